This is an optimization exercise on Yosys and OpenROAD, whose aim is small area, not a production implementation.
RTL that was checked went through simulation tests only; none was proved equivalent to the original.
Runs are listed by start time; runs that overlapped did not see each other's results, and the first one shown may already differ from the original design.
Not every run is shown, and edits may drop behaviour that the tests do not exercise.
Function not checked in runs 1, 12 and 14: the RTL went through the layout flow alone.

[flow/run.sh]
#!/bin/bash
# synth_recipe.tcl (not shown) runs the flow's synth.tcl, then flattens the netlist and writes it again
# the make line also repeats each setting of config.mk as NAME=value (left out here)
make -C /OpenROAD-flow-scripts/flow DESIGN_CONFIG=/design/flow/config.mk WORK_HOME=/design/flow/orfs CLKGATE_MAP_FILE= SYNTH_SCRIPT=/design/flow/synth_recipe.tcl finish
[flow/config.mk]
export PLATFORM = sky130hd
export DESIGN_NAME = daq_top
export DESIGN_NICKNAME = daq_top
export VERILOG_FILES = /design/flow/design.v
export SDC_FILE = /design/flow/constraint.sdc
export NUM_CORES = 4
export LEC_CHECK = 0
export CAP_MARGIN = 20
export CORE_MARGIN = 2
export CORE_UTILIZATION = 40
export SLEW_MARGIN = 20
[flow/constraint.sdc]
create_clock -name core_clock -period 5.0 [get_ports {clk}]
set_input_delay 1.0000 -clock core_clock [delete_from_list [all_inputs] [get_ports {clk}]]
set_output_delay 1.0000 -clock core_clock [all_outputs]
set_load 0.01 [all_outputs]
[flow/design.v]
module data_ingress #(
    parameter int DATA_W = 32,
    parameter int ADC_W = 16
) (
    input logic clk,
    input logic rst,
    output logic [DATA_W-1:0] m_tdata,
    output logic m_tvalid,
    input  logic m_tready,
    output logic m_tlast,
    output logic [7:0] m_tuser,
    input logic [15:0]adc_ch0,
    input logic [15:0]adc_ch1,
    input logic adc_valid
);
    logic tvalid_reg;
    logic [DATA_W-1:0] tdata_reg;
    assign m_tvalid = tvalid_reg;
    assign m_tdata = tdata_reg;
    assign m_tlast = 1'b0;
    assign m_tuser = '0;
    always_ff @( posedge clk ) begin
        if (rst) begin
            tvalid_reg<=1'b0;
            tdata_reg<='0;
        end
        else begin
            if(!tvalid_reg && adc_valid) begin
                tdata_reg<={adc_ch1,adc_ch0};
                tvalid_reg<=1'b1;
            end
            else if(tvalid_reg && m_tready) begin
                tvalid_reg<=1'b0;
            end
        end
    end
endmodule
module axi_capture_controller #(
    parameter int DATA_W = 32,
    parameter int USER_W = 8,
    parameter int TS_W   = 32
)(
    input  logic clk,
    input  logic rst,
    input  logic [DATA_W-1:0] s_tdata,
    input  logic s_tvalid,
    output logic s_tready,
    input  logic s_tlast,
    input  logic [USER_W-1:0] s_tuser,
    output logic [DATA_W-1:0] m_tdata,
    output logic m_tvalid,
    input  logic m_tready,
    output logic m_tlast,
    output logic [USER_W-1:0] m_tuser,
    input  logic trigger_in,
    input  logic [15:0] debounce_cycles,
    input  logic [15:0] capture_length,
    input  logic [TS_W-1:0] timestamp_counter,
    output logic [TS_W-1:0] latched_timestamp,
    output logic capture_active
);
typedef enum logic [1:0] {IDLE, CAPTURE} state_t;
state_t state_curr, state_next;
logic trigger_sync, trigger_prev;
logic trigger_rise;
logic [15:0] debounce_cnt;
logic trigger_valid;
logic trigger_latched;
logic [15:0] sample_count;
wire sample_fire;
wire last_sample;
always_ff @(posedge clk) begin
    if (rst) begin
        trigger_sync <= 0;
        trigger_prev <= 0;
    end else begin
        trigger_sync <= trigger_in;
        trigger_prev <= trigger_sync;
    end
end
assign trigger_rise = trigger_sync & ~trigger_prev;
always_ff @(posedge clk) begin
    if (rst)
        debounce_cnt <= 0;
    else if (trigger_rise)
        debounce_cnt <= (debounce_cycles == 0) ? 16'd1 : debounce_cycles;
    else if (debounce_cnt != 0)
        debounce_cnt <= debounce_cnt - 1;
end
assign trigger_valid = (debounce_cnt == 16'd1);
assign sample_fire = s_tvalid && s_tready;
assign capture_active = (state_curr == CAPTURE);
assign s_tready = (state_curr == CAPTURE) && m_tready;
assign m_tvalid = (state_curr == CAPTURE) && s_tvalid;
assign m_tdata  = s_tdata;
assign m_tuser  = s_tuser;
assign last_sample =
    (state_curr == CAPTURE) &&
    sample_fire &&
    (sample_count == capture_length - 1);
assign m_tlast = last_sample;
always_ff @(posedge clk) begin
    if (rst)
        state_curr <= IDLE;
    else
        state_curr <= state_next;
end
always_comb begin
    state_next = state_curr;
    case (state_curr)
        IDLE:
            if (trigger_valid && !trigger_latched)
                state_next = CAPTURE;
        CAPTURE:
            if (last_sample)
                state_next = IDLE;
    endcase
end
always_ff @(posedge clk) begin
    if (rst)
        sample_count <= 0;
    else if (state_curr == IDLE)
        sample_count <= 0;
    else if (sample_fire && state_curr==CAPTURE)
        sample_count <= sample_count + 1;
end
always_ff @(posedge clk) begin
    if (rst)
        latched_timestamp <= 0;
    else if (state_curr == IDLE && trigger_valid)
        latched_timestamp <= timestamp_counter;
end
always_ff @(posedge clk) begin
    if (rst)
        trigger_latched <= 0;
    else if (state_curr == CAPTURE)
        trigger_latched <= 1;
    else if (!trigger_sync)
        trigger_latched <= 0;
end
endmodule
module axi_fifo #(
    parameter int DATA_W = 32,
    parameter int USER_W = 8,
    parameter int DEPTH  = 16
)(
    input logic clk,
    input logic rst,
    input  logic [DATA_W-1:0] s_tdata,
    input  logic s_tvalid,
    output logic s_tready,
    input  logic s_tlast,
    input  logic [USER_W-1:0] s_tuser,
    output logic [DATA_W-1:0] m_tdata,
    output logic m_tvalid,
    input  logic m_tready,
    output logic m_tlast,
    output logic [USER_W-1:0] m_tuser
);
localparam int ENTRY_W = DATA_W + 1 + USER_W;
logic [ENTRY_W-1:0] mem [0:DEPTH-1];
logic [ENTRY_W-1:0] out_reg;
logic out_valid;
logic [$clog2(DEPTH)-1:0] wr_ptr, rd_ptr;
logic [$clog2(DEPTH)-1:0] rd_ptr_next;
logic [$clog2(DEPTH+1)-1:0] count;
wire push = s_tvalid && s_tready;
wire pop  = m_tvalid && m_tready;
assign s_tready = (count < DEPTH);
assign m_tvalid = out_valid;
assign rd_ptr_next = (rd_ptr == DEPTH-1) ? '0 : rd_ptr + 1'b1;
assign m_tdata = out_reg[ENTRY_W-1 -: DATA_W];
assign m_tlast = out_reg[USER_W];
assign m_tuser = out_reg[USER_W-1:0];
always_ff @(posedge clk) begin
    if (rst) begin
        wr_ptr    <= '0;
        rd_ptr    <= '0;
        count     <= '0;
        out_valid <= 1'b0;
    end else begin
        if(push) begin
            mem[wr_ptr] <= {s_tdata, s_tlast, s_tuser};
            wr_ptr<= (wr_ptr == DEPTH-1) ? '0 : wr_ptr + 1'b1;
        end
        if (!out_valid&& count != 0) begin
            out_reg<= mem[rd_ptr];
            out_valid <= 1'b1;
        end
        else if(pop) begin
            rd_ptr<= rd_ptr_next;
            if(count>1) begin
               out_reg <= mem[rd_ptr_next];
            end
            else if(push) begin
                out_reg <= {s_tdata, s_tlast, s_tuser};
            end
            else begin
                out_valid <= 0;
            end
        end
        case({push, pop})
            2'b10: count <= count + 1'b1;
            2'b01: count <= count - 1'b1;
            default: ;
        endcase
    end
end
endmodule
module axi_packetizer #(
    parameter int DATA_W = 32,
    parameter int USER_W = 8
) (
    input logic clk,
    input logic rst,
    input  logic [DATA_W-1:0] s_tdata,
    input  logic s_tvalid,
    output logic s_tready,
    input  logic s_tlast,
    input  logic [USER_W-1:0] s_tuser,
    output logic [31:0] m_tdata,
    output logic m_tvalid,
    input  logic m_tready,
    output logic m_tlast,
    input logic [31:0] timestamp_latched,
    input logic [7:0] capture_len_cfg,
    input logic [15:0] error_flags
);
typedef enum logic [3:0]{
    ST_IDLE,
    ST_HEADER,
    ST_TIMESTAMP,
    ST_CHNID,
    ST_SAMPLECOUNT,
    ST_PAYLOAD,
    ST_INFO,
    ST_DONE
} trans_state ;
trans_state state_curr, state_next;
localparam logic [31:0] header=32'h30415144;
logic [31:0] payload_reg;
logic word_active;
logic [7:0] channel_id;
logic [7:0] sample_cnt;
logic [1:0] byte_idx;
logic [7:0] payload_byte_cnt;
logic[1:0] sample_byte_idx;
logic [7:0] capture_len_latched;
logic [31:0] timestamp_reg;
logic [15:0] error_flags_reg;
wire notify_out = m_tvalid && m_tready;
wire notify_in = s_tvalid && s_tready;
always_ff @(posedge clk) begin
    if(rst) state_curr <= ST_IDLE;
    else state_curr <= state_next;
end
always_ff @( posedge clk ) begin 
    if (rst) begin
        byte_idx <= 0;
        sample_cnt <= '0;
        payload_byte_cnt <= 0;
        word_active <= 0;
        sample_byte_idx<='0;
    end
    else begin
        if (state_curr != state_next) byte_idx<=0;
        else if (notify_out) byte_idx<=byte_idx + 1;
        if (state_curr == ST_IDLE && notify_in && state_next == ST_HEADER) begin
            payload_byte_cnt<= 0;
            sample_cnt<=0;
            channel_id <= s_tuser[3:0];
            capture_len_latched <= capture_len_cfg;
            timestamp_reg <= timestamp_latched;
            error_flags_reg <= error_flags;
        end
        if (state_curr == ST_PAYLOAD && notify_in && !word_active) begin
            payload_reg<= s_tdata;
            payload_byte_cnt<= payload_byte_cnt+1;
            sample_byte_idx <= 0;
            word_active <= 1;
            sample_cnt <= sample_cnt+1;
        end
        if (state_curr == ST_PAYLOAD && notify_out && word_active) begin
            sample_byte_idx<=sample_byte_idx+1;
            if (sample_byte_idx == 2'd3) word_active <=0;
        end
        end
end
always_ff @(posedge clk) begin
    if (rst) begin
        m_tvalid <= 1'b0;
        m_tdata  <= 8'h0;
        m_tlast  <= 1'b0;
    end else begin
        m_tvalid <= 1'b0;
        m_tlast  <= 1'b0;
        case (state_next) 
            ST_IDLE: begin
                m_tdata <= 8'h0;
            end
            ST_HEADER: begin
                m_tvalid <= 1'b1;
                m_tdata  <= header >> (8 * (state_curr == ST_HEADER ? (notify_out ? byte_idx + 1 : byte_idx) : 0));
            end
            ST_TIMESTAMP: begin
                m_tvalid <= 1'b1;
                m_tdata  <= timestamp_reg >> (8 * (state_curr == ST_TIMESTAMP ? (notify_out ? byte_idx + 1 : byte_idx) : 0));
            end
            ST_CHNID: begin
                m_tvalid <= 1'b1;
                m_tdata  <= channel_id;
            end
            ST_SAMPLECOUNT: begin
                m_tvalid <= 1'b1;
                m_tdata  <= capture_len_latched;
            end
            ST_PAYLOAD: begin
                if (word_active || (state_curr == ST_IDLE && notify_in)) begin
                    m_tvalid <= 1'b1;
                    m_tdata  <= (word_active) ? (payload_reg >> (8 * sample_byte_idx)) : s_tdata[7:0];
                end
            end
            ST_INFO: begin
                m_tvalid <= 1'b1;
                m_tdata  <= error_flags_reg >> (8 * (state_curr == ST_INFO ? (notify_out ? byte_idx + 1 : byte_idx) : 0));
            end
            ST_DONE: begin
                m_tvalid <= 1'b1;
                m_tdata  <= 8'h00;
                m_tlast  <= 1'b1;
            end
        endcase
    end
end
always_comb begin
    state_next = state_curr;
    s_tready = 1'b0;
    case (state_curr)
        ST_IDLE: begin
            s_tready = 1'b1;
            if (notify_in) state_next = ST_HEADER;
        end
        ST_HEADER: begin
            if (notify_out && byte_idx == 2'd3) state_next = ST_TIMESTAMP;
        end
        ST_TIMESTAMP: begin
            if (notify_out && byte_idx == 2'd3) state_next = ST_CHNID;
        end
        ST_CHNID: begin
            if (notify_out) state_next = ST_SAMPLECOUNT;
        end
        ST_SAMPLECOUNT: begin
            if (notify_out) state_next = ST_PAYLOAD;
        end
        ST_PAYLOAD: begin
            s_tready = !word_active;
            if (notify_out && sample_byte_idx == 2'd3 && sample_cnt == capture_len_latched) 
                state_next = ST_INFO;
        end
        ST_INFO: begin
            if (notify_out && byte_idx == 1'd1) state_next = ST_DONE; 
        end
        ST_DONE: begin
            if (notify_out) state_next = ST_IDLE;
        end
    endcase
end
endmodule
module usb_tx_if #(
    parameter DATA_W = 32
)(
    input  logic clk,
    input  logic rst,
    input  logic [DATA_W-1:0] s_tdata,
    input  logic s_tvalid,
    output logic s_tready,
    input  logic s_tlast,
    output logic [DATA_W-1:0] usb_data,
    output logic usb_wr_en,
    input  logic usb_full
);
    logic write_enable;
    assign s_tready = ~usb_full;
    assign write_enable = s_tvalid & ~usb_full;
    always_ff @(posedge clk) begin
        if (rst) begin
            usb_data <= '0;
            usb_wr_en <= 1'b0;
        end
        else begin
            usb_wr_en <= write_enable;
            if (write_enable) begin
                usb_data <= s_tdata;
            end
        end
    end
endmodule
module daq_top (
    input logic clk,
    input logic rst,
    input logic [15:0] adc_ch0,
    input logic [15:0] adc_ch1,
    input logic adc_valid,
    input logic trigger_in,
    input logic [31:0] timestamp_counter,
    input logic [7:0] capture_len_cfg,
    input logic [15:0] error_flags,
    input logic usb_full,
    output logic [7:0] tx_data,
    output logic tx_valid,
    input  logic tx_ready,
    output logic tx_last,
    output logic capture_active,
    output logic [31:0]usb_data,
    output logic usb_wr_en
);
    logic [31:0] ingress_tdata;
    logic ingress_tvalid, ingress_tready, ingress_tlast;
    logic [7:0] ingress_tuser;
    logic [31:0] capture_tdata;
    logic capture_tvalid, capture_tready, capture_tlast;
    logic [7:0] capture_tuser;
    logic [31:0] fifo_tdata;
    logic fifo_tvalid, fifo_tready, fifo_tlast;
    logic [7:0] fifo_tuser;
    logic [31:0] packet_tdata;
    logic packet_tvalid, packet_tready, packet_tlast;
    logic [31:0] latched_timestamp;
    logic usb_ready;
    data_ingress u_ingress (
        .clk(clk),
        .rst(rst),
        .m_tdata(ingress_tdata),
        .m_tvalid(ingress_tvalid),
        .m_tready(ingress_tready),
        .m_tlast(ingress_tlast),
        .m_tuser(ingress_tuser),
        .adc_ch0(adc_ch0),
        .adc_ch1(adc_ch1),
        .adc_valid(adc_valid)
    );
    axi_capture_controller u_capture (
        .clk(clk),
        .rst(rst),
        .s_tdata(ingress_tdata),
        .s_tvalid(ingress_tvalid),
        .s_tready(ingress_tready),
        .s_tlast(ingress_tlast),
        .s_tuser(ingress_tuser),
        .m_tdata(capture_tdata),
        .m_tvalid(capture_tvalid),
        .m_tready(capture_tready),
        .m_tlast(capture_tlast),
        .m_tuser(capture_tuser),
        .trigger_in(trigger_in),
        .debounce_cycles(16'd2),
        .capture_length({{8{1'b0}},capture_len_cfg}),
        .timestamp_counter(timestamp_counter),
        .latched_timestamp(latched_timestamp),
        .capture_active(capture_active)
    );
    axi_fifo u_fifo (
        .clk(clk),
        .rst(rst),
        .s_tdata(capture_tdata),
        .s_tvalid(capture_tvalid),
        .s_tready(capture_tready),
        .s_tlast(capture_tlast),
        .s_tuser(capture_tuser),
        .m_tdata(fifo_tdata),
        .m_tvalid(fifo_tvalid),
        .m_tready(fifo_tready),
        .m_tlast(fifo_tlast),
        .m_tuser(fifo_tuser)
    );
    axi_packetizer u_packetizer (
        .clk(clk),
        .rst(rst),
        .s_tdata(fifo_tdata),
        .s_tvalid(fifo_tvalid),
        .s_tready(fifo_tready),
        .s_tlast(fifo_tlast),
        .s_tuser(fifo_tuser),
        .m_tdata(packet_tdata),
        .m_tvalid(packet_tvalid),
        .m_tready(packet_tready),
        .m_tlast(packet_tlast),
        .timestamp_latched(latched_timestamp),
        .capture_len_cfg(capture_len_cfg),
        .error_flags(error_flags)
    );
    usb_tx_if usb_tx_inst (
        .clk(clk),
        .rst(rst),
        .s_tdata(packet_tdata),
        .s_tvalid(packet_tvalid),
        .s_tready(usb_ready),
        .s_tlast(packet_tlast),
        .usb_data(usb_data),
        .usb_wr_en(usb_wr_en),
        .usb_full(usb_full)
    );
    assign tx_data  = packet_tdata[7:0];
    assign tx_valid = packet_tvalid;
    assign packet_tready = usb_ready & tx_ready;
    assign tx_last  = packet_tlast;
endmodule
==> flow_metrics.tcl, run 1 <==
set metrics [dict create \
    cts_resized 0 \
    antenna_found_initial 3 \
    ios 138 \
    largest_reg_flops 512 \
    yosys.area_share.simple 0.08076 \
    fin_tns_setup_ns 0 \
    synth_area_sq_mm 0.03774 \
    use_met1 0.2884 \
    fin_crit_ns 3.739 \
    crit_required_ns 5.26 \
    grt_pass1_wl_um 154700 \
    worst-setup-path-type "register to register" \
    report.final.slew_viol_count 0 \
    drive_gt1_frac 0.2098 \
    synth_ff_type "edfxtp_1" \
    fmaxAchievable_ghz 0.2674 \
    gp_congestion 0.8689 \
    arrival_ns 4.00 \
    first_pass_iters 8 \
    syn-num-nets 2717 \
    synth_top_cell_by_area "edfxtp_1" \
    drcViolationCount 0 \
    die_x_um 311.2 \
    use_met2 0.3523 \
    critPathMaxFanout 32 \
    final_common_cell "edfxtp_1" \
    synth_adder_area_share 0.007957 \
    syn_to_final_growth_pct 15.96 \
    regMostFlops "u_fifo.mem" \
    synth-compound-area-share 0.05851 \
    cts_buffers 88 \
    root_buffer "clkbuf_16" \
    yosys_warnings 5 \
    setup_viol 0 \
    portBuffers 137 \
    start_kind "register" \
    grt_pass1_vias 23440 \
    mostFrequentLayoutCells "632 x edfxtp_1, 386 x nand2_1, 266 x mux4_2" \
    die_area_sq_mm 0.09683 \
    synth_top_area_share 0.5029 \
    clock-sinks 835 \
    ys_seq_area_frac 0.6105 \
    grt.met3_usage 0.03492 \
    wl_per_cell_um 25.64 \
    core-area_sq_mm 0.09347 \
    top_usage_layer "met2" \
    hold_buffers 0 \
    vias 23450 \
    async_flop_share 0 \
    fp.dieH_um 311.2 \
    row_count 112 \
    h-tree-depth 3 \
    min_path_type "register to register" \
    rsz0062_at_grt "false" \
    tightest_slew_ns 1.102 \
    post-dp-hpwl_um 64280 \
    status "timing/DRC/antenna clean" \
    start_util 0.4038 \
    synth_top_family_by_area "multiplexers" \
    postRouteAntennaNets 0 \
    synth-edff-count 632 \
    synth_area_leaders "edfxtp_1 50%, mux4_2 16%, dfxtp_1 11%" \
    grt_usage 0.2126 \
    grt_max_degree 93 \
    synthMuxAreaShare 0.2060 \
    clkTransAtPathRegs_ns 0.06 \
    ys_ff_latch 835 \
    synthCells 2599 \
    post_cts_buffers 0 \
    diodes 0 \
    maxCapViolations 0 \
    finClkSkew_ns 0.02136 \
    cp-end-kind "register" \
    drt-initial-drc-count 2304 \
    routed_wl_um 103500 \
    clock_latency_ns 0.66 \
    layout.nets 2826 \
    grt_overflow 0 \
    final.period_utilization 0.7479 \
    hold_viol 0 \
    clock_path_buffers 3 \
    syn_avg_cell_area_sq_um 14.52 \
    synthXorXnorAreaFrac 0.01296 \
    cts_tree "built" \
    synth_cell_types 80 \
    drt-vias-per-instance 5.806 \
    nFillCells 8033 \
    slew_headroom 0.2656 \
]
==> per-stage QoR <==
stage	setup slack (ns)	util	hold slack [ns]	area [sq um]	cells
6_report	1.261	0.4682	0.4152	43760	4038
5_1_grt	0.9128	0.4682	0.4268	43760	4038
4_1_cts	1.266	0.4679	0.4162	43740	4037
3_5_place_dp	1.006	0.4358	0.4054	40730	3871
3_3_place_gp	1.020	0.4357	0.4024	40720	3871
2_1_floorplan	0.5577	-	0.4003	37740	2599
==> cell usage after synthesis, types with 10 or more instances <==
library cell and number:
nand2_1 386, nor2_1 139, ha_1 24, o21ai_0 49
buf_2 43, nand3_1 49, buf_1 26, a31oi_1 44
clkbuf_1 105, a21oi_1 146, buf_4 11, xor2_1 22
mux4_2 266, a22oi_1 13, inv_1 19, mux2i_1 121
edfxtp_1 632, nor3_1 20, xnor2_1 32, mux2_2 50
or3_1 10, o211ai_1 13, a211oi_1 12, dfxtp_1 203
and3_1 12, nor2b_1 10
==> per-layer routing <==
metal,routed length [um],up-vias
met3,6800,182
li1,-,10290
met2,50390,963
met5,13,-
met4,2785,2
met1,43530,12010
==> cell type report <==
| class | count | area [sq um] | share of cell area |
|---|---|---|---|
| sequential | 835 | 23050 | 0.5267 |
| multi-input combinational | 1558 | 14040 | 0.3208 |
| clock buffer | 112 | 2447 | 0.05592 |
| timing repair buffer | 206 | 2028 | 0.04634 |
| tap | 1254 | 1569 | 0.03585 |
| clock inverter | 54 | 558.0 | 0.01275 |
| inverter | 19 | 71.32 | 0.001630 |
==> path summary, 6_finish.rpt <==
kind | slack, ns | start | depth (start not counted) | end
setup reg to reg | 1.26 | u_packetizer.state_curr[0] | 7 | u_fifo.out_reg[34]
hold reg to reg | 0.42 | u_fifo.out_reg[38] | 0 | u_packetizer.payload_reg[29]
setup / recovery | 1.26 | u_packetizer.state_curr[0] | 7 | u_fifo.out_reg[34]
hold / removal | 0.42 | u_fifo.out_reg[38] | 0 | u_packetizer.payload_reg[29]
==> cell families (layout without fill, tap and decap cells) <==
| logic type | count (synthesis) | count (layout) |
|---|---|---|
| AO/OA/AOI/OAI | 350 | 350 |
| flip-flops | 835 | 835 |
| AND/OR/NAND/NOR | 691 | 691 |
| adder cells (fa/ha/maj) | 24 | 24 |
| XOR/XNOR | 55 | 55 |
| buffers and inverters | 206 | 391 |
| multiplexers | 438 | 438 |
==> critical path, stage by stage, from the launching register on <==
cell and delay [ns]:
dfxtp_1 0.62, inv_1 0.17, or3_1 0.56, nor3b_2 0.42
nor2_1 0.19, inv_1 0.31, o21ai_0 0.23, a21oi_4 0.84
Power of run 1 is not shown: the default activity estimate is doubtful for this run.
==> inputs of run 2 (changes only) <==
==> flow/design.v (replaced) <==
module data_ingress (
    input  logic        clk,
    input  logic        rst,
    input  logic [15:0] adc_ch0,
    input  logic [15:0] adc_ch1,
    input  logic        adc_valid,
    output logic [31:0] m_tdata,
    output logic        m_tvalid,
    input  logic        m_tready
);
    always_ff @(posedge clk) begin
        if (!m_tvalid) m_tdata <= {adc_ch1, adc_ch0};
        if (rst)
            m_tvalid <= 1'b0;
        else if (!m_tvalid)
            m_tvalid <= adc_valid;
        else if (m_tready)
            m_tvalid <= 1'b0;
    end
endmodule
module axi_capture_controller (
    input  logic        clk,
    input  logic        rst,
    input  logic        s_tvalid,
    output logic        s_tready,
    input  logic        m_tready,
    output logic        m_tvalid,
    input  logic        trigger_in,
    input  logic [7:0]  capture_len_cfg,
    input  logic [31:0] timestamp_counter,
    output logic [31:0] latched_timestamp,
    output logic        capture_active
);
    logic trigger_sync, trigger_prev;
    logic rise_d1, trigger_valid;
    logic trigger_latched;
    logic [15:0] sample_count;
    logic [16:0] sample_count_inc;
    logic sample_fire, last_sample;
    always_ff @(posedge clk) begin
        if (rst) begin
            trigger_sync  <= 1'b0;
            trigger_prev  <= 1'b0;
            rise_d1       <= 1'b0;
            trigger_valid <= 1'b0;
        end else begin
            trigger_sync  <= trigger_in;
            trigger_prev  <= trigger_sync;
            rise_d1       <= trigger_sync & ~trigger_prev;
            trigger_valid <= rise_d1;
        end
    end
    assign s_tready    = capture_active & m_tready;
    assign m_tvalid    = capture_active & s_tvalid;
    assign sample_fire = s_tvalid & s_tready;
    assign sample_count_inc = {1'b0, sample_count} + 17'd1;
    assign last_sample = sample_fire && (sample_count_inc == {9'd0, capture_len_cfg});
    always_ff @(posedge clk) begin
        if (rst)
            capture_active <= 1'b0;
        else if (capture_active)
            capture_active <= !last_sample;
        else
            capture_active <= trigger_valid && !trigger_latched;
        if (rst || !capture_active)
            sample_count <= '0;
        else if (sample_fire)
            sample_count <= sample_count_inc[15:0];
        if (!capture_active && trigger_valid)
            latched_timestamp <= timestamp_counter;
        if (rst)
            trigger_latched <= 1'b0;
        else if (capture_active)
            trigger_latched <= 1'b1;
        else if (!trigger_sync)
            trigger_latched <= 1'b0;
    end
endmodule
module axi_fifo (
    input  logic        clk,
    input  logic        rst,
    input  logic [31:0] s_tdata,
    input  logic        s_tvalid,
    output logic        s_tready,
    output logic [31:0] m_tdata,
    output logic        m_tvalid,
    input  logic        m_tready
);
    logic [31:0] mem [0:15];
    logic [3:0] wr_ptr, rd_ptr;
    logic [4:0] count;
    logic [15:0] rd_sel;
    wire full  = count[4];
    wire empty = (count == 5'd0);
    wire push  = s_tvalid & ~full;
    wire pop   = m_tvalid & m_tready;
    assign s_tready = ~full;
    always_ff @(posedge clk) begin
        for (int i = 0; i < 16; i++)
            if (!full && wr_ptr == i[3:0]) mem[i] <= s_tdata;
    end
    always_comb begin
        m_tdata = '0;
        for (int i = 0; i < 16; i++) begin
            rd_sel[i] = (rd_ptr == i[3:0]);
            m_tdata = m_tdata | ({32{rd_sel[i]}} & mem[i]);
        end
    end
    always_ff @(posedge clk) begin
        if (rst) begin
            wr_ptr   <= '0;
            rd_ptr   <= '0;
            count    <= '0;
            m_tvalid <= 1'b0;
        end else begin
            if (push) wr_ptr <= wr_ptr + 4'd1;
            if (pop)  rd_ptr <= rd_ptr + 4'd1;
            if (push && !pop) count <= count + 5'd1;
            else if (pop && !push) count <= count - 5'd1;
            m_tvalid <= !empty && !(count == 5'd1 && pop && !push);
        end
    end
endmodule
module axi_packetizer (
    input  logic        clk,
    input  logic        rst,
    input  logic [31:0] s_tdata,
    input  logic        s_tvalid,
    output logic        s_tready,
    output logic [31:0] m_tdata,
    output logic        m_tvalid,
    input  logic        m_tready,
    output logic        m_tlast,
    input  logic [31:0] timestamp_latched,
    input  logic [7:0]  capture_len_cfg,
    input  logic [15:0] error_flags
);
    localparam logic [2:0] ST_IDLE        = 3'd0,
                           ST_HEADER      = 3'd1,
                           ST_TIMESTAMP   = 3'd2,
                           ST_CHNID       = 3'd3,
                           ST_SAMPLECOUNT = 3'd4,
                           ST_PAYLOAD     = 3'd5,
                           ST_INFO        = 3'd6,
                           ST_DONE        = 3'd7;
    localparam logic [31:0] HEADER = 32'h30415144;
    logic [2:0]  state;
    logic [1:0]  byte_idx;
    logic [1:0]  out_idx;
    logic        word_active, word_active_d;
    logic [7:0]  remaining;
    logic [31:0] timestamp_reg;
    logic [15:0] error_flags_reg;
    logic [31:0] payload_reg;
    wire st_idle    = (state == ST_IDLE);
    wire st_header  = (state == ST_HEADER);
    wire st_ts      = (state == ST_TIMESTAMP);
    wire st_count   = (state == ST_SAMPLECOUNT);
    wire st_payload = (state == ST_PAYLOAD);
    wire st_info    = (state == ST_INFO);
    assign s_tready = st_idle | (st_payload & ~word_active);
    assign m_tvalid = ~st_idle & (~st_payload | word_active_d);
    assign m_tlast  = (state == ST_DONE);
    wire notify_out = m_tvalid & m_tready;
    wire load_word  = st_payload & ~word_active & s_tvalid;
    logic advance;
    always_comb begin
        case (state)
            ST_IDLE:      advance = s_tvalid;
            ST_HEADER,
            ST_TIMESTAMP: advance = notify_out & (byte_idx == 2'd3);
            ST_PAYLOAD:   advance = notify_out & (byte_idx == 2'd3) & (remaining == 8'd0);
            ST_INFO:      advance = notify_out & byte_idx[0];
            default:      advance = notify_out;
        endcase
    end
    wire idx_inc = notify_out & (st_header | st_ts | st_info | (st_payload & word_active));
    always_ff @(posedge clk) begin
        if (rst) state <= ST_IDLE;
        else if (advance) state <= state + 3'd1;
        if (st_idle) byte_idx <= 2'd0;
        else if (idx_inc) byte_idx <= byte_idx + 2'd1;
        word_active   <= st_payload & (word_active ? ~(notify_out & byte_idx == 2'd3) : s_tvalid);
        word_active_d <= word_active;
        out_idx       <= byte_idx;
        if (st_idle) begin
            remaining       <= capture_len_cfg;
            timestamp_reg   <= timestamp_latched;
            error_flags_reg <= error_flags;
        end else if (load_word) begin
            remaining <= remaining - 8'd1;
        end
        if (!word_active) payload_reg <= s_tdata;
    end
    logic [31:0] field;
    logic [1:0]  shift;
    always_comb begin
        field = '0;
        if (st_header)  field = HEADER;
        if (st_ts)      field = timestamp_reg;
        if (st_count)   field = {24'd0, remaining};
        if (st_payload) field = payload_reg;
        if (st_info)    field = {16'd0, error_flags_reg};
        shift = st_payload ? out_idx : byte_idx;
        m_tdata = field >> (8 * shift);
    end
endmodule
module usb_tx_if (
    input  logic        clk,
    input  logic        rst,
    input  logic [31:0] s_tdata,
    input  logic        s_tvalid,
    output logic        s_tready,
    output logic [31:0] usb_data,
    output logic        usb_wr_en,
    input  logic        usb_full
);
    assign s_tready = ~usb_full;
    always_ff @(posedge clk) begin
        usb_data <= s_tdata;
        if (rst) usb_wr_en <= 1'b0;
        else     usb_wr_en <= s_tvalid & ~usb_full;
    end
endmodule
module daq_top (
    input logic clk,
    input logic rst,
    input logic [15:0] adc_ch0,
    input logic [15:0] adc_ch1,
    input logic adc_valid,
    input logic trigger_in,
    input logic [31:0] timestamp_counter,
    input logic [7:0] capture_len_cfg,
    input logic [15:0] error_flags,
    input logic usb_full,
    output logic [7:0] tx_data,
    output logic tx_valid,
    input  logic tx_ready,
    output logic tx_last,
    output logic capture_active,
    output logic [31:0]usb_data,
    output logic usb_wr_en
);
    logic [31:0] ingress_tdata;
    logic ingress_tvalid, ingress_tready;
    logic capture_tvalid, capture_tready;
    logic [31:0] fifo_tdata;
    logic fifo_tvalid, fifo_tready;
    logic [31:0] packet_tdata;
    logic packet_tvalid, packet_tready, packet_tlast;
    logic [31:0] latched_timestamp;
    logic usb_ready;
    data_ingress u_ingress (
        .clk(clk),
        .rst(rst),
        .adc_ch0(adc_ch0),
        .adc_ch1(adc_ch1),
        .adc_valid(adc_valid),
        .m_tdata(ingress_tdata),
        .m_tvalid(ingress_tvalid),
        .m_tready(ingress_tready)
    );
    axi_capture_controller u_capture (
        .clk(clk),
        .rst(rst),
        .s_tvalid(ingress_tvalid),
        .s_tready(ingress_tready),
        .m_tready(capture_tready),
        .m_tvalid(capture_tvalid),
        .trigger_in(trigger_in),
        .capture_len_cfg(capture_len_cfg),
        .timestamp_counter(timestamp_counter),
        .latched_timestamp(latched_timestamp),
        .capture_active(capture_active)
    );
    axi_fifo u_fifo (
        .clk(clk),
        .rst(rst),
        .s_tdata(ingress_tdata),
        .s_tvalid(capture_tvalid),
        .s_tready(capture_tready),
        .m_tdata(fifo_tdata),
        .m_tvalid(fifo_tvalid),
        .m_tready(fifo_tready)
    );
    axi_packetizer u_packetizer (
        .clk(clk),
        .rst(rst),
        .s_tdata(fifo_tdata),
        .s_tvalid(fifo_tvalid),
        .s_tready(fifo_tready),
        .m_tdata(packet_tdata),
        .m_tvalid(packet_tvalid),
        .m_tready(packet_tready),
        .m_tlast(packet_tlast),
        .timestamp_latched(latched_timestamp),
        .capture_len_cfg(capture_len_cfg),
        .error_flags(error_flags)
    );
    usb_tx_if usb_tx_inst (
        .clk(clk),
        .rst(rst),
        .s_tdata(packet_tdata),
        .s_tvalid(packet_tvalid),
        .s_tready(usb_ready),
        .usb_data(usb_data),
        .usb_wr_en(usb_wr_en),
        .usb_full(usb_full)
    );
    assign tx_data  = packet_tdata[7:0];
    assign tx_valid = packet_tvalid;
    assign packet_tready = usb_ready & tx_ready;
    assign tx_last  = packet_tlast;
endmodule
==> run 2 against run 1 <==
  * Register-to-register slack improved by 0.33 ns
  * Synthesized cell count fell by 32%
  * Synthesized area fell by 25%
  * Final area fell by 24%
  * Non-clock buffer count fell by 19
  * Global-route usage fell by 0.46 points
  * Worst setup slack got worse by 0.77 ns
  * Die area fell by 25%
  * Cell count fell by 28%
  * Critical path depth fell by 1
==> flow_metrics.tcl, run 2 <==
set metrics [dict create \
    synth-edff-count 664 \
    row_count 97 \
    cp-end-kind "primary output" \
    regMostFlops "u_fifo.mem" \
    crit_buf_inv 1 \
    path_cells "nand2_2 > nor2_2 > a22o_1 > o21ai_0 > o21ai_0 > clkdlybuf4s50_1" \
    ys_seq_area_frac 0.7642 \
    fin_crit_ns 4.510 \
    arrival_ns 3.51 \
    fp.dieH_um 269.3 \
    ios 138 \
    crit_start "u_packetizer.state[2]" \
    vias 16730 \
    drt-initial-drc-count 2047 \
    start_util 0.4028 \
    synth_area_leaders "edfxtp_1 71%, dfxtp_1 5.6%, a22oi_1 2.8%" \
    grt_pass1_vias 16270 \
    portBuffers 137 \
    tightest_slew_ns 1.135 \
    rsz0062_at_grt "false" \
    syn-num-nets 1886 \
    status "timing/DRC/antenna clean" \
    postRouteAntennaNets 0 \
    clock_path_buffers 3 \
    grt_usage 0.2079 \
    final_common_cell "edfxtp_1" \
    h-tree-depth 3 \
    slew_headroom 0.2436 \
    critPathMaxFanout 19 \
    die_x_um 269.3 \
    ff2ff_setup_slack_ns 1.59 \
    clock-sinks 743 \
    whs_endpoint "u_capture.rise_d1" \
    max_stage_delay_ns 0.69 \
    drt-vias-per-instance 5.733 \
    synth_ff_type "edfxtp_1" \
    start_kind "register" \
    ys_ff_latch 743 \
    fin_tns_setup_ns 0 \
    synth_area_sq_mm 0.02816 \
    antenna_found_initial 2 \
    grt_overflow 0 \
    gp_congestion 0.8801 \
    yosysMostFrequentCell "edfxtp_1" \
    cts_resized 0 \
    synth_top_area_share 0.7080 \
    root_buffer "clkbuf_16" \
    crit_required_ns 4.00 \
    crit_slowest_cell "dfxtp_1" \
    clkTransAtPathRegs_ns 0.06 \
    maxCapViolations 0 \
    drcViolationCount 0 \
    final.period_utilization 0.9019 \
    r2r-start "u_fifo.rd_ptr[3]" \
    synthTopCellsByCount "664 x edfxtp_1, 118 x nand2_1, 104 x a22oi_1, 87 x nor2_1, 79 x dfxtp_1" \
    finClkSkew_ns 0.02111 \
    mostFrequentLayoutCells "664 x edfxtp_1, 137 x clkdlybuf4s50_1, 118 x nand2_1" \
    worst-setup-path-type "register to primary output" \
    setup_viol 0 \
    largest_reg_flops 512 \
    synth_top_cell_by_area "edfxtp_1" \
    crit_family "simple AND/OR/NAND/NOR gates" \
    yosys_warnings 6 \
    r2r_end "u_packetizer.payload_reg[29]" \
    grt_max_degree 72 \
    layout.nets 2035 \
    async_flop_share 0 \
    fin_util 0.4737 \
    die_area_sq_mm 0.07254 \
    hold_depth 1 \
    ff2ff_path_depth 6 \
    cts_tree "built" \
    hold_buffers 0 \
    place_ws_ns 1.158 \
    nFillCells 5971 \
    fmaxAchievable_ghz 0.2217 \
    core-area_sq_mm 0.06991 \
    routed_wl_um 76700 \
    clock_latency_ns 0.62 \
    syn_to_final_growth_pct 17.59 \
    drive_gt1_frac 0.1088 \
    post_cts_buffers 0 \
    setup_slack_ns 0.4904 \
    critPathMostFrequentCell "o21ai_0" \
    wl_per_cell_um 26.29 \
    synth_cell_types 68 \
    cts_buffers 78 \
    grt_pass1_wl_um 111100 \
    min_path_type "register to register" \
    post-dp-hpwl_um 44470 \
    hold_viol 0 \
    hp-start "u_capture.trigger_prev" \
    synthCells 1771 \
    report.final.slew_viol_count 0 \
    syn_avg_cell_area_sq_um 15.90 \
    first_pass_iters 6 \
]
run 2: worst max path at each step:
stage	endpoint	slack (ns)	depth (start not counted)
final	tx_data[3]	0.49	6
after global routing	tx_data[6]	0.24	6
after CTS	tx_data[6]	0.48	6
after detailed placement	tx_data[6]	1.16	8
after global placement	tx_data[6]	1.20	8
after floorplan	tx_valid	1.30	7
run 2: worst reg2reg max path: cells and delay by family (launching register included):
| family | cells | cell delay [ns] |
|---|---|---|
| flops | 1 | 0.51 |
| simple gates | 3 | 1.89 |
| buf+inv | 1 | 0.31 |
| compound gates | 2 | 0.43 |
run 2: kinds of logic (layout without fill, tap and decap cells):
group                      Yosys count  after routing  share of synthesized area
AOI/OAI and AO/OA                  412            412                     0.1097
xor gates and xnor gates            40             40                    0.01244
adders and majority gates           21             21                   0.009330
buffers and inverters              137            343                    0.02244
DFF                                743            743                     0.7642
muxes                               35             35                    0.01471
other                                0              1                          0
and+or+nand+nor                    383            383                    0.06718
run 2: area by class of cell:
type / count / area (sq um) / area share
sequential: 743 / 21520 / 0.6500
multi-input combinational: 891 / 6143 / 0.1855
clock buffer: 104 / 2153 / 0.06503
timing repair buffer: 187 / 1774 / 0.05358
tap: 940 / 1176 / 0.03552
clock inverter: 33 / 270.3 / 0.008161
inverter: 19 / 71.32 / 0.002154
antenna: 1 / 2.502 / 0.00007557
run 2: routing by layer:
metal	track usage	vias to the layer above	part of all wire
met5	0	-	0
met4	0.06535	0	0.024
met3	0.03633	118	0.092
met2	0.3331	886	0.47
met1	0.2899	8412	0.41
li1	-	7312	-
run 2: metrics by stage:
step	instance area (sq um)	std cells	hold WS, ns
finish	33110	2918	0.3879
global placement	30640	2778	0.3770
global route	33110	2917	0.4099
CTS	33080	2916	0.3927
detailed placement	30660	2779	0.3858
floorplan	28160	1771	0.3674
Power of run 2 is not shown: the default activity estimate is doubtful for this run.
==> inputs of run 3 (changes only) <==
--- a/flow/config.mk
+++ b/flow/config.mk
@@ -8,4 +8,7 @@
 export CAP_MARGIN = 20
 export CORE_MARGIN = 2
 export CORE_UTILIZATION = 40
+export CTS_BUF_LIST = sky130_fd_sc_hd__clkbuf_16
+export CTS_CLUSTER_DIAMETER = 100
+export CTS_CLUSTER_SIZE = 24
 export SLEW_MARGIN = 20
==> run 3 against run 2 <==
  * Still clean on timing, DRC and antenna
  * Worst setup slack better by 0.015 ns
  * Final area fell by 4.0%
  * Cell count down 2.9%
  * Sequential share of layout area rose by 2.7 points
  * Count of clock-buffer cells in the layout decreased by 65
  * Register-to-register slack about the same
  * Hold slack improved by 0.0062 ns
  * Synthesized area stayed put
  * Maximum frequency up 0.33%
  * Routed wire length down 1.1%
  * Critical endpoint unchanged
  * Largest cell class unchanged
  * Highest routed layer unchanged
==> flow_metrics.tcl, run 3 <==
set metrics [dict create \
    crit_required_ns 4.00 \
    routed_wl_um 75830 \
    first_pass_iters 5 \
    max_stage_delay_ns 0.71 \
    hold_buffers 0 \
    grt_pass1_vias 15850 \
    final_common_cell "edfxtp_1" \
    cts_resized 0 \
    arrival_ns 3.49 \
    async_flop_share 0 \
    synth_ff_type "edfxtp_1" \
    crit_slowest_cell "dfxtp_1" \
    drive_gt1_frac 0.08289 \
    gp_congestion 0.8801 \
    syn_to_final_growth_pct 12.89 \
    grt_pass1_wl_um 109500 \
    clock_path_buffers 3 \
    die_area_sq_mm 0.07254 \
    ios 138 \
    rsz0062_at_grt "false" \
    final.period_utilization 0.8990 \
    cp-end-kind "primary output" \
    synth_top_area_share 0.7080 \
    row_count 97 \
    syn-num-nets 1886 \
    drt-initial-drc-count 2025 \
    vias 16410 \
    fin_crit_ns 4.495 \
    fp.dieH_um 269.3 \
    finClkSkew_ns 0.02091 \
    nFillCells 6095 \
    maxCapViolations 0 \
    hold_viol 0 \
    h-tree-depth 2 \
    grt_max_degree 72 \
    hold_slack_ns 0.3941 \
    postRouteAntennaNets 0 \
    grt_overflow 0 \
    start_util 0.4028 \
    post_cts_buffers 0 \
    ff_latch_area_sq_mm 0.02152 \
    regMostFlops "u_fifo.mem" \
    clock-sinks 743 \
    yosysMostFrequentCell "edfxtp_1" \
    synth_area_leaders "edfxtp_1 71%, dfxtp_1 5.6%, a22oi_1 2.8%" \
    multi_input_area_sq_mm 0.006143 \
    critPathMostFrequentCell "o21ai_0" \
    layout.nets 1995 \
    worst-setup-path-type "register to primary output" \
    synth_top_cell_by_area "edfxtp_1" \
    finish.instance_area_sq_mm 0.03179 \
    setup_viol 0 \
    syn_avg_cell_area_sq_um 15.90 \
    synth_cell_types 68 \
    drt-vias-per-instance 5.792 \
    drcViolationCount 0 \
    critPathMaxFanout 19 \
    wl_per_cell_um 26.76 \
    min_path_type "register to register" \
    synthCells 1771 \
    fin_tns_setup_ns 0 \
    synthTopCellsByCount "664 x edfxtp_1, 118 x nand2_1, 104 x a22oi_1, 87 x nor2_1, 79 x dfxtp_1" \
    clock_latency_ns 0.61 \
    path_cells "nand2_2 > nor2_2 > a22o_1 > o21ai_0 > o21ai_0 > clkdlybuf4s50_1" \
    root_buffer "clkbuf_16" \
    tightest_slew_ns 1.099 \
    clkTransAtPathRegs_ns 0.10 \
    ys_seq_area_frac 0.7642 \
    grt_usage 0.2042 \
    start_kind "register" \
    dpl_cell_area_sq_mm 0.03066 \
    portBuffers 137 \
    diodes 0 \
    yosys_warnings 6 \
    report.final.slew_viol_count 0 \
    synth-edff-count 664 \
    fmaxAchievable_ghz 0.2225 \
    post-dp-hpwl_um 44470 \
    synth_area_sq_mm 0.02816 \
    status "timing/DRC/antenna clean" \
    antenna_found_initial 2 \
    cts_tree "built" \
    die_x_um 269.3 \
    largest_reg_flops 512 \
    slew_headroom 0.2676 \
    core-area_sq_mm 0.06991 \
    mostFrequentLayoutCells "664 x edfxtp_1, 137 x clkdlybuf4s50_1, 118 x nand2_1" \
    ys_ff_latch 743 \
    cts_buffers 38 \
]
[run 3: path summary, 6_finish.rpt]
kind / start / to / slack (ns) / cells after the start
setup / recovery: u_packetizer.state[2] / tx_data[3] / 0.51 / 6
hold / removal: u_capture.trigger_prev / u_capture.rise_d1 / 0.39 / 1
hold reg to reg: u_capture.trigger_prev / u_capture.rise_d1 / 0.39 / 1
setup reg to reg: u_fifo.rd_ptr[3] / u_packetizer.payload_reg[28] / 1.58 / 7
[run 3: layer usage]
layer / track usage / vias to the layer above / share of wire
li1: - / 7160 / -
met1: 0.2874 / 8379 / 0.42
met2: 0.3317 / 777 / 0.48
met3: 0.03322 / 98 / 0.083
met4: 0.05161 / 0 / 0.021
met5: 0 / - / 0
[run 3: layout make-up]
cell class | instances | area share
flip-flops and latches | 743 | 0.6770
multi-input cells | 891 | 0.1932
repair buffers | 187 | 0.05581
well taps | 940 | 0.03700
clock buffers | 39 | 0.03070
clock inverters | 15 | 0.003975
inverters | 19 | 0.002243
[run 3: through the flow]
| step | util | setup WS (ns) | instances |
|---|---|---|---|
| after floorplan | - | 1.298 | 1771 |
| after global placement | 0.4383 | 1.196 | 2778 |
| after detailed placement | 0.4386 | 1.158 | 2779 |
| after CTS | 0.4544 | 0.4992 | 2833 |
| after global routing | 0.4548 | 0.2355 | 2834 |
| final | 0.4548 | 0.5051 | 2834 |
[run 3: kinds of logic (layout without fill, tap and decap cells)]
logic type,after synthesis,count (layout),synth area share
flip-flops,743,743,0.7642
buffers and inverters,137,260,0.02244
multiplexers,35,35,0.01471
AND/OR/NAND/NOR,383,383,0.06718
adder cells (fa/ha/maj),21,21,0.009330
XOR/XNOR,40,40,0.01244
AO/OA/AOI/OAI,412,412,0.1097
[run 3: worst max-delay path: cells and delay by family, from the launching register on]
kind / cells / cell delay (ns)
AND/OR/NAND/NOR: 2 / 0.85
AO/OA/AOI/OAI: 3 / 0.73
flip-flops: 1 / 0.71
buffers and inverters: 1 / 0.61
Power of run 3 is not shown: the default activity estimate is doubtful for this run.
==> inputs of run 4 (changes only) <==
--- a/flow/config.mk
+++ b/flow/config.mk
@@ -8,7 +8,7 @@
 export CAP_MARGIN = 20
 export CORE_MARGIN = 2
 export CORE_UTILIZATION = 40
-export CTS_BUF_LIST = sky130_fd_sc_hd__clkbuf_16
-export CTS_CLUSTER_DIAMETER = 100
-export CTS_CLUSTER_SIZE = 24
+export CTS_BUF_LIST = sky130_fd_sc_hd__clkbuf_8
+export CTS_CLUSTER_DIAMETER = 60
+export CTS_CLUSTER_SIZE = 16
 export SLEW_MARGIN = 20
==> run 4 against run 3 <==
  * Worst setup slack got worse by 0.097 ns
  * Non-clock buffer count unchanged
  * Routed wire length grew 0.28%
  * Count of clock-buffer cells in the layout is 20 higher
==> flow_metrics.tcl, run 4 <==
set metrics [dict create \
    crit_start "u_packetizer.state[2]" \
    fp.dieH_um 269.3 \
    fin_crit_ns 4.592 \
    fin_tns_setup_ns 0 \
    clock-sinks 743 \
    postRouteAntennaNets 0 \
    critPathMaxFanout 19 \
    r2r_end "u_packetizer.payload_reg[29]" \
    crit_family "simple AND/OR/NAND/NOR gates" \
    arrival_ns 3.59 \
    fmaxAchievable_ghz 0.2178 \
    place_inst 2779 \
    cts_resized 0 \
    path_cells "nand2_2 > nor2_2 > a22o_1 > o21ai_0 > o21ai_0 > clkdlybuf4s50_1" \
    maxCapViolations 0 \
    syn-num-nets 1886 \
    yosys_warnings 6 \
    crit_end "tx_data[4]" \
    report.final.slew_viol_count 0 \
    cts_buffers 57 \
    r2r-start "u_fifo.rd_ptr[3]" \
    synth_area_leaders "edfxtp_1 71%, dfxtp_1 5.6%, a22oi_1 2.8%" \
    post_cts_buffers 0 \
    routed_wl_um 76050 \
    grt_pass1_wl_um 109900 \
    diodes 0 \
    synth_area_sq_mm 0.02816 \
    nFillCells 6120 \
    first_pass_iters 5 \
    grt_pass1_vias 16040 \
    grt_max_degree 72 \
    synth_top_area_share 0.7080 \
    critPathMostFrequentCell "o21ai_0" \
    layoutNonFillerInstCount 2869 \
    drcViolationCount 0 \
    setup_viol 0 \
    gp_congestion 0.8801 \
    antenna_found_initial 1 \
    status "timing/DRC/antenna clean" \
    synth-edff-count 664 \
    tightest_slew_ns 1.090 \
    ys_ff_latch 743 \
    h-tree-depth 2 \
    start_kind "register" \
    crit_cells 6 \
    hold_buffers 0 \
    post-dp-hpwl_um 44470 \
    async_flop_share 0 \
    synthTopCellsByCount "664 x edfxtp_1, 118 x nand2_1, 104 x a22oi_1, 87 x nor2_1, 79 x dfxtp_1" \
    synth_cell_types 68 \
    slew_headroom 0.2732 \
    syn_avg_cell_area_sq_um 15.90 \
    cp-end-kind "primary output" \
    rsz0062_at_grt "false" \
    regMostFlops "u_fifo.mem" \
    drt-vias-per-instance 5.735 \
    crit_required_ns 4.00 \
    ys_seq_area_frac 0.7642 \
    drt-initial-drc-count 1965 \
    grt_usage 0.2051 \
    finClkSkew_ns 0.03112 \
    die_area_sq_mm 0.07254 \
    mostFrequentLayoutCells "664 x edfxtp_1, 137 x clkdlybuf4s50_1, 118 x nand2_1" \
    row_count 97 \
    core-area_sq_mm 0.06991 \
    drive_gt1_frac 0.09539 \
    syn_to_final_growth_pct 12.61 \
    cts_tree "built" \
    die_x_um 269.3 \
    start_util 0.4028 \
    root_buffer "clkbuf_8" \
    vias 16450 \
    ff2ff_path_depth 6 \
    ff2ff_setup_slack_ns 1.63 \
    max_stage_delay_ns 0.71 \
    clkTransAtPathRegs_ns 0.10 \
    clock_path_buffers 3 \
    crit_buf_inv 1 \
    largest_reg_flops 512 \
    grt_overflow 0 \
    hold_viol 0 \
    worst-setup-path-type "register to primary output" \
    synth_ff_type "edfxtp_1" \
    synthCells 1771 \
    yosysMostFrequentCell "edfxtp_1" \
    min_path_type "register to register" \
    synth_top_cell_by_area "edfxtp_1" \
    ios 138 \
    clock_latency_ns 0.72 \
    layout.nets 2014 \
    portBuffers 137 \
    crit_slowest_cell "dfxtp_1" \
    final.period_utilization 0.9185 \
    wl_per_cell_um 26.51 \
    final_common_cell "edfxtp_1" \
]
[run 4: cell counts after synthesis]
Identical to the previous run, type by type.
[run 4: cells by family after synthesis]
logic type | count (synthesis) | synth area share
multiplexers | 35 | 0.01471
buffers and inverters | 137 | 0.02244
flip-flops | 743 | 0.7642
AO/OA/AOI/OAI | 412 | 0.1097
AND/OR/NAND/NOR | 383 | 0.06718
XOR/XNOR | 40 | 0.01244
adder cells (fa/ha/maj) | 21 | 0.009330
[run 4: worst min path at each step]
stage	slack (ns)	cells past startpoint	to	from
floorplan	0.37	1	u_capture.rise_d1	u_capture.trigger_prev
global placement	0.38	1	u_capture.rise_d1	u_capture.trigger_prev
detailed placement	0.39	1	u_capture.rise_d1	u_capture.trigger_prev
CTS	0.41	0	u_packetizer.out_idx[1]	u_packetizer.byte_idx[1]
global route	0.42	0	u_packetizer.timestamp_reg[31]	u_capture.latched_timestamp[31]
finish	0.40	0	u_packetizer.out_idx[1]	u_packetizer.byte_idx[1]
[run 4: stage by stage]
step,utilization,cell area [sq um],setup WS [ns],hold WS (ns)
global route,0.4536,31710,0.1160,0.4180
finish,0.4536,31710,0.4077,0.3968
global placement,0.4383,30640,1.196,0.3770
CTS,0.4532,31680,0.3545,0.4058
floorplan,-,28160,1.298,0.3674
detailed placement,0.4386,30660,1.158,0.3858
[run 4: metal layers]
layer | share of wire | wire length, um | global-route usage
met3 | 0.082 | 6252 | 0.03411
met1 | 0.42 | 32120 | 0.2852
met2 | 0.47 | 35800 | 0.3328
met5 | 0 | 0 | 0
met4 | 0.025 | 1878 | 0.05994
[run 4: cell type report]
cell class                      count  area, sq um  area share
Sequential cell                   743        21520      0.6787
Inverter                           19        71.32    0.002249
Timing Repair Buffer              187         1774     0.05595
Multi-Input combinational cell    891         6143      0.1937
Clock inverter                     30        211.5    0.006668
Clock buffer                       59        812.0     0.02561
Tap cell                          940         1176     0.03709
[run 4: worst register-to-register path, stage by stage, from the launching register on]
cell and delay (ns):
dfxtp_2 0.52, nor2_1 0.89, buf_4 0.32, and2_2 0.75, a221oi_1 0.24, and4_1 0.24
o21ai_0 0.19
Power of run 4 is not shown: the default activity estimate is doubtful for this run.
==> inputs of run 5 (changes only) <==
--- a/flow/design.v
+++ b/flow/design.v
@@ -87,9 +87,9 @@
     input  logic        m_tready
 );
     logic [31:0] mem [0:15];
-    logic [3:0] wr_ptr, rd_ptr;
+    logic [3:0] wr_ptr;
+    logic [15:0] rd_oh;
     logic [4:0] count;
-    logic [15:0] rd_sel;
     wire full  = count[4];
     wire empty = (count == 5'd0);
     wire push  = s_tvalid & ~full;
@@ -101,20 +101,18 @@
     end
     always_comb begin
         m_tdata = '0;
-        for (int i = 0; i < 16; i++) begin
-            rd_sel[i] = (rd_ptr == i[3:0]);
-            m_tdata = m_tdata | ({32{rd_sel[i]}} & mem[i]);
-        end
+        for (int i = 0; i < 16; i++)
+            m_tdata = m_tdata | ({32{rd_oh[i]}} & mem[i]);
     end
     always_ff @(posedge clk) begin
         if (rst) begin
             wr_ptr   <= '0;
-            rd_ptr   <= '0;
+            rd_oh    <= 16'd1;
             count    <= '0;
             m_tvalid <= 1'b0;
         end else begin
             if (push) wr_ptr <= wr_ptr + 4'd1;
-            if (pop)  rd_ptr <= rd_ptr + 4'd1;
+            if (pop)  rd_oh <= {rd_oh[14:0], rd_oh[15]};
             if (push && !pop) count <= count + 5'd1;
             else if (pop && !push) count <= count - 5'd1;
             m_tvalid <= !empty && !(count == 5'd1 && pop && !push);
@@ -149,7 +147,6 @@
     logic [1:0]  out_idx;
     logic        word_active, word_active_d;
     logic [7:0]  remaining;
-    logic [31:0] timestamp_reg;
     logic [15:0] error_flags_reg;
     logic [31:0] payload_reg;
     wire st_idle    = (state == ST_IDLE);
@@ -185,19 +182,19 @@
         out_idx       <= byte_idx;
         if (st_idle) begin
             remaining       <= capture_len_cfg;
-            timestamp_reg   <= timestamp_latched;
             error_flags_reg <= error_flags;
         end else if (load_word) begin
             remaining <= remaining - 8'd1;
         end
-        if (!word_active) payload_reg <= s_tdata;
+        if (st_idle) payload_reg <= timestamp_latched;
+        else if (st_payload && !word_active) payload_reg <= s_tdata;
     end
     logic [31:0] field;
     logic [1:0]  shift;
     always_comb begin
         field = '0;
         if (st_header)  field = HEADER;
-        if (st_ts)      field = timestamp_reg;
+        if (st_ts)      field = payload_reg;
         if (st_count)   field = {24'd0, remaining};
         if (st_payload) field = payload_reg;
         if (st_info)    field = {16'd0, error_flags_reg};
==> run 5 against run 4 <==
  * Count of clock-buffer cells in the layout down 4
  * Critical endpoint is now tx_data[6]
  * First-iteration DRC count down 8.0%
  * Global-route usage up 0.34 points
  * Sequential share of layout area up 0.73 points
==> flow_metrics.tcl, run 5 <==
set metrics [dict create \
    min_path_type "register to register" \
    clock-sinks 723 \
    die_area_sq_mm 0.06953 \
    ff2ff_setup_slack_ns 1.20 \
    grt_max_degree 47 \
    fin_crit_ns 4.781 \
    portBuffers 137 \
    cts_tree "built" \
    synth_cell_types 59 \
    die_x_um 263.7 \
    cp-end-kind "primary output" \
    first_pass_iters 7 \
    clkTransAtPathRegs_ns 0.10 \
    diodes 0 \
    maxCapViolations 0 \
    postRouteAntennaNets 0 \
    setup_slack_ns 0.2190 \
    drt-vias-per-instance 5.793 \
    status "timing/DRC/antenna clean" \
    slew_headroom 0.2468 \
    drive_gt1_frac 0.07981 \
    routed_wl_um 73580 \
    ff2ff_path_depth 9 \
    grt_pass1_vias 15510 \
    r2r_end "u_fifo.count[4]" \
    finClkSkew_ns 0.03210 \
    async_flop_share 0 \
    post_cts_buffers 0 \
    synth_top_cell_by_area "edfxtp_1" \
    cts_resized 0 \
    synth_area_sq_mm 0.02697 \
    synthTopCellsByCount "632 x edfxtp_1, 142 x a22oi_1, 129 x nor2_1, 91 x dfxtp_1, 91 x nand2_1" \
    fp.dieH_um 263.7 \
    fmaxAchievable_ghz 0.2092 \
    synth_ff_type "edfxtp_1" \
    largest_reg_flops 512 \
    h-tree-depth 2 \
    wl_per_cell_um 26.85 \
    final_common_cell "edfxtp_1" \
    hold_slack_ns 0.3962 \
    grt_pass1_wl_um 106500 \
    hold_depth 1 \
    nFillCells 5797 \
    grt_overflow 0 \
    cts_buffers 54 \
    drcViolationCount 0 \
    tightest_slew_ns 1.128 \
    drt-initial-drc-count 1808 \
    syn-num-nets 1831 \
    clock_latency_ns 0.70 \
    row_count 95 \
    synth_top_area_share 0.7036 \
    fin_tns_setup_ns 0 \
    whs_endpoint "u_capture.rise_d1" \
    hold_viol 0 \
    setup_viol 0 \
    layout.nets 1951 \
    rsz0062_at_grt "false" \
    synth_area_leaders "edfxtp_1 70%, dfxtp_1 6.8%, a22oi_1 4.0%" \
    start_kind "register" \
    synth-edff-count 632 \
    regMostFlops "u_fifo.mem" \
    core-area_sq_mm 0.06692 \
    worst-setup-path-type "register to primary output" \
    critPathMaxFanout 20 \
    yosysMostFrequentCell "edfxtp_1" \
    post-dp-hpwl_um 41550 \
    report.final.slew_viol_count 0 \
    ys_seq_area_frac 0.7711 \
    mostFrequentLayoutCells "632 x edfxtp_1, 142 x a22oi_1, 137 x clkdlybuf4s50_1" \
    r2r-start "u_packetizer.state[2]" \
    syn_to_final_growth_pct 12.40 \
    clock_path_buffers 3 \
    arrival_ns 3.78 \
    ys_ff_latch 723 \
    synthCells 1720 \
    crit_start "u_packetizer.state[0]" \
    yosys_warnings 6 \
    hp-start "u_capture.trigger_prev" \
    antenna_found_initial 1 \
    vias 15870 \
    final.period_utilization 0.9562 \
    grt_usage 0.2085 \
    gp_congestion 0.8673 \
    hold_buffers 0 \
    start_util 0.4031 \
    syn_avg_cell_area_sq_um 15.68 \
    ios 138 \
    place_ws_ns 0.8975 \
    crit_required_ns 4.00 \
    root_buffer "clkbuf_8" \
]
-- run 5: cell types whose count changed after synthesis, moves of 16 or more --
cell / change
edfxtp_1: -32
nor2_1: +42
nand2_1: -27
a222oi_1: -27
a221oi_1: +35
o21ai_0: -32
a22oi_1: +38
nor3_1: +17
clkbuf_1: +16
buf_2: -16
mux2_2: -16
-- run 5: how the worst max path moves through the flow --
stage / to / cells past startpoint
finish: tx_data[6] / 8
global route: tx_data[6] / 8
CTS: tx_data[7] / 8
detailed placement: tx_data[6] / 8
global placement: tx_data[5] / 9
floorplan: u_fifo.count[4] / 14
-- run 5: layout make-up --
cell class,count,area [sq um],share of cell area
Multi-Input combinational cell,861,5693,0.1878
Sequential cell,723,20800,0.6860
Tap cell,873,1092,0.03603
Inverter,16,61.31,0.002022
Clock buffer,55,757.0,0.02497
Timing Repair Buffer,184,1762,0.05810
Clock inverter,28,153.9,0.005076
-- run 5: critical path, cell delays in order, from the launching register on --
cell             delay [ns]
dfxtp_1                0.38
inv_1                  0.10
ha_1                   0.45
nor2b_4                0.45
a21bo_2                0.44
nand3_1                0.12
o21a_1                 0.13
o21ai_0                0.36
clkdlybuf4s50_1        0.63
-- run 5: layer usage --
layer,wire length [um],GRT usage
met1,30520,0.2880
met2,35160,0.3423
met3,6254,0.03486
met4,1649,0.05699
met5,0,0
-- run 5: per-stage QoR --
step | std cells | util | cell area (sq um)
3_3_place_gp | 2657 | 0.4395 | 29410
5_1_grt | 2740 | 0.4531 | 30320
2_1_floorplan | 1720 | - | 26970
4_1_cts | 2740 | 0.4531 | 30320
3_5_place_dp | 2657 | 0.4395 | 29410
6_report | 2740 | 0.4531 | 30320
-- run 5: cell families (layout without fill, tap and decap cells) --
group | Yosys count | after routing | synth area share
flops | 723 | 723 | 0.7711
compound gates | 408 | 408 | 0.1127
simple gates | 381 | 381 | 0.06684
buf+inv | 136 | 283 | 0.02254
xor+xnor | 38 | 38 | 0.01234
fa+ha+maj | 17 | 17 | 0.007885
mux | 17 | 17 | 0.006586
Power of run 5 is not shown: the default activity estimate is doubtful for this run.
==> inputs of run 6 (changes only) <==
--- a/flow/config.mk
+++ b/flow/config.mk
@@ -9,6 +9,6 @@
 export CORE_MARGIN = 2
 export CORE_UTILIZATION = 40
 export CTS_BUF_LIST = sky130_fd_sc_hd__clkbuf_8
-export CTS_CLUSTER_DIAMETER = 60
-export CTS_CLUSTER_SIZE = 16
+export CTS_CLUSTER_DIAMETER = 50
+export CTS_CLUSTER_SIZE = 20
 export SLEW_MARGIN = 20
==> run 6 against run 5 <==
  * Still clean
  * Register-to-register slack lost 0.02 ns
  * Maximum frequency grew 0.91%
  * Sequential share of layout area shrank 1.7 points
  * Sequential cell count is the same
  * Critical path type unchanged
  * Largest cell class unchanged
==> flow_metrics.tcl, run 6 <==
set metrics [dict create \
    yosys_warnings 6 \
    hold_viol 0 \
    drt-vias-per-instance 5.739 \
    max_stage_delay_ns 0.63 \
    maxCapViolations 0 \
    ys_ff_latch 723 \
    grt_max_degree 47 \
    rsz0062_at_grt "false" \
    final.period_utilization 0.9476 \
    post_cts_buffers 0 \
    report.final.slew_viol_count 0 \
    largest_reg_flops 512 \
    syn_avg_cell_area_sq_um 15.68 \
    regMostFlops "u_fifo.mem" \
    cts_tree "built" \
    ys_seq_area_frac 0.7711 \
    synth_top_cell_by_area "edfxtp_1" \
    yosysMostFrequentCell "edfxtp_1" \
    crit_family "compound AO/OA/AOI/OAI gates" \
    grt_usage 0.2108 \
    synth_cell_types 59 \
    drive_gt1_frac 0.1074 \
    slew_headroom 0.2642 \
    synth_top_area_share 0.7036 \
    row_count 95 \
    clock_latency_ns 0.70 \
    crit_slowest_cell "clkdlybuf4s50_1" \
    die_x_um 263.7 \
    synth_area_leaders "edfxtp_1 70%, dfxtp_1 6.8%, a22oi_1 4.0%" \
    fin_util 0.4647 \
    syn-num-nets 1831 \
    start_util 0.4031 \
    drt-initial-drc-count 1933 \
    critPathMaxFanout 20 \
    grt_overflow 0 \
    place_inst 2657 \
    vias 16020 \
    crit_required_ns 4.00 \
    diodes 0 \
    syn_to_final_growth_pct 15.29 \
    async_flop_share 0 \
    status "timing/DRC/antenna clean" \
    root_buffer "clkbuf_8" \
    antenna_found_initial 1 \
    drcViolationCount 0 \
    fin_tns_setup_ns 0 \
    first_pass_iters 5 \
    gp_congestion 0.8673 \
    post-dp-hpwl_um 41550 \
    final_common_cell "edfxtp_1" \
    fp.dieH_um 263.7 \
    portBuffers 137 \
    synth_ff_type "edfxtp_1" \
    path_cells "inv_1 > ha_1 > nor2b_4 > a21bo_2 > nand3_1 > o21a_1 > o21ai_0 > clkdlybuf4s50_1" \
    tightest_slew_ns 1.102 \
    core-area_sq_mm 0.06692 \
    clkTransAtPathRegs_ns 0.08 \
    worst-setup-path-type "register to primary output" \
    synth_area_sq_mm 0.02697 \
    synthCells 1720 \
    crit_buf_inv 2 \
    grt_pass1_wl_um 107400 \
    finClkSkew_ns 0.03517 \
    synth-edff-count 632 \
    min_path_type "register to register" \
    setup_viol 0 \
    layoutNonFillerInstCount 2791 \
    mostFrequentLayoutCells "632 x edfxtp_1, 142 x a22oi_1, 137 x clkdlybuf4s50_1" \
    routed_wl_um 74110 \
    wl_per_cell_um 26.55 \
    die_area_sq_mm 0.06953 \
    fmaxAchievable_ghz 0.2111 \
    clock_path_buffers 3 \
    clock-sinks 723 \
    cp-end-kind "primary output" \
    arrival_ns 3.74 \
    fin_crit_ns 4.738 \
    cts_buffers 73 \
    layout.nets 1970 \
    postRouteAntennaNets 0 \
    h-tree-depth 3 \
    synthTopCellsByCount "632 x edfxtp_1, 142 x a22oi_1, 129 x nor2_1, 91 x dfxtp_1, 91 x nand2_1" \
    start_kind "register" \
    ios 138 \
    grt_pass1_vias 15710 \
]
[run 6: cell counts after synthesis]
No cell type changed its count.
[run 6: worst paths after layout]
check	start	to	slack, ns	cells past startpoint
min	u_capture.trigger_prev	u_capture.rise_d1	0.39	1
min reg2reg	u_capture.trigger_prev	u_capture.rise_d1	0.39	1
max	u_packetizer.state[0]	tx_data[6]	0.26	8
max reg2reg	u_packetizer.state[1]	u_fifo.count[4]	1.18	11
[run 6: routing by layer]
| layer | up-vias | wire length [um] | global-route usage |
|---|---|---|---|
| met5 | - | 0 | 0 |
| met4 | 0 | 1721 | 0.05714 |
| met3 | 112 | 5908 | 0.03896 |
| met2 | 762 | 35270 | 0.3449 |
| met1 | 8110 | 31210 | 0.2899 |
| li1 | 7033 | - | - |
[run 6: cells by family (layout without fill, tap and decap cells)]
| group | Yosys count | after routing | share of synthesized area |
|---|---|---|---|
| flip-flops | 723 | 723 | 0.7711 |
| AO/OA/AOI/OAI | 408 | 408 | 0.1127 |
| AND/OR/NAND/NOR | 381 | 381 | 0.06684 |
| buffers and inverters | 136 | 334 | 0.02254 |
| XOR/XNOR | 38 | 38 | 0.01234 |
| adder cells (fa/ha/maj) | 17 | 17 | 0.007885 |
| multiplexers | 17 | 17 | 0.006586 |
[run 6: worst reg2reg max path, cell delays in order (launching register included)]
cell and delay (ns):
dfxtp_1 0.35, inv_1 0.09, ha_1 0.34, nand2_2 0.24, o21ai_4 0.21, and2_1 0.58, clkinv_2 0.42, ha_1 0.40
or4b_2 0.66, a21oi_1 0.22, xnor2_1 0.15, nor2_1 0.05
[run 6: final cells by class]
type	count	area [sq um]
flip-flops and latches	723	20800
clock inverters	55	604.3
multi-input cells	861	5693
well taps	873	1092
repair buffers	184	1762
inverters	16	61.31
clock buffers	79	1087
fillers	5723	35820
[run 6: per-stage QoR]
step,setup WS [ns],hold WS (ns),instance area [sq um]
after CTS,0.1411,0.3974,31100
after detailed placement,0.8975,0.3815,29410
after global placement,0.9509,0.3748,29410
after floorplan,0.7089,0.3674,26970
after global routing,0.06231,0.4234,31100
final,0.2622,0.3924,31100
[run 6: timing repair]
item | in CTS | in global routing
setup endpoints to repair | 0 | 5
hold buffers | 0 | 0
gates resized for setup | 0 | 1
Power of run 6 is not shown: the default activity estimate is doubtful for this run.
==> inputs of run 7 (changes only) <==
--- a/flow/config.mk
+++ b/flow/config.mk
@@ -7,8 +7,8 @@
 export LEC_CHECK = 0
 export CAP_MARGIN = 20
 export CORE_MARGIN = 2
-export CORE_UTILIZATION = 40
+export CORE_UTILIZATION = 65
 export CTS_BUF_LIST = sky130_fd_sc_hd__clkbuf_8
-export CTS_CLUSTER_DIAMETER = 50
-export CTS_CLUSTER_SIZE = 20
+export CTS_CLUSTER_DIAMETER = 60
+export CTS_CLUSTER_SIZE = 16
 export SLEW_MARGIN = 20
==> run 7 against run 6 <==
  * Register-to-register slack improved by 0.04 ns
  * Routed wire length is 7.6% lower
  * Sequential share of layout area is 2.4 points higher
  * Synthesized area stayed put
  * Clock skew increased by 0.013 ns
  * Hold slack lost 0.0015 ns
  * Sequential cell count is the same
  * Final area decreased by 3.4%
  * Synthesized cell count unchanged
  * Global-route usage grew 11 points
==> flow_metrics.tcl, run 7 <==
set metrics [dict create \
    status "timing/DRC/antenna clean" \
    routed_wl_um 68480 \
    highest_layer "met4" \
    setup_viol 0 \
    cts_tree "built" \
    drt-vias-per-instance 6.688 \
    r2r-start "u_packetizer.state[2]" \
    grt_overflow 0 \
    grt_usage 0.3174 \
    slew_headroom 0.2840 \
    drt-initial-drc-count 1924 \
    vias 16110 \
    ff2ff_path_depth 9 \
    synth_ff_type "edfxtp_1" \
    regMostFlops "u_fifo.mem" \
    place_ws_ns 0.8944 \
    yosys_warnings 6 \
    tightest_slew_ns 1.072 \
    crit_end "tx_data[5]" \
    die_x_um 207.7 \
    yosysMostFrequentCell "edfxtp_1" \
    final.period_utilization 0.9479 \
    synth_top_cell_by_area "edfxtp_1" \
    met3RoutedLength_um 7967 \
    h-tree-depth 2 \
    arrival_ns 3.74 \
    postRouteAntennaNets 0 \
    ff2ff_setup_slack_ns 1.22 \
    wl_per_cell_um 28.43 \
    layout.nets 1956 \
    fmaxAchievable_ghz 0.2110 \
    critPathMaxFanout 42 \
    hold_slack_ns 0.3910 \
    drive_gt1_frac 0.08098 \
    cp-end-kind "primary output" \
    synth-edff-count 632 \
    maxCapViolations 0 \
    row_count 74 \
    clock_path_buffers 3 \
    fin_crit_ns 4.739 \
    antenna_found_initial 1 \
    first_pass_iters 5 \
    synth_top_area_share 0.7036 \
    r2r_end "u_fifo.count[4]" \
    crit_start "u_packetizer.state[0]" \
    crit_required_ns 4.00 \
    cts_buffers 53 \
    root_buffer "clkbuf_8" \
    worst-setup-path-type "register to primary output" \
    grt_max_degree 43 \
    final_common_cell "edfxtp_1" \
    start_util 0.6591 \
    synth_area_sq_mm 0.02697 \
    clock_latency_ns 0.70 \
    ios 138 \
    async_flop_share 0 \
    hold_viol 0 \
    mostFrequentLayoutCells "632 x edfxtp_1, 142 x a22oi_1, 137 x clkdlybuf4s50_1" \
    post_cts_buffers 0 \
    finClkSkew_ns 0.04835 \
    gp_congestion 0.8789 \
    ys_seq_area_frac 0.7711 \
    grt_pass1_wl_um 100100 \
    synth_area_leaders "edfxtp_1 70%, dfxtp_1 6.8%, a22oi_1 4.0%" \
    synthTopCellsByCount "632 x edfxtp_1, 142 x a22oi_1, 129 x nor2_1, 91 x dfxtp_1, 91 x nand2_1" \
    ys_ff_latch 723 \
    min_path_type "register to register" \
    portBuffers 137 \
    drcViolationCount 0 \
    clock-sinks 723 \
    setup_slack_ns 0.2607 \
    core-area_sq_mm 0.04092 \
    syn_to_final_growth_pct 11.36 \
    largest_reg_flops 512 \
    die_area_sq_mm 0.04315 \
    synthCells 1720 \
    start_kind "register" \
    wl_met2_um 31850 \
    clkTransAtPathRegs_ns 0.10 \
    fin_tns_setup_ns 0 \
    rsz0062_at_grt "false" \
    syn_avg_cell_area_sq_um 15.68 \
    syn-num-nets 1831 \
    synth_cell_types 59 \
    diodes 0 \
    report.final.slew_viol_count 0 \
    grt_pass1_vias 15420 \
    fp.dieH_um 207.7 \
    wl_met1_um 26630 \
    post-dp-hpwl_um 38970 \
]
## run 7: cell counts after synthesis
Identical to the previous run, type by type.
## run 7: kinds of logic (layout without fill, tap and decap cells)
family | after synthesis | in the layout | synth area share
xor gates and xnor gates | 38 | 38 | 0.01234
muxes | 17 | 17 | 0.006586
DFF | 723 | 723 | 0.7711
and+or+nand+nor | 381 | 381 | 0.06684
adders and majority gates | 17 | 17 | 0.007885
buffers and inverters | 136 | 293 | 0.02254
AOI/OAI and AO/OA | 408 | 408 | 0.1127
## run 7: stage by stage
step / cells / area (sq um) / util
2_1_floorplan: 1720 / 26970 / -
3_3_place_gp: 2321 / 29000 / 0.7086
3_5_place_dp: 2321 / 29000 / 0.7086
4_1_cts: 2408 / 30020 / 0.7335
5_1_grt: 2409 / 30040 / 0.7340
6_report: 2409 / 30040 / 0.7340
## run 7: what timing repair did
item,CTS,global route
hold buffers,0,0
endpoints found under the hold margin,0,0
endpoints found under the setup margin,0,2
gates resized for setup,0,1
## run 7: layout make-up
| type | instances | area [sq um] |
|---|---|---|
| tap | 532 | 665.6 |
| sequential | 723 | 20800 |
| inverter | 16 | 61.31 |
| multi-input combinational | 861 | 5699 |
| timing repair buffer | 190 | 1794 |
| clock buffer | 55 | 757.0 |
| clock inverter | 32 | 260.3 |
| fill | 2582 | 10890 |
## run 7: worst min path at each step
| stage | start | to | slack (ns) | cells past startpoint |
|---|---|---|---|---|
| 6_report | u_capture.trigger_prev | u_capture.rise_d1 | 0.39 | 1 |
| 3_5_place_dp | u_capture.trigger_prev | u_capture.rise_d1 | 0.39 | 1 |
| 4_1_cts | u_capture.trigger_prev | u_capture.rise_d1 | 0.40 | 1 |
| 2_1_floorplan | u_capture.trigger_prev | u_capture.rise_d1 | 0.37 | 1 |
| 5_1_grt | u_capture.trigger_prev | u_capture.rise_d1 | 0.43 | 1 |
| 3_3_place_gp | u_capture.trigger_prev | u_capture.rise_d1 | 0.37 | 1 |
## run 7: worst max-delay path, cell delays in order (launching register included)
cell	delay [ns]
dfxtp_1	0.38
inv_1	0.10
ha_1	0.21
buf_4	0.26
nor2b_4	0.41
a21bo_2	0.44
a221oi_1	0.20
a21oi_1	0.18
nor2_1	0.06
a21oi_1	0.22
clkdlybuf4s50_1	0.58
## run 7: routing by layer
| layer | global-route usage | up-vias |
|---|---|---|
| met5 | 0 | - |
| met4 | 0.09611 | 0 |
| met3 | 0.08079 | 148 |
| met2 | 0.5002 | 997 |
| li1 | - | 6958 |
| met1 | 0.4443 | 8009 |
Power of run 7 is not shown: the default activity estimate is doubtful for this run.
==> inputs of run 8 (changes only) <==
==> flow/flow/run.sh (new file) <==
#!/bin/bash
# Standard layout (standard.sh: standard synthesis and ORFS flow) with two
# changes passed as make variables:
#  - port buffers are sky130_fd_sc_hd__buf_1 instead of the default choice;
#  - CTS without dummy loads, with clkbuf_8 and the clustering of config.mk.
# Each tool's full output goes to the ORFS logs under orfs/logs; make's own
# output goes to flow_make.log here.
set -euo pipefail
bash standard.sh \
  "BUFFER_PORTS_ARGS=-buffer_cell sky130_fd_sc_hd__buf_1" \
  "CTS_ARGS=-sink_clustering_enable -repair_clock_nets -dont_use_dummy_load -buf_list sky130_fd_sc_hd__clkbuf_8 -sink_clustering_size 16 -sink_clustering_max_diameter 60" \
  finish > flow_make.log 2>&1
==> flow/standard.sh (new file) <==
#!/bin/bash
# synth_recipe.tcl (not shown) runs the flow's synth.tcl, then flattens the netlist and writes it again
# the make line also repeats each setting of config.mk as NAME=value (left out here)
make -C /OpenROAD-flow-scripts/flow DESIGN_CONFIG=/design/flow/config.mk WORK_HOME=/design/flow/orfs CLKGATE_MAP_FILE= SYNTH_SCRIPT=/design/flow/synth_recipe.tcl "${@:-finish}"
--- a/flow/config.mk
+++ b/flow/config.mk
@@ -7,7 +7,7 @@
 export LEC_CHECK = 0
 export CAP_MARGIN = 20
 export CORE_MARGIN = 2
-export CORE_UTILIZATION = 65
+export CORE_UTILIZATION = 40
 export CTS_BUF_LIST = sky130_fd_sc_hd__clkbuf_8
 export CTS_CLUSTER_DIAMETER = 60
 export CTS_CLUSTER_SIZE = 16
removed: flow/run.sh
==> run 8 against run 7 <==
  * Still clean on timing, DRC and antenna
  * Die area is 61% higher
  * Via count shrank 1.7%
  * Synthesized area unchanged
  * Critical path depth down 2
  * Worst setup slack improved by 0.44 ns
  * Cell count grew 13%
==> flow_metrics.tcl, run 8 <==
set metrics [dict create \
    status "timing/DRC/antenna clean" \
    drcViolationCount 0 \
    grt_usage 0.2064 \
    grt_max_degree 59 \
    async_flop_share 0 \
    ff_latch_area_sq_mm 0.02080 \
    multi_input_area_sq_mm 0.005693 \
    row_count 95 \
    setup_slack_ns 0.6970 \
    setup_viol 0 \
    hp-start "u_capture.trigger_prev" \
    synth_top_area_share 0.7036 \
    crit_end "tx_data[0]" \
    routed_wl_um 72500 \
    start_kind "register" \
    crit_required_ns 4.00 \
    cp-end-kind "primary output" \
    synth_area_sq_mm 0.02697 \
    syn-num-nets 1831 \
    wl_per_cell_um 26.67 \
    drt-vias-per-instance 5.826 \
    finClkSkew_ns 0.04736 \
    rsz0062_at_grt "false" \
    syn_to_final_growth_pct 8.832 \
    gp_congestion 0.9308 \
    largest_reg_flops 512 \
    critPathMaxFanout 18 \
    postRouteAntennaNets 0 \
    cts_buffers 56 \
    r2r_end "u_fifo.count[4]" \
    post-dp-hpwl_um 41530 \
    final_common_cell "edfxtp_1" \
    ys_ff_latch 723 \
    yosysMostFrequentCell "edfxtp_1" \
    post_cts_buffers 0 \
    yosys_warnings 6 \
    hold_viol 0 \
    drive_gt1_frac 0.07696 \
    clock_path_buffers 3 \
    fp.dieH_um 263.7 \
    dpl_cell_area_sq_mm 0.02856 \
    arrival_ns 3.30 \
    h-tree-depth 2 \
    crit_start "u_packetizer.state[0]" \
    portBuffers 137 \
    nFillCells 5912 \
    grt_pass1_wl_um 105600 \
    synth_area_leaders "edfxtp_1 70%, dfxtp_1 6.8%, a22oi_1 4.0%" \
    die_x_um 263.7 \
    r2r-start "u_packetizer.state[1]" \
    maxCapViolations 0 \
    mostFrequentLayoutCells "632 x edfxtp_1, 142 x a22oi_1, 137 x buf_1" \
    worst-setup-path-type "register to primary output" \
    antenna_found_initial 2 \
    synth-edff-count 632 \
    hold_buffers 0 \
    drt-initial-drc-count 1594 \
    report.final.slew_viol_count 0 \
    grt_overflow 0 \
    fin_util 0.4387 \
    layout.nets 1958 \
    cts_tree "built" \
    first_pass_iters 5 \
    synth_ff_type "edfxtp_1" \
    cts_resized 0 \
    core-area_sq_mm 0.06692 \
    place_ws_ns 1.398 \
    regMostFlops "u_fifo.mem" \
    finish.instance_area_sq_mm 0.02936 \
    grt_pass1_vias 15530 \
    min_path_type "register to register" \
    clock_latency_ns 0.68 \
    start_util 0.4031 \
    synthCells 1720 \
    tightest_slew_ns 1.054 \
    ff2ff_path_depth 11 \
    ys_seq_area_frac 0.7711 \
    synth_cell_types 59 \
    synth_top_cell_by_area "edfxtp_1" \
    die_area_sq_mm 0.06953 \
    final.period_utilization 0.8606 \
    slew_headroom 0.2774 \
    fin_tns_setup_ns 0 \
    fin_crit_ns 4.303 \
    ios 138 \
    root_buffer "clkbuf_8" \
    fmaxAchievable_ghz 0.2324 \
    syn_avg_cell_area_sq_um 15.68 \
    synthTopCellsByCount "632 x edfxtp_1, 142 x a22oi_1, 129 x nor2_1, 91 x dfxtp_1, 91 x nand2_1" \
    vias 15840 \
    clock-sinks 723 \
    clkTransAtPathRegs_ns 0.08 \
    ff2ff_setup_slack_ns 1.33 \
]
-- run 8: cell counts after synthesis --
Identical to the previous run, type by type.
-- run 8: cell families (layout without fill, tap and decap cells) --
logic type	Yosys count	after routing	share of synthesized area
other cells	0	1	0
fa+ha+maj	17	17	0.007885
xor+xnor	38	38	0.01234
mux	17	17	0.006586
flops	723	723	0.7711
buf+inv	136	261	0.02254
simple gates	381	381	0.06684
compound gates	408	408	0.1127
-- run 8: critical path: stages, from the launching register on --
cell and delay [ns]:
dfxtp_1 0.37, inv_1 0.10, ha_1 0.43, nor2b_4 0.44
a21bo_1 0.50, nand3_1 0.17, o21a_1 0.15, o21ai_0 0.28
buf_1 0.19
-- run 8: area by class of cell --
cell class                 count  area share
clock buffer                  56     0.02625
inverter                      16    0.002088
sequential                   723      0.7085
tap                          873     0.03721
antenna                        1  0.00008524
multi-input combinational    861      0.1939
timing repair buffer         189     0.03192
-- run 8: per-layer routing --
layer | share of wire | GRT usage
met5 | 0 | 0
met2 | 0.48 | 0.3396
met4 | 0.027 | 0.06208
met3 | 0.077 | 0.02852
met1 | 0.42 | 0.2863
-- run 8: metrics by stage --
stage               hold slack [ns]  instances
CTS                          0.3869       2717
global placement             0.3736       2661
finish                       0.3837       2719
floorplan                    0.3674       1720
detailed placement           0.3752       2661
global route                 0.4060       2718
-- run 8: worst min-delay path by stage --
stage	depth (start not counted)	slack, ns	end
after CTS	1	0.39	u_capture.rise_d1
after global placement	1	0.37	u_capture.rise_d1
after global routing	1	0.41	u_capture.rise_d1
after detailed placement	1	0.38	u_capture.rise_d1
after floorplan	1	0.37	u_capture.rise_d1
final	1	0.38	u_capture.rise_d1
Power of run 8 is not shown: the default activity estimate is doubtful for this run.
==> inputs of run 9 (changes only) <==
==> flow/flow/run.sh (replaced) <==
#!/bin/bash
# Standard layout (standard.sh: standard synthesis and ORFS flow) with two
# changes passed as make variables:
#  - port buffers are sky130_fd_sc_hd__buf_1 instead of the default choice;
#  - CTS without dummy loads, with clkbuf_4, at most 10 sinks per cluster.
# Each tool's full output goes to the ORFS logs under orfs/logs; make's own
# output goes to flow_make.log here.
set -euo pipefail
bash standard.sh \
  "BUFFER_PORTS_ARGS=-buffer_cell sky130_fd_sc_hd__buf_1" \
  "CTS_ARGS=-sink_clustering_enable -repair_clock_nets -dont_use_dummy_load -buf_list sky130_fd_sc_hd__clkbuf_4 -sink_clustering_size 10 -sink_clustering_max_diameter 40" \
  finish > flow_make.log 2>&1
==> run 9 against run 8 <==
  * Still clean
  * Via count increased by 1.1%
  * Routed wire length increased by 0.30%
  * First-iteration DRC count shrank 8.1%
  * Critical path depth stayed put
  * Sequential share of layout area about the same
  * Critical path type unchanged
  * Largest cell class unchanged
  * Highest routed layer unchanged
==> flow_metrics.tcl, run 9 <==
set metrics [dict create \
    status "timing/DRC/antenna clean" \
    regMostFlops "u_fifo.mem" \
    synth_ff_type "edfxtp_1" \
    synth_top_family_by_area "compound AO/OA/AOI/OAI gates" \
    maxCapViolations 0 \
    crit_family "compound AO/OA/AOI/OAI gates" \
    mostFrequentLayoutCells "632 x edfxtp_1, 142 x a22oi_1, 137 x buf_1" \
    grt_overflow 0 \
    largest_reg_flops 512 \
    wl_per_cell_um 26.28 \
    hold_viol 0 \
    cp-end-kind "primary output" \
    worst-setup-path-type "register to primary output" \
    final_common_cell "edfxtp_1" \
    arrival_ns 3.48 \
    setup_viol 0 \
    row_count 95 \
    vias 16010 \
    slew_headroom 0.2521 \
    rsz0062_at_grt "false" \
    hold_buffers 0 \
    synth-edff-count 632 \
    cts_buffers 104 \
    fin_tns_setup_ns 0 \
    finClkSkew_ns 0.09094 \
    yosys.area_share.simple 0.06684 \
    fin_crit_ns 4.477 \
    layout.nets 2006 \
    synth_cell_types 59 \
    drt-initial-drc-count 1465 \
    finish.instance_area_sq_mm 0.02937 \
    synth_area_sq_mm 0.02697 \
    synth_top_area_share 0.7036 \
    place_ws_ns 1.398 \
    clock-sinks 723 \
    root_buffer "clkbuf_4" \
    grt_pass1_vias 15940 \
    yosysMostFrequentCell "edfxtp_1" \
    final.period_utilization 0.8954 \
    critPathMaxFanout 18 \
    first_pass_iters 5 \
    crit_slowest_cell "a21bo_1" \
    routed_wl_um 72720 \
    clock_latency_ns 0.91 \
    synth_top_cell_by_area "edfxtp_1" \
    synth-compound-area-share 0.1127 \
    syn_to_final_growth_pct 8.869 \
    dpl_cell_area_sq_mm 0.02856 \
    syn-num-nets 1831 \
    yosys_warnings 6 \
    start_util 0.4031 \
    path_cells "inv_1 > ha_1 > nor2b_4 > a21bo_1 > a221oi_1 > a211o_1 > o21ai_0 > buf_1" \
    die_x_um 263.7 \
    gp_congestion 0.9308 \
    report.final.slew_viol_count 0 \
    synthTopCellsByCount "632 x edfxtp_1, 142 x a22oi_1, 129 x nor2_1, 91 x dfxtp_1, 91 x nand2_1" \
    start_kind "register" \
    synth_area_leaders "edfxtp_1 70%, dfxtp_1 6.8%, a22oi_1 4.0%" \
    ys_ff_latch 723 \
    synth_adder_area_share 0.007885 \
    grt_usage 0.2087 \
    core-area_sq_mm 0.06692 \
    synthXorXnorAreaFrac 0.01234 \
    cts_resized 0 \
    setup_slack_ns 0.5229 \
    fmaxAchievable_ghz 0.2234 \
    ios 138 \
    ys_seq_area_frac 0.7711 \
    cts_tree "built" \
    post-dp-hpwl_um 41530 \
    clkTransAtPathRegs_ns 0.10 \
    crit_buf_inv 2 \
    h-tree-depth 3 \
    synthCells 1720 \
    drt-vias-per-instance 5.786 \
    tightest_slew_ns 1.091 \
    clock_path_buffers 3 \
    drcViolationCount 0 \
    post_cts_buffers 0 \
    min_path_type "input port to register" \
    async_flop_share 0 \
    fp.dieH_um 263.7 \
    antenna_found_initial 3 \
    grt_max_degree 59 \
    postRouteAntennaNets 0 \
    synthMuxAreaShare 0.006587 \
    syn_avg_cell_area_sq_um 15.68 \
    max_stage_delay_ns 0.49 \
    grt_pass1_wl_um 106400 \
    die_area_sq_mm 0.06953 \
    drive_gt1_frac 0.1004 \
    portBuffers 137 \
    crit_required_ns 4.00 \
]
[run 9: through the flow]
| step | hold slack [ns] | util | cells |
|---|---|---|---|
| after floorplan | 0.3674 | - | 1720 |
| after global placement | 0.3736 | 0.4267 | 2661 |
| after detailed placement | 0.3752 | 0.4267 | 2661 |
| after CTS | 0.1743 | 0.4384 | 2765 |
| after global routing | 0.1986 | 0.4388 | 2767 |
| final | 0.2455 | 0.4388 | 2767 |
[run 9: cell type report]
type,count,area [sq um]
Inverter,16,61.31
Sequential cell,723,20800
Tap cell,873,1092
Clock buffer,104,780.7
Timing Repair Buffer,189,937.1
Antenna cell,1,2.502
Fill cell,5944,37550
Multi-Input combinational cell,861,5693
[run 9: worst paths after layout]
kind	start	end	slack (ns)	cells past startpoint
hold reg to reg	u_capture.trigger_prev	u_capture.rise_d1	0.38	1
setup / recovery	u_packetizer.state[0]	tx_data[0]	0.52	8
hold / removal	error_flags[10]	u_packetizer.error_flags_reg[10]	0.25	1
setup reg to reg	u_packetizer.state[1]	u_fifo.count[4]	1.33	11
[run 9: per-layer routing]
layer | track usage | vias to the layer above | part of all wire
met2 | 0.3417 | 708 | 0.48
met1 | 0.2823 | 8106 | 0.42
li1 | - | 7071 | -
met4 | 0.06981 | 0 | 0.026
met5 | 0 | - | 0
met3 | 0.03738 | 124 | 0.075
[run 9: cells by family after synthesis]
logic type	count (synthesis)
adders and majority gates	17
AOI/OAI and AO/OA	408
buffers and inverters	136
xor gates and xnor gates	38
muxes	17
and+or+nand+nor	381
DFF	723
[run 9: worst register-to-register path, cell delays in order, from the launching register on]
cell	delay (ns)
dfxtp_1	0.34
inv_1	0.09
ha_1	0.31
nand2_2	0.24
o21ai_4	0.19
and2_1	0.57
clkinv_2	0.40
ha_1	0.39
or4b_2	0.64
a21oi_1	0.19
xnor2_1	0.13
nor2_1	0.05
Power of run 9 is not shown: the default activity estimate is doubtful for this run.
==> inputs of run 10 (changes only) <==
--- a/flow/design.v
+++ b/flow/design.v
@@ -87,35 +87,30 @@
     input  logic        m_tready
 );
     logic [31:0] mem [0:15];
-    logic [3:0] wr_ptr;
-    logic [15:0] rd_oh;
-    logic [4:0] count;
-    wire full  = count[4];
-    wire empty = (count == 5'd0);
-    wire push  = s_tvalid & ~full;
-    wire pop   = m_tvalid & m_tready;
+    logic [16:0] fill;
+    wire full = fill[16];
+    wire push = s_tvalid & ~full;
+    wire pop  = m_tvalid & m_tready;
     assign s_tready = ~full;
     always_ff @(posedge clk) begin
-        for (int i = 0; i < 16; i++)
-            if (!full && wr_ptr == i[3:0]) mem[i] <= s_tdata;
+        if (push) begin
+            mem[0] <= s_tdata;
+            for (int i = 1; i < 16; i++) mem[i] <= mem[i-1];
+        end
     end
     always_comb begin
         m_tdata = '0;
         for (int i = 0; i < 16; i++)
-            m_tdata = m_tdata | ({32{rd_oh[i]}} & mem[i]);
+            m_tdata = m_tdata | ({32{fill[i+1]}} & mem[i]);
     end
     always_ff @(posedge clk) begin
         if (rst) begin
-            wr_ptr   <= '0;
-            rd_oh    <= 16'd1;
-            count    <= '0;
+            fill     <= 17'd1;
             m_tvalid <= 1'b0;
         end else begin
-            if (push) wr_ptr <= wr_ptr + 4'd1;
-            if (pop)  rd_oh <= {rd_oh[14:0], rd_oh[15]};
-            if (push && !pop) count <= count + 5'd1;
-            else if (pop && !push) count <= count - 5'd1;
-            m_tvalid <= !empty && !(count == 5'd1 && pop && !push);
+            if (push && !pop) fill <= {fill[15:0], 1'b0};
+            else if (pop && !push) fill <= {1'b0, fill[16:1]};
+            m_tvalid <= !fill[0] && !(fill[1] && pop && !push);
         end
     end
 endmodule
==> flow/flow/run.sh (replaced) <==
#!/bin/bash
# Standard layout (standard.sh: standard synthesis and ORFS flow) with two
# changes passed as make variables:
#  - port buffers are sky130_fd_sc_hd__buf_1 instead of the default choice;
#  - CTS without dummy loads, with clkbuf_16, at most 40 sinks per cluster.
# Each tool's full output goes to the ORFS logs under orfs/logs; make's own
# output goes to flow_make.log here.
set -euo pipefail
bash standard.sh \
  "BUFFER_PORTS_ARGS=-buffer_cell sky130_fd_sc_hd__buf_1" \
  "CTS_ARGS=-sink_clustering_enable -repair_clock_nets -dont_use_dummy_load -buf_list sky130_fd_sc_hd__clkbuf_16 -sink_clustering_size 40 -sink_clustering_max_diameter 50" \
  finish > flow_make.log 2>&1
==> run 10 against run 9 <==
  * Still clean
  * First-iteration DRC count increased by 17%
  * Maximum frequency up 4.0%
  * Die area fell by 1.6%
  * Routed wire length shrank 12%
  * Final area up 1.1%
  * Via count shrank 3.8%
  * Utilization up 1.3 points
  * Cell count is 4.1% lower
  * Clock skew fell by 0.018 ns
  * Synthesized cell count is 3.1% lower
==> flow_metrics.tcl, run 10 <==
set metrics [dict create \
    drt-initial-drc-count 1720 \
    clkTransAtPathRegs_ns 0.06 \
    cts_resized 0 \
    syn_avg_cell_area_sq_um 15.92 \
    cp-end-kind "primary output" \
    portBuffers 137 \
    row_count 94 \
    final_common_cell "edfxtp_1" \
    clock-sinks 715 \
    crit_required_ns 4.00 \
    grt_usage 0.1865 \
    grt_pass1_vias 15050 \
    post_cts_buffers 0 \
    syn_to_final_growth_pct 11.90 \
    grt_overflow 0 \
    cts_tree "built" \
    clock_latency_ns 0.62 \
    largest_reg_flops 512 \
    report.final.slew_viol_count 0 \
    layout.nets 1895 \
    final.period_utilization 0.8612 \
    multi_input_area_sq_mm 0.005363 \
    diodes 0 \
    first_pass_iters 6 \
    drcViolationCount 0 \
    grt_pass1_wl_um 95080 \
    synth_area_leaders "edfxtp_1 72%, dfxtp_1 6.3%, a22oi_1 4.4%" \
    fmaxAchievable_ghz 0.2322 \
    status "timing/DRC/antenna clean" \
    synth-edff-count 632 \
    setup_viol 0 \
    synth_top_area_share 0.7155 \
    yosys_warnings 6 \
    start_kind "register" \
    ios 138 \
    core-area_sq_mm 0.06575 \
    start_util 0.4034 \
    hold_viol 0 \
    h-tree-depth 3 \
    yosysMostFrequentCell "edfxtp_1" \
    fin_tns_setup_ns 0 \
    synth_area_sq_mm 0.02652 \
    ys_ff_latch 715 \
    drive_gt1_frac 0.06872 \
    die_x_um 261.5 \
    die_area_sq_mm 0.06839 \
    root_buffer "clkbuf_16" \
    finClkSkew_ns 0.07278 \
    worst-setup-path-type "register to primary output" \
    synthTopCellsByCount "632 x edfxtp_1, 155 x a22oi_1, 134 x nor2_1, 83 x clkbuf_1, 83 x dfxtp_1" \
    antenna_found_initial 2 \
    critPathMaxFanout 13 \
    syn-num-nets 1769 \
    regMostFlops "u_fifo.mem" \
    wl_per_cell_um 24.17 \
    synthCells 1666 \
    fin_crit_ns 4.306 \
    min_path_type "register to register" \
    tightest_slew_ns 1.143 \
    hold_buffers 0 \
    routed_wl_um 64150 \
    drt-vias-per-instance 5.802 \
    post-dp-hpwl_um 38340 \
    ff_latch_area_sq_mm 0.02064 \
    fp.dieH_um 261.5 \
    arrival_ns 3.31 \
    synth_top_cell_by_area "edfxtp_1" \
    nFillCells 5719 \
    cts_buffers 69 \
    synth_ff_type "edfxtp_1" \
    postRouteAntennaNets 0 \
    async_flop_share 0 \
    slew_headroom 0.2370 \
    maxCapViolations 0 \
    clock_path_buffers 3 \
    ys_seq_area_frac 0.7781 \
    grt_max_degree 181 \
    mostFrequentLayoutCells "632 x edfxtp_1, 155 x a22oi_1, 137 x buf_1" \
    vias 15400 \
    synth_cell_types 61 \
    rsz0062_at_grt "false" \
    gp_congestion 0.9076 \
]
==> run 10: layer usage <==
metal,share of wire,global-route usage
met2,0.46,0.2884
met3,0.068,0.03087
met5,0,0
met4,0.026,0.05745
met1,0.44,0.2711
==> run 10: per-stage QoR <==
stage / util / worst slack [ns] / std cells / hold WS, ns / instance area (sq um)
2_1_floorplan: - / 0.1752 / 1666 / 0.3674 / 26530
3_5_place_dp: 0.4249 / 1.365 / 2584 / 0.3911 / 27930
4_1_cts: 0.4511 / 0.7089 / 2653 / 0.3987 / 29660
5_1_grt: 0.4515 / 0.4570 / 2654 / 0.4003 / 29680
6_report: 0.4515 / 0.6941 / 2654 / 0.3937 / 29680
3_3_place_gp: 0.4249 / 1.518 / 2584 / 0.3780 / 27930
==> run 10: area by class of cell <==
type | instances | share of cell area
Sequential cell | 715 | 0.6954
Timing Repair Buffer | 171 | 0.02719
Multi-Input combinational cell | 825 | 0.1807
Clock buffer | 69 | 0.05817
Inverter | 10 | 0.002150
Tap cell | 864 | 0.03642
==> run 10: critical path: stages, from the launching register on <==
cell     delay, ns
dfxtp_1       0.39
inv_1         0.09
ha_1          0.29
nand2_1       0.35
mux2i_1       0.85
o21ai_0       0.26
o22ai_1       0.26
buf_1         0.18
==> run 10: path summary, 6_finish.rpt <==
check	from	to	slack, ns	cells past startpoint
max	u_packetizer.state[1]	tx_data[2]	0.69	7
min	u_ingress.m_tdata[16]	u_fifo.mem[0][16]	0.39	0
max reg2reg	u_capture.capture_active	u_fifo.fill[8]	1.71	7
min reg2reg	u_ingress.m_tdata[16]	u_fifo.mem[0][16]	0.39	0
==> run 10: cell families (layout without fill, tap and decap cells) <==
family / count (synthesis) / in the layout / synth area share
xor gates and xnor gates: 27 / 27 / 0.008916
adders and majority gates: 9 / 9 / 0.004246
buffers and inverters: 126 / 250 / 0.02047
AOI/OAI and AO/OA: 408 / 408 / 0.1142
muxes: 30 / 30 / 0.01160
DFF: 715 / 715 / 0.7781
and+or+nand+nor: 351 / 351 / 0.06246
Power of run 10 is not shown: the default activity estimate is doubtful for this run.
==> inputs of run 11 (changes only) <==
==> flow/flow/run.sh (replaced) <==
#!/bin/bash
# Standard layout (standard.sh: standard synthesis and ORFS flow) with two
# changes passed as make variables:
#  - port buffers are sky130_fd_sc_hd__buf_1 instead of the default choice;
#  - CTS without dummy loads, with clkbuf_8, at most 22 sinks per cluster.
# Each tool's full output goes to the ORFS logs under orfs/logs; make's own
# output goes to flow_make.log here.
set -euo pipefail
bash standard.sh \
  "BUFFER_PORTS_ARGS=-buffer_cell sky130_fd_sc_hd__buf_1" \
  "CTS_ARGS=-sink_clustering_enable -repair_clock_nets -dont_use_dummy_load -buf_list sky130_fd_sc_hd__clkbuf_8 -sink_clustering_size 22 -sink_clustering_max_diameter 35" \
  finish > flow_make.log 2>&1
==> run 11 against run 10 <==
  * Non-clock buffer count is the same
  * Global-route usage grew 0.12 points
  * Hold slack lost 0.011 ns
  * Via count grew 0.99%
  * Clock skew grew 0.00053 ns
  * Critical path type unchanged
  * Utilization shrank 0.32 points
  * Worst setup slack lost 0.064 ns
  * Register-to-register slack is essentially flat
  * Sequential share of layout area grew 0.50 points
  * Synthesized cell count is the same
  * Still clean on timing, DRC and antenna
==> flow_metrics.tcl, run 11 <==
set metrics [dict create \
    core-area_sq_mm 0.06575 \
    synth_top_area_share 0.7155 \
    postRouteAntennaNets 0 \
    synth_area_leaders "edfxtp_1 72%, dfxtp_1 6.3%, a22oi_1 4.4%" \
    grt_overflow 0 \
    largest_reg_flops 512 \
    gp_congestion 0.9076 \
    synth-edff-count 632 \
    root_buffer "clkbuf_8" \
    yosysMostFrequentCell "edfxtp_1" \
    hold_buffers 0 \
    grt_pass1_vias 15370 \
    routed_wl_um 64640 \
    layout.nets 1936 \
    slew_headroom 0.2626 \
    drt-vias-per-instance 5.768 \
    post-dp-hpwl_um 38340 \
    drcViolationCount 0 \
    portBuffers 137 \
    die_area_sq_mm 0.06839 \
    wl_per_cell_um 23.97 \
    clock-sinks 715 \
    nFillCells 5769 \
    start_util 0.4034 \
    synth_top_cell_by_area "edfxtp_1" \
    report.final.slew_viol_count 0 \
    drt-initial-drc-count 1750 \
    syn_to_final_growth_pct 11.11 \
    synthXorXnorAreaFrac 0.008916 \
    fin_crit_ns 4.370 \
    layoutNonFillerInstCount 2696 \
    die_x_um 261.5 \
    ys_seq_area_frac 0.7781 \
    start_kind "register" \
    synth_ff_type "edfxtp_1" \
    ios 138 \
    row_count 94 \
    fin_tns_setup_ns 0 \
    clkTransAtPathRegs_ns 0.08 \
    ys_ff_latch 715 \
    cts_buffers 110 \
    syn_avg_cell_area_sq_um 15.92 \
    regMostFlops "u_fifo.mem" \
    cts_resized 0 \
    crit_start "u_packetizer.state[1]" \
    first_pass_iters 5 \
    vias 15550 \
    r2r-start "u_capture.capture_active" \
    clock_latency_ns 0.71 \
    grt_max_degree 181 \
    finClkSkew_ns 0.07330 \
    synthTopCellsByCount "632 x edfxtp_1, 155 x a22oi_1, 134 x nor2_1, 83 x clkbuf_1, 83 x dfxtp_1" \
    cp-end-kind "primary output" \
    crit_slowest_cell "mux2i_1" \
    synth_top_family_by_area "compound AO/OA/AOI/OAI gates" \
    maxCapViolations 0 \
    cts_tree "built" \
    yosys.area_share.simple 0.06246 \
    synth_area_sq_mm 0.02652 \
    synthMuxAreaShare 0.01160 \
    rsz0062_at_grt "false" \
    yosys_warnings 6 \
    synth_adder_area_share 0.004245 \
    tightest_slew_ns 1.105 \
    h-tree-depth 3 \
    grt_usage 0.1877 \
    final.period_utilization 0.8740 \
    synth_cell_types 61 \
    async_flop_share 0 \
    crit_required_ns 4.00 \
    min_path_type "register to register" \
    place_inst 2584 \
    drive_gt1_frac 0.08957 \
    status "timing/DRC/antenna clean" \
    grt_pass1_wl_um 95900 \
    worst-setup-path-type "register to primary output" \
    fp.dieH_um 261.5 \
    synth-compound-area-share 0.1142 \
    syn-num-nets 1769 \
    max_stage_delay_ns 0.84 \
    arrival_ns 3.37 \
    synthCells 1666 \
    ff2ff_setup_slack_ns 1.72 \
    antenna_found_initial 3 \
    setup_viol 0 \
    clock_path_buffers 3 \
    post_cts_buffers 0 \
    mostFrequentLayoutCells "632 x edfxtp_1, 155 x a22oi_1, 137 x buf_1" \
    final_common_cell "edfxtp_1" \
    hold_viol 0 \
    fmaxAchievable_ghz 0.2288 \
    hp-start "u_fifo.mem[11][13]" \
    fin_util 0.4483 \
    path_cells "inv_1 > ha_1 > nand2_1 > mux2i_1 > o21ai_0 > o22ai_1 > buf_1" \
    critPathMaxFanout 13 \
]
==> run 11: worst max-delay path: cells and delay by family, from the launching register on <==
family | cells | cell delay (ns)
AOI/OAI and AO/OA | 2 | 0.56
and+or+nand+nor | 1 | 0.35
buffers and inverters | 2 | 0.28
DFF | 1 | 0.38
adders and majority gates | 1 | 0.29
muxes | 1 | 0.84
==> run 11: worst paths after layout <==
| path | to | cells after the start |
|---|---|---|
| worst max-delay path | tx_data[2] | 7 |
| worst min-delay path | u_fifo.mem[12][13] | 0 |
| worst max register to register | u_fifo.fill[8] | 7 |
| worst min register to register | u_fifo.mem[12][13] | 0 |
==> run 11: layer usage <==
| layer | track usage | share of wire | vias to the layer above |
|---|---|---|---|
| met4 | 0.06155 | 0.026 | 2 |
| met2 | 0.2865 | 0.46 | 738 |
| met5 | 0 | 0.00020 | - |
| met1 | 0.2693 | 0.44 | 7820 |
| li1 | - | - | 6857 |
| met3 | 0.03910 | 0.079 | 134 |
==> run 11: per-stage QoR <==
stage          instance area [sq um]  hold slack, ns  setup WS, ns
6_report                       29470          0.3829        0.6300
5_1_grt                        29470          0.4072        0.3436
4_1_cts                        29450          0.3909        0.6150
3_5_place_dp                   27930          0.3911         1.365
3_3_place_gp                   27930          0.3780         1.518
2_1_floorplan                  26530          0.3674        0.1752
==> run 11: kinds of logic (layout without fill, tap and decap cells) <==
group | Yosys count | after routing
flops | 715 | 715
compound gates | 408 | 408
simple gates | 351 | 351
buf+inv | 126 | 291
mux | 30 | 30
xor+xnor | 27 | 27
fa+ha+maj | 9 | 9
other cells | 0 | 1
==> run 11: area by class of cell <==
type,instances,area [sq um],area share
tap,864,1081,0.03668
clock buffer,110,1514,0.05137
multi-input combinational,825,5363,0.1820
antenna,1,2.502,0.00008491
timing repair buffer,171,807.0,0.02738
inverter,10,63.81,0.002165
sequential,715,20640,0.7003
Power of run 11 is not shown: the default activity estimate is doubtful for this run.
==> inputs of run 12 (changes only) <==
--- a/flow/design.v
+++ b/flow/design.v
@@ -128,48 +128,36 @@
     input  logic [7:0]  capture_len_cfg,
     input  logic [15:0] error_flags
 );
-    localparam logic [2:0] ST_IDLE        = 3'd0,
-                           ST_HEADER      = 3'd1,
-                           ST_TIMESTAMP   = 3'd2,
-                           ST_CHNID       = 3'd3,
-                           ST_SAMPLECOUNT = 3'd4,
-                           ST_PAYLOAD     = 3'd5,
-                           ST_INFO        = 3'd6,
-                           ST_DONE        = 3'd7;
     localparam logic [31:0] HEADER = 32'h30415144;
-    logic [2:0]  state;
+    logic [7:0]  state;    
     logic [1:0]  byte_idx;
     logic [1:0]  out_idx;
     logic        word_active, word_active_d;
     logic [7:0]  remaining;
     logic [15:0] error_flags_reg;
     logic [31:0] payload_reg;
-    wire st_idle    = (state == ST_IDLE);
-    wire st_header  = (state == ST_HEADER);
-    wire st_ts      = (state == ST_TIMESTAMP);
-    wire st_count   = (state == ST_SAMPLECOUNT);
-    wire st_payload = (state == ST_PAYLOAD);
-    wire st_info    = (state == ST_INFO);
+    wire st_idle    = state[0];
+    wire st_header  = state[1];
+    wire st_ts      = state[2];
+    wire st_chnid   = state[3];
+    wire st_count   = state[4];
+    wire st_payload = state[5];
+    wire st_info    = state[6];
+    wire st_done    = state[7];
     assign s_tready = st_idle | (st_payload & ~word_active);
     assign m_tvalid = ~st_idle & (~st_payload | word_active_d);
-    assign m_tlast  = (state == ST_DONE);
+    assign m_tlast  = st_done;
     wire notify_out = m_tvalid & m_tready;
     wire load_word  = st_payload & ~word_active & s_tvalid;
-    logic advance;
-    always_comb begin
-        case (state)
-            ST_IDLE:      advance = s_tvalid;
-            ST_HEADER,
-            ST_TIMESTAMP: advance = notify_out & (byte_idx == 2'd3);
-            ST_PAYLOAD:   advance = notify_out & (byte_idx == 2'd3) & (remaining == 8'd0);
-            ST_INFO:      advance = notify_out & byte_idx[0];
-            default:      advance = notify_out;
-        endcase
-    end
+    wire advance = (st_idle & s_tvalid)
+                 | (notify_out & (((st_header | st_ts) & byte_idx == 2'd3)
+                                  | (st_payload & byte_idx == 2'd3 & remaining == 8'd0)
+                                  | (st_info & byte_idx[0])
+                                  | st_chnid | st_count | st_done));
     wire idx_inc = notify_out & (st_header | st_ts | st_info | (st_payload & word_active));
     always_ff @(posedge clk) begin
-        if (rst) state <= ST_IDLE;
-        else if (advance) state <= state + 3'd1;
+        if (rst) state <= 8'd1;
+        else if (advance) state <= {state[6:0], state[7]};
         if (st_idle) byte_idx <= 2'd0;
         else if (idx_inc) byte_idx <= byte_idx + 2'd1;
         word_active   <= st_payload & (word_active ? ~(notify_out & byte_idx == 2'd3) : s_tvalid);
==> flow/flow/run.sh (replaced) <==
#!/bin/bash
# Standard layout (standard.sh: standard synthesis and ORFS flow) with two
# changes passed as make variables:
#  - port buffers are sky130_fd_sc_hd__buf_1 instead of the default choice;
#  - CTS without dummy loads, with clkbuf_8 and the clustering of config.mk.
# Each tool's full output goes to the ORFS logs under orfs/logs; make's own
# output goes to flow_make.log here.
set -euo pipefail
bash standard.sh \
  "BUFFER_PORTS_ARGS=-buffer_cell sky130_fd_sc_hd__buf_1" \
  "CTS_ARGS=-sink_clustering_enable -repair_clock_nets -dont_use_dummy_load -buf_list sky130_fd_sc_hd__clkbuf_8 -sink_clustering_size 16 -sink_clustering_max_diameter 60" \
  finish > flow_make.log 2>&1
==> run 12 against run 11 <==
  * Worst setup slack improved by 0.18 ns
  * Synthesized area increased by 0.45%
  * Global-route usage about the same
  * Critical path depth decreased by 3
  * Synthesized cell count decreased by 1.3%
  * Still clean on timing, DRC and antenna
  * Sequential share of layout area increased by 2.0 points
  * Count of clock-buffer cells in the layout decreased by 58
==> flow_metrics.tcl, run 12 <==
set metrics [dict create \
    final.period_utilization 0.8389 \
    crit_buf_inv 1 \
    rsz0062_at_grt "false" \
    hold_buffers 0 \
    drive_gt1_frac 0.06221 \
    drt-initial-drc-count 1770 \
    fin_crit_ns 4.195 \
    routed_wl_um 65210 \
    yosysMostFrequentCell "edfxtp_1" \
    final_common_cell "edfxtp_1" \
    critPathMaxFanout 28 \
    max_stage_delay_ns 0.89 \
    drcViolationCount 0 \
    post_cts_buffers 0 \
    largest_reg_flops 512 \
    regMostFlops "u_fifo.mem" \
    crit_family "flip-flops" \
    grt_pass1_vias 14790 \
    hold_depth 0 \
    portBuffers 137 \
    cts_buffers 52 \
    cts_tree "built" \
    synth-edff-count 632 \
    crit_cells 4 \
    grt_usage 0.1874 \
    root_buffer "clkbuf_8" \
    syn_to_final_growth_pct 8.101 \
    first_pass_iters 5 \
    clock-sinks 720 \
    dpl_cell_area_sq_mm 0.02805 \
    async_flop_share 0 \
    finClkSkew_ns 0.05035 \
    cts_resized 0 \
    crit_required_ns 4.00 \
    vias 15190 \
    setup_viol 0 \
    wl_per_cell_um 24.92 \
    start_util 0.4045 \
    maxCapViolations 0 \
    worst-setup-path-type "register to primary output" \
    synthCells 1645 \
    hold_viol 0 \
    synth_cell_types 73 \
    die_x_um 262.1 \
    clkTransAtPathRegs_ns 0.10 \
    status "timing/DRC/antenna clean" \
    drt-vias-per-instance 5.804 \
    min_path_type "register to register" \
    synth_area_sq_mm 0.02664 \
    ff2ff_path_depth 8 \
    postRouteAntennaNets 0 \
    h-tree-depth 2 \
    clock_path_buffers 3 \
    gp_congestion 0.8932 \
    grt_overflow 0 \
    clock_latency_ns 0.69 \
    layout.nets 1852 \
    tightest_slew_ns 0.9424 \
    synth_top_cell_by_area "edfxtp_1" \
    fp.dieH_um 262.1 \
    syn-num-nets 1743 \
    start_kind "register" \
    report.final.slew_viol_count 0 \
    syn_avg_cell_area_sq_um 16.20 \
    ios 138 \
    synth_top_area_share 0.7123 \
    path_cells "mux2_2 > a21oi_1 > o32ai_1 > buf_1" \
    finish.instance_area_sq_mm 0.02880 \
    mostFrequentLayoutCells "632 x edfxtp_1, 146 x a22oi_1, 137 x buf_1" \
    row_count 94 \
    antenna_found_initial 3 \
    fin_tns_setup_ns 0 \
    grt_pass1_wl_um 95770 \
    slew_headroom 0.3709 \
    ys_ff_latch 720 \
    core-area_sq_mm 0.06586 \
    crit_slowest_cell "dfxtp_1" \
    synth_area_leaders "edfxtp_1 71%, dfxtp_1 6.6%, a22oi_1 4.1%" \
    yosys_warnings 6 \
    synth_ff_type "edfxtp_1" \
    synthTopCellsByCount "632 x edfxtp_1, 146 x a22oi_1, 91 x nor2_1, 88 x dfxtp_1, 66 x clkbuf_1" \
    post-dp-hpwl_um 38670 \
    nFillCells 5832 \
    grt_max_degree 221 \
    arrival_ns 3.19 \
    cp-end-kind "primary output" \
    fmaxAchievable_ghz 0.2384 \
    die_area_sq_mm 0.06869 \
    ys_seq_area_frac 0.7784 \
    fin_util 0.4373 \
]
run 12: cell count changes after synthesis, moves of 11 or more:
cell / delta
inv_1: +26
nand2_1: -24
o21ai_0: -20
a21oi_1: +11
nor2_1: -43
xnor2_1: +11
clkbuf_1: -17
run 12: metrics by stage:
step | hold WS, ns | setup slack (ns) | std cells
2_1_floorplan | 0.3674 | 0.6765 | 1645
3_3_place_gp | 0.3733 | 1.547 | 2562
3_5_place_dp | 0.3843 | 1.505 | 2563
4_1_cts | 0.3934 | 0.7539 | 2615
5_1_grt | 0.3863 | 0.6793 | 2617
6_report | 0.3774 | 0.8054 | 2617
run 12: cells by family after synthesis:
group           share of synthesized area
compound gates                     0.1142
fa+ha+maj                        0.001879
xor+xnor                         0.009862
simple gates                      0.05598
mux                               0.01625
buf+inv                           0.02343
flops                              0.7784
run 12: layout make-up:
cell class                      count  area (sq um)  area share
Timing Repair Buffer              168         807.0     0.02802
Multi-Input combinational cell    776          5290      0.1837
Antenna cell                        1         2.502  0.00008688
Sequential cell                   720         20740      0.7202
Tap cell                          864          1081     0.03753
Clock buffer                       52         715.7     0.02485
Inverter                           36         161.4    0.005604
run 12: worst paths after layout:
| check | startpoint | end | slack, ns |
|---|---|---|---|
| worst max register to register | u_packetizer.state[5] | u_fifo.fill[5] | 1.66 |
| worst max-delay path | u_packetizer.state[5] | tx_data[7] | 0.81 |
| worst min register to register | u_ingress.m_tdata[16] | u_fifo.mem[0][16] | 0.38 |
| worst min-delay path | u_ingress.m_tdata[16] | u_fifo.mem[0][16] | 0.38 |
run 12: per-layer routing:
layer / global-route usage / wire (um) / up-vias
met1: 0.2667 / 28680 / 7723
met4: 0.05807 / 1639 / 4
met5: 0 / 27 / -
met3: 0.03588 / 4821 / 93
li1: - / - / 6694
met2: 0.2923 / 30050 / 675
Power of run 12 is not shown: the default activity estimate is doubtful for this run.
==> inputs of run 13 (changes only) <==
==> flow/design.v: back to that of run 10 <==
==> run 13 against run 12 <==
  * Still clean
  * Maximum frequency down 4.2%
  * Via count up 0.64%
  * Synthesized cell count up 1.3%
  * Critical path type unchanged
  * Highest routed layer unchanged
==> flow_metrics.tcl, run 13 <==
set metrics [dict create \
    tightest_slew_ns 1.149 \
    synth_cell_types 61 \
    synthCells 1666 \
    synth_top_area_share 0.7155 \
    antenna_found_initial 4 \
    slew_headroom 0.2327 \
    synthTopCellsByCount "632 x edfxtp_1, 155 x a22oi_1, 134 x nor2_1, 83 x clkbuf_1, 83 x dfxtp_1" \
    wl_per_cell_um 24.26 \
    synth_top_cell_by_area "edfxtp_1" \
    synth_ff_type "edfxtp_1" \
    layout.nets 1881 \
    synth_area_leaders "edfxtp_1 72%, dfxtp_1 6.3%, a22oi_1 4.4%" \
    fmaxAchievable_ghz 0.2283 \
    fin_tns_setup_ns 0 \
    mostFrequentLayoutCells "632 x edfxtp_1, 155 x a22oi_1, 137 x buf_1" \
    async_flop_share 0 \
    largest_reg_flops 512 \
    status "timing/DRC/antenna clean" \
    synth-edff-count 632 \
    report.final.slew_viol_count 0 \
    layoutNonFillerInstCount 2642 \
    vias 15290 \
    grt_usage 0.1853 \
    ys_seq_area_frac 0.7781 \
    clock_path_buffers 3 \
    clock_latency_ns 0.70 \
    rsz0062_at_grt "false" \
    min_path_type "register to register" \
    fp.dieH_um 261.5 \
    cts_resized 0 \
    final_common_cell "edfxtp_1" \
    drcViolationCount 0 \
    worst-setup-path-type "register to primary output" \
    hold_slack_ns 0.3764 \
    gp_congestion 0.9076 \
    yosys_warnings 6 \
    portBuffers 137 \
    start_kind "register" \
    maxCapViolations 0 \
    hold_buffers 0 \
    regMostFlops "u_fifo.mem" \
    finClkSkew_ns 0.08620 \
    die_x_um 261.5 \
    drt-vias-per-instance 5.786 \
    clkTransAtPathRegs_ns 0.09 \
    post_cts_buffers 0 \
    ys_ff_latch 715 \
    syn_avg_cell_area_sq_um 15.92 \
    die_area_sq_mm 0.06839 \
    syn-num-nets 1769 \
    arrival_ns 3.38 \
    grt_overflow 0 \
    routed_wl_um 64090 \
    ios 138 \
    place_inst 2584 \
    cts_buffers 55 \
    clock-sinks 715 \
    hold_viol 0 \
    final.period_utilization 0.8759 \
    setup_viol 0 \
    fin_util 0.4368 \
    core-area_sq_mm 0.06575 \
    grt_max_degree 181 \
    root_buffer "clkbuf_8" \
    fin_crit_ns 4.379 \
    grt_pass1_wl_um 94960 \
    crit_required_ns 4.00 \
    postRouteAntennaNets 0 \
    cts_tree "built" \
    post-dp-hpwl_um 38340 \
    yosysMostFrequentCell "edfxtp_1" \
    row_count 94 \
    drive_gt1_frac 0.06137 \
    synth_area_sq_mm 0.02652 \
    syn_to_final_growth_pct 8.265 \
    start_util 0.4034 \
    critPathMaxFanout 13 \
    cp-end-kind "primary output" \
    first_pass_iters 8 \
    grt_pass1_vias 14900 \
    h-tree-depth 2 \
    drt-initial-drc-count 1695 \
]
-- run 13: cell types whose count changed after synthesis, moves of 11 or more --
cell | before | now
xnor2_1 | 23 | 12
inv_1 | 35 | 9
clkbuf_1 | 66 | 83
a21oi_1 | 59 | 48
nor2_1 | 91 | 134
o21ai_0 | 24 | 44
nand2_1 | 42 | 66
-- run 13: layout make-up --
| type | count | area, sq um |
|---|---|---|
| clock buffers | 55 | 757.0 |
| repair buffers | 171 | 807.0 |
| multi-input cells | 825 | 5363 |
| well taps | 864 | 1081 |
| fillers | 5818 | 37030 |
| inverters | 10 | 63.81 |
| diodes | 2 | 5.005 |
| flip-flops and latches | 715 | 20640 |
-- run 13: metrics by stage --
step                area [sq um]  setup WS [ns]
floorplan                  26530         0.1752
global placement           27930          1.518
detailed placement         27930          1.365
CTS                        28690         0.6313
global route               28720         0.3980
finish                     28720         0.6205
-- run 13: metal layers --
metal,vias up,global-route usage,part of all wire
met4,2,0.04956,0.021
met3,102,0.02865,0.073
met2,693,0.2886,0.46
met5,-,0,0.00020
met1,7736,0.2721,0.44
li1,6753,-,-
-- run 13: worst paths after layout --
check / startpoint / end / slack, ns / depth (start not counted)
setup reg to reg: u_fifo.fill[16] / u_fifo.fill[2] / 1.65 / 6
hold / removal: u_ingress.m_tdata[16] / u_fifo.mem[0][16] / 0.38 / 0
hold reg to reg: u_ingress.m_tdata[16] / u_fifo.mem[0][16] / 0.38 / 0
setup / recovery: u_packetizer.state[1] / tx_data[2] / 0.62 / 7
-- run 13: critical path, cell delays in order (launching register included) --
cell	delay, ns
dfxtp_1	0.41
inv_1	0.09
ha_1	0.29
nand2_1	0.35
mux2i_1	0.85
o21ai_0	0.27
o22ai_1	0.27
buf_1	0.19
-- run 13: cells by family (layout without fill, tap and decap cells) --
| logic type | count (synthesis) | count (layout) | synth area share |
|---|---|---|---|
| mux | 30 | 30 | 0.01160 |
| other cells | 0 | 2 | 0 |
| flops | 715 | 715 | 0.7781 |
| fa+ha+maj | 9 | 9 | 0.004246 |
| compound gates | 408 | 408 | 0.1142 |
| simple gates | 351 | 351 | 0.06246 |
| xor+xnor | 27 | 27 | 0.008916 |
| buf+inv | 126 | 236 | 0.02047 |
Power of run 13 is not shown: the default activity estimate is doubtful for this run.
==> inputs of run 14 (changes only) <==
--- a/flow/design.v
+++ b/flow/design.v
@@ -34,8 +34,10 @@
     logic trigger_sync, trigger_prev;
     logic rise_d1, trigger_valid;
     logic trigger_latched;
-    logic [15:0] sample_count;
-    logic [16:0] sample_count_inc;
+    logic [7:0]  count_lo;      
+    logic [7:0]  count_hi;      
+    logic [8:0]  count_lo_inc;
+    logic        hi_feedback;
     logic sample_fire, last_sample;
     always_ff @(posedge clk) begin
         if (rst) begin
@@ -53,8 +55,11 @@
     assign s_tready    = capture_active & m_tready;
     assign m_tvalid    = capture_active & s_tvalid;
     assign sample_fire = s_tvalid & s_tready;
-    assign sample_count_inc = {1'b0, sample_count} + 17'd1;
-    assign last_sample = sample_fire && (sample_count_inc == {9'd0, capture_len_cfg});
+    assign count_lo_inc = {1'b0, count_lo} + 9'd1;
+    assign last_sample  = sample_fire && (count_hi == 8'd0)
+                          && (count_lo_inc == {1'b0, capture_len_cfg});
+    assign hi_feedback  = count_hi[7] ^ count_hi[5] ^ count_hi[4] ^ count_hi[3]
+                          ^ (count_hi[6:0] == 7'd0);
     always_ff @(posedge clk) begin
         if (rst)
             capture_active <= 1'b0;
@@ -62,10 +67,13 @@
             capture_active <= !last_sample;
         else
             capture_active <= trigger_valid && !trigger_latched;
-        if (rst || !capture_active)
-            sample_count <= '0;
-        else if (sample_fire)
-            sample_count <= sample_count_inc[15:0];
+        if (rst || !capture_active) begin
+            count_lo <= '0;
+            count_hi <= '0;
+        end else if (sample_fire) begin
+            count_lo <= count_lo_inc[7:0];
+            if (count_lo_inc[8]) count_hi <= {count_hi[6:0], hi_feedback};
+        end
         if (!capture_active && trigger_valid)
             latched_timestamp <= timestamp_counter;
         if (rst)
@@ -184,17 +192,28 @@
         if (st_idle) payload_reg <= timestamp_latched;
         else if (st_payload && !word_active) payload_reg <= s_tdata;
     end
-    logic [31:0] field;
-    logic [1:0]  shift;
+    logic [1:0] shift;
+    logic [3:0] sel_hdr, sel_pl;
+    logic [1:0] sel_ef;
     always_comb begin
-        field = '0;
-        if (st_header)  field = HEADER;
-        if (st_ts)      field = payload_reg;
-        if (st_count)   field = {24'd0, remaining};
-        if (st_payload) field = payload_reg;
-        if (st_info)    field = {16'd0, error_flags_reg};
         shift = st_payload ? out_idx : byte_idx;
-        m_tdata = field >> (8 * shift);
+        for (int d = 0; d < 4; d++) begin
+            sel_hdr[d] = st_header & (shift == d[1:0]);
+            sel_pl[d]  = (st_ts | st_payload) & (shift == d[1:0]);
+        end
+        for (int d = 0; d < 2; d++)
+            sel_ef[d] = st_info & (shift == d[1:0]);
+        m_tdata = '0;
+        for (int lane = 0; lane < 4; lane++)
+            for (int d = 0; d < 4 - lane; d++) begin
+                m_tdata[8*lane +: 8] = m_tdata[8*lane +: 8]
+                    | ({8{sel_hdr[d]}} & HEADER[8*(lane+d) +: 8])
+                    | ({8{sel_pl[d]}}  & payload_reg[8*(lane+d) +: 8]);
+                if (lane + d < 2 && d < 2)
+                    m_tdata[8*lane +: 8] = m_tdata[8*lane +: 8]
+                        | ({8{sel_ef[d]}} & error_flags_reg[8*(lane+d) +: 8]);
+            end
+        m_tdata[7:0] = m_tdata[7:0] | ({8{st_count}} & remaining);
     end
 endmodule
 module usb_tx_if (
==> run 14 against run 13 <==
  * Via count decreased by 1.1%
  * Synthesized cell count decreased by 6.5%
  * Critical path depth increased by 1
  * Highest routed layer unchanged
==> flow_metrics.tcl, run 14 <==
set metrics [dict create \
    status "timing/DRC/antenna clean" \
    ys_ff_latch 715 \
    maxCapViolations 0 \
    min_path_type "register to register" \
    max_stage_delay_ns 0.73 \
    drcViolationCount 0 \
    cts_resized 0 \
    drive_gt1_frac 0.06687 \
    layout.nets 1780 \
    synth_top_cell_by_area "edfxtp_1" \
    diodes 0 \
    ys_seq_area_frac 0.7843 \
    largest_reg_flops 512 \
    crit_required_ns 4.00 \
    fin_crit_ns 4.340 \
    crit_slowest_cell "o31ai_4" \
    whs_endpoint "u_capture.rise_d1" \
    met3RoutedLength_um 5949 \
    cts_tree "built" \
    row_count 94 \
    wl_met2_um 28920 \
    ff2ff_setup_slack_ns 1.75 \
    portBuffers 137 \
    synth_area_sq_mm 0.02632 \
    hold_depth 1 \
    r2r_end "u_fifo.fill[12]" \
    synthTopCellsByCount "632 x edfxtp_1, 105 x a22o_1, 99 x a221oi_1, 99 x nor2_1, 91 x a22oi_1" \
    setup_viol 0 \
    h-tree-depth 2 \
    cp-end-kind "primary output" \
    syn_avg_cell_area_sq_um 16.89 \
    fin_tns_setup_ns 0 \
    grt_usage 0.1864 \
    regMostFlops "u_fifo.mem" \
    post_cts_buffers 0 \
    fmaxAchievable_ghz 0.2304 \
    clock-sinks 715 \
    post-dp-hpwl_um 37940 \
    tightest_slew_ns 0.9940 \
    grt_pass1_wl_um 94410 \
    syn_to_final_growth_pct 8.335 \
    start_util 0.4024 \
    hold_viol 0 \
    drt-vias-per-instance 5.952 \
    synth-edff-count 632 \
    r2r-start "u_packetizer.state[1]" \
    syn-num-nets 1661 \
    grt_max_degree 180 \
    clkTransAtPathRegs_ns 0.10 \
    core-area_sq_mm 0.06539 \
    grt_pass1_vias 14730 \
    final_common_cell "edfxtp_1" \
    final.period_utilization 0.8679 \
    fp.dieH_um 260.5 \
    synthCells 1558 \
    multi_input_area_sq_mm 0.005151 \
    crit_buf_inv 2 \
    worst-setup-path-type "register to primary output" \
    first_pass_iters 7 \
    routed_wl_um 64600 \
    synth_top_area_share 0.7212 \
    crit_start "u_packetizer.state[1]" \
    hold_buffers 0 \
    wl_met1_um 27880 \
    nFillCells 5846 \
    report.final.slew_viol_count 0 \
    ios 138 \
    hp-start "u_capture.trigger_prev" \
    crit_family "compound AO/OA/AOI/OAI gates" \
    critPathMaxFanout 22 \
    cts_buffers 54 \
    clock_latency_ns 0.69 \
    ff_latch_area_sq_mm 0.02064 \
    start_kind "register" \
    synth_area_leaders "edfxtp_1 72%, dfxtp_1 6.3%, a22o_1 3.5%" \
    slew_headroom 0.3374 \
    die_x_um 260.5 \
    root_buffer "clkbuf_8" \
    clock_path_buffers 3 \
    mostFrequentLayoutCells "632 x edfxtp_1, 137 x buf_1, 105 x a22o_1" \
    finClkSkew_ns 0.06686 \
    synth_ff_type "edfxtp_1" \
    die_area_sq_mm 0.06786 \
    highest_layer "met5" \
    drt-initial-drc-count 1861 \
    postRouteAntennaNets 0 \
    async_flop_share 0 \
    yosysMostFrequentCell "edfxtp_1" \
    antenna_found_initial 4 \
    yosys_warnings 6 \
    path_cells "inv_1 > ha_1 > nand2_2 > o31ai_4 > a22o_1 > a22oi_1 > o221ai_1 > buf_1" \
    rsz0062_at_grt "false" \
    ff2ff_path_depth 10 \
    grt_overflow 0 \
    gp_congestion 0.8736 \
    wl_per_cell_um 25.44 \
    vias 15110 \
    synth_cell_types 60 \
    arrival_ns 3.34 \
]
==> run 14: changes by cell type in the layout (fill, tap and decap cells not counted), sizes merged, moves of 11 or more <==
| cell | previous run | this run |
|---|---|---|
| a22oi | 155 | 92 |
| nand2 | 67 | 38 |
| a22o | 58 | 105 |
| a21oi | 48 | 33 |
| and3 | 13 | 38 |
| a221oi | 57 | 99 |
| nor3 | 31 | 9 |
| nor2 | 135 | 101 |
| a41oi | 11 | 32 |
| nand4 | 28 | 4 |
| o22ai | 11 | 0 |
| nand3 | 36 | 13 |
==> run 14: cell families after synthesis <==
family          Yosys count  share of synthesized area
fa+ha+maj                 9                   0.004279
mux                      26                   0.009985
compound gates          427                     0.1291
buf+inv                 123                    0.02092
flops                   715                     0.7843
simple gates            235                    0.04370
xor+xnor                 23                   0.007655
==> run 14: per-stage QoR <==
stage	instances	utilization	hold slack [ns]	cell area, sq um	setup WS (ns)
after floorplan	1558	-	0.3519	26330	0.4138
after global placement	2485	0.4246	0.3769	27770	1.431
after detailed placement	2485	0.4246	0.4045	27770	1.368
final	2539	0.4360	0.3747	28510	0.6604
after global routing	2539	0.4360	0.4015	28510	0.4248
after CTS	2539	0.4360	0.3784	28510	0.6145
==> run 14: worst max path at each step <==
stage | slack [ns] | to | cells past startpoint
3_5_place_dp | 1.37 | tx_data[0] | 8
2_1_floorplan | 0.41 | u_fifo.fill[4] | 11
3_3_place_gp | 1.43 | tx_data[3] | 8
6_report | 0.66 | tx_data[0] | 8
4_1_cts | 0.61 | tx_data[0] | 8
5_1_grt | 0.42 | tx_data[0] | 8
==> run 14: final cells by class <==
class | instances | share of cell area
clock buffers | 54 | 0.02607
inverters | 14 | 0.002765
multi-input cells | 720 | 0.1807
flip-flops and latches | 715 | 0.7240
well taps | 864 | 0.03792
repair buffers | 172 | 0.02857
==> run 14: per-layer routing <==
metal / vias up / GRT usage
met5: - / 0
met4: 2 / 0.06095
met3: 131 / 0.03992
met2: 762 / 0.2838
met1: 7739 / 0.2674
li1: 6478 / -
Power of run 14 is not shown: the default activity estimate is doubtful for this run.
==> inputs of run 15 (changes only) <==
--- a/flow/design.v
+++ b/flow/design.v
@@ -34,10 +34,8 @@
     logic trigger_sync, trigger_prev;
     logic rise_d1, trigger_valid;
     logic trigger_latched;
-    logic [7:0]  count_lo;      
-    logic [7:0]  count_hi;      
-    logic [8:0]  count_lo_inc;
-    logic        hi_feedback;
+    logic [15:0] sample_count;
+    logic [16:0] sample_count_inc;
     logic sample_fire, last_sample;
     always_ff @(posedge clk) begin
         if (rst) begin
@@ -55,11 +53,8 @@
     assign s_tready    = capture_active & m_tready;
     assign m_tvalid    = capture_active & s_tvalid;
     assign sample_fire = s_tvalid & s_tready;
-    assign count_lo_inc = {1'b0, count_lo} + 9'd1;
-    assign last_sample  = sample_fire && (count_hi == 8'd0)
-                          && (count_lo_inc == {1'b0, capture_len_cfg});
-    assign hi_feedback  = count_hi[7] ^ count_hi[5] ^ count_hi[4] ^ count_hi[3]
-                          ^ (count_hi[6:0] == 7'd0);
+    assign sample_count_inc = {1'b0, sample_count} + 17'd1;
+    assign last_sample = sample_fire && (sample_count_inc == {9'd0, capture_len_cfg});
     always_ff @(posedge clk) begin
         if (rst)
             capture_active <= 1'b0;
@@ -67,13 +62,10 @@
             capture_active <= !last_sample;
         else
             capture_active <= trigger_valid && !trigger_latched;
-        if (rst || !capture_active) begin
-            count_lo <= '0;
-            count_hi <= '0;
-        end else if (sample_fire) begin
-            count_lo <= count_lo_inc[7:0];
-            if (count_lo_inc[8]) count_hi <= {count_hi[6:0], hi_feedback};
-        end
+        if (rst || !capture_active)
+            sample_count <= '0;
+        else if (sample_fire)
+            sample_count <= sample_count_inc[15:0];
         if (!capture_active && trigger_valid)
             latched_timestamp <= timestamp_counter;
         if (rst)
==> run 15 against run 14 <==
  * Still clean
  * Sequential share of layout area about the same
  * Maximum frequency fell by 6.6%
  * First-iteration DRC count is 0.21% higher
  * Critical endpoint is now tx_data[7]
  * Highest routed layer unchanged
==> flow_metrics.tcl, run 15 <==
set metrics [dict create \
    synth_top_cell_by_area "edfxtp_1" \
    cp-end-kind "primary output" \
    grt_overflow 0 \
    crit_family "simple AND/OR/NAND/NOR gates" \
    clkTransAtPathRegs_ns 0.11 \
    first_pass_iters 6 \
    status "timing/DRC/antenna clean" \
    syn_to_final_growth_pct 8.386 \
    synth_ff_type "edfxtp_1" \
    layout.nets 1812 \
    drt-vias-per-instance 5.866 \
    ys_seq_area_frac 0.7851 \
    wl_per_cell_um 25.20 \
    critPathMaxFanout 20 \
    final_common_cell "edfxtp_1" \
    regMostFlops "u_fifo.mem" \
    syn_avg_cell_area_sq_um 16.49 \
    path_cells "inv_1 > ha_1 > nand2_1 > o31a_1 > nor2_2 > buf_4 > a22oi_1 > nand3_1 > buf_1" \
    fp.dieH_um 260.4 \
    arrival_ns 3.65 \
    largest_reg_flops 512 \
    synth-compound-area-share 0.1150 \
    finClkSkew_ns 0.07289 \
    core-area_sq_mm 0.06470 \
    ys_ff_latch 715 \
    start_kind "register" \
    synthCells 1594 \
    final.period_utilization 0.9294 \
    grt_pass1_vias 14680 \
    place_ws_ns 1.119 \
    maxCapViolations 0 \
    syn-num-nets 1697 \
    drcViolationCount 0 \
    async_flop_share 0 \
    row_count 93 \
    layoutNonFillerInstCount 2564 \
    tightest_slew_ns 1.128 \
    postRouteAntennaNets 0 \
    hold_buffers 0 \
    crit_required_ns 4.00 \
    die_x_um 260.4 \
    crit_buf_inv 3 \
    clock_latency_ns 0.69 \
    synth_area_leaders "edfxtp_1 72%, dfxtp_1 6.3%, a22oi_1 4.2%" \
    worst-setup-path-type "register to primary output" \
    setup_viol 0 \
    synthMuxAreaShare 0.007805 \
    r2r-start "u_packetizer.state[1]" \
    yosys_warnings 6 \
    synth_top_area_share 0.7219 \
    hold_viol 0 \
    place_inst 2508 \
    fin_tns_setup_ns 0 \
    grt_pass1_wl_um 95610 \
    clock-sinks 715 \
    grt_usage 0.1882 \
    vias 15040 \
    min_path_type "register to register" \
    post_cts_buffers 0 \
    cts_tree "built" \
    setup_slack_ns 0.3529 \
    synthTopCellsByCount "632 x edfxtp_1, 147 x a22oi_1, 113 x nor2_1, 83 x dfxtp_1, 81 x clkbuf_1" \
    slew_headroom 0.2471 \
    synthXorXnorAreaFrac 0.009995 \
    rsz0062_at_grt "false" \
    drive_gt1_frac 0.06151 \
    synth_adder_area_share 0.004283 \
    routed_wl_um 64610 \
    report.final.slew_viol_count 0 \
    ios 138 \
    grt_max_degree 210 \
    h-tree-depth 2 \
    synth_top_family_by_area "compound AO/OA/AOI/OAI gates" \
    cts_buffers 53 \
    fin_crit_ns 4.647 \
    crit_start "u_packetizer.state[1]" \
    drt-initial-drc-count 1865 \
    crit_slowest_cell "ha_1" \
    gp_congestion 0.9006 \
    die_area_sq_mm 0.06779 \
    hold_slack_ns 0.3862 \
    hp-start "u_ingress.m_tdata[2]" \
    start_util 0.4063 \
    synth_cell_types 61 \
    max_stage_delay_ns 0.54 \
    antenna_found_initial 2 \
    cts_resized 0 \
    yosysMostFrequentCell "edfxtp_1" \
    mostFrequentLayoutCells "632 x edfxtp_1, 147 x a22oi_1, 137 x buf_1" \
    post-dp-hpwl_um 38020 \
    portBuffers 137 \
    synth-edff-count 632 \
    synth_area_sq_mm 0.02629 \
    yosys.area_share.simple 0.05826 \
    fmaxAchievable_ghz 0.2152 \
    root_buffer "clkbuf_8" \
    clock_path_buffers 3 \
]
## run 15: changes by cell type in the layout (fill, tap and decap cells not counted), sizes merged, moves of 6 or more
cell / previous run / this run
nor2: 101 / 114
o21ai: 38 / 19
nand4: 4 / 23
a22o: 105 / 68
nor4: 1 / 9
nand3: 13 / 37
nor3b: 0 / 6
nor3: 9 / 24
and3: 38 / 17
a41oi: 32 / 16
a221oi: 99 / 65
a222oi: 2 / 9
a22oi: 92 / 147
## run 15: cells by family (layout without fill, tap and decap cells)
| logic type | count (synthesis) | in the layout |
|---|---|---|
| multiplexers | 20 | 20 |
| adder cells (fa/ha/maj) | 9 | 9 |
| flip-flops | 715 | 715 |
| XOR/XNOR | 30 | 30 |
| buffers and inverters | 123 | 236 |
| AND/OR/NAND/NOR | 309 | 309 |
| AO/OA/AOI/OAI | 388 | 388 |
| other | 0 | 2 |
## run 15: metal layers
metal / share of wire / GRT usage / routed length (um)
met3: 0.083 / 0.03419 / 5346
met4: 0.020 / 0.04698 / 1262
met5: 0.00028 / 0 / 18
met1: 0.44 / 0.2756 / 28340
met2: 0.46 / 0.2911 / 29640
## run 15: through the flow
step                  util  area (sq um)
floorplan                -         26300
global placement    0.4286         27730
detailed placement  0.4286         27730
CTS                 0.4399         28460
global route        0.4404         28490
finish              0.4404         28490
## run 15: worst paths after layout
kind | slack (ns) | cells past startpoint | end
setup / recovery | 0.35 | 9 | tx_data[7]
hold / removal | 0.39 | 0 | u_fifo.mem[0][2]
setup reg to reg | 1.43 | 10 | u_fifo.fill[11]
hold reg to reg | 0.39 | 0 | u_fifo.mem[0][2]
## run 15: area by class of cell
type	instances	area [sq um]
Sequential cell	715	20640
Antenna cell	2	5.005
Multi-Input combinational cell	756	5160
Timing Repair Buffer	172	822.0
Tap cell	855	1070
Inverter	11	67.56
Clock buffer	53	729.5
Fill cell	5709	36200
Power of run 15 is not shown: the default activity estimate is doubtful for this run.
==> inputs of run 16 (changes only) <==
==> flow/config.mk (replaced) <==
export PLATFORM = sky130hd
export DESIGN_NAME = daq_top
export DESIGN_NICKNAME = daq_top
export VERILOG_FILES = /design/flow/design.v
export SDC_FILE = /design/flow/constraint.sdc
export NUM_CORES = 4
export LEC_CHECK = 0
export CAP_MARGIN = 0
export CORE_MARGIN = 2
export CORE_UTILIZATION = 40
export SLEW_MARGIN = 0
==> run 16 against run 15 <==
  * Maximum frequency is essentially flat
  * Sequential cell count unchanged
  * Via count down 0.27%
  * Routed wire length is essentially flat
  * Critical path type unchanged
==> flow_metrics.tcl, run 16 <==
set metrics [dict create \
    status "timing/DRC/antenna clean" \
    yosys_warnings 6 \
    grt_pass1_vias 14680 \
    cts_tree "built" \
    fin_tns_setup_ns 0 \
    drt-vias-per-instance 5.853 \
    place_inst 2508 \
    ys_ff_latch 715 \
    final.period_utilization 0.9289 \
    syn-num-nets 1697 \
    report.final.slew_viol_count 0 \
    fin_crit_ns 4.644 \
    ys_seq_area_frac 0.7851 \
    ff2ff_path_depth 10 \
    finish.instance_area_sq_mm 0.02847 \
    slew_headroom 0.2057 \
    synth_area_leaders "edfxtp_1 72%, dfxtp_1 6.3%, a22oi_1 4.2%" \
    synthTopCellsByCount "632 x edfxtp_1, 147 x a22oi_1, 113 x nor2_1, 83 x dfxtp_1, 81 x clkbuf_1" \
    layoutNonFillerInstCount 2563 \
    synth_ff_type "edfxtp_1" \
    hold_viol 0 \
    drive_gt1_frac 0.06096 \
    maxCapViolations 0 \
    synth_area_sq_mm 0.02629 \
    start_util 0.4063 \
    ios 138 \
    arrival_ns 3.64 \
    regMostFlops "u_fifo.mem" \
    first_pass_iters 5 \
    setup_viol 0 \
    die_x_um 260.4 \
    post_cts_buffers 0 \
    mostFrequentLayoutCells "632 x edfxtp_1, 147 x a22oi_1, 137 x buf_1" \
    root_buffer "clkbuf_8" \
    syn_to_final_growth_pct 8.282 \
    grt_usage 0.1882 \
    h-tree-depth 2 \
    yosysMostFrequentCell "edfxtp_1" \
    vias 15000 \
    clock-sinks 715 \
    grt_pass1_wl_um 95610 \
    synth_top_area_share 0.7219 \
    cp-end-kind "primary output" \
    syn_avg_cell_area_sq_um 16.49 \
    worst-setup-path-type "register to primary output" \
    clkTransAtPathRegs_ns 0.11 \
    fmaxAchievable_ghz 0.2153 \
    synth-edff-count 632 \
    clock_latency_ns 0.69 \
    post-dp-hpwl_um 38020 \
    die_area_sq_mm 0.06779 \
    synthCells 1594 \
    dpl_cell_area_sq_mm 0.02773 \
    portBuffers 137 \
    rsz0062_at_grt "false" \
    row_count 93 \
    start_kind "register" \
    grt_overflow 0 \
    hold_depth 0 \
    largest_reg_flops 512 \
    antenna_found_initial 2 \
    fp.dieH_um 260.4 \
    finClkSkew_ns 0.07575 \
    drcViolationCount 0 \
    clock_path_buffers 3 \
    layout.nets 1811 \
    cts_buffers 53 \
    final_common_cell "edfxtp_1" \
    tightest_slew_ns 1.191 \
    routed_wl_um 64620 \
    hold_slack_ns 0.3861 \
    postRouteAntennaNets 0 \
    drt-initial-drc-count 2054 \
    min_path_type "register to register" \
    grt_max_degree 210 \
    crit_required_ns 4.00 \
    async_flop_share 0 \
    critPathMaxFanout 20 \
    synth_top_cell_by_area "edfxtp_1" \
    cts_resized 0 \
    core-area_sq_mm 0.06470 \
    gp_congestion 0.9006 \
    synth_cell_types 61 \
    hold_buffers 0 \
    wl_per_cell_um 25.21 \
]
[run 16: cell types whose count changed in the layout (fill, tap and decap cells not counted)]
cell    before  now
buf_16       1    0
[run 16: final timing paths]
check	slack [ns]	startpoint	endpoint
setup / recovery	0.36	u_packetizer.state[1]	tx_data[7]
hold / removal	0.39	u_ingress.m_tdata[2]	u_fifo.mem[0][2]
setup reg to reg	1.41	u_packetizer.state[1]	u_fifo.fill[11]
hold reg to reg	0.39	u_ingress.m_tdata[2]	u_fifo.mem[0][2]
[run 16: cells by family after synthesis]
kind of cell	after synthesis	synth area share
xor+xnor	30	0.009995
buf+inv	123	0.01951
simple gates	309	0.05826
compound gates	388	0.1150
flops	715	0.7851
fa+ha+maj	9	0.004284
mux	20	0.007805
[run 16: area by class of cell]
type | count | area [sq um]
Antenna cell | 2 | 5.005
Clock buffer | 53 | 729.5
Fill cell | 5711 | 36230
Inverter | 11 | 67.56
Multi-Input combinational cell | 756 | 5160
Sequential cell | 715 | 20640
Tap cell | 855 | 1070
Timing Repair Buffer | 171 | 794.5
[run 16: metrics by stage]
step                worst slack (ns)  utilization
detailed placement             1.119       0.4286
floorplan                     0.3120            -
finish                        0.3558       0.4400
global placement               1.288       0.4286
CTS                           0.3475       0.4399
global route                  0.1211       0.4400
[run 16: metal layers]
layer  wire length (um)  global-route usage  part of all wire
met5                 18                   0           0.00028
met4               1331             0.04698             0.021
met3               5000             0.03419             0.077
met2              29660              0.2911              0.46
met1              28610              0.2756              0.44
[run 16: critical path, cell delays in order, from the launching register on]
cell     delay, ns
dfxtp_1       0.36
inv_1         0.09
ha_1          0.54
nand2_1       0.41
o31a_1        0.39
nor2_2        0.36
buf_4         0.31
a22oi_1       0.12
nand3_1       0.18
buf_1         0.20
Power of run 16 is not shown: the default activity estimate is doubtful for this run.
==> inputs of run 17 (changes only) <==
--- a/flow/design.v
+++ b/flow/design.v
@@ -87,7 +87,10 @@
     input  logic        m_tready
 );
     logic [31:0] mem [0:15];
-    logic [16:0] fill;
+    logic [16:1] fill;
+    wire empty = ~|fill;
+    logic was_nonempty;
+    assign m_tvalid = was_nonempty & ~empty;
     wire full = fill[16];
     wire push = s_tvalid & ~full;
     wire pop  = m_tvalid & m_tready;
@@ -103,14 +106,13 @@
         for (int i = 0; i < 16; i++)
             m_tdata = m_tdata | ({32{fill[i+1]}} & mem[i]);
     end
+    always_ff @(posedge clk) was_nonempty <= ~empty;
     always_ff @(posedge clk) begin
         if (rst) begin
-            fill     <= 17'd1;
-            m_tvalid <= 1'b0;
+            fill     <= '0;
         end else begin
-            if (push && !pop) fill <= {fill[15:0], 1'b0};
-            else if (pop && !push) fill <= {1'b0, fill[16:1]};
-            m_tvalid <= !fill[0] && !(fill[1] && pop && !push);
+            if (push && !pop) fill <= {fill[15:1], empty};
+            else if (pop && !push) fill <= {1'b0, fill[16:2]};
         end
     end
 endmodule
--- a/flow/config.mk
+++ b/flow/config.mk
@@ -5,7 +5,10 @@
 export SDC_FILE = /design/flow/constraint.sdc
 export NUM_CORES = 4
 export LEC_CHECK = 0
-export CAP_MARGIN = 0
+export CAP_MARGIN = 20
 export CORE_MARGIN = 2
 export CORE_UTILIZATION = 40
-export SLEW_MARGIN = 0
+export CTS_BUF_LIST = sky130_fd_sc_hd__clkbuf_8
+export CTS_CLUSTER_DIAMETER = 60
+export CTS_CLUSTER_SIZE = 16
+export SLEW_MARGIN = 20
==> run 17 against run 16 <==
  * Still clean
  * Final area shrank 0.26%
  * Synthesized area shrank 0.15%
  * Register-to-register slack gained 0.38 ns
  * Worst setup slack gained 0.14 ns
  * Clock skew grew 0.0017 ns
==> flow_metrics.tcl, run 17 <==
set metrics [dict create \
    setup_viol 0 \
    synth_area_leaders "edfxtp_1 72%, dfxtp_1 6.3%, a22oi_1 4.7%" \
    drt-vias-per-instance 5.890 \
    crit_buf_inv 2 \
    largest_reg_flops 512 \
    antenna_found_initial 2 \
    ff2ff_path_depth 9 \
    cts_tree "built" \
    grt_max_degree 184 \
    crit_family "simple AND/OR/NAND/NOR gates" \
    clock_latency_ns 0.70 \
    die_area_sq_mm 0.06769 \
    synthTopCellsByCount "632 x edfxtp_1, 163 x a22oi_1, 124 x nor2_1, 82 x dfxtp_1, 62 x clkbuf_1" \
    mostFrequentLayoutCells "632 x edfxtp_1, 163 x a22oi_1, 137 x buf_1" \
    die_x_um 260.2 \
    synth_top_cell_by_area "edfxtp_1" \
    path_cells "inv_1 > ha_1 > nand2_2 > nor3b_1 > a31oi_1 > nor2_2 > a222oi_1 > nand3_1 > buf_1" \
    yosys_warnings 6 \
    critPathMaxFanout 24 \
    root_buffer "clkbuf_8" \
    synth_ff_type "edfxtp_1" \
    synth_area_sq_mm 0.02625 \
    layout.nets 1795 \
    whs_endpoint "u_fifo.mem[0][27]" \
    grt_overflow 0 \
    hold_depth 0 \
    core-area_sq_mm 0.06470 \
    regMostFlops "u_fifo.mem" \
    nFillCells 5767 \
    fp.dieH_um 260.2 \
    final_common_cell "edfxtp_1" \
    row_count 93 \
    portBuffers 137 \
    syn_avg_cell_area_sq_um 16.62 \
    clkTransAtPathRegs_ns 0.10 \
    fin_crit_ns 4.507 \
    synth_top_area_share 0.7230 \
    start_util 0.4057 \
    routed_wl_um 63690 \
    r2r_end "u_fifo.fill[1]" \
    h-tree-depth 2 \
    vias 15000 \
    synth-edff-count 632 \
    hp-start "u_ingress.m_tdata[27]" \
    yosysMostFrequentCell "edfxtp_1" \
    start_kind "register" \
    drcViolationCount 0 \
    cp-end-kind "primary output" \
    wl_per_cell_um 25.02 \
    maxCapViolations 0 \
    post_cts_buffers 0 \
    syn-num-nets 1682 \
    synthCells 1579 \
    drive_gt1_frac 0.06331 \
    gp_congestion 0.9349 \
    arrival_ns 3.51 \
    worst-setup-path-type "register to primary output" \
    async_flop_share 0 \
    drt-initial-drc-count 2225 \
    cts_buffers 57 \
    tightest_slew_ns 1.047 \
    ff_latch_area_sq_mm 0.02062 \
    place_inst 2488 \
    crit_slowest_cell "nor2_2" \
    fin_tns_setup_ns 0 \
    finClkSkew_ns 0.07748 \
    syn_to_final_growth_pct 8.170 \
    grt_pass1_wl_um 93430 \
    grt_pass1_vias 14470 \
    status "timing/DRC/antenna clean" \
    hold_buffers 0 \
    ios 138 \
    post-dp-hpwl_um 35570 \
    min_path_type "register to register" \
    ys_ff_latch 714 \
    cts_resized 0 \
    fmaxAchievable_ghz 0.2219 \
    ff2ff_setup_slack_ns 1.79 \
    grt_usage 0.1838 \
    multi_input_area_sq_mm 0.005100 \
    hold_viol 0 \
    max_stage_delay_ns 0.78 \
    synth_cell_types 66 \
    first_pass_iters 7 \
    crit_required_ns 4.00 \
    r2r-start "u_packetizer.state[2]" \
    ys_seq_area_frac 0.7855 \
    layoutNonFillerInstCount 2546 \
    clock-sinks 714 \
    slew_headroom 0.3021 \
    clock_path_buffers 3 \
    final.period_utilization 0.9013 \
    postRouteAntennaNets 0 \
    rsz0062_at_grt "false" \
    report.final.slew_viol_count 0 \
]
[run 17: changes by cell type after synthesis, moves of 7 or more]
cell	delta
clkbuf_1	-19
o21ai_0	-7
nor2_1	+11
nand2_1	-10
a22oi_1	+16
a22o_1	-7
buf_1	+10
[run 17: area by class of cell]
class	count	area share
Clock buffer	57	0.02763
Sequential cell	714	0.7262
Timing Repair Buffer	165	0.02640
Inverter	11	0.002380
Multi-Input combinational cell	743	0.1796
Antenna cell	1	0.00008813
Tap cell	855	0.03768
[run 17: cell families after synthesis]
| family | count (synthesis) | share of synthesized area |
|---|---|---|
| flip-flops | 714 | 0.7855 |
| AO/OA/AOI/OAI | 374 | 0.1120 |
| AND/OR/NAND/NOR | 303 | 0.05639 |
| buffers and inverters | 122 | 0.02121 |
| XOR/XNOR | 35 | 0.01168 |
| multiplexers | 22 | 0.008866 |
| adder cells (fa/ha/maj) | 9 | 0.004290 |
[run 17: layer usage]
layer,vias up,part of all wire,GRT usage
met5,-,0.00013,0
met4,2,0.021,0.04206
met3,109,0.090,0.03713
met2,723,0.45,0.2842
met1,7672,0.44,0.2684
li1,6490,-,-
[run 17: how the worst max path moves through the flow]
stage / startpoint / endpoint / slack (ns) / cells past startpoint
final: u_packetizer.state[1] / tx_data[4] / 0.49 / 9
after global routing: u_packetizer.state[1] / tx_data[4] / 0.22 / 9
after detailed placement: u_packetizer.state[1] / tx_data[4] / 1.33 / 9
after floorplan: u_packetizer.state[0] / u_fifo.fill[8] / 0.44 / 12
after global placement: u_packetizer.state[1] / tx_data[4] / 1.49 / 8
after CTS: u_packetizer.state[1] / tx_data[4] / 0.51 / 9
[run 17: per-stage QoR]
| stage | cell area [sq um] | worst slack, ns | utilization | hold slack, ns |
|---|---|---|---|---|
| after floorplan | 26260 | 0.4443 | - | 0.3497 |
| after global placement | 27600 | 1.494 | 0.4266 | 0.3750 |
| after detailed placement | 27600 | 1.329 | 0.4266 | 0.3754 |
| after CTS | 28390 | 0.5146 | 0.4388 | 0.3939 |
| after global routing | 28390 | 0.2208 | 0.4389 | 0.3987 |
| final | 28390 | 0.4933 | 0.4389 | 0.3917 |
Power of run 17 is not shown: the default activity estimate is doubtful for this run.
==> inputs of run 18 (changes only) <==
==> flow/config.mk (replaced) <==
export PLATFORM = sky130hd
export DESIGN_NAME = daq_top
export DESIGN_NICKNAME = daq_top
export VERILOG_FILES = /design/flow/design.v
export SDC_FILE = /design/flow/constraint.sdc
export NUM_CORES = 4
export LEC_CHECK = 0
export CAP_MARGIN = 0
export CORE_MARGIN = 2
export CORE_UTILIZATION = 40
export SLEW_MARGIN = 0
==> run 18 against run 17 <==
  * Clock skew down 0.0054 ns
  * Via count down 0.42%
  * Critical path depth unchanged
  * Sequential share of layout area about the same
  * Die area unchanged
  * Synthesized area unchanged
  * Utilization about the same
  * Final area about the same
  * Count of clock-buffer cells in the layout unchanged
  * Global-route usage unchanged
==> flow_metrics.tcl, run 18 <==
set metrics [dict create \
    synth_cell_types 66 \
    synth_top_area_share 0.7230 \
    hold_viol 0 \
    antenna_found_initial 2 \
    min_path_type "register to register" \
    clock_path_buffers 3 \
    grt_pass1_wl_um 93430 \
    root_buffer "clkbuf_8" \
    gp_congestion 0.9349 \
    clkTransAtPathRegs_ns 0.10 \
    maxCapViolations 0 \
    slew_headroom 0.2137 \
    largest_reg_flops 512 \
    start_util 0.4057 \
    h-tree-depth 2 \
    cts_buffers 57 \
    fp.dieH_um 260.2 \
    met3RoutedLength_um 5720 \
    worst-setup-path-type "register to primary output" \
    tightest_slew_ns 1.179 \
    report.final.slew_viol_count 0 \
    rsz0062_at_grt "false" \
    core-area_sq_mm 0.06470 \
    first_pass_iters 6 \
    path_cells "inv_1 > ha_1 > nand2_2 > nor3b_1 > a31oi_1 > nor2_2 > a222oi_1 > nand3_1 > buf_1" \
    fin_util 0.4388 \
    grt_max_degree 184 \
    max_stage_delay_ns 0.76 \
    syn_avg_cell_area_sq_um 16.62 \
    layout.nets 1795 \
    fin_tns_setup_ns 0 \
    synth_top_cell_by_area "edfxtp_1" \
    grt_usage 0.1838 \
    die_area_sq_mm 0.06769 \
    crit_family "simple AND/OR/NAND/NOR gates" \
    drt-initial-drc-count 2292 \
    drive_gt1_frac 0.06272 \
    synthTopCellsByCount "632 x edfxtp_1, 163 x a22oi_1, 124 x nor2_1, 82 x dfxtp_1, 62 x clkbuf_1" \
    cts_resized 0 \
    drcViolationCount 0 \
    regMostFlops "u_fifo.mem" \
    hold_buffers 0 \
    fin_crit_ns 4.475 \
    critPathMaxFanout 24 \
    async_flop_share 0 \
    cts_tree "built" \
    final_common_cell "edfxtp_1" \
    yosysMostFrequentCell "edfxtp_1" \
    cp-end-kind "primary output" \
    ios 138 \
    synth_area_sq_mm 0.02625 \
    mostFrequentLayoutCells "632 x edfxtp_1, 163 x a22oi_1, 137 x buf_1" \
    postRouteAntennaNets 0 \
    portBuffers 137 \
    wl_met2_um 28860 \
    start_kind "register" \
    final.period_utilization 0.8950 \
    post-dp-hpwl_um 35570 \
    grt_pass1_vias 14470 \
    routed_wl_um 63740 \
    highest_layer "met5" \
    yosys_warnings 6 \
    synth_area_leaders "edfxtp_1 72%, dfxtp_1 6.3%, a22oi_1 4.7%" \
    drt-vias-per-instance 5.865 \
    setup_viol 0 \
    status "timing/DRC/antenna clean" \
    clock_latency_ns 0.69 \
    syn_to_final_growth_pct 8.156 \
    post_cts_buffers 0 \
    synthCells 1579 \
    synth_ff_type "edfxtp_1" \
    fmaxAchievable_ghz 0.2235 \
    syn-num-nets 1682 \
    wl_met1_um 27860 \
    ys_seq_area_frac 0.7855 \
    arrival_ns 3.47 \
    wl_per_cell_um 25.03 \
    ys_ff_latch 714 \
    crit_slowest_cell "nor2_2" \
    row_count 93 \
    grt_overflow 0 \
    finClkSkew_ns 0.07209 \
    synth-edff-count 632 \
    crit_required_ns 4.00 \
    clock-sinks 714 \
    crit_buf_inv 2 \
    die_x_um 260.2 \
    vias 14930 \
]
## run 18: routing by layer
layer | track usage | vias up
met5 | 0 | -
met4 | 0.04206 | 2
met3 | 0.03713 | 97
met2 | 0.2842 | 735
met1 | 0.2684 | 7609
li1 | - | 6490
## run 18: final timing paths
check | endpoint | depth (start not counted) | from | slack [ns]
hold reg to reg | u_fifo.mem[0][27] | 0 | u_ingress.m_tdata[27] | 0.39
setup / recovery | tx_data[4] | 9 | u_packetizer.state[1] | 0.53
setup reg to reg | u_fifo.fill[1] | 9 | u_packetizer.state[2] | 1.80
hold / removal | u_fifo.mem[0][27] | 0 | u_ingress.m_tdata[27] | 0.39
## run 18: cell families (layout without fill, tap and decap cells)
logic type | count (synthesis) | after routing | synth area share
compound gates | 374 | 374 | 0.1120
xor+xnor | 35 | 35 | 0.01168
fa+ha+maj | 9 | 9 | 0.004290
buf+inv | 122 | 233 | 0.02121
flops | 714 | 714 | 0.7855
mux | 22 | 22 | 0.008866
other cells | 0 | 1 | 0
simple gates | 303 | 303 | 0.05639
## run 18: final cells by class
cell class / instances / area, sq um
Fill cell: 5767 / 36310
Sequential cell: 714 / 20620
Multi-Input combinational cell: 743 / 5096
Tap cell: 855 / 1070
Clock buffer: 57 / 784.5
Timing Repair Buffer: 165 / 749.5
Inverter: 11 / 67.56
Antenna cell: 1 / 2.502
## run 18: through the flow
stage	area (sq um)	std cells	hold slack (ns)	setup WS, ns
2_1_floorplan	26260	1579	0.3497	0.4443
3_3_place_gp	27600	2488	0.3750	1.494
3_5_place_dp	27600	2488	0.3754	1.329
4_1_cts	28390	2545	0.3939	0.5146
5_1_grt	28390	2546	0.3987	0.2208
6_report	28390	2546	0.3924	0.5252
Power of run 18 is not shown: the default activity estimate is doubtful for this run.
==> inputs of run 19 (changes only) <==
==> flow/flow/run.sh (replaced) <==
#!/bin/bash
# Standard layout (standard.sh: standard synthesis and ORFS flow) with two
# changes passed as make variables:
#  - port buffers are sky130_fd_sc_hd__buf_1 instead of the default choice;
#  - CTS without dummy loads, with clkbuf_8 in the tree and clkbuf_16 at the leaves, at most 30 sinks per cluster.
# Each tool's full output goes to the ORFS logs under orfs/logs; make's own
# output goes to flow_make.log here.
set -euo pipefail
bash standard.sh \
  "BUFFER_PORTS_ARGS=-buffer_cell sky130_fd_sc_hd__buf_1" \
  "CTS_ARGS=-sink_clustering_enable -repair_clock_nets -dont_use_dummy_load -buf_list sky130_fd_sc_hd__clkbuf_8 -sink_clustering_buffer sky130_fd_sc_hd__clkbuf_16 -sink_clustering_size 30 -sink_clustering_max_diameter 70" \
  finish > flow_make.log 2>&1
==> run 19 against run 18 <==
  * Still clean on timing, DRC and antenna
  * Die area unchanged
  * Largest cell class unchanged
  * Register-to-register slack is essentially flat
  * Critical endpoint unchanged
  * Clock skew is 0.0024 ns higher
  * Via count hardly changed
  * Global-route usage decreased by 0.13 points
  * Maximum frequency is 1.3% lower
  * Routed wire length shrank 0.86%
  * First-iteration DRC count rose by 2.2%
  * Utilization increased by 0.25 points
  * Sequential cell count stayed put
  * Count of clock-buffer cells in the layout shrank 17
  * Non-clock buffer count did not move
==> flow_metrics.tcl, run 19 <==
set metrics [dict create \
    cts_tree "built" \
    row_count 93 \
    crit_required_ns 4.00 \
    cts_resized 0 \
    grt_overflow 0 \
    arrival_ns 3.53 \
    hold_buffers 0 \
    post-dp-hpwl_um 35570 \
    report.final.slew_viol_count 0 \
    path_cells "inv_1 > ha_1 > nand2_2 > nor3b_1 > a31oi_1 > nor2_2 > a222oi_1 > nand3_1 > buf_1" \
    async_flop_share 0 \
    grt_max_degree 184 \
    synth_area_leaders "edfxtp_1 72%, dfxtp_1 6.3%, a22oi_1 4.7%" \
    post_cts_buffers 0 \
    ios 138 \
    rsz0062_at_grt "false" \
    setup_viol 0 \
    postRouteAntennaNets 0 \
    regMostFlops "u_fifo.mem" \
    crit_buf_inv 2 \
    synth_ff_type "edfxtp_1" \
    mostFrequentLayoutCells "632 x edfxtp_1, 163 x a22oi_1, 137 x buf_1" \
    portBuffers 137 \
    worst-setup-path-type "register to primary output" \
    grt_pass1_vias 14330 \
    start_kind "register" \
    vias 14950 \
    first_pass_iters 9 \
    final.period_utilization 0.9066 \
    slew_headroom 0.2201 \
    clock_latency_ns 0.70 \
    clkTransAtPathRegs_ns 0.10 \
    max_stage_delay_ns 0.77 \
    cts_buffers 40 \
    critPathMaxFanout 24 \
    synth_top_area_share 0.7230 \
    routed_wl_um 63190 \
    h-tree-depth 2 \
    die_x_um 260.2 \
    hold_viol 0 \
    layout.nets 1778 \
    syn_to_final_growth_pct 8.776 \
    synthTopCellsByCount "632 x edfxtp_1, 163 x a22oi_1, 124 x nor2_1, 82 x dfxtp_1, 62 x clkbuf_1" \
    fmaxAchievable_ghz 0.2206 \
    die_area_sq_mm 0.06769 \
    drive_gt1_frac 0.05320 \
    yosysMostFrequentCell "edfxtp_1" \
    ys_ff_latch 714 \
    drt-vias-per-instance 5.907 \
    fp.dieH_um 260.2 \
    tightest_slew_ns 1.170 \
    min_path_type "register to register" \
    maxCapViolations 0 \
    root_buffer "clkbuf_8" \
    synth_top_cell_by_area "edfxtp_1" \
    clock-sinks 714 \
    fin_crit_ns 4.533 \
    syn-num-nets 1682 \
    synth_area_sq_mm 0.02625 \
    core-area_sq_mm 0.06470 \
    final_common_cell "edfxtp_1" \
    gp_congestion 0.9349 \
    grt_pass1_wl_um 92670 \
    clock_path_buffers 3 \
    grt_usage 0.1825 \
    fin_tns_setup_ns 0 \
    finClkSkew_ns 0.07452 \
    crit_family "simple AND/OR/NAND/NOR gates" \
    syn_avg_cell_area_sq_um 16.62 \
    status "timing/DRC/antenna clean" \
    start_util 0.4057 \
    drt-initial-drc-count 2343 \
    synth-edff-count 632 \
    drcViolationCount 0 \
    largest_reg_flops 512 \
    ys_seq_area_frac 0.7855 \
    crit_slowest_cell "nor2_2" \
    cp-end-kind "primary output" \
    antenna_found_initial 1 \
    wl_per_cell_um 24.98 \
    synth_cell_types 66 \
    synthCells 1579 \
    yosys_warnings 6 \
]
## run 19: cell count changes in the layout (fill, tap and decap cells not counted)
cell,delta
clkbuf_8,-52
clkbuf_16,+35
diode_2,+1
## run 19: layout make-up
cell class / instances / area, sq um
clock buffers: 40 / 944.7
multi-input cells: 743 / 5096
diodes: 2 / 5.005
inverters: 11 / 67.56
fillers: 5743 / 36140
flip-flops and latches: 714 / 20620
repair buffers: 165 / 749.5
well taps: 855 / 1070
## run 19: kinds of logic (layout without fill, tap and decap cells)
group | Yosys count | count (layout) | share of synthesized area
adders and majority gates | 9 | 9 | 0.004290
muxes | 22 | 22 | 0.008866
AOI/OAI and AO/OA | 374 | 374 | 0.1120
DFF | 714 | 714 | 0.7855
xor gates and xnor gates | 35 | 35 | 0.01168
and+or+nand+nor | 303 | 303 | 0.05639
other | 0 | 2 | 0
buffers and inverters | 122 | 216 | 0.02121
## run 19: through the flow
stage	instances	hold slack, ns	utilization	area, sq um	setup WS [ns]
floorplan	1579	0.3497	-	26260	0.4443
global placement	2488	0.3750	0.4266	27600	1.494
detailed placement	2488	0.3754	0.4266	27600	1.329
CTS	2528	0.3918	0.4412	28550	0.5315
global route	2529	0.4044	0.4413	28550	0.2441
finish	2530	0.3875	0.4413	28550	0.4670
## run 19: final timing paths
check / startpoint / to / slack, ns / depth (start not counted)
worst max-delay path: u_packetizer.state[1] / tx_data[4] / 0.47 / 9
worst min-delay path: u_capture.trigger_prev / u_capture.rise_d1 / 0.39 / 1
worst max register to register: u_packetizer.state[2] / u_fifo.fill[1] / 1.79 / 9
worst min register to register: u_capture.trigger_prev / u_capture.rise_d1 / 0.39 / 1
## run 19: layer usage
metal,global-route usage,up-vias,wire length (um)
met3,0.03333,85,5563
met1,0.2669,7613,27610
met5,0,-,0
met4,0.04063,0,1188
li1,-,6476,-
met2,0.2850,771,28830
Power of run 19 is not shown: the default activity estimate is doubtful for this run.
==> inputs of run 20 (changes only) <==
==> flow/flow/run.sh (replaced) <==
#!/bin/bash
# Standard layout (standard.sh: standard synthesis and ORFS flow) with two
# changes passed as make variables:
#  - port buffers are sky130_fd_sc_hd__buf_1 instead of the default choice;
#  - CTS without dummy loads, with clkbuf_8, at most 18 sinks per cluster.
# Each tool's full output goes to the ORFS logs under orfs/logs; make's own
# output goes to flow_make.log here.
set -euo pipefail
bash standard.sh \
  "BUFFER_PORTS_ARGS=-buffer_cell sky130_fd_sc_hd__buf_1" \
  "CTS_ARGS=-sink_clustering_enable -repair_clock_nets -dont_use_dummy_load -buf_list sky130_fd_sc_hd__clkbuf_8 -sink_clustering_size 18 -sink_clustering_max_diameter 60" \
  finish > flow_make.log 2>&1
--- a/flow/config.mk
+++ b/flow/config.mk
@@ -8,4 +8,5 @@
 export CAP_MARGIN = 0
 export CORE_MARGIN = 2
 export CORE_UTILIZATION = 40
+export GPL_TIMING_DRIVEN = 0
 export SLEW_MARGIN = 0
==> run 20 against run 19 <==
  * Highest routed layer is now met5
  * Now fails the layout checks on max-slew violations
  * Critical endpoint is now tx_data[0]
  * Via count grew 4.0%
  * First-iteration DRC count grew 6.8%
  * Sequential cell count is the same
  * Clock skew is essentially flat
  * Register-to-register slack lost 0.55 ns
  * Count of clock-buffer cells in the layout grew 11
  * Critical path depth grew 3
  * Utilization grew 0.23 points
  * Global-route usage grew 2.4 points
==> flow_metrics.tcl, run 20 <==
set metrics [dict create \
    status "complete, but fails checks" \
    violations "max-slew violations" \
    post-dp-hpwl_um 45230 \
    maxCapViolations 0 \
    drt-vias-per-instance 5.917 \
    worst-setup-path-type "register to primary output" \
    synth_area_leaders "edfxtp_1 72%, dfxtp_1 6.3%, a22oi_1 4.7%" \
    root_buffer "clkbuf_8" \
    r2r-start "u_fifo.fill[3]" \
    arrival_ns 3.33 \
    start_util 0.4057 \
    layout.nets 1876 \
    synth_ff_type "edfxtp_1" \
    finClkSkew_ns 0.07477 \
    fp.dieH_um 260.2 \
    ys_seq_area_frac 0.7855 \
    start_kind "register" \
    critPathMaxFanout 10 \
    grt_pass1_wl_um 101900 \
    synth_top_area_share 0.7230 \
    diodes 0 \
    async_flop_share 0 \
    synthCells 1579 \
    report.final.slew_viol_count 29 \
    cts_resized 0 \
    cts_tree "built" \
    synth_cell_types 66 \
    final_common_cell "edfxtp_1" \
    grt_usage 0.2063 \
    gp_congestion 0.8978 \
    slew_headroom -0.007775 \
    setup_viol 0 \
    fin_crit_ns 4.325 \
    grt_max_degree 255 \
    fmaxAchievable_ghz 0.2312 \
    row_count 93 \
    hold_buffers 0 \
    drt-initial-drc-count 2503 \
    hold_depth 0 \
    hold_viol 0 \
    ff2ff_path_depth 5 \
    postRouteAntennaNets 0 \
    vias 15540 \
    whs_endpoint "u_packetizer.out_idx[1]" \
    ff2ff_setup_slack_ns 1.24 \
    place_inst 2575 \
    tightest_slew_ns 1.512 \
    clock_latency_ns 0.70 \
    hp-start "u_packetizer.byte_idx[1]" \
    clkTransAtPathRegs_ns 0.11 \
    final.period_utilization 0.8650 \
    yosys_warnings 6 \
    drcViolationCount 0 \
    first_pass_iters 7 \
    synth_area_sq_mm 0.02625 \
    synth_top_cell_by_area "edfxtp_1" \
    cts_buffers 51 \
    regMostFlops "u_fifo.mem" \
    clock-sinks 714 \
    syn-num-nets 1682 \
    post_cts_buffers 0 \
    layoutNonFillerInstCount 2626 \
    clock_path_buffers 3 \
    grt_overflow 0 \
    h-tree-depth 2 \
    synthTopCellsByCount "632 x edfxtp_1, 163 x a22oi_1, 124 x nor2_1, 82 x dfxtp_1, 62 x clkbuf_1" \
    syn_to_final_growth_pct 9.333 \
    wl_per_cell_um 26.98 \
    antenna_found_initial 1 \
    grt_pass1_vias 15120 \
    routed_wl_um 70850 \
    synth-edff-count 632 \
    min_path_type "register to register" \
    die_x_um 260.2 \
    syn_avg_cell_area_sq_um 16.62 \
    portBuffers 136 \
    cp-end-kind "primary output" \
    die_area_sq_mm 0.06769 \
    crit_required_ns 4.00 \
    yosysMostFrequentCell "edfxtp_1" \
    mostFrequentLayoutCells "632 x edfxtp_1, 163 x a22oi_1, 151 x buf_1" \
    rsz0062_at_grt "false" \
    ys_ff_latch 714 \
    drive_gt1_frac 0.06155 \
    ios 138 \
    largest_reg_flops 512 \
    core-area_sq_mm 0.06470 \
    r2r_end "u_packetizer.payload_reg[25]" \
]
run 20: layout make-up:
type / instances / area [sq um]
fillers: 5782 / 36000
flip-flops and latches: 714 / 20620
multi-input cells: 743 / 5091
well taps: 855 / 1070
clock buffers: 51 / 701.9
repair buffers: 141 / 633.1
plain buffers: 111 / 515.5
inverters: 11 / 67.56
run 20: routing by layer:
metal	GRT usage	share of wire
met1	0.2955	0.42
met2	0.3189	0.45
met3	0.04055	0.096
met4	0.06317	0.029
met5	0	0.00016
run 20: logic make-up after synthesis:
kind of cell               count (synthesis)  synth area share
muxes                                     22          0.008866
buffers and inverters                    122           0.02121
adders and majority gates                  9          0.004290
and+or+nand+nor                          303           0.05639
AOI/OAI and AO/OA                        374            0.1120
xor gates and xnor gates                  35           0.01168
DFF                                      714            0.7855
run 20: worst max path at each step:
stage	from	end	slack (ns)
2_1_floorplan	u_packetizer.state[0]	u_fifo.fill[8]	0.44
4_1_cts	u_packetizer.state[0]	tx_valid	0.11
5_1_grt	u_packetizer.state[1]	tx_valid	0.44
3_3_place_gp	u_packetizer.state[0]	u_fifo.fill[13]	-1.16
3_5_place_dp	u_packetizer.state[0]	tx_valid	0.84
6_report	u_packetizer.state[1]	tx_data[0]	0.67
run 20: through the flow:
stage	setup WS (ns)	cell area [sq um]	hold slack, ns	util	setup TNS (ns)
after CTS	0.1132	28700	0.3758	0.4436	0
final	0.6748	28700	0.3761	0.4436	0
after global routing	0.4373	28700	0.3879	0.4436	0
after floorplan	0.4443	26260	0.3497	-	0
after detailed placement	0.8447	28000	0.3628	0.4327	0
after global placement	-1.161	27840	0.3591	0.4303	-17.58
run 20: worst max-delay path, stage by stage (launching register included):
cell and delay [ns]:
dfxtp_1 0.40, inv_1 0.08, ha_1 0.17, buf_2 0.17, nand2_2 0.23, nor3_1 0.09, a21oi_2 0.25, nor2_1 0.11
buf_4 0.20, a222oi_1 0.47, nand3_1 0.20, buf_4 0.18, buf_1 0.12
Power of run 20 is not shown: the default activity estimate is doubtful for this run.
==> inputs of run 21 (changes only) <==
--- a/flow/config.mk
+++ b/flow/config.mk
@@ -8,5 +8,5 @@
 export CAP_MARGIN = 0
 export CORE_MARGIN = 2
 export CORE_UTILIZATION = 40
-export GPL_TIMING_DRIVEN = 0
+export PLACE_DENSITY = 0.75
 export SLEW_MARGIN = 0
==> run 21 against run 20 <==
  * The run now finishes clean
  * Via count fell by 2.8%
  * Utilization fell by 0.70 points
  * Critical path depth fell by 4
==> flow_metrics.tcl, run 21 <==
set metrics [dict create \
    portBuffers 137 \
    row_count 93 \
    largest_reg_flops 512 \
    drive_gt1_frac 0.05655 \
    synth_cell_types 66 \
    grt_pass1_vias 14640 \
    setup_viol 0 \
    clock_path_buffers 3 \
    cts_buffers 50 \
    synth_area_sq_mm 0.02625 \
    report.final.slew_viol_count 0 \
    regMostFlops "u_fifo.mem" \
    worst-setup-path-type "register to primary output" \
    clock-sinks 714 \
    post-dp-hpwl_um 35390 \
    cts_tree "built" \
    synthTopCellsByCount "632 x edfxtp_1, 163 x a22oi_1, 124 x nor2_1, 82 x dfxtp_1, 62 x clkbuf_1" \
    die_x_um 260.2 \
    crit_required_ns 4.00 \
    ys_ff_latch 714 \
    status "timing/DRC/antenna clean" \
    core-area_sq_mm 0.06470 \
    multi_input_area_sq_mm 0.005086 \
    first_pass_iters 6 \
    drcViolationCount 0 \
    hold_viol 0 \
    gp_congestion 0.9120 \
    synth_top_cell_by_area "edfxtp_1" \
    cp-end-kind "primary output" \
    drt-initial-drc-count 2137 \
    start_util 0.4057 \
    min_path_type "register to register" \
    start_kind "register" \
    ios 138 \
    die_area_sq_mm 0.06769 \
    final_common_cell "edfxtp_1" \
    postRouteAntennaNets 0 \
    fin_crit_ns 4.451 \
    clkTransAtPathRegs_ns 0.11 \
    finClkSkew_ns 0.06399 \
    async_flop_share 0 \
    synth-edff-count 632 \
    grt_overflow 0 \
    synth_area_leaders "edfxtp_1 72%, dfxtp_1 6.3%, a22oi_1 4.7%" \
    post_cts_buffers 0 \
    fmaxAchievable_ghz 0.2247 \
    root_buffer "clkbuf_8" \
    synth_ff_type "edfxtp_1" \
    critPathMaxFanout 16 \
    grt_usage 0.1762 \
    synthCells 1579 \
    yosysMostFrequentCell "edfxtp_1" \
    synth_top_area_share 0.7230 \
    ys_seq_area_frac 0.7855 \
    cts_resized 0 \
    nFillCells 5664 \
    vias 15100 \
    maxCapViolations 0 \
    syn_avg_cell_area_sq_um 16.62 \
    drt-vias-per-instance 5.957 \
    syn-num-nets 1682 \
    layout.nets 1785 \
    h-tree-depth 2 \
    fin_tns_setup_ns 0 \
    clock_latency_ns 0.68 \
    antenna_found_initial 1 \
    final.period_utilization 0.8901 \
    hold_buffers 0 \
    grt_pass1_wl_um 90400 \
    tightest_slew_ns 1.248 \
    fp.dieH_um 260.2 \
    ff_latch_area_sq_mm 0.02062 \
    wl_per_cell_um 24.21 \
    rsz0062_at_grt "false" \
    grt_max_degree 224 \
    yosys_warnings 6 \
    arrival_ns 3.45 \
    routed_wl_um 61380 \
    diodes 0 \
    slew_headroom 0.1678 \
    mostFrequentLayoutCells "632 x edfxtp_1, 163 x a22oi_1, 137 x buf_1" \
    syn_to_final_growth_pct 7.607 \
]
[run 21: cell counts after synthesis]
Identical to the previous run, type by type.
[run 21: final cells by class]
| class | instances | share of cell area |
|---|---|---|
| tap | 855 | 0.03787 |
| sequential | 714 | 0.7300 |
| clock buffer | 50 | 0.02436 |
| timing repair buffer | 162 | 0.02529 |
| inverter | 11 | 0.002392 |
| multi-input combinational | 743 | 0.1801 |
[run 21: logic make-up after synthesis]
group	Yosys count	share of synthesized area
buf+inv	122	0.02121
flops	714	0.7855
mux	22	0.008866
xor+xnor	35	0.01168
fa+ha+maj	9	0.004290
compound gates	374	0.1120
simple gates	303	0.05639
[run 21: worst paths after layout]
path | depth (start not counted) | slack, ns | to | from
worst max-delay path | 8 | 0.55 | tx_data[1] | u_packetizer.state[0]
worst min register to register | 0 | 0.40 | u_fifo.mem[10][31] | u_fifo.mem[9][31]
worst min-delay path | 0 | 0.40 | u_fifo.mem[10][31] | u_fifo.mem[9][31]
worst max register to register | 7 | 1.89 | u_fifo.fill[9] | u_capture.capture_active
[run 21: critical path, stage by stage (launching register included)]
cell and delay [ns]:
dfxtp_1 0.41, ha_1 0.37, nand2_2 0.21, nor3_1 0.25
a21oi_2 0.11, nor2_1 0.83, a222oi_1 0.28, nand3_1 0.17
buf_1 0.17
[run 21: routing by layer]
metal	GRT usage	part of all wire	vias to the layer above
met5	0	0	-
met4	0.05349	0.025	0
met3	0.03538	0.11	97
met2	0.2714	0.45	990
met1	0.2531	0.41	7528
li1	-	-	6486
[run 21: stage by stage]
step,instances,hold WS [ns],utilization,setup slack (ns),cell area [sq um]
2_1_floorplan,1579,0.3497,-,0.4443,26260
3_3_place_gp,2485,0.3742,0.4260,1.494,27560
3_5_place_dp,2485,0.3869,0.4260,1.340,27560
4_1_cts,2535,0.3954,0.4366,0.5844,28250
5_1_grt,2535,0.3988,0.4366,0.2487,28250
6_report,2535,0.3982,0.4366,0.5495,28250
Power of run 21 is not shown: the default activity estimate is doubtful for this run.
==> inputs of run 22 (changes only) <==
--- a/flow/config.mk
+++ b/flow/config.mk
@@ -8,5 +8,4 @@
 export CAP_MARGIN = 0
 export CORE_MARGIN = 2
 export CORE_UTILIZATION = 40
-export PLACE_DENSITY = 0.75
 export SLEW_MARGIN = 0
==> run 22 against run 21 <==
  * Critical endpoint is now tx_data[4]
  * Cell count rose by 0.39%
  * Highest routed layer is now met5
  * Global-route usage grew 0.70 points
  * Sequential cell count stayed put
  * Maximum frequency shrank 1.5%
  * Via count fell by 0.98%
  * Register-to-register slack got worse by 0.11 ns
  * Count of clock-buffer cells in the layout grew 5
  * Final area grew 0.42%
  * Critical path depth grew 1
  * Still clean
  * Worst setup slack got worse by 0.066 ns
==> flow_metrics.tcl, run 22 <==
set metrics [dict create \
    yosys_warnings 6 \
    fin_util 0.4384 \
    first_pass_iters 6 \
    clkTransAtPathRegs_ns 0.10 \
    clock_path_buffers 3 \
    ff2ff_setup_slack_ns 1.78 \
    hold_slack_ns 0.3747 \
    vias 14950 \
    crit_family "simple AND/OR/NAND/NOR gates" \
    worst-setup-path-type "register to primary output" \
    hold_viol 0 \
    core-area_sq_mm 0.06470 \
    synth-edff-count 632 \
    cp-end-kind "primary output" \
    largest_reg_flops 512 \
    crit_slowest_cell "nor2_2" \
    ios 138 \
    final_common_cell "edfxtp_1" \
    grt_pass1_wl_um 93200 \
    mostFrequentLayoutCells "632 x edfxtp_1, 163 x a22oi_1, 137 x buf_1" \
    max_stage_delay_ns 0.77 \
    cts_resized 0 \
    crit_required_ns 4.00 \
    die_area_sq_mm 0.06769 \
    final.period_utilization 0.9032 \
    die_x_um 260.2 \
    root_buffer "clkbuf_8" \
    finish.instance_area_sq_mm 0.02836 \
    fin_tns_setup_ns 0 \
    synthTopCellsByCount "632 x edfxtp_1, 163 x a22oi_1, 124 x nor2_1, 82 x dfxtp_1, 62 x clkbuf_1" \
    crit_buf_inv 2 \
    drt-vias-per-instance 5.875 \
    grt_usage 0.1833 \
    cts_tree "built" \
    drcViolationCount 0 \
    async_flop_share 0 \
    path_cells "inv_1 > ha_1 > nand2_2 > nor3b_1 > a31oi_1 > nor2_2 > a222oi_1 > nand3_1 > buf_1" \
    cts_buffers 55 \
    status "timing/DRC/antenna clean" \
    syn-num-nets 1682 \
    row_count 93 \
    dpl_cell_area_sq_mm 0.02760 \
    regMostFlops "u_fifo.mem" \
    postRouteAntennaNets 0 \
    synthCells 1579 \
    report.final.slew_viol_count 0 \
    drive_gt1_frac 0.06161 \
    gp_congestion 0.9349 \
    clock_latency_ns 0.69 \
    synth_area_sq_mm 0.02625 \
    h-tree-depth 2 \
    clock-sinks 714 \
    grt_pass1_vias 14540 \
    ys_ff_latch 714 \
    drt-initial-drc-count 2160 \
    fin_crit_ns 4.516 \
    grt_overflow 0 \
    wl_per_cell_um 24.95 \
    synth_top_cell_by_area "edfxtp_1" \
    layout.nets 1793 \
    min_path_type "register to register" \
    grt_max_degree 184 \
    fmaxAchievable_ghz 0.2214 \
    antenna_found_initial 2 \
    synth_cell_types 66 \
    slew_headroom 0.2276 \
    syn_to_final_growth_pct 8.060 \
    rsz0062_at_grt "false" \
    synth_top_area_share 0.7230 \
    finClkSkew_ns 0.08702 \
    post_cts_buffers 0 \
    maxCapViolations 0 \
    ys_seq_area_frac 0.7855 \
    post-dp-hpwl_um 35570 \
    syn_avg_cell_area_sq_um 16.62 \
    critPathMaxFanout 24 \
    synth_ff_type "edfxtp_1" \
    start_kind "register" \
    hold_buffers 0 \
    yosysMostFrequentCell "edfxtp_1" \
    start_util 0.4057 \
    fp.dieH_um 260.2 \
    synth_area_leaders "edfxtp_1 72%, dfxtp_1 6.3%, a22oi_1 4.7%" \
    routed_wl_um 63490 \
    arrival_ns 3.52 \
    portBuffers 137 \
    tightest_slew_ns 1.159 \
    setup_viol 0 \
]
-- run 22: cell counts after synthesis --
Identical to the previous run, type by type.
-- run 22: path summary, 6_finish.rpt --
check	from	endpoint	cells after the start
max	u_packetizer.state[1]	tx_data[4]	9
min	u_ingress.m_tdata[8]	u_fifo.mem[0][8]	0
max reg2reg	u_packetizer.state[2]	u_fifo.fill[1]	9
min reg2reg	u_ingress.m_tdata[8]	u_fifo.mem[0][8]	0
-- run 22: final cells by class --
type                            count  area (sq um)
Clock buffer                       55         757.0
Fill cell                        5769         36330
Timing Repair Buffer              165         749.5
Tap cell                          855          1070
Multi-Input combinational cell    743          5096
Antenna cell                        2         5.005
Sequential cell                   714         20620
Inverter                           11         67.56
-- run 22: routing by layer --
layer  track usage  up-vias  share of wire
met5             0        -        0.00013
met4       0.05000        2          0.022
met3       0.03528      100          0.090
met2        0.2846      764           0.45
met1        0.2644     7599           0.44
li1              -     6488              -
-- run 22: logic make-up (layout without fill, tap and decap cells) --
kind of cell / after synthesis / after routing / share of synthesized area
compound gates: 374 / 374 / 0.1120
buf+inv: 122 / 231 / 0.02121
xor+xnor: 35 / 35 / 0.01168
other cells: 0 / 2 / 0
simple gates: 303 / 303 / 0.05639
flops: 714 / 714 / 0.7855
mux: 22 / 22 / 0.008866
fa+ha+maj: 9 / 9 / 0.004290
-- run 22: stage by stage --
| stage | worst slack, ns | std cells |
|---|---|---|
| final | 0.4838 | 2545 |
| after global placement | 1.494 | 2488 |
| after global routing | 0.2471 | 2544 |
| after CTS | 0.5477 | 2543 |
| after detailed placement | 1.329 | 2488 |
| after floorplan | 0.4443 | 1579 |
Power of run 22 is not shown: the default activity estimate is doubtful for this run.
==> inputs of run 23 (changes only) <==
--- a/flow/config.mk
+++ b/flow/config.mk
@@ -8,4 +8,5 @@
 export CAP_MARGIN = 0
 export CORE_MARGIN = 2
 export CORE_UTILIZATION = 40
+export PLACE_DENSITY = 0.9
 export SLEW_MARGIN = 0
==> run 23 against run 22 <==
  * Maximum frequency increased by 3.9%
  * Critical path depth unchanged
  * Worst setup slack improved by 0.17 ns
  * Critical endpoint unchanged
  * Still clean on timing, DRC and antenna
  * Highest routed layer unchanged
  * Utilization decreased by 0.20 points
  * Via count increased by 3.7%
  * Synthesized area unchanged
  * Non-clock buffer count decreased by 1
  * Hold slack improved by 0.014 ns
==> flow_metrics.tcl, run 23 <==
set metrics [dict create \
    status "timing/DRC/antenna clean" \
    worst-setup-path-type "register to primary output" \
    fin_crit_ns 4.345 \
    gp_congestion 0.9074 \
    clock_latency_ns 0.66 \
    final_common_cell "edfxtp_1" \
    clock_path_buffers 3 \
    portBuffers 137 \
    synth_area_sq_mm 0.02625 \
    critPathMaxFanout 24 \
    grt.met3_usage 0.04610 \
    r2r-start "u_packetizer.state[2]" \
    synth_area_leaders "edfxtp_1 72%, dfxtp_1 6.3%, a22oi_1 4.7%" \
    regMostFlops "u_fifo.mem" \
    fin_util 0.4364 \
    use_met2 0.2781 \
    start_util 0.4057 \
    use_met1 0.2352 \
    layout.nets 1785 \
    yosys_warnings 6 \
    hold_buffers 0 \
    grt_pass1_wl_um 90600 \
    root_buffer "clkbuf_8" \
    wl_per_cell_um 24.30 \
    crit_required_ns 4.00 \
    hp-start "u_ingress.m_tdata[31]" \
    grt_overflow 0 \
    row_count 93 \
    arrival_ns 3.35 \
    fmaxAchievable_ghz 0.2301 \
    nFillCells 5508 \
    h-tree-depth 2 \
    die_x_um 260.2 \
    report.final.slew_viol_count 0 \
    synth_ff_type "edfxtp_1" \
    vias 15510 \
    post-dp-hpwl_um 37110 \
    postRouteAntennaNets 0 \
    grt_usage 0.1769 \
    first_pass_iters 8 \
    finClkSkew_ns 0.06605 \
    synth_top_area_share 0.7230 \
    syn_avg_cell_area_sq_um 16.62 \
    ys_seq_area_frac 0.7855 \
    async_flop_share 0 \
    hold_viol 0 \
    drcViolationCount 0 \
    clkTransAtPathRegs_ns 0.11 \
    synth_cell_types 66 \
    drt-initial-drc-count 2746 \
    min_path_type "register to register" \
    cts_tree "built" \
    diodes 0 \
    cp-end-kind "primary output" \
    final.period_utilization 0.8690 \
    maxCapViolations 0 \
    slew_headroom 0.2608 \
    synthTopCellsByCount "632 x edfxtp_1, 163 x a22oi_1, 124 x nor2_1, 82 x dfxtp_1, 62 x clkbuf_1" \
    top_usage_layer "met2" \
    drt-vias-per-instance 6.119 \
    antenna_found_initial 7 \
    fin_tns_setup_ns 0 \
    ios 138 \
    yosysMostFrequentCell "edfxtp_1" \
    synth_top_cell_by_area "edfxtp_1" \
    grt_max_degree 213 \
    largest_reg_flops 512 \
    cts_buffers 48 \
    setup_viol 0 \
    synthCells 1579 \
    ys_ff_latch 714 \
    rsz0062_at_grt "false" \
    start_kind "register" \
    clock-sinks 714 \
    cts_resized 0 \
    core-area_sq_mm 0.06470 \
    grt_pass1_vias 15070 \
    die_area_sq_mm 0.06769 \
    fp.dieH_um 260.2 \
    post_cts_buffers 0 \
    syn-num-nets 1682 \
    drive_gt1_frac 0.05655 \
    syn_to_final_growth_pct 7.560 \
    routed_wl_um 61610 \
    synth-edff-count 632 \
    crit_start "u_packetizer.state[1]" \
    tightest_slew_ns 1.109 \
    mostFrequentLayoutCells "632 x edfxtp_1, 163 x a22oi_1, 137 x buf_1" \
]
==> run 23: cell counts after synthesis <==
Identical to the previous run, type by type.
==> run 23: logic make-up after synthesis <==
family,Yosys count,share of synthesized area
simple gates,303,0.05639
compound gates,374,0.1120
mux,22,0.008866
buf+inv,122,0.02121
flops,714,0.7855
xor+xnor,35,0.01168
fa+ha+maj,9,0.004290
==> run 23: worst paths after layout <==
check	slack, ns	to	cells past startpoint
max	0.65	tx_data[4]	9
min	0.39	u_fifo.mem[0][31]	0
max reg2reg	1.83	u_fifo.fill[1]	9
min reg2reg	0.39	u_fifo.mem[0][31]	0
==> run 23: critical path: stages (launching register included) <==
cell and delay, ns:
dfxtp_1 0.37, inv_1 0.10, ha_1 0.34, nand2_2 0.21, nor3b_1 0.24, a31oi_1 0.11, nor2_2 0.73, a222oi_1 0.26
nand3_1 0.18, buf_1 0.17
==> run 23: final cells by class <==
type,instances,area (sq um),share of cell area
clock buffers,48,660.6,0.02340
inverters,11,67.56,0.002393
multi-input cells,743,5086,0.1801
flip-flops and latches,714,20620,0.7303
well taps,855,1070,0.03789
repair buffers,164,729.5,0.02584
==> run 23: routing by layer <==
metal	up-vias	routed length [um]
li1	6475	-
met1	7524	22590
met2	1299	28030
met3	201	8682
met4	12	2244
met5	-	70
==> run 23: per-stage QoR <==
stage	setup slack, ns	hold slack, ns	instances	cell area, sq um
2_1_floorplan	0.4443	0.3497	1579	26260
3_3_place_gp	1.495	0.3723	2487	27570
3_5_place_dp	1.397	0.3730	2487	27570
4_1_cts	0.6877	0.3895	2535	28230
5_1_grt	0.3591	0.4040	2535	28230
6_report	0.6549	0.3887	2535	28230
Power of run 23 is not shown: the default activity estimate is doubtful for this run.
==> inputs of run 24 (changes only) <==
==> flow/flow/run.sh (replaced) <==
#!/bin/bash
# Own layout flow:
#  1. the standard synthesis (standard.sh synth), unchanged.
#  2. The combinational logic of that netlist is mapped again by Yosys/ABC for
#     area (flow/remap.tcl); every flip-flop instance of the standard synthesis
#     is kept as it is (same instance, name and cell type).
#  3. The rest of the standard ORFS flow (standard.sh finish) on that netlist,
#     with two make variables:
#     - port buffers are sky130_fd_sc_hd__buf_1;
#     - CTS without dummy loads, clkbuf_8, at most 18 sinks per cluster.
# Each tool's full output is in a log file here (flow_*.log) or, for the ORFS
# steps, under orfs/logs.
set -euo pipefail
R=orfs/results/${FLOW_PLATFORM}/daq_top/base
YOSYS=${YOSYS_EXE:-$(command -v yosys || echo $FLOW_HOME/../tools/install/yosys/bin/yosys)}
export REMAP_LIB=$FLOW_HOME/platforms/${FLOW_PLATFORM}/lib/sky130_fd_sc_hd__tt_025C_1v80.lib
export REMAP_DONT_USE="-dont_use sky130_fd_sc_hd__probe_p_8 -dont_use sky130_fd_sc_hd__probec_p_8 -dont_use sky130_fd_sc_hd__lpflow_bleeder_1 -dont_use sky130_fd_sc_hd__lpflow_clkbufkapwr_1 -dont_use sky130_fd_sc_hd__lpflow_clkbufkapwr_16 -dont_use sky130_fd_sc_hd__lpflow_clkbufkapwr_2 -dont_use sky130_fd_sc_hd__lpflow_clkbufkapwr_4 -dont_use sky130_fd_sc_hd__lpflow_clkbufkapwr_8 -dont_use sky130_fd_sc_hd__lpflow_clkinvkapwr_1 -dont_use sky130_fd_sc_hd__lpflow_clkinvkapwr_16 -dont_use sky130_fd_sc_hd__lpflow_clkinvkapwr_2 -dont_use sky130_fd_sc_hd__lpflow_clkinvkapwr_4 -dont_use sky130_fd_sc_hd__lpflow_clkinvkapwr_8 -dont_use sky130_fd_sc_hd__lpflow_decapkapwr_12 -dont_use sky130_fd_sc_hd__lpflow_decapkapwr_3 -dont_use sky130_fd_sc_hd__lpflow_decapkapwr_4 -dont_use sky130_fd_sc_hd__lpflow_decapkapwr_6 -dont_use sky130_fd_sc_hd__lpflow_decapkapwr_8 -dont_use sky130_fd_sc_hd__lpflow_inputiso0n_1 -dont_use sky130_fd_sc_hd__lpflow_inputiso0p_1 -dont_use sky130_fd_sc_hd__lpflow_inputiso1n_1 -dont_use sky130_fd_sc_hd__lpflow_inputiso1p_1 -dont_use sky130_fd_sc_hd__lpflow_inputisolatch_1 -dont_use sky130_fd_sc_hd__lpflow_isobufsrc_1 -dont_use sky130_fd_sc_hd__lpflow_isobufsrc_16 -dont_use sky130_fd_sc_hd__lpflow_isobufsrc_2 -dont_use sky130_fd_sc_hd__lpflow_isobufsrc_4 -dont_use sky130_fd_sc_hd__lpflow_isobufsrc_8 -dont_use sky130_fd_sc_hd__lpflow_isobufsrckapwr_16 -dont_use sky130_fd_sc_hd__lpflow_lsbuf_lh_hl_isowell_tap_1 -dont_use sky130_fd_sc_hd__lpflow_lsbuf_lh_hl_isowell_tap_2 -dont_use sky130_fd_sc_hd__lpflow_lsbuf_lh_hl_isowell_tap_4 -dont_use sky130_fd_sc_hd__lpflow_lsbuf_lh_isowell_4 -dont_use sky130_fd_sc_hd__lpflow_lsbuf_lh_isowell_tap_1 -dont_use sky130_fd_sc_hd__lpflow_lsbuf_lh_isowell_tap_2 -dont_use sky130_fd_sc_hd__lpflow_lsbuf_lh_isowell_tap_4"

bash standard.sh synth > flow_synth.log 2>&1
cp $R/1_2_yosys.v flow_standard_synth.v
REMAP_IN=flow_standard_synth.v REMAP_OUT=$R/1_2_yosys.v $YOSYS -c flow/remap.tcl > flow_remap.log 2>&1
rm -f $R/1_synth.odb $R/1_synth.sdc
bash standard.sh \
  "BUFFER_PORTS_ARGS=-buffer_cell sky130_fd_sc_hd__buf_1" \
  "CTS_ARGS=-sink_clustering_enable -repair_clock_nets -dont_use_dummy_load -buf_list sky130_fd_sc_hd__clkbuf_8 -sink_clustering_size 18 -sink_clustering_max_diameter 60" \
  finish > flow_make.log 2>&1
==> flow/flow/remap.tcl (new file) <==
# Map the combinational logic of the standard synthesis netlist again, for area.
# Flip-flops and tie cells are black boxes here, so they stay as they are.
yosys -import
set lib $::env(REMAP_LIB)
read_liberty -ignore_miss_func -ignore_miss_dir $lib
blackbox sky130_fd_sc_hd__dfxtp_1 sky130_fd_sc_hd__dfxtp_2 sky130_fd_sc_hd__dfxtp_4 sky130_fd_sc_hd__edfxtp_1 sky130_fd_sc_hd__conb_1
read_verilog $::env(REMAP_IN)
hierarchy -top $::env(FLOW_TOP)
flatten
opt_clean -purge
read_liberty -lib -overwrite $lib
abc -liberty $lib {*}$::env(REMAP_DONT_USE) -script "+strash;&get,-n;&st;&dch;&nf,-R,1000;&put"
opt_clean -purge
hilomap -singleton -hicell sky130_fd_sc_hd__conb_1 HI -locell sky130_fd_sc_hd__conb_1 LO
splitnets
opt_clean -purge
insbuf -buf sky130_fd_sc_hd__buf_4 A X
check -assert -mapped
stat -liberty $lib
write_verilog -noattr -nohex -nodec $::env(REMAP_OUT)
--- a/flow/config.mk
+++ b/flow/config.mk
@@ -8,5 +8,4 @@
 export CAP_MARGIN = 0
 export CORE_MARGIN = 2
 export CORE_UTILIZATION = 40
-export PLACE_DENSITY = 0.9
 export SLEW_MARGIN = 0
==> run 24 against run 23 <==
  * Synthesized cell count is 8.5% lower
  * Critical endpoint is now tx_data[3]
  * Utilization rose by 0.61 points
  * Die area down 3.6%
  * Global-route usage is 2.3 points higher
  * Largest cell class unchanged
  * Sequential share of layout area increased by 1.2 points
  * Hold slack worse by 0.012 ns
  * Register-to-register slack lost 0.15 ns
  * Synthesized area decreased by 3.7%
  * First-iteration DRC count shrank 12%
  * Maximum frequency is 5.6% lower
==> flow_metrics.tcl, run 24 <==
set metrics [dict create \
    arrival_ns 3.60 \
    die_x_um 255.4 \
    cp-end-kind "primary output" \
    crit_slowest_cell "o21ai_1" \
    hp-start "u_fifo.mem[8][23]" \
    start_util 0.4030 \
    gp_congestion 0.8996 \
    fin_tns_setup_ns 0 \
    root_buffer "clkbuf_8" \
    setup_viol 0 \
    syn_avg_cell_area_sq_um 17.51 \
    critPathMaxFanout 15 \
    crit_cells 8 \
    drt-vias-per-instance 6.007 \
    crit_buf_inv 1 \
    post-dp-hpwl_um 37230 \
    yosys_warnings 6 \
    path_cells "nand2b_1 > nor2_1 > nor3_1 > or3_1 > o21ai_1 > a22oi_1 > nand3_1 > buf_1" \
    finClkSkew_ns 0.08222 \
    crit_required_ns 4.00 \
    tightest_slew_ns 1.250 \
    postRouteAntennaNets 0 \
    rsz0062_at_grt "false" \
    hold_depth 0 \
    grt_pass1_vias 14650 \
    largest_reg_flops 512 \
    first_pass_iters 10 \
    grt_usage 0.1998 \
    slew_headroom 0.1651 \
    maxCapViolations 0 \
    die_area_sq_mm 0.06523 \
    crit_family "simple AND/OR/NAND/NOR gates" \
    antenna_found_initial 2 \
    synthCells 1444 \
    portBuffers 137 \
    hold_viol 0 \
    routed_wl_um 66420 \
    clkTransAtPathRegs_ns 0.11 \
    grt_pass1_wl_um 97810 \
    core-area_sq_mm 0.06274 \
    layout.nets 1746 \
    fp.dieH_um 255.4 \
    report.final.slew_viol_count 0 \
    clock-sinks 714 \
    regMostFlops "u_fifo.mem" \
    clock_path_buffers 3 \
    r2r_end "u_fifo.fill[11]" \
    synth_area_sq_mm 0.02528 \
    start_kind "register" \
    clock_latency_ns 0.71 \
    hold_buffers 0 \
    fmaxAchievable_ghz 0.2173 \
    row_count 92 \
    ios 138 \
    status "timing/DRC/antenna clean" \
    post_cts_buffers 0 \
    r2r-start "u_packetizer.state[2]" \
    drive_gt1_frac 0.05273 \
    grt_overflow 0 \
    fin_crit_ns 4.602 \
    mostFrequentLayoutCells "632 x edfxtp_1, 137 x buf_1, 131 x nand2_1" \
    diodes 0 \
    final_common_cell "edfxtp_1" \
    syn_to_final_growth_pct 9.819 \
    max_stage_delay_ns 0.89 \
    syn-num-nets 1538 \
    wl_per_cell_um 26.61 \
    drcViolationCount 0 \
    whs_endpoint "u_fifo.mem[9][23]" \
    ff2ff_setup_slack_ns 1.68 \
    cts_tree "built" \
    grt_max_degree 209 \
    min_path_type "register to register" \
    vias 14990 \
    worst-setup-path-type "register to primary output" \
    cts_resized 0 \
    ff2ff_path_depth 7 \
    cts_buffers 50 \
    drt-initial-drc-count 2403 \
    h-tree-depth 2 \
    final.period_utilization 0.9204 \
]
[run 24: per-stage QoR]
step | hold slack (ns) | area [sq um] | util | setup WS (ns) | instances
2_1_floorplan | 0.3674 | 25290 | - | 0.2261 | 1444
3_3_place_gp | 0.3774 | 27070 | 0.4316 | 1.254 | 2446
3_5_place_dp | 0.3818 | 27070 | 0.4316 | 1.178 | 2446
4_1_cts | 0.3759 | 27760 | 0.4425 | 0.4266 | 2496
5_1_grt | 0.4004 | 27760 | 0.4425 | 0.09236 | 2496
6_report | 0.3762 | 27760 | 0.4425 | 0.3979 | 2496
[run 24: layer usage]
metal | share of wire | track usage
met5 | 0 | 0
met4 | 0.021 | 0.05163
met3 | 0.11 | 0.04722
met2 | 0.45 | 0.2991
met1 | 0.42 | 0.2938
[run 24: area by class of cell]
class | instances | area, sq um
Fill cell | 5520 | 34970
Sequential cell | 714 | 20620
Multi-Input combinational cell | 715 | 4599
Tap cell | 846 | 1059
Timing Repair Buffer | 164 | 742.0
Clock buffer | 50 | 688.2
Inverter | 7 | 52.55
[run 24: how the worst max path moves through the flow]
stage                          start               to  slack, ns
6_report       u_packetizer.state[0]       tx_data[3]       0.40
2_1_floorplan  u_packetizer.state[2]  u_fifo.fill[11]       0.23
3_5_place_dp   u_packetizer.state[1]       tx_data[0]       1.18
3_3_place_gp   u_packetizer.state[0]       tx_data[0]       1.25
5_1_grt        u_packetizer.state[0]       tx_data[0]       0.09
4_1_cts        u_packetizer.state[0]       tx_data[0]       0.43
Power of run 24 is not shown: the default activity estimate is doubtful for this run.
==> inputs of run 25 (changes only) <==
--- a/flow/config.mk
+++ b/flow/config.mk
@@ -8,4 +8,5 @@
 export CAP_MARGIN = 0
 export CORE_MARGIN = 2
 export CORE_UTILIZATION = 40
+export PLACE_DENSITY = 0.75
 export SLEW_MARGIN = 0
==> run 25 against run 24 <==
  * Worst setup slack worse by 0.054 ns
  * Utilization barely moved
  * Register-to-register slack gained 0.22 ns
  * Die area did not move
  * Critical path depth unchanged
  * Via count is 0.81% higher
  * Final area barely moved
  * Critical path type unchanged
  * Critical endpoint is now tx_data[4]
==> flow_metrics.tcl, run 25 <==
set metrics [dict create \
    finClkSkew_ns 0.07850 \
    whs_endpoint "u_fifo.mem[0][24]" \
    h-tree-depth 2 \
    rsz0062_at_grt "false" \
    ios 138 \
    routed_wl_um 64080 \
    ff2ff_path_depth 5 \
    worst-setup-path-type "register to primary output" \
    core-area_sq_mm 0.06274 \
    crit_start "u_packetizer.state[0]" \
    r2r-start "u_fifo.fill[16]" \
    antenna_found_initial 3 \
    wl_per_cell_um 25.65 \
    cts_buffers 49 \
    final_common_cell "edfxtp_1" \
    post_cts_buffers 0 \
    syn-num-nets 1538 \
    drt-initial-drc-count 2653 \
    vias 15120 \
    grt_pass1_wl_um 94210 \
    syn_to_final_growth_pct 9.795 \
    clkTransAtPathRegs_ns 0.10 \
    synth_area_sq_mm 0.02528 \
    mostFrequentLayoutCells "632 x edfxtp_1, 137 x buf_1, 131 x nand2_1" \
    hold_viol 0 \
    clock-sinks 714 \
    syn_avg_cell_area_sq_um 17.51 \
    post-dp-hpwl_um 37280 \
    fin_tns_setup_ns 0 \
    crit_slowest_cell "nor2_1" \
    start_util 0.4030 \
    setup_viol 0 \
    clock_path_buffers 3 \
    drcViolationCount 0 \
    row_count 92 \
    ff2ff_setup_slack_ns 1.90 \
    grt_overflow 0 \
    cts_tree "built" \
    hold_buffers 0 \
    diodes 0 \
    postRouteAntennaNets 0 \
    slew_headroom 0.1718 \
    largest_reg_flops 512 \
    final.period_utilization 0.9311 \
    path_cells "nor2b_1 > nand2_1 > nor3_1 > a21oi_1 > nor2_1 > a222oi_1 > nand3_1 > buf_1" \
    min_path_type "register to register" \
    clock_latency_ns 0.71 \
    tightest_slew_ns 1.232 \
    max_stage_delay_ns 0.87 \
    hold_depth 0 \
    fmaxAchievable_ghz 0.2148 \
    status "timing/DRC/antenna clean" \
    yosys_warnings 6 \
    fp.dieH_um 255.4 \
    report.final.slew_viol_count 0 \
    die_x_um 255.4 \
    grt_usage 0.1915 \
    r2r_end "u_fifo.mem[2][24]" \
    maxCapViolations 0 \
    layout.nets 1748 \
    crit_required_ns 4.00 \
    grt_pass1_vias 14820 \
    gp_congestion 0.9305 \
    regMostFlops "u_fifo.mem" \
    drt-vias-per-instance 6.051 \
    root_buffer "clkbuf_8" \
    die_area_sq_mm 0.06523 \
    fin_crit_ns 4.656 \
    grt_max_degree 193 \
    synthCells 1444 \
    portBuffers 137 \
    cp-end-kind "primary output" \
    arrival_ns 3.66 \
    hp-start "u_ingress.m_tdata[24]" \
    critPathMaxFanout 16 \
    drive_gt1_frac 0.05266 \
    start_kind "register" \
    cts_resized 0 \
    first_pass_iters 10 \
]
run 25: cell types whose count changed in the layout (fill, tap and decap cells not counted), sizes merged:
cell	before	now
buf	164	167
clkbuf	50	49
run 25: worst max-delay path by stage:
stage	end	cells after the start
global placement	tx_data[4]	8
global route	tx_data[7]	8
detailed placement	tx_data[7]	8
floorplan	u_fifo.fill[11]	7
CTS	tx_data[7]	8
finish	tx_data[4]	8
run 25: final cells by class:
class	instances	area, sq um
fill	5410	34980
tap	846	1059
inverter	7	52.55
multi-input combinational	715	4599
timing repair buffer	167	752.0
clock buffer	49	674.4
sequential	714	20620
run 25: metal layers:
layer | vias to the layer above | share of wire | global-route usage
met5 | - | 0.00020 | 0
met4 | 2 | 0.037 | 0.06944
met3 | 172 | 0.14 | 0.05873
met2 | 1120 | 0.44 | 0.2848
met1 | 7389 | 0.38 | 0.2661
li1 | 6433 | - | -
run 25: metrics by stage:
stage / utilization / setup WS [ns] / cells / hold WS [ns] / cell area (sq um)
final: 0.4424 / 0.3443 / 2498 / 0.3719 / 27760
after detailed placement: 0.4317 / 1.148 / 2449 / 0.3938 / 27080
after global routing: 0.4424 / 0.1462 / 2498 / 0.3707 / 27760
after global placement: 0.4317 / 1.377 / 2449 / 0.3744 / 27080
after floorplan: - / 0.2261 / 1444 / 0.3674 / 25290
after CTS: 0.4424 / 0.4261 / 2498 / 0.3702 / 27760
run 25: critical path, delay by kind of cell, from the launching register on:
kind | cells | cell delay, ns
buf+inv | 1 | 0.18
flops | 1 | 0.48
compound gates | 2 | 0.40
simple gates | 5 | 1.97
Power of run 25 is not shown: the default activity estimate is doubtful for this run.
==> inputs of run 26 (changes only) <==
--- a/flow/flow/remap.tcl
+++ b/flow/flow/remap.tcl
@@ -9,7 +9,8 @@
 flatten
 opt_clean -purge
 read_liberty -lib -overwrite $lib
-abc -liberty $lib {*}$::env(REMAP_DONT_USE) -script "+strash;&get,-n;&st;&dch;&nf,-R,1000;&put"
+# three rounds of choice computation and area-oriented mapping
+abc -liberty $lib {*}$::env(REMAP_DONT_USE) -script "+strash;&get,-n;&st;&dch;&nf,-R,1000;&put;&get,-n;&st;&dch;&nf,-R,1000;&put;&get,-n;&st;&dch;&nf,-R,1000;&put;"
 opt_clean -purge
 hilomap -singleton -hicell sky130_fd_sc_hd__conb_1 HI -locell sky130_fd_sc_hd__conb_1 LO
 splitnets
==> run 26 against run 25 <==
  * Hold slack got worse by 0.010 ns
  * Maximum frequency rose by 1.0%
  * Final area fell by 0.91%
  * Cell count fell by 2.5%
  * Count of clock-buffer cells in the layout fell by 1
  * Register-to-register slack got worse by 0.75 ns
  * Routed wire length rose by 0.43%
  * Sequential cell count did not move
  * Synthesized area fell by 0.84%
  * Utilization rose by 0.24 points
  * Non-clock buffer count fell by 3
  * Global-route usage rose by 0.60 points
  * Critical endpoint is now tx_data[7]
  * Highest routed layer is now met4
==> flow_metrics.tcl, run 26 <==
set metrics [dict create \
    top_usage_layer "met2" \
    ff2ff_setup_slack_ns 1.15 \
    clkTransAtPathRegs_ns 0.12 \
    path_cells "nand2b_1 > nor2_1 > nor2_1 > nor2_1 > a21oi_1 > nor2_2 > a222oi_1 > nand3_1 > buf_1" \
    synthCells 1395 \
    worst-setup-path-type "register to primary output" \
    use_met1 0.2729 \
    drt-vias-per-instance 6.090 \
    row_count 91 \
    fp.dieH_um 254.3 \
    tightest_slew_ns 1.205 \
    grt_pass1_vias 14750 \
    core-area_sq_mm 0.06183 \
    synth_area_sq_mm 0.02507 \
    post_cts_buffers 0 \
    yosys_warnings 6 \
    arrival_ns 3.61 \
    use_met2 0.2862 \
    grt_max_degree 199 \
    die_area_sq_mm 0.06469 \
    grt_pass1_wl_um 94300 \
    drcViolationCount 0 \
    finClkSkew_ns 0.06746 \
    postRouteAntennaNets 0 \
    vias 14840 \
    clock-sinks 714 \
    grt_usage 0.1976 \
    drive_gt1_frac 0.05253 \
    layout.nets 1695 \
    portBuffers 137 \
    routed_wl_um 64360 \
    syn_to_final_growth_pct 9.717 \
    grt.met3_usage 0.06583 \
    hold_depth 1 \
    regMostFlops "u_fifo.mem" \
    final_common_cell "edfxtp_1" \
    fmaxAchievable_ghz 0.2169 \
    hold_viol 0 \
    slew_headroom 0.1969 \
    start_util 0.4055 \
    clock_path_buffers 3 \
    clock_latency_ns 0.70 \
    whs_endpoint "u_capture.rise_d1" \
    ios 138 \
    cts_tree "built" \
    critPathMaxFanout 16 \
    maxCapViolations 0 \
    wl_per_cell_um 26.42 \
    fin_tns_setup_ns 0 \
    cts_resized 0 \
    max_stage_delay_ns 0.49 \
    grt_overflow 0 \
    crit_required_ns 4.00 \
    report.final.slew_viol_count 0 \
    setup_viol 0 \
    fin_crit_ns 4.610 \
    r2r-start "u_packetizer.state[2]" \
    antenna_found_initial 1 \
    syn_avg_cell_area_sq_um 17.97 \
    h-tree-depth 2 \
    gp_congestion 0.9387 \
    critPathMostFrequentCell "nor2_1" \
    first_pass_iters 9 \
    root_buffer "clkbuf_8" \
    drt-initial-drc-count 2844 \
    syn-num-nets 1489 \
    hp-start "u_capture.trigger_prev" \
    die_x_um 254.3 \
    mostFrequentLayoutCells "632 x edfxtp_1, 153 x a222oi_1, 137 x buf_1" \
    diodes 0 \
    post-dp-hpwl_um 36980 \
    ff2ff_path_depth 7 \
    cp-end-kind "primary output" \
    start_kind "register" \
    final.period_utilization 0.9219 \
    cts_buffers 48 \
    largest_reg_flops 512 \
    rsz0062_at_grt "false" \
    crit_slowest_cell "a21oi_1" \
    r2r_end "u_fifo.fill[15]" \
    hold_buffers 0 \
    status "timing/DRC/antenna clean" \
    min_path_type "register to register" \
]
-- run 26: changes by cell type in the layout (fill, tap and decap cells not counted), moves of 7 or more --
cell	delta
a211oi_1	-7
a21oi_1	+30
a221oi_1	+15
a222oi_1	+23
a22oi_1	-30
a31oi_1	-20
nand2_1	-40
o21ai_0	+11
-- run 26: worst max-delay path, delay by kind of cell, from the launching register on --
family	cells	cell delay [ns]
AOI/OAI and AO/OA	2	0.90
buffers and inverters	1	0.20
DFF	1	0.46
and+or+nand+nor	6	1.37
-- run 26: how the worst max path moves through the flow --
stage / startpoint / endpoint / slack, ns / cells past startpoint
final: u_packetizer.state[1] / tx_data[7] / 0.39 / 9
after global routing: u_packetizer.state[1] / tx_data[1] / 0.11 / 9
after CTS: u_packetizer.state[0] / tx_data[6] / 0.30 / 9
after detailed placement: u_packetizer.state[0] / tx_data[6] / 1.05 / 9
after global placement: u_packetizer.state[0] / tx_data[6] / 1.22 / 9
after floorplan: u_fifo.fill[16] / u_fifo.fill[15] / 0.11 / 6
-- run 26: final cells by class --
type	count	area, sq um
clock buffers	48	660.6
fillers	5304	34320
inverters	7	52.55
multi-input cells	666	4395
flip-flops and latches	714	20620
well taps	837	1047
repair buffers	164	729.5
-- run 26: routing by layer --
metal	wire, um	vias up
met2	27690	1171
li1	-	6327
met4	2875	0
met5	0	-
met3	9609	170
met1	24180	7168
-- run 26: per-stage QoR --
| stage | worst slack [ns] | util | area [sq um] | hold WS, ns | std cells |
|---|---|---|---|---|---|
| after CTS | 0.3020 | 0.4448 | 27500 | 0.3660 | 2436 |
| after global routing | 0.1113 | 0.4449 | 27510 | 0.3694 | 2436 |
| after floorplan | 0.1116 | - | 25080 | 0.3592 | 1395 |
| after detailed placement | 1.049 | 0.4341 | 26840 | 0.3810 | 2388 |
| after global placement | 1.221 | 0.4341 | 26840 | 0.3717 | 2388 |
| final | 0.3903 | 0.4449 | 27510 | 0.3619 | 2436 |
Power of run 26 is not shown: the default activity estimate is doubtful for this run.
==> inputs of run 27 (changes only) <==
--- a/flow/flow/run.sh
+++ b/flow/flow/run.sh
@@ -7,7 +7,7 @@
 #  3. The rest of the standard ORFS flow (standard.sh finish) on that netlist,
 #     with two make variables:
 #     - port buffers are sky130_fd_sc_hd__buf_1;
-#     - CTS without dummy loads, clkbuf_8, at most 18 sinks per cluster.
+#     - CTS without dummy loads, clkbuf_8, at most 16 sinks per cluster.
 # Each tool's full output is in a log file here (flow_*.log) or, for the ORFS
 # steps, under orfs/logs.
 set -euo pipefail
@@ -22,5 +22,5 @@
 rm -f $R/1_synth.odb $R/1_synth.sdc
 bash standard.sh \
   "BUFFER_PORTS_ARGS=-buffer_cell sky130_fd_sc_hd__buf_1" \
-  "CTS_ARGS=-sink_clustering_enable -repair_clock_nets -dont_use_dummy_load -buf_list sky130_fd_sc_hd__clkbuf_8 -sink_clustering_size 18 -sink_clustering_max_diameter 60" \
+  "CTS_ARGS=-sink_clustering_enable -repair_clock_nets -dont_use_dummy_load -buf_list sky130_fd_sc_hd__clkbuf_8 -sink_clustering_size 16 -sink_clustering_max_diameter 60" \
   finish > flow_make.log 2>&1
==> run 27 against run 26 <==
  * Synthesized cell count did not move
  * Cell count up 0.21%
  * Maximum frequency rose by 0.48%
  * First-iteration DRC count grew 5.1%
  * Register-to-register slack better by 0.02 ns
  * Hold slack gained 0.026 ns
  * Critical path depth stayed put
==> flow_metrics.tcl, run 27 <==
set metrics [dict create \
    arrival_ns 3.59 \
    finish.instance_area_sq_mm 0.02757 \
    syn-num-nets 1489 \
    grt_usage 0.1978 \
    die_area_sq_mm 0.06469 \
    critPathMaxFanout 16 \
    regMostFlops "u_fifo.mem" \
    diodes 0 \
    postRouteAntennaNets 0 \
    ios 138 \
    hold_viol 0 \
    final_common_cell "edfxtp_1" \
    drcViolationCount 0 \
    drt-vias-per-instance 6.129 \
    setup_viol 0 \
    clock_path_buffers 3 \
    clkTransAtPathRegs_ns 0.11 \
    maxCapViolations 0 \
    h-tree-depth 2 \
    cts_resized 0 \
    min_path_type "register to register" \
    routed_wl_um 64420 \
    fmaxAchievable_ghz 0.2180 \
    grt_pass1_vias 14810 \
    status "timing/DRC/antenna clean" \
    fin_crit_ns 4.588 \
    wl_per_cell_um 26.39 \
    first_pass_iters 9 \
    grt_max_degree 199 \
    largest_reg_flops 512 \
    gp_congestion 0.9387 \
    die_x_um 254.3 \
    start_util 0.4055 \
    mostFrequentLayoutCells "632 x edfxtp_1, 153 x a222oi_1, 137 x buf_1" \
    grt_pass1_wl_um 94510 \
    drive_gt1_frac 0.05549 \
    core-area_sq_mm 0.06183 \
    place_ws_ns 1.049 \
    final.period_utilization 0.9175 \
    clock-sinks 714 \
    antenna_found_initial 1 \
    row_count 91 \
    syn_to_final_growth_pct 9.992 \
    root_buffer "clkbuf_8" \
    fin_tns_setup_ns 0 \
    hold_buffers 0 \
    syn_avg_cell_area_sq_um 17.97 \
    finClkSkew_ns 0.05279 \
    setup_slack_ns 0.4124 \
    layout.nets 1700 \
    cts_tree "built" \
    grt_overflow 0 \
    cp-end-kind "primary output" \
    dpl_cell_area_sq_mm 0.02684 \
    tightest_slew_ns 1.238 \
    drt-initial-drc-count 2990 \
    hold_slack_ns 0.3879 \
    synthCells 1395 \
    start_kind "register" \
    fp.dieH_um 254.3 \
    rsz0062_at_grt "false" \
    synth_area_sq_mm 0.02507 \
    post-dp-hpwl_um 36980 \
    portBuffers 137 \
    post_cts_buffers 0 \
    clock_latency_ns 0.68 \
    worst-setup-path-type "register to primary output" \
    nFillCells 5296 \
    yosys_warnings 6 \
    cts_buffers 53 \
    report.final.slew_viol_count 0 \
    slew_headroom 0.1746 \
    crit_required_ns 4.00 \
    vias 14960 \
]
[run 27: critical path, cell delays in order, from the launching register on]
cell and delay, ns:
dfxtp_1 0.46, nand2b_1 0.26, nor2_1 0.11, nor2_1 0.34, nor2_1 0.10, a21oi_1 0.49, nor2_2 0.29, a222oi_1 0.44
nand3_1 0.24, buf_1 0.19
[run 27: per-layer routing]
layer / GRT usage / routed length [um] / up-vias
met2: 0.2869 / 27880 / 1127
met3: 0.06022 / 9146 / 164
met5: 0 / 0 / -
met4: 0.08739 / 2903 / 0
met1: 0.2754 / 24490 / 7338
li1: - / - / 6332
[run 27: final timing paths]
check                                            start           endpoint  slack, ns  depth (start not counted)
worst min-delay path            u_capture.trigger_prev  u_capture.rise_d1       0.39                          1
worst min register to register  u_capture.trigger_prev  u_capture.rise_d1       0.39                          1
worst max register to register   u_packetizer.state[2]    u_fifo.fill[15]       1.17                          7
worst max-delay path             u_packetizer.state[1]         tx_data[3]       0.41                          9
[run 27: area by class of cell]
type                            instances  area (sq um)  share of cell area
Clock buffer                           53         729.5             0.02645
Inverter                                7         52.55            0.001906
Multi-Input combinational cell        666          4395              0.1594
Sequential cell                       714         20620              0.7478
Tap cell                              837          1047             0.03798
Timing Repair Buffer                  164         729.5             0.02645
[run 27: per-stage QoR]
step / std cells / util
after floorplan: 1395 / -
after global placement: 2388 / 0.4341
after detailed placement: 2388 / 0.4341
after CTS: 2441 / 0.4459
after global routing: 2441 / 0.4460
final: 2441 / 0.4460
Power of run 27 is not shown: the default activity estimate is doubtful for this run.
==> inputs of run 28 (changes only) <==
--- a/flow/flow/run.sh
+++ b/flow/flow/run.sh
@@ -7,7 +7,7 @@
 #  3. The rest of the standard ORFS flow (standard.sh finish) on that netlist,
 #     with two make variables:
 #     - port buffers are sky130_fd_sc_hd__buf_1;
-#     - CTS without dummy loads, clkbuf_8, at most 16 sinks per cluster.
+#     - CTS without dummy loads, clkbuf_8, at most 18 sinks per cluster.
 # Each tool's full output is in a log file here (flow_*.log) or, for the ORFS
 # steps, under orfs/logs.
 set -euo pipefail
@@ -22,5 +22,5 @@
 rm -f $R/1_synth.odb $R/1_synth.sdc
 bash standard.sh \
   "BUFFER_PORTS_ARGS=-buffer_cell sky130_fd_sc_hd__buf_1" \
-  "CTS_ARGS=-sink_clustering_enable -repair_clock_nets -dont_use_dummy_load -buf_list sky130_fd_sc_hd__clkbuf_8 -sink_clustering_size 16 -sink_clustering_max_diameter 60" \
+  "CTS_ARGS=-sink_clustering_enable -repair_clock_nets -dont_use_dummy_load -buf_list sky130_fd_sc_hd__clkbuf_8 -sink_clustering_size 18 -sink_clustering_max_diameter 60" \
   finish > flow_make.log 2>&1
--- a/flow/config.mk
+++ b/flow/config.mk
@@ -7,6 +7,6 @@
 export LEC_CHECK = 0
 export CAP_MARGIN = 0
 export CORE_MARGIN = 2
-export CORE_UTILIZATION = 40
+export CORE_UTILIZATION = 55
 export PLACE_DENSITY = 0.75
 export SLEW_MARGIN = 0
==> run 28 against run 27 <==
  * First-iteration DRC count decreased by 0.20%
  * Final area decreased by 1.3%
  * Routed wire length decreased by 4.3%
  * Global-route usage increased by 6.2 points
  * Via count decreased by 0.84%
  * Highest routed layer unchanged
==> flow_metrics.tcl, run 28 <==
set metrics [dict create \
    start_kind "register" \
    grt_pass1_vias 14510 \
    routed_wl_um 61650 \
    drt-initial-drc-count 2984 \
    setup_viol 0 \
    grt_max_degree 180 \
    syn-num-nets 1489 \
    slew_headroom 0.1713 \
    h-tree-depth 2 \
    nFillCells 3280 \
    final.period_utilization 0.9364 \
    maxCapViolations 0 \
    syn_avg_cell_area_sq_um 17.97 \
    crit_required_ns 4.00 \
    fin_crit_ns 4.682 \
    ff_latch_area_sq_mm 0.02062 \
    crit_family "simple AND/OR/NAND/NOR gates" \
    grt_pass1_wl_um 90260 \
    cts_resized 0 \
    post-dp-hpwl_um 34740 \
    largest_reg_flops 512 \
    ios 138 \
    status "timing/DRC/antenna clean" \
    cts_tree "built" \
    tightest_slew_ns 1.240 \
    max_stage_delay_ns 0.90 \
    final_common_cell "edfxtp_1" \
    die_x_um 217.5 \
    critPathMostFrequentCell "nor2_1" \
    syn_to_final_growth_pct 8.545 \
    layout.nets 1693 \
    worst-setup-path-type "register to primary output" \
    clkTransAtPathRegs_ns 0.08 \
    hold_viol 0 \
    mostFrequentLayoutCells "632 x edfxtp_1, 153 x a222oi_1, 137 x buf_1" \
    core-area_sq_mm 0.04519 \
    report.final.slew_viol_count 0 \
    drcViolationCount 0 \
    min_path_type "register to register" \
    synth_area_sq_mm 0.02507 \
    post_cts_buffers 0 \
    row_count 78 \
    cp-end-kind "primary output" \
    synthCells 1395 \
    arrival_ns 3.68 \
    wl_per_cell_um 28.06 \
    drt-vias-per-instance 6.753 \
    finClkSkew_ns 0.05752 \
    start_util 0.5548 \
    diodes 0 \
    cts_buffers 48 \
    clock_path_buffers 3 \
    rsz0062_at_grt "false" \
    first_pass_iters 13 \
    fmaxAchievable_ghz 0.2136 \
    regMostFlops "u_fifo.mem" \
    critPathMaxFanout 16 \
    clock_latency_ns 0.66 \
    grt_usage 0.2603 \
    fp.dieH_um 217.5 \
    place_inst 2149 \
    yosys_warnings 6 \
    portBuffers 137 \
    root_buffer "clkbuf_8" \
    gp_congestion 0.8946 \
    hold_slack_ns 0.3820 \
    fin_tns_setup_ns 0 \
    postRouteAntennaNets 0 \
    grt_overflow 0 \
    vias 14840 \
    path_cells "nand2b_1 > nor2_1 > nor2_1 > nor2_1 > a21oi_1 > nor2_1 > a222oi_1 > nand3_1 > buf_1" \
    drive_gt1_frac 0.05072 \
    antenna_found_initial 0 \
    layoutNonFillerInstCount 2197 \
    die_area_sq_mm 0.04730 \
    multi_input_area_sq_mm 0.004388 \
    crit_buf_inv 1 \
    hold_buffers 0 \
    clock-sinks 714 \
    crit_slowest_cell "nor2_1" \
]
==> run 28: metrics by stage <==
step,setup slack [ns],cell area (sq um),utilization
after floorplan,0.1116,25080,-
after global placement,1.232,26550,0.5876
after detailed placement,1.072,26550,0.5876
after CTS,0.3838,27210,0.6022
after global routing,0.1097,27210,0.6022
final,0.3180,27210,0.6022
==> run 28: final timing paths <==
| path | from | depth (start not counted) | slack (ns) | endpoint |
|---|---|---|---|---|
| worst min-delay path | u_packetizer.word_active | 0 | 0.38 | u_packetizer.word_active_d |
| worst min register to register | u_packetizer.word_active | 0 | 0.38 | u_packetizer.word_active_d |
| worst max-delay path | u_packetizer.state[0] | 9 | 0.32 | tx_data[7] |
| worst max register to register | u_packetizer.state[2] | 8 | 1.18 | u_fifo.fill[15] |
==> run 28: per-layer routing <==
metal | GRT usage | part of all wire | vias up
met5 | 0 | 0 | -
met4 | 0.1146 | 0.042 | 0
met3 | 0.06792 | 0.13 | 176
met2 | 0.3775 | 0.44 | 1109
met1 | 0.3753 | 0.38 | 7227
li1 | - | - | 6324
==> run 28: cell type report <==
class                   count  area share
repair buffers            162     0.02717
well taps                 600     0.02759
inverters                   7    0.001931
flip-flops and latches    714      0.7578
clock buffers              48     0.02428
multi-input cells         666      0.1613
Power of run 28 is not shown: the default activity estimate is doubtful for this run.
==> inputs of run 29 (changes only) <==
--- a/flow/flow/remap.tcl
+++ b/flow/flow/remap.tcl
@@ -9,8 +9,8 @@
 flatten
 opt_clean -purge
 read_liberty -lib -overwrite $lib
-# three rounds of choice computation and area-oriented mapping
-abc -liberty $lib {*}$::env(REMAP_DONT_USE) -script "+strash;&get,-n;&st;&dch;&nf,-R,1000;&put;&get,-n;&st;&dch;&nf,-R,1000;&put;&get,-n;&st;&dch;&nf,-R,1000;&put;"
+# four rounds of choice computation (with extra choices) and area-oriented mapping
+abc -liberty $lib {*}$::env(REMAP_DONT_USE) -script "+strash;&get,-n;&st;&dch,-x;&nf,-R,1000;&put;&get,-n;&st;&dch,-x;&nf,-R,1000;&put;&get,-n;&st;&dch,-x;&nf,-R,1000;&put;&get,-n;&st;&dch,-x;&nf,-R,1000;&put;"
 opt_clean -purge
 hilomap -singleton -hicell sky130_fd_sc_hd__conb_1 HI -locell sky130_fd_sc_hd__conb_1 LO
 splitnets
--- a/flow/config.mk
+++ b/flow/config.mk
@@ -7,6 +7,6 @@
 export LEC_CHECK = 0
 export CAP_MARGIN = 0
 export CORE_MARGIN = 2
-export CORE_UTILIZATION = 55
+export CORE_UTILIZATION = 40
 export PLACE_DENSITY = 0.75
 export SLEW_MARGIN = 0
==> run 29 against run 28 <==
  * Synthesized area down 0.32%
  * Die area up 36%
  * Utilization down 16 points
  * Count of clock-buffer cells in the layout up 2
  * Critical path depth down 1
  * Cell count up 11%
  * Clock skew up 0.013 ns
  * Hold slack better by 0.0020 ns
  * Via count about the same
  * Non-clock buffer count up 5
  * Critical path type unchanged
==> flow_metrics.tcl, run 29 <==
set metrics [dict create \
    clock_latency_ns 0.69 \
    synth_area_sq_mm 0.02499 \
    final.period_utilization 0.9152 \
    slew_headroom 0.1581 \
    clock_path_buffers 3 \
    fin_crit_ns 4.576 \
    fin_tns_setup_ns 0 \
    die_x_um 253.9 \
    drt-initial-drc-count 2687 \
    arrival_ns 3.58 \
    syn_to_final_growth_pct 10.00 \
    grt_usage 0.1926 \
    setup_slack_ns 0.4240 \
    cts_tree "built" \
    path_cells "nand2b_1 > nor2_1 > nor2_1 > nor2_1 > nor2_2 > a222oi_1 > nand2_1 > buf_1" \
    yosys_warnings 6 \
    crit_slowest_cell "nor2_2" \
    drt-vias-per-instance 6.099 \
    hold_viol 0 \
    syn_avg_cell_area_sq_um 18.04 \
    clkTransAtPathRegs_ns 0.11 \
    syn-num-nets 1479 \
    grt_max_degree 211 \
    layoutNonFillerInstCount 2431 \
    die_area_sq_mm 0.06449 \
    place_inst 2381 \
    grt_overflow 0 \
    crit_required_ns 4.00 \
    root_buffer "clkbuf_8" \
    start_util 0.4049 \
    status "timing/DRC/antenna clean" \
    rsz0062_at_grt "false" \
    grt_pass1_vias 14490 \
    diodes 0 \
    hold_slack_ns 0.3839 \
    report.final.slew_viol_count 0 \
    wl_per_cell_um 25.97 \
    place_ws_ns 1.192 \
    largest_reg_flops 512 \
    fp.dieH_um 253.9 \
    postRouteAntennaNets 0 \
    routed_wl_um 63130 \
    grt_pass1_wl_um 91720 \
    min_path_type "register to register" \
    h-tree-depth 2 \
    vias 14830 \
    finClkSkew_ns 0.07082 \
    post-dp-hpwl_um 36520 \
    gp_congestion 0.8945 \
    hold_buffers 0 \
    ios 138 \
    post_cts_buffers 0 \
    critPathMostFrequentCell "nor2_1" \
    portBuffers 137 \
    start_kind "register" \
    drive_gt1_frac 0.05521 \
    tightest_slew_ns 1.260 \
    final_common_cell "edfxtp_1" \
    max_stage_delay_ns 0.82 \
    maxCapViolations 0 \
    setup_viol 0 \
    synthCells 1385 \
    worst-setup-path-type "register to primary output" \
    antenna_found_initial 0 \
    layout.nets 1690 \
    mostFrequentLayoutCells "632 x edfxtp_1, 153 x a222oi_1, 137 x buf_1" \
    cp-end-kind "primary output" \
    critPathMaxFanout 27 \
    row_count 91 \
    cts_buffers 50 \
    core-area_sq_mm 0.06171 \
    drcViolationCount 0 \
    first_pass_iters 10 \
    cts_resized 0 \
    fmaxAchievable_ghz 0.2185 \
    regMostFlops "u_fifo.mem" \
    clock-sinks 714 \
    nFillCells 5374 \
]
==> run 29: per-layer routing <==
layer,vias up,part of all wire,global-route usage
li1,6296,-,-
met1,7299,0.38,0.2726
met5,-,0,0
met2,1096,0.45,0.2928
met4,0,0.033,0.07210
met3,136,0.13,0.04189
==> run 29: final timing paths <==
path                                             from               end  slack, ns  cells after the start
worst min register to register   u_ingress.m_tdata[7]  u_fifo.mem[0][7]       0.38                      0
worst min-delay path             u_ingress.m_tdata[7]  u_fifo.mem[0][7]       0.38                      0
worst max register to register         u_fifo.fill[1]   u_fifo.fill[15]       1.61                      9
worst max-delay path            u_packetizer.state[1]        tx_data[4]       0.42                      8
==> run 29: cell type report <==
class | count | area [sq um] | share of cell area
Clock buffer | 50 | 688.2 | 0.02504
Inverter | 8 | 56.30 | 0.002048
Multi-Input combinational cell | 655 | 4310 | 0.1568
Sequential cell | 714 | 20620 | 0.7502
Tap cell | 837 | 1047 | 0.03810
Timing Repair Buffer | 167 | 764.5 | 0.02781
==> run 29: through the flow <==
step / utilization / cell area (sq um)
floorplan: - / 25000
global placement: 0.4342 / 26800
detailed placement: 0.4342 / 26800
CTS: 0.4454 / 27490
global route: 0.4454 / 27490
finish: 0.4454 / 27490
==> run 29: critical path, delay by kind of cell (launching register included) <==
kind                   cells  cell delay [ns]
AND/OR/NAND/NOR            6             1.99
flip-flops                 1             0.47
AO/OA/AOI/OAI              1             0.27
buffers and inverters      1             0.18
Power of run 29 is not shown: the default activity estimate is doubtful for this run.
==> inputs of run 30 (changes only) <==
--- a/flow/flow/run.sh
+++ b/flow/flow/run.sh
@@ -7,7 +7,7 @@
 #  3. The rest of the standard ORFS flow (standard.sh finish) on that netlist,
 #     with two make variables:
 #     - port buffers are sky130_fd_sc_hd__buf_1;
-#     - CTS without dummy loads, clkbuf_8, at most 18 sinks per cluster.
+#     - CTS without dummy loads, clkbuf_8, at most 16 sinks per cluster.
 # Each tool's full output is in a log file here (flow_*.log) or, for the ORFS
 # steps, under orfs/logs.
 set -euo pipefail
@@ -22,5 +22,5 @@
 rm -f $R/1_synth.odb $R/1_synth.sdc
 bash standard.sh \
   "BUFFER_PORTS_ARGS=-buffer_cell sky130_fd_sc_hd__buf_1" \
-  "CTS_ARGS=-sink_clustering_enable -repair_clock_nets -dont_use_dummy_load -buf_list sky130_fd_sc_hd__clkbuf_8 -sink_clustering_size 18 -sink_clustering_max_diameter 60" \
+  "CTS_ARGS=-sink_clustering_enable -repair_clock_nets -dont_use_dummy_load -buf_list sky130_fd_sc_hd__clkbuf_8 -sink_clustering_size 16 -sink_clustering_max_diameter 60" \
   finish > flow_make.log 2>&1
==> run 30 against run 29 <==
  * Synthesized area did not move
  * Maximum frequency is 0.76% higher
  * Global-route usage barely moved
  * Sequential cell count unchanged
  * Critical path type unchanged
  * Synthesized cell count is the same
  * Hold slack gained 0.0016 ns
  * Routed wire length up 0.40%
  * Cell count increased by 0.21%
  * Worst setup slack better by 0.034 ns
  * Utilization up 0.093 points
  * Die area is the same
  * Clock skew fell by 0.0012 ns
==> flow_metrics.tcl, run 30 <==
set metrics [dict create \
    fmaxAchievable_ghz 0.2202 \
    cts_buffers 54 \
    mostFrequentLayoutCells "632 x edfxtp_1, 153 x a222oi_1, 137 x buf_1" \
    final_common_cell "edfxtp_1" \
    crit_cells 8 \
    clkTransAtPathRegs_ns 0.09 \
    antenna_found_initial 0 \
    grt_pass1_vias 14580 \
    setup_slack_ns 0.4584 \
    report.final.slew_viol_count 0 \
    layout.nets 1694 \
    grt_usage 0.1929 \
    cts_resized 0 \
    die_area_sq_mm 0.06449 \
    maxCapViolations 0 \
    path_cells "nand2b_1 > nor2_1 > nor2_1 > nor2_1 > nor2_2 > a222oi_1 > nand2_1 > buf_1" \
    crit_buf_inv 1 \
    min_path_type "register to register" \
    grt_max_degree 211 \
    setup_viol 0 \
    h-tree-depth 2 \
    crit_slowest_cell "nor2_2" \
    ff2ff_path_depth 9 \
    row_count 91 \
    syn_to_final_growth_pct 10.23 \
    syn_avg_cell_area_sq_um 18.04 \
    critPathMaxFanout 27 \
    cts_tree "built" \
    largest_reg_flops 512 \
    hold_buffers 0 \
    postRouteAntennaNets 0 \
    clock_latency_ns 0.70 \
    synthCells 1385 \
    start_util 0.4049 \
    vias 14800 \
    wl_per_cell_um 26.02 \
    finClkSkew_ns 0.06962 \
    yosys_warnings 6 \
    drcViolationCount 0 \
    clock-sinks 714 \
    clock_path_buffers 3 \
    cp-end-kind "primary output" \
    hold_depth 0 \
    grt_overflow 0 \
    first_pass_iters 8 \
    arrival_ns 3.54 \
    place_inst 2381 \
    layoutNonFillerInstCount 2436 \
    nFillCells 5383 \
    core-area_sq_mm 0.06171 \
    crit_family "simple AND/OR/NAND/NOR gates" \
    start_kind "register" \
    fin_crit_ns 4.542 \
    rsz0062_at_grt "false" \
    status "timing/DRC/antenna clean" \
    place_ws_ns 1.192 \
    root_buffer "clkbuf_8" \
    tightest_slew_ns 1.298 \
    worst-setup-path-type "register to primary output" \
    critPathMostFrequentCell "nor2_1" \
    max_stage_delay_ns 0.81 \
    ios 138 \
    drive_gt1_frac 0.05757 \
    fin_tns_setup_ns 0 \
    hold_viol 0 \
    crit_required_ns 4.00 \
    slew_headroom 0.1349 \
    final.period_utilization 0.9083 \
    drt-vias-per-instance 6.076 \
    routed_wl_um 63380 \
    synth_area_sq_mm 0.02499 \
    fp.dieH_um 253.9 \
    post_cts_buffers 0 \
    post-dp-hpwl_um 36520 \
    regMostFlops "u_fifo.mem" \
    gp_congestion 0.8945 \
    syn-num-nets 1479 \
    grt_pass1_wl_um 91870 \
    die_x_um 253.9 \
    portBuffers 137 \
    drt-initial-drc-count 2591 \
]
## run 30: layout make-up
| class | instances | area, sq um | area share |
|---|---|---|---|
| flip-flops and latches | 714 | 20620 | 0.7486 |
| multi-input cells | 655 | 4310 | 0.1565 |
| well taps | 837 | 1047 | 0.03802 |
| repair buffers | 167 | 764.5 | 0.02776 |
| clock buffers | 54 | 743.2 | 0.02698 |
| inverters | 8 | 56.30 | 0.002044 |
| diodes | 1 | 2.502 | 0.00009085 |
## run 30: worst reg2reg max path, stage by stage (launching register included)
cell and delay [ns]:
dfxtp_1 0.31, buf_4 0.55, clkinv_1 0.20, nand3_1 0.17, and2_0 0.24, nand2_1 0.12
nor2_1 0.74, nor2_1 0.45, a222oi_1 0.40, nor2_1 0.08
## run 30: routing by layer
metal	global-route usage	vias to the layer above	wire length [um]
met5	0	-	0
met4	0.07714	0	2134
met3	0.04056	140	8531
met2	0.2914	1152	28380
met1	0.2735	7204	24330
li1	-	6304	-
## run 30: path summary, 6_finish.rpt
| kind | start | endpoint | slack, ns |
|---|---|---|---|
| worst max-delay path | u_packetizer.state[1] | tx_data[4] | 0.46 |
| worst min-delay path | u_ingress.m_tdata[29] | u_fifo.mem[0][29] | 0.39 |
| worst min register to register | u_ingress.m_tdata[29] | u_fifo.mem[0][29] | 0.39 |
| worst max register to register | u_fifo.fill[1] | u_fifo.fill[15] | 1.66 |
## run 30: stage by stage
step                      hold WS (ns)  area (sq um)  utilization
after floorplan                 0.3560         25000            -
after global placement          0.3770         26800       0.4342
after detailed placement        0.3761         26800       0.4342
after CTS                       0.3872         27540       0.4463
after global routing            0.3915         27540       0.4463
final                           0.3855         27540       0.4463
Power of run 30 is not shown: the default activity estimate is doubtful for this run.

==> afterwards: timing with drivers on the ports <==
How much do the figures lean on ideal ports? The routed layouts below were timed once more, with nothing changed but the port constraints. Step 1 (the two cells are an assumption about what drives the block):
set clk [get_ports {clk}]
set_driving_cell -lib_cell sky130_fd_sc_hd__clkbuf_16 $clk
set_driving_cell -lib_cell sky130_fd_sc_hd__buf_2 [delete_from_list [all_inputs] $clk]
Step 2, shift: input delay + t, output delay - t, t = (earliest + latest rising clock arrival at the registers) / 2. This alone moves slack from input paths to output paths. Three values: ideal ports, drivers, drivers and shift; two values: the first two.
| run | t, ns | slack for setup (ns) | hold slack, ns | worst data-port slew with drivers (ns) | pins driven straight from the clock port |
|---|---|---|---|---|---|
| run 1 | 0.716 | 1.261 / 1.261 / 0.890 | 0.415 / 0.415 / 0.415 | 0.16 | 1 |
| run 2 | 0.678 | 0.490 / 0.424 / 1.103 | 0.388 / 0.388 / 0.388 | 0.09 | 1 |
| run 3 | 0.650 | 0.505 / 0.442 / 1.092 | 0.394 / 0.394 / 0.394 | 0.10 | 1 |
| run 4 | 0.760 | 0.408 / 0.348 / 1.108 | 0.397 / 0.397 / 0.397 | 0.09 | 1 |
| run 5 | 0.748 | 0.219 / 0.162 / 0.910 | 0.396 / 0.396 / 0.396 | 0.09 | 1 |
| run 6 | 0.736 | 0.262 / 0.203 / 0.939 | 0.392 / 0.392 / 0.392 | 0.09 | 1 |
| run 7 | 0.732 | 0.261 / 0.206 / 0.937 | 0.391 / 0.391 / 0.391 | 0.07 | 1 |
| run 8 | 0.722 | 0.697 / 0.642 / 1.331 | 0.384 / 0.384 / 0.384 | 0.10 | 1 |
| run 9 | 0.919 | 0.523 / 0.461 / 1.334 | 0.245 / 0.246 / 0.385 | 0.09 | 1 |
| run 10 | 0.647 | 0.694 / 0.629 / 1.275 | 0.394 / 0.394 / 0.394 | 0.08 | 1 |
| run 11 | 0.730 | 0.630 / 0.575 / 1.305 | 0.383 / 0.383 / 0.383 | 0.08 | 1 |
| run 12 | 0.721 | 0.805 / 0.747 / 1.468 | 0.377 / 0.377 / 0.377 | 0.10 | 1 |
| run 13 | 0.713 | 0.621 / 0.565 / 1.278 | 0.376 / 0.376 / 0.376 | 0.07 | 1 |
| run 14 | 0.709 | 0.660 / 0.604 / 1.313 | 0.375 / 0.375 / 0.375 | 0.09 | 1 |
| run 15 | 0.719 | 0.353 / 0.298 / 1.016 | 0.386 / 0.386 / 0.386 | 0.06 | 1 |
| run 16 | 0.719 | 0.356 / 0.300 / 1.019 | 0.386 / 0.386 / 0.386 | 0.06 | 1 |
| run 17 | 0.720 | 0.493 / 0.435 / 1.155 | 0.392 / 0.392 / 0.392 | 0.08 | 1 |
| run 18 | 0.715 | 0.525 / 0.468 / 1.182 | 0.392 / 0.392 / 0.392 | 0.08 | 1 |
| run 19 | 0.727 | 0.467 / 0.408 / 1.135 | 0.388 / 0.388 / 0.388 | 0.08 | 1 |
| run 20 | 0.716 | 0.675 / 0.621 / 1.240 | 0.376 / 0.376 / 0.376 | 0.07 | 1 |
| run 21 | 0.699 | 0.549 / 0.496 / 1.195 | 0.398 / 0.398 / 0.398 | 0.08 | 1 |
| run 22 | 0.709 | 0.484 / 0.426 / 1.135 | 0.375 / 0.375 / 0.375 | 0.08 | 1 |
| run 23 | 0.690 | 0.655 / 0.598 / 1.288 | 0.389 / 0.389 / 0.389 | 0.09 | 1 |
| run 24 | 0.728 | 0.398 / 0.344 / 1.072 | 0.376 / 0.376 / 0.376 | 0.07 | 1 |
| run 25 | 0.723 | 0.344 / 0.286 / 1.009 | 0.372 / 0.372 / 0.372 | 0.06 | 1 |
| run 26 | 0.715 | 0.390 / 0.338 / 1.053 | 0.362 / 0.362 / 0.362 | 0.06 | 1 |
| run 27 | 0.707 | 0.412 / 0.360 / 1.067 | 0.388 / 0.388 / 0.388 | 0.06 | 1 |
| run 28 | 0.683 | 0.318 / 0.268 / 0.951 | 0.382 / 0.382 / 0.382 | 0.06 | 1 |
| run 29 | 0.709 | 0.424 / 0.368 / 1.076 | 0.384 / 0.384 / 0.384 | 0.06 | 1 |
| run 30 | 0.719 | 0.458 / 0.403 / 1.122 | 0.386 / 0.386 / 0.386 | 0.05 | 1 |
For run 1, which loses most, drivers alone change the setup slack by 0.000 ns; drivers and shift together by -0.371 ns.
